Source: an optimization exercise on an open RTL-to-GDS flow (aim: small area, a short achievable clock period and few clock cycles). Production flows keep margins and buffers that such runs may drop. RTL that was checked went through simulation tests only; none was proved equivalent to the original. Runs are listed by start time; runs that overlapped did not see each other's results, and the first one shown may already differ from the original design. Some runs may be left out. An edit can pass the tests and still lose a function that they never use. The RTL of run 3 was laid out without a check of its function. Power and IR drop assume default switching activity.

==> config.mk <==
export PLATFORM = sky130hd
export DESIGN_NAME = mips_top
export DESIGN_NICKNAME = mips_top
export VERILOG_FILES = /design/flow/design.v
export SDC_FILE = /design/flow/constraint.sdc
export NUM_CORES = 8
export LEC_CHECK = 0
export CAP_MARGIN = 20
export CORE_MARGIN = 2
export CORE_UTILIZATION = 40
export PLACE_DENSITY = 0.6
export SLEW_MARGIN = 20
==> constraint.sdc <==
create_clock -name core_clock -period 14.0 [get_ports {clk}]
set_input_delay 2.8000 -clock core_clock [delete_from_list [all_inputs] [get_ports {clk}]]
set_output_delay 2.8000 -clock core_clock [all_outputs]
set_load 0.01 [all_outputs]
==> design.v <==
 module mips_top (   
                    input clk, 
                    input rst,
                    input port_sel,
                    input port_en,
                    input [31:0] user_input,
                    input  [31:0] mem_rdata,
                    output [7:0]  mem_addr,
                    output [31:0] mem_wdata,
                    output        mem_we,
                    output [31:0] outport,
                    output        halted);
    wire [31:0] opcode;
    wire [5:0]  ALUOp;
    wire        PCWriteCond;
    wire        PCWrite;
    wire        IorD;
    wire        MemRead;
    wire        MemWrite;
    wire        MemToReg;
    wire        IRWrite;
    wire        isSigned;
    wire [1:0]  PCSource;
    wire        ALUSrcA;
    wire [1:0]  ALUSrcB;
    wire        RegWrite;
    wire        RegDst;
    wire        JumpAndLink;
    wire        in_sel;
    wire        in_en;
    wire        port_rst;
    assign in_sel   = port_sel;
    assign in_en    = port_en;
    assign port_rst = 1'b0;
    mips_controller i_mips_controller ( .clk(clk), 
                                        .rst(rst),
                                        .opcode(opcode),
                                        .PCWriteCond(PCWriteCond),
                                        .PCWrite(PCWrite),
                                        .IorD(IorD),
                                        .MemRead(MemRead),
                                        .MemWrite(MemWrite),
                                        .MemToReg(MemToReg),
                                        .IRWrite(IRWrite),
                                        .isSigned(isSigned),
                                        .PCSource(PCSource),
                                        .ALUOp(ALUOp),
                                        .ALUSrcA(ALUSrcA),
                                        .ALUSrcB(ALUSrcB),
                                        .RegWrite(RegWrite),
                                        .RegDst(RegDst),
                                        .JumpAndLink(JumpAndLink),
                                        .halted(halted));
    mips_datapath i_mips_datapath ( .clk(clk), 
                                    .rst(rst),
                                    .port_rst(port_rst),
                                    .PCWriteCond(PCWriteCond),
                                    .PCWrite(PCWrite),
                                    .IorD(IorD),
                                    .MemRead(MemRead),
                                    .MemWrite(MemWrite),
                                    .MemToReg(MemToReg),
                                    .IRWrite(IRWrite),
                                    .JumpAndLink(JumpAndLink),
                                    .isSigned(isSigned),
                                    .PCSrc(PCSource),
                                    .ALUOp(ALUOp),
                                    .ALUSrcA(ALUSrcA),
                                    .ALUSrcB(ALUSrcB),
                                    .RegWrite(RegWrite),
                                    .RegDst(RegDst),
                                    .in_sel(in_sel),
                                    .in_en(in_en),
                                    .in0_1(user_input),
                                    .ram_rdata(mem_rdata),
                                    .ram_addr(mem_addr),
                                    .ram_wdata(mem_wdata),
                                    .ram_we(mem_we),
                                    .outport(outport),
                                    .opcode(opcode));
 endmodule
module mips_controller( input clk,
                        input rst,
                        input [31:0]    opcode,
                        output reg          PCWriteCond,
                        output reg          PCWrite,
                        output reg          IorD,
                        output reg          MemRead,
                        output reg          MemWrite,
                        output reg          MemToReg,
                        output reg          IRWrite,
                        output reg          isSigned,
                        output reg [1:0]    PCSource,
                        output reg [5:0]    ALUOp,
                        output reg          ALUSrcA,
                        output reg [1:0]    ALUSrcB,
                        output reg          RegWrite,
                        output reg          RegDst,
                        output reg          JumpAndLink,
                        output              halted);
    localparam
        INIT                = 5'd0,
        INSTRUCTION_FETCH   = 5'd1,
        INSTRUCTION_DECODE  = 5'd2,
        JUMP_STATE_0        = 5'd3,
        JUMP_STATE_1        = 5'd4,
        JR_STATE            = 5'd5,
        JUMP_LINK_STATE_0   = 5'd6,
        JUMP_LINK_STATE_1   = 5'd7,
        R_TYPE_0            = 5'd8,
        R_TYPE_1            = 5'd9,
        R_TYPE_2            = 5'd10,
        IMMEDIATE_0         = 5'd11,
        IMMEDIATE_1         = 5'd12,
        IMMEDIATE_2         = 5'd13,
        IMMEDIATE_3         = 5'd14,
        LOAD_0              = 5'd15,
        LOAD_1              = 5'd16,
        LOAD_2              = 5'd17,
        LOAD_3              = 5'd18,
        LOAD_4              = 5'd19,
        LOAD_PORT_0         = 5'd20,
        LOAD_PORT_1         = 5'd21,
        STORE_0             = 5'd22,
        STORE_1             = 5'd23,
        STORE_2             = 5'd24,
        WAIT                = 5'd25,
        BRANCH_0            = 5'd26,
        BRANCH_1            = 5'd27,
        BRANCH_2            = 5'd28,
        DUMMY_0             = 5'd29,
        DUMMY_1             = 5'd30,
        DUMMY_2             = 5'd31;
    reg [4:0] state;
    reg [4:0] debug_state;
    assign halted = (state == WAIT);
    always @(posedge clk)
    begin
        if (rst) begin
            state       <= INIT;
            PCWriteCond <= 0;
            JumpAndLink <= 0;
            PCWrite     <= 0;
            IorD        <= 0;
            MemRead     <= 0;
            MemWrite    <= 0;
            MemToReg    <= 0;
            IRWrite     <= 0;
            isSigned    <= 0;
            PCSource    <= 0;
            ALUOp       <= 0;
            ALUSrcA     <= 0;
            ALUSrcB     <= 0;
            RegWrite    <= 0;
            RegDst      <= 0;
        end else begin  
            debug_state <= state;
            PCWriteCond <= 0;
            JumpAndLink <= 0;
            PCWrite     <= 0;
            IorD        <= 0;
            MemRead     <= 0;
            MemWrite    <= 0;
            MemToReg    <= 0;
            IRWrite     <= 0;
            isSigned    <= 0;
            PCSource    <= 0;
            ALUOp       <= 6'b001001;  
            ALUSrcA     <= 0;
            ALUSrcB     <= 0;
            RegWrite    <= 0;
            RegDst      <= 0;
            case (state)
                INIT:
                    begin
                        state   <= INSTRUCTION_FETCH;
                        IRWrite <= 1;
                    end
                INSTRUCTION_FETCH:
                    begin
                        state   <= INSTRUCTION_DECODE;
                        PCWrite <= 1;
                        MemRead <= 1;
                        IRWrite <= 1;
                        ALUOp   <= 6'b001001;
                        ALUSrcB <= 2'b01;
                    end
                INSTRUCTION_DECODE:
                    begin
                        ALUSrcA <= 0;
                        ALUSrcB <= 2'b11;
                        ALUOp   <= 6'b001001;
                        case (opcode[31:26])
                            6'b000000:
                                state   <= R_TYPE_0;
                            6'b000010:
                                state   <= JUMP_STATE_0;
                            6'b000011:
                                state   <= JUMP_LINK_STATE_0;
                            6'b000100:
                                state   <= BRANCH_0;
                            6'b000101:
                                state   <= BRANCH_0;
                            6'b001001:
                                state   <= IMMEDIATE_1;
                            6'b001010:
                                state   <= IMMEDIATE_1;
                            6'b001100:
                                state   <= IMMEDIATE_1;
                            6'b001101:
                                state   <= IMMEDIATE_1;
                            6'b001110:
                                state   <= IMMEDIATE_1;
                            6'b010000:
                                state   <= IMMEDIATE_1;
                            6'b100011:
                                state   <= LOAD_0;
                            6'b101011:
                                state   <= STORE_0;
                            6'b111111:
                                state   <= WAIT;
                            default:
                                state   <= INSTRUCTION_DECODE;
                        endcase
                    end
                JUMP_STATE_0:
                    begin
                        PCWrite     <= 1;
                        PCSource    <= 2'b10;
                        state       <= JUMP_STATE_1;
                    end
                JUMP_STATE_1:
                    begin
                        PCWrite     <= 1;
                        PCSource    <= 2'b10;
                        IRWrite     <= 1;
                        state       <= INIT;  
                    end
                JR_STATE:
                    begin
                        IRWrite     <= 1;
                        state       <= INIT;  
                    end
                JUMP_LINK_STATE_0:
                    begin
                        PCWrite     <= 1;
                        PCSource    <= 2'b10;
                        JumpAndLink <= 1;
                        state       <= JUMP_LINK_STATE_1;
                    end
                JUMP_LINK_STATE_1:
                    begin
                        PCWrite     <= 1;
                        PCSource    <= 2'b10;
                        IRWrite     <= 1;
                        state       <= INIT;  
                    end
                R_TYPE_0:
                    begin
                        ALUSrcA     <= 1;
                        ALUSrcB     <= 0;
                        ALUOp       <= opcode[31:26];
                        MemToReg    <= 0;
                        RegDst      <= 1;  
                        state       <= R_TYPE_1;
                    end
                R_TYPE_1:
                    begin
                        ALUSrcA     <= 1;
                        ALUSrcB     <= 0;
                        ALUOp       <= opcode[31:26];
                        MemToReg    <= 0;
                        RegDst      <= 1;
                        RegWrite    <= 1;  
                        state       <= R_TYPE_2;
                    end
                R_TYPE_2:
                    begin
                        ALUSrcA     <= 1;
                        ALUSrcB     <= 0;
                        ALUOp       <= opcode[31:26];
                        MemToReg    <= 0;
                        RegDst      <= 1;
                        RegWrite    <= 1;
                        IRWrite     <= 1;
                        state       <= INSTRUCTION_FETCH;
                        if (opcode[5:0] == 6'b001000) begin
                            PCWrite <= 1;
                            state   <= JR_STATE;
                        end
                    end
                IMMEDIATE_0:
                    begin
                        ALUSrcA     <= 1;
                        ALUSrcB     <= 2'b10;
                        ALUOp       <= opcode[31:26];
                        state       <= IMMEDIATE_1;
                    end
                IMMEDIATE_1:
                    begin
                        ALUSrcA     <= 1;
                        ALUSrcB     <= 2'b10;
                        ALUOp       <= opcode[31:26];
                        state       <= IMMEDIATE_2;
                    end
                IMMEDIATE_2:
                    begin
                        ALUSrcA     <= 1;
                        ALUSrcB     <= 2'b10;
                        ALUOp       <= opcode[31:26];
                        RegDst      <= 0;
                        RegWrite    <= 0;
                        state       <= IMMEDIATE_3;
                    end
                IMMEDIATE_3:
                    begin
                        RegDst      <= 0;
                        RegWrite    <= 1;
                        IRWrite     <= 1;
                        state       <= INSTRUCTION_FETCH;
                    end
                LOAD_0:
                    begin
                        ALUSrcA     <= 1;
                        ALUSrcB     <= 2'b10;
                        ALUOp       <= 6'b001001;
                        state       <= LOAD_1;
                    end
                LOAD_1:
                    begin
                        ALUSrcA     <= 1;
                        ALUSrcB     <= 2'b10;
                        MemRead     <= 1;
                        IorD        <= 1;
                        ALUOp       <= 6'b001001;  
                        state       <= LOAD_2;
                    end
                LOAD_2:
                    begin
                        RegDst      <= 0;
                        MemToReg    <= 1;
                        RegWrite    <= 0;  
                        IorD        <= 1;  
                        if (opcode[15:0] == 16'hFFF8) begin
                            RegWrite    <= 1;
                            state       <= LOAD_PORT_0;
                        end else if (opcode[15:0] == 16'hFFFC) begin
                            RegWrite    <= 1;
                            state       <= LOAD_PORT_0;
                        end else begin
                            state       <= LOAD_3;
                        end
                    end
                LOAD_3:
                    begin
                        RegDst      <= 0;
                        MemToReg    <= 1;
                        RegWrite    <= 1;
                        state       <= LOAD_4;
                    end
                LOAD_4:
                    begin
                        RegDst      <= 0;
                        MemToReg    <= 1;
                        RegWrite    <= 1;  
                        IRWrite     <= 1;
                        state       <= INSTRUCTION_FETCH;
                    end
                LOAD_PORT_0:
                    begin
                        state       <= LOAD_PORT_1;
                    end
                LOAD_PORT_1:
                    begin
                        IRWrite     <= 1;
                        state       <= INSTRUCTION_FETCH;
                    end
                STORE_0:
                    begin
                        ALUSrcA     <= 1;
                        ALUSrcB     <= 2'b10;
                        ALUOp       <= 6'b001001;
                        state       <= STORE_1;
                    end
                STORE_1:
                    begin
                        MemWrite    <= 1;
                        IorD        <= 1;
                        state       <= STORE_2;
                    end
                STORE_2:
                    begin
                        MemWrite    <= 0;
                        IorD        <= 0;
                        IRWrite     <= 1;
                        state       <= INSTRUCTION_FETCH;
                    end
                WAIT:
                    begin
                        state       <= WAIT;
                    end
                BRANCH_0:
                    begin
                        PCWriteCond <= 0;
                        PCSource    <= 2'b01;
                        ALUOp       <= 6'b001001;
                        ALUSrcA     <= 0;
                        ALUSrcB     <= 2'b11;
                        state       <= BRANCH_1;
                    end
                BRANCH_1:
                    begin
                        PCWriteCond <= 1;
                        PCSource    <= 2'b01;
                        ALUOp       <= opcode[31:26];
                        ALUSrcA     <= 1;
                        ALUSrcB     <= 0;
                        state       <= BRANCH_2;
                    end
                BRANCH_2:
                    begin
                        IRWrite     <= 1;
                        state       <= INIT;  
                    end
                DUMMY_0:
                    begin
                    end
                DUMMY_1:
                    begin
                    end
                DUMMY_2:
                    begin
                    end
            endcase  
        end  
    end  
endmodule
module mips_datapath(   input           clk,
                        input           rst,
                        input           port_rst,
                        input           PCWriteCond,
                        input           PCWrite,
                        input           IorD,
                        input           MemRead,
                        input           MemWrite,
                        input           MemToReg,
                        input           IRWrite,
                        input           JumpAndLink,
                        input           isSigned,
                        input [1:0]     PCSrc,
                        input [5:0]     ALUOp,
                        input           ALUSrcA,
                        input [1:0]     ALUSrcB,
                        input           RegWrite,
                        input           RegDst,
                        input           in_sel,
                        input           in_en,
                        input [31:0]    in0_1,
                        input [31:0]    ram_rdata,
                        output [7:0]    ram_addr,
                        output [31:0]   ram_wdata,
                        output          ram_we,
                        output [31:0]   outport,
                        output [31:0]   opcode);
    wire [31:0] program_counter_reg_in;
    wire [31:0] program_counter_reg_out;
    wire [31:0] program_counter_wire;
    wire [31:0] memory_out_wire;
    wire [31:0] memory_reg_out_wire;
    wire [31:0] memory_reg_mux_wire;
    wire [31:0] instruction_wire;
    wire [4:0]  instruction_mux_wire;
    wire [31:0] alu_mux_wire;
    wire [31:0] RegA_wire;
    wire [31:0] RegB_wire;
    wire [31:0] RegA_mux_wire;
    wire [31:0] RegB_mux_wire;
    wire [4:0]  op_sel;
    wire [31:0] alu_out_lo;
    wire [31:0] alu_out_hi;
    wire [31:0] alu_reg_out;
    wire [31:0] alu_lo_reg_wire;
    wire [31:0] alu_hi_reg_wire;
    wire        bt;
    wire        lo_en;
    wire        hi_en;
    wire [1:0]  alu_mux_sel;
    wire [31:0] shifted_wire;
    wire [31:0] sign_extended_wire;
    register i_program_counter (        .clk(clk),
                                        .rst(rst),
                                        .en(PCWrite || (PCWriteCond && bt)),
                                        .in(program_counter_reg_in),
                                        .out(program_counter_reg_out));
    assign program_counter_wire = (IorD) ? alu_reg_out : program_counter_reg_out;
    memory i_inst_data_memory (         .clk(clk),
                                        .rst(rst),
                                        .port_rst(port_rst),
                                        .addr(program_counter_wire),
                                        .pc_addr(program_counter_reg_out),
                                        .MemRead(MemRead),
                                        .MemWrite(MemWrite),
                                        .inport_sel(in_sel),
                                        .inport_en(in_en),
                                        .WrData(RegB_wire),
                                        .in0_1(in0_1),
                                        .ram_rdata(ram_rdata),
                                        .ram_addr(ram_addr),
                                        .ram_wdata(ram_wdata),
                                        .ram_we(ram_we),
                                        .outport(outport),
                                        .data(memory_out_wire));
    register i_mem_data_reg (           .clk(clk),
                                        .rst(rst),
                                        .en(1'b1),
                                        .in(memory_out_wire),
                                        .out(memory_reg_out_wire));
    assign memory_reg_mux_wire = (MemToReg) ? memory_reg_out_wire : alu_mux_wire;
    register i_instruction_register (   .clk(clk),
                                        .rst(rst),
                                        .en(IRWrite),
                                        .in(memory_out_wire),
                                        .out(instruction_wire));
    assign opcode = instruction_wire;
    assign instruction_mux_wire = (RegDst) ? instruction_wire[15:11] : instruction_wire[20:16];
    register_file i_register_file (     .clk(clk),
                                        .rst(rst),
                                        .wr_en(RegWrite),
                                        .JumpAndLink(JumpAndLink),
                                        .jal_addr(program_counter_reg_out),
                                        .wr_addr(instruction_mux_wire),
                                        .wr_data(memory_reg_mux_wire),
                                        .rd_addr0(instruction_wire[25:21]),
                                        .rd_addr1(instruction_wire[20:16]),
                                        .rd_data0(RegA_wire),
                                        .rd_data1(RegB_wire));
    assign sign_extended_wire = (isSigned) ? {16'hFFFF, instruction_wire[15:0]} : {16'b0, instruction_wire[15:0]};
    assign shifted_wire = {sign_extended_wire[29:0], 2'b0};
    assign RegA_mux_wire = (ALUSrcA) ? RegA_wire : program_counter_reg_out;
    assign RegB_mux_wire = (ALUSrcB[1]) ? (ALUSrcB[0] ? shifted_wire : sign_extended_wire) : (ALUSrcB[0] ? 32'd4 : RegB_wire);
    alu i_alu (                         .in0(RegA_mux_wire),
                                        .in1(RegB_mux_wire),
                                        .shift(instruction_wire[10:6]),
                                        .op(op_sel),
                                        .bt_out(bt),
                                        .result_out(alu_out_lo),
                                        .result_out_high(alu_out_hi));
    alu_controller i_alu_controller (   .ir(instruction_wire[5:0]),
                                        .op(ALUOp),
                                        .op_sel(op_sel),
                                        .hi_en(hi_en),
                                        .lo_en(lo_en),
                                        .alu_lo_hi(alu_mux_sel));
    register i_alu_out_reg (            .clk(clk),
                                        .rst(rst),
                                        .en(1'b1),
                                        .in(alu_out_lo),
                                        .out(alu_reg_out));
    register i_alu_lo_reg (             .clk(clk),
                                        .rst(rst),
                                        .en(lo_en),
                                        .in(alu_out_lo),
                                        .out(alu_lo_reg_wire));
    register i_alu_hi_reg (             .clk(clk),
                                        .rst(rst),
                                        .en(hi_en),
                                        .in(alu_out_hi),
                                        .out(alu_hi_reg_wire));
    assign alu_mux_wire = (alu_mux_sel[1]) ? (alu_mux_sel[0] ? 32'b0 : alu_hi_reg_wire) : (alu_mux_sel[0] ? alu_lo_reg_wire : alu_reg_out);
    assign program_counter_reg_in = (PCSrc[1]) ? (PCSrc[0] ? 32'b0 : ({program_counter_reg_out[31:28], instruction_wire[25:0], 2'b00})) : (PCSrc[0] ? alu_reg_out : alu_out_lo);
endmodule
module memory(  input           clk,
                input           rst,
                input           port_rst,
                input [31:0]    addr,
                input [31:0]    pc_addr,
                input           MemRead,
                input           MemWrite,
                input           inport_sel,
                input           inport_en,
                input [31:0]    WrData,
                input [31:0]    in0_1,
                input [31:0]    ram_rdata,
                output [7:0]    ram_addr,
                output [31:0]   ram_wdata,
                output          ram_we,
                output [31:0]   outport,
                output [31:0]   data);
    wire        wr_en;
    wire        out_en;
    wire        in0_en;
    wire        in1_en;
    wire [1:0]  mux_sel;
    wire [31:0] inport0;
    wire [31:0] inport1;
    wire [31:0] ram_data;
    assign in0_en = (inport_sel == 1'b0 && inport_en == 1'b1) ? 1 : 0;
    assign in1_en = (inport_sel == 1'b1 && inport_en == 1'b1) ? 1 : 0;
    assign ram_addr  = out_en ? pc_addr[9:2] : addr[9:2];
    assign ram_wdata = WrData;
    assign ram_we    = wr_en;
    assign ram_data  = ram_rdata;
    memory_controller i_memory_controller ( .addr(addr),
                                            .MemRead(MemRead),
                                            .MemWrite(MemWrite),
                                            .wr_en(wr_en),
                                            .out_en(out_en),
                                            .mux_sel(mux_sel));
    register i_inport0_register (   .clk(clk),
                                    .rst(port_rst),
                                    .en(in0_en),
                                    .in(in0_1),
                                    .out(inport0));
    register i_inport1_register (   .clk(clk),
                                    .rst(port_rst),
                                    .en(in1_en),
                                    .in(in0_1),
                                    .out(inport1));
    register i_outport_register (   .clk(clk),
                                    .rst(rst),
                                    .en(out_en),
                                    .in(WrData),
                                    .out(outport));
    assign data = (mux_sel[1]) ? (mux_sel[0] ? 32'b0 : inport1) : (mux_sel[0] ? inport0 : ram_data);
endmodule
module memory_controller(   input [31:0]    addr,
                            input           MemRead,
                            input           MemWrite,
                            output reg         wr_en,
                            output reg         out_en,
                            output reg [1:0]    mux_sel);
    localparam
        USER_PORT_0 = 32'h0000FFF8,
        USER_PORT_1 = 32'h0000FFFC,
        USER_PORT_2 = 32'h0000FFFC;
    always @(*)
    begin
        wr_en   = 0;
        out_en  = 0;
        mux_sel = 0;
        if (MemRead) begin
            if (addr == USER_PORT_0)
                mux_sel = 2'b01;
            else if (addr == USER_PORT_1)
                mux_sel = 2'b10;
            else
                mux_sel = 0;
        end else if (MemWrite) begin
            if (addr == USER_PORT_2)
                out_en  = 1;
            else
                wr_en   = 1;
        end
    end
endmodule
module register(    input               clk,
                    input               rst,
                    input               en,
                    input      [31:0]   in,
                    output reg [31:0]   out);
    always @(posedge clk)
    begin
        if (rst)
            out <= 0;
        else begin
            if (en)
                out <= in;
        end
    end
endmodule
module register_file(   input           clk,
                        input           rst,
                        input           wr_en,
                        input           JumpAndLink,
                        input  [31:0]   jal_addr,
                        input  [4:0]    wr_addr,
                        input  [31:0]   wr_data,
                        input  [4:0]    rd_addr0,
                        input  [4:0]    rd_addr1,
                        output reg [31:0]   rd_data0,
                        output reg [31:0]   rd_data1);
    reg [31:0] registers [0:31];
    wire [31:0] rd_next0 = (rd_addr0 == 5'b0) ? 32'b0 :
                           (wr_en && wr_addr == rd_addr0) ? wr_data :
                           (JumpAndLink && rd_addr0 == 5'd31) ? jal_addr :
                           registers[rd_addr0];
    wire [31:0] rd_next1 = (rd_addr1 == 5'b0) ? 32'b0 :
                           (wr_en && wr_addr == rd_addr1) ? wr_data :
                           (JumpAndLink && rd_addr1 == 5'd31) ? jal_addr :
                           registers[rd_addr1];
    integer i;
    always @(posedge clk)
    begin
        if (rst == 1) begin
            for (i = 0; i < 32; i = i + 1)
                registers[i] <= 32'b0;
        end else begin  
            if (JumpAndLink)
                registers[31] <= jal_addr;
            if (wr_en) begin
                if (wr_addr == 5'b0) begin
                    registers[0] <= 32'b0;
                end else begin  
                    registers[wr_addr] <= wr_data;
                end  
            end  
            rd_data0 <= rd_next0;
            rd_data1 <= rd_next1;
        end  
    end  
endmodule
module alu( input [31:0]        in0,
            input [31:0]        in1,
            input [4:0]         shift,
            input [4:0]         op,
            output          bt_out,
            output [31:0]   result_out,
            output [31:0]   result_out_high);
    localparam
        ADD     = 5'd0,
        SUB     = 5'd1,
        MULTS   = 5'd2, 
        MULTU   = 5'd3,
        AND     = 5'd4,
        SRL     = 5'd5,
        SRA     = 5'd6,
        SLT     = 5'd7,
        BGT     = 5'd8,
        BLTE    = 5'd9,
        OR      = 5'd10,
        XOR     = 5'd11,
        BEQ     = 5'd12,
        BNE     = 5'd13,
        BLT     = 5'd14,
        BGTE    = 5'd15,
        SLL     = 5'd16,
        JA      = 5'd17,
        JAL     = 5'd18,
        JR      = 5'd19,
        MFHI    = 5'd20,
        MFLO    = 5'd21,
        SLTU    = 5'd22,
        SW      = 5'd23,
        LW      = 5'd24;
    reg [63:0] tmp_unsigned;
    reg signed [63:0] tmp_signed;
    reg [31:0] result;
    reg [31:0] result_high;
    reg bt;
    assign bt_out = bt;
    assign result_out = result;
    assign result_out_high = result_high;
    always @ (in0 or in1 or shift or op) begin
        tmp_unsigned    = 0;
        tmp_signed      = 0;
        bt              = 0;
        result          = 0;
        result_high     = 0;
        case(op)
            ADD :
                begin
                    result      = in0 + in1;
                end  
            SUB :
                begin
                    result      = in0 - in1;
                end  
            MULTS:
                begin
                    tmp_signed  = $signed(in0) * $signed(in1);
                    result      = tmp_signed[31:0];
                    result_high = tmp_signed[63:32];
                end
            MULTU:
                begin
                    tmp_unsigned    = in0 * in1;
                    result          = tmp_unsigned[31:0];
                    result_high     = tmp_unsigned[63:32];
                end
            AND:
                begin
                    result  = in0 & in1;
                end
            SRL:
                begin
                    result  = in1 >> shift;
                end
            SRA:
                begin
                    result = in1 >>> shift;
                end
            SLT:
                begin
                    if ($signed(in0) < $signed(in1))
                        result = 32'b1;
                end
            BGT:
                begin
                    if ($signed(in0) > $signed(0))
                        bt = 1'b1;
                end
            BLTE:
                begin
                    if ($signed(in0) <= $signed(0))
                        bt = 1'b1;
                end
            OR:
                begin
                    result = in0 | in1;
                end
            XOR:
                begin
                    result = in0 ^ in1;
                end
            BEQ:
                begin
                    if ($signed(in0) == $signed(in1))
                        bt = 1;
                end
            BNE:
                begin
                    if ($signed(in0) != $signed(in1))
                        bt = 1;
                end
            BLT:
                begin
                    if ($signed(in0) < $signed(0))
                        bt = 1;
                end
            BGTE:
                begin
                    if ($signed(in0) >= $signed(0))
                        bt = 1;
                end
            SLL:
                begin
                    result = in1 << shift;
                end
            SW:
                begin
                    result = in0 + in1;
                end
            LW:
                begin
                    result = in0 + in1;
                end
        endcase  
    end  
endmodule
module alu_controller(  input [5:0]         ir,
                        input [5:0]         op,
                        output reg [4:0]    op_sel,
                        output reg          hi_en,
                        output reg          lo_en,
                        output reg [1:0]    alu_lo_hi);
    localparam
        ADD     = 5'd0,
        SUB     = 5'd1,
        MULTS   = 5'd2, 
        MULTU   = 5'd3,
        AND     = 5'd4,
        SRL     = 5'd5,
        SRA     = 5'd6,
        SLT     = 5'd7,
        BGT     = 5'd8,
        BLTE    = 5'd9,
        OR      = 5'd10,
        XOR     = 5'd11,
        BEQ     = 5'd12,
        BNE     = 5'd13,
        BLT     = 5'd14,
        BGTE    = 5'd15,
        SLL     = 5'd16,
        JA      = 5'd17,
        JAL     = 5'd18,
        JR      = 5'd19,
        MFHI    = 5'd20,
        MFLO    = 5'd21,
        SLTU    = 5'd22,
        SW      = 5'd23,
        LW      = 5'd24;
    always @ (*) begin
        op_sel      = 0;
        hi_en       = 0;
        lo_en       = 0;
        alu_lo_hi   = 0;
        case(op)
            6'b000000:
                case(ir)
                6'b100001 :
                    begin
                        op_sel      = ADD;
                        hi_en       = 0;
                        lo_en       = 0;
                        alu_lo_hi   = 0;
                    end  
                6'b100011 :
                    begin
                        op_sel      = SUB;
                        hi_en       = 0;
                        lo_en       = 0;
                        alu_lo_hi   = 0;
                    end  
                6'b011000:
                    begin
                        op_sel      = MULTS;
                        hi_en       = 1;
                        lo_en       = 1;
                        alu_lo_hi   = 0;
                    end
                6'b011001:
                    begin
                        op_sel      = MULTU;
                        hi_en       = 1;
                        lo_en       = 1;
                        alu_lo_hi   = 0;
                    end
                6'b100100:
                    begin
                        op_sel      = AND;
                        hi_en       = 0;
                        lo_en       = 0;
                        alu_lo_hi   = 0;
                    end
                6'b000010:
                    begin
                        op_sel      = SRL;
                        hi_en       = 0;
                        lo_en       = 0;
                        alu_lo_hi   = 0;
                    end
                6'b000011:
                    begin
                        op_sel      = SRA;
                        hi_en       = 0;
                        lo_en       = 0;
                        alu_lo_hi   = 0;
                    end
                6'b101010:
                    begin
                        op_sel      = SLT;
                        hi_en       = 0;
                        lo_en       = 0;
                        alu_lo_hi   = 0;
                    end
                6'b101011:
                    begin
                        op_sel      = SLT;
                        hi_en       = 0;
                        lo_en       = 0;
                        alu_lo_hi   = 0;
                    end
                6'b100101:
                    begin
                        op_sel      = OR;
                        hi_en       = 0;
                        lo_en       = 0;
                        alu_lo_hi   = 0;
                    end
                6'b100110:
                    begin
                        op_sel      = XOR;
                        hi_en       = 0;
                        lo_en       = 0;
                        alu_lo_hi   = 0;
                    end
                6'b000000:
                    begin
                        op_sel      = SLL;
                        hi_en       = 0;
                        lo_en       = 0;
                        alu_lo_hi   = 0;
                    end
                6'b001000:
                    begin
                        op_sel      = ADD;
                        hi_en       = 0;
                        lo_en       = 0;
                        alu_lo_hi   = 0;
                    end
                6'b010000:  
                    begin
                        op_sel      = MFHI;
                        hi_en       = 0;
                        lo_en       = 0;
                        alu_lo_hi   = 2'b10;
                   end
                6'b010010:  
                    begin
                        op_sel      = MFLO;
                        hi_en       = 0;
                        lo_en       = 0;
                        alu_lo_hi   = 2'b01;
                  end
                endcase  
            6'b001001:
                begin
                    op_sel      = ADD;
                    hi_en       = 0;
                    lo_en       = 0;
                    alu_lo_hi   = 0;
                end
            6'b010000:
                begin
                    op_sel      = SUB;
                    hi_en       = 0;
                    lo_en       = 0;
                    alu_lo_hi   = 0;
                end
            6'b001100:
                begin
                    op_sel      = AND;
                    hi_en       = 0;
                    lo_en       = 0;
                    alu_lo_hi   = 0;
                end
            6'b001101:
                begin
                    op_sel      = OR;
                    hi_en       = 0;
                    lo_en       = 0;
                    alu_lo_hi   = 0;
                end
            6'b001110:
                begin
                    op_sel      = XOR;
                    hi_en       = 0;
                    lo_en       = 0;
                    alu_lo_hi   = 0;
                end
            6'b100011:
                begin
                    op_sel      = ADD;
                    hi_en       = 0;
                    lo_en       = 0;
                    alu_lo_hi   = 0;
                end
            6'b101011:
                begin
                    op_sel      = ADD;
                    hi_en       = 0;
                    lo_en       = 0;
                    alu_lo_hi   = 0;
                end
            6'b000100:
                begin
                    op_sel      = BEQ;
                    hi_en       = 0;
                    lo_en       = 0;
                    alu_lo_hi   = 0;
                end
            6'b000101:
                begin
                    op_sel      = BNE;
                    hi_en       = 0;
                    lo_en       = 0;
                    alu_lo_hi   = 0;
                end
            6'b000110:
                begin
                    op_sel      = BLTE;
                    hi_en       = 0;
                    lo_en       = 0;
                    alu_lo_hi   = 0;
                end
            6'b000111:
                begin
                    op_sel      = BGT;
                    hi_en       = 0;
                    lo_en       = 0;
                    alu_lo_hi   = 0;
                end
            6'b000001:
                begin
                    op_sel      = BLT;
                    hi_en       = 0;
                    lo_en       = 0;
                    alu_lo_hi   = 0;
                end
        endcase  
    end  
endmodule
==> run.sh <==
#!/bin/bash
# synth_recipe.tcl (not shown) runs the flow's synth.tcl, then flattens the netlist and writes it again
# the make line also repeats each setting of config.mk as NAME=value (left out here)
make -C /OpenROAD-flow-scripts/flow DESIGN_CONFIG=/design/flow/config.mk WORK_HOME=/design/flow/orfs CLKGATE_MAP_FILE= SYNTH_SCRIPT=/design/flow/synth_recipe.tcl finish
==> run_results.csv, run 1 <==
group,metric,value,unit
run_status,status,"no timing/DRC/antenna violations",
worst_setup_path,ff2ff_path_depth,31,
worst_setup_path,endpoint,"i_mips_datapath.i_alu_hi_reg.out[30]",
routing,dr.pass1.iters,8,
die,dieArea,327500,um2
worst_setup_path,critical_path.max_fanout,37,
routing,final_antenna_net_count,0,
placement,hpwl,354900,um
logic_synthesis,synth_cells,12070,
die,start_util,0.4022,
grt,antenna_found_initial,26,
cts,clk_pin_slew,0.06,ns
placement,gp_congestion,1.044,
cts,cts_resized,0,
logic_synthesis,synth_top_cell_by_area,"edfxtp_1",
worst_setup_path,path_common_cell,"fa_1",
grt,grt_overflow,0,
cells_and_area,syn_to_final_growth,9.197,%
logic_synthesis,synth_warnings,6,
cells_and_area,drive_above_1_share,0.1263,
timing,slew_viol_final,0,
grt,track_usage,0.3070,
timing,fin_crit,11.11,ns
timing,period_share,0.7937,
cts,clockBufferDepth,3,
routing,vias,98500,
timing,setup_tns,0,ns
routing,vias_per_cell,6.042,
cts,h-tree-depth,4,
cts,clock-sinks,1415,
cells_and_area,fill_cells,30260,
placement,io_buffers,141,
grt,grt_pass1_wl,720600,um
logic_synthesis,synth_top_area_share,0.2678,
die,ios,142,
die,die_w,572.3,um
grt,grt_pass1_vias,99190,
cts,cts_buffers,158,
die,dieHeight,572.3,um
die,rows,208,
worst_setup_path,r2r_end,"i_mips_datapath.i_alu_hi_reg.out[30]",
timing,tightestPinTransition,1.287,ns
worst_setup_path,worstSetupStartpointType,"register",
timing,final.setup_skew,0.06131,ns
cts,clk_latency,0.84,ns
cells_and_area,final_nets,13900,
logic_synthesis,syn-cell-area,129200,um2
worst_setup_path,cp_slowest_cell,"buf_4",
timing,maxSlewHeadroom,0.1394,
cells_and_area,largest_register_ffs,1024,
logic_synthesis,synth_edf_count,1152,
cells_and_area,max_flop_register,"i_mips_datapath.i_register_file.registers",
worst_setup_path,r2r-start,"i_mips_controller.ALUSrcB[1]",
worst_setup_path,required,14.73,ns
logic_synthesis,synth_flop_cell,"edfxtp_1",
worst_setup_path,startpoint,"i_mips_controller.ALUSrcB[1]",
logic_synthesis,synth_area_leaders,"edfxtp_1, fa_1, mux4_2, nor2_1, inv_1",
worst_setup_path,cp.arrival,11.84,ns
cts,ctsHoldBuffers,0,
worst_setup_path,critPathMaxStageDelay,0.64,ns
routing,drt_iter0_markers,13180,
timing,hold_viol_final,0,
timing,rsz0062_at_grt,"no",
cts,cts_tree,"built",
logic_synthesis,synth-async-reset-ratio,0,
logic_synthesis,avgSynthCellArea,10.70,um2
routing,drc,0,
timing,setup_violations,0,
hold_path,min_path_type,"reg -> reg",
logic_synthesis,synth.distinct_cells,109,
logic_synthesis,yosysSeqAreaShare,0.3086,
grt,grt_max_degree,143,
job,drv_cap,0,
worst_setup_path,reg2reg_setup_slack,2.89,ns
timing,fmax,89.99,MHz
worst_setup_path,critPathCaptureType,"register",
die,core-area,321100,um2
routing,routed_wl,501500,um
logic_synthesis,synth-seq-cells,1415,
worst_setup_path,crit_type,"reg -> reg",
cts,root_buffer,"clkbuf_16",
cts,cts_setup_buffers,0,
routing,route.detailed.wl_per_inst,30.76,um
## synthesized netlist by cell type (all sizes together), types with 26 or more instances
| cell type | instances |
|---|---|
| a211oi | 127 |
| a21o | 105 |
| a21oi | 402 |
| a221oi | 47 |
| a22o | 38 |
| a22oi | 56 |
| a31oi | 43 |
| a32oi | 26 |
| and2 | 52 |
| and3 | 39 |
| buf | 211 |
| clkbuf | 649 |
| dfxtp | 263 |
| edfxtp | 1152 |
| fa | 1474 |
| ha | 493 |
| inv | 1679 |
| mux2 | 61 |
| mux2i | 197 |
| mux4 | 680 |
| nand2 | 846 |
| nand2b | 31 |
| nand3 | 146 |
| nand4 | 53 |
| nor2 | 2074 |
| nor2b | 42 |
| nor3 | 101 |
| nor4 | 32 |
| o211ai | 46 |
| o21a | 31 |
| o21ai | 331 |
| o21bai | 32 |
| o221ai | 29 |
| o22ai | 48 |
| xnor2 | 85 |
| xor2 | 58 |
## per-stage QoR
stage               instance area, um2  hold WS, ns  setup WS (ns)  instances    util
floorplan                       129300       0.4215          4.794      12100       -
global placement                135900       0.4413          3.316      16000  0.4233
detailed placement              135900       0.4416          3.143      16000  0.4233
CTS                             141000       0.4557          3.071      16290  0.4389
global route                    141000       0.4777          2.422      16300  0.4391
finish                          141000       0.4571          2.888      16300  0.4392
## worst max-delay path: cells and delay by family (launching register included)
family | cells | cell delay, ns
AOI/OAI and AO/OA | 7 | 2.35
xor gates and xnor gates | 1 | 0.19
adders and majority gates | 10 | 5.04
buffers and inverters | 8 | 2.05
DFF | 1 | 0.31
and+or+nand+nor | 5 | 0.99
## layer usage
layer | wire [um] | vias up | track usage | share of wire
met4 | 35640 | 12 | 0.1827 | 0.071
met1 | 185900 | 50450 | 0.3977 | 0.37
met5 | 87 | - | 0 | 0.00017
met3 | 52010 | 1452 | 0.05740 | 0.10
met2 | 227900 | 6205 | 0.4803 | 0.45
li1 | - | 40380 | - | -
## logic make-up after synthesis
group	Yosys count	synth area share
adders and majority gates	1967	0.2762
xor gates and xnor gates	143	0.009697
DFF	1415	0.3086
other	1	0.00002903
buffers and inverters	2560	0.07519
and+or+nand+nor	3502	0.1120
AOI/OAI and AO/OA	1542	0.07916
muxes	938	0.1392
## worst min-delay path by stage
stage	endpoint	from	cells after the start	slack, ns
2_1_floorplan	i_mips_controller.ALUOp[1]	i_mips_datapath.i_instruction_register.out[27]	1	0.42
3_3_place_gp	i_mips_controller.ALUOp[4]	i_mips_datapath.i_instruction_register.out[30]	1	0.44
3_5_place_dp	i_mips_controller.ALUOp[4]	i_mips_datapath.i_instruction_register.out[30]	1	0.44
4_1_cts	i_mips_controller.ALUOp[4]	i_mips_datapath.i_instruction_register.out[30]	1	0.46
5_1_grt	i_mips_controller.ALUOp[4]	i_mips_datapath.i_instruction_register.out[30]	1	0.48
6_report	i_mips_controller.ALUOp[4]	i_mips_datapath.i_instruction_register.out[30]	1	0.46
## area by class of cell
cell class | count | area (um2) | share of cell area
clock buffer | 201 | 4232 | 0.03000
clock inverter | 86 | 788.3 | 0.005589
antenna | 9 | 22.52 | 0.0001597
sequential | 1415 | 39900 | 0.2829
timing repair buffer | 463 | 3918 | 0.02778
multi-input combinational | 8124 | 80400 | 0.5701
inverter | 1700 | 6389 | 0.04530
tap | 4305 | 5386 | 0.03819
## cells in the final DEF (no fill, tap or decap), types with 32 or more instances in the layout
master | Yosys | layout
nor2_1 | 2072 | 2067
inv_1 | 1666 | 1658
fa_1 | 1474 | 1474
edfxtp_1 | 1152 | 1152
nand2_1 | 846 | 787
mux4_2 | 680 | 680
ha_1 | 493 | 493
a21oi_1 | 402 | 369
buf_4 | 6 | 314
o21ai_0 | 312 | 312
dfxtp_1 | 263 | 246
mux2i_1 | 197 | 197
clkbuf_16 | 0 | 160
nand3_1 | 146 | 145
clkdlybuf4s50_1 | 0 | 140
a211oi_1 | 125 | 124
a21o_1 | 105 | 105
nor3_1 | 99 | 93
xnor2_1 | 85 | 85
mux2_2 | 59 | 59
xor2_1 | 58 | 58
nand2_2 | 0 | 58
clkinv_1 | 21 | 56
nand4_1 | 53 | 53
and2_1 | 51 | 51
a221oi_1 | 47 | 47
o22ai_1 | 47 | 46
o211ai_1 | 46 | 46
a22oi_1 | 49 | 44
a31oi_1 | 43 | 43
and3_1 | 39 | 38
a22o_1 | 38 | 38
nor2b_1 | 42 | 38
clkbuf_1 | 649 | 33
o21bai_1 | 32 | 32
conb_1 | 1 | 32
Testbench counts, summed over its fixed seeds: cycles 724,827.
Power of run 1 is left out: the tool's default activity adds up to more than one toggle a clock period on the data nets, which glitch-free logic cannot reach.
==> run 2, diff against run 1 <==
==> design.v (replaced) <==
module mips_top (input         clk,
                 input         rst,
                 input         port_sel,
                 input         port_en,
                 input  [31:0] user_input,
                 input  [31:0] mem_rdata,
                 output [7:0]  mem_addr,
                 output [31:0] mem_wdata,
                 output        mem_we,
                 output [31:0] outport,
                 output        halted);
    reg [31:0] inport0, inport1, outp;
    always @(posedge clk) begin
        if (port_en && !port_sel) inport0 <= user_input;
        if (port_en &&  port_sel) inport1 <= user_input;
    end
    assign outport = outp;
    reg  [7:0]  ma;      
    reg         fv;      
    reg  [7:0]  ra;      
    reg  [7:0]  da;      
    reg         dv;      
    reg         mwe;
    reg  [31:0] mwd;
    assign mem_addr  = ma;
    assign mem_we    = mwe;
    assign mem_wdata = mwd;
    reg         ldm;     
    reg  [4:0]  ldm_rt;
    reg         ldw;     
    reg  [4:0]  ldw_rt;
    reg  [31:0] ir;
    reg         iv;
    reg  [31:0] pc;      
    reg         hlt;
    assign halted = hlt;
    wire [5:0]  op    = ir[31:26];
    wire [5:0]  fn    = ir[5:0];
    wire [4:0]  rs    = ir[25:21];
    wire [4:0]  rt    = ir[20:16];
    wire [4:0]  rd    = ir[15:11];
    wire [4:0]  sh    = ir[10:6];
    wire [15:0] imm   = ir[15:0];
    wire rtype   = (op == 6'h00);
    wire f_addu  = rtype && (fn == 6'h21);
    wire f_subu  = rtype && (fn == 6'h23);
    wire f_and   = rtype && (fn == 6'h24);
    wire f_or    = rtype && (fn == 6'h25);
    wire f_xor   = rtype && (fn == 6'h26);
    wire f_sll   = rtype && (fn == 6'h00);
    wire f_srl   = rtype && (fn == 6'h02 || fn == 6'h03);
    wire f_slt   = rtype && (fn == 6'h2a || fn == 6'h2b);
    wire f_mult  = rtype && (fn == 6'h18 || fn == 6'h19);
    wire f_mfhi  = rtype && (fn == 6'h10);
    wire f_mflo  = rtype && (fn == 6'h12);
    wire f_jr    = rtype && (fn == 6'h08);
    wire i_add   = (op == 6'h09) || (op == 6'h0a);
    wire i_and   = (op == 6'h0c);
    wire i_or    = (op == 6'h0d);
    wire i_xor   = (op == 6'h0e);
    wire i_sub   = (op == 6'h10);
    wire i_lw    = (op == 6'h23);
    wire i_sw    = (op == 6'h2b);
    wire i_beq   = (op == 6'h04);
    wire i_bne   = (op == 6'h05);
    wire i_j     = (op == 6'h02);
    wire i_jal   = (op == 6'h03);
    wire i_halt  = (op == 6'h3f);
    wire lw_p0   = i_lw && (imm == 16'hFFF8);
    wire lw_p1   = i_lw && (imm == 16'hFFFC);
    wire lw_mem  = i_lw && !lw_p0 && !lw_p1;
    wire [31:0] a, b;        
    reg         rf_we;
    reg  [4:0]  rf_wa;
    reg  [31:0] rf_wd;
    register_file i_rf (.clk(clk), .rst(rst), .we(rf_we), .wa(rf_wa), .wd(rf_wd),
                        .ra0(rs), .ra1(rt), .rd0(a), .rd1(b));
    wire        mbusy;
    wire [31:0] hi, lo;
    wire ld_haz = ldm && (ldm_rt != 5'd0) &&
                  (rs == ldm_rt || rt == ldm_rt || (rtype && rd == ldm_rt));
    wire stall  = ldw || ld_haz || ((f_mfhi || f_mflo) && mbusy);
    wire exec   = iv && !hlt && !stall;
    mips_mul i_mul (.clk(clk), .rst(rst), .start(exec && f_mult), .sgn(!fn[0]),
                    .a(a), .b(b), .busy(mbusy), .hi(hi), .lo(lo));
    wire        use_imm = !rtype;
    wire [31:0] zimm    = {16'd0, imm};
    wire [31:0] bop     = use_imm ? zimm : b;
    wire        do_sub  = f_subu || i_sub || f_slt;
    wire [31:0] sum     = a + (do_sub ? ~bop : bop) + {31'd0, do_sub};
    wire        lt      = (a[31] ^ b[31]) ? a[31] : sum[31];
    wire [31:0] pc4     = pc + 32'd4;
    reg [31:0] res;
    always @(*) begin
        res = sum;
        if (f_and || i_and)      res = a & bop;
        else if (f_or || i_or)   res = a | bop;
        else if (f_xor || i_xor) res = a ^ bop;
        else if (f_sll)          res = b << sh;
        else if (f_srl)          res = b >> sh;
        else if (f_slt)          res = {31'd0, lt};
        else if (f_mfhi)         res = hi;
        else if (f_mflo)         res = lo;
        else if (i_jal)          res = pc4;
        else if (lw_p0)          res = inport0;
        else if (lw_p1)          res = inport1;
    end
    wire x_wr = rtype ? !(f_mult || f_jr) :
                (i_add || i_and || i_or || i_xor || i_sub || lw_p0 || lw_p1 || i_jal);
    wire [4:0] x_wa = rtype ? rd : (i_jal ? 5'd31 : rt);
    always @(*) begin
        rf_we = 1'b0;
        rf_wa = x_wa;
        rf_wd = res;
        if (ldw) begin
            rf_we = 1'b1;
            rf_wa = ldw_rt;
            rf_wd = mem_rdata;
        end else if (exec && x_wr) begin
            rf_we = 1'b1;
        end
    end
    wire        eq      = (a == b);
    wire        taken   = (i_beq && eq) || (i_bne && !eq);
    wire [31:0] btarget = {pc[31:2] + {14'd0, imm} + 30'd1, 2'b00};
    wire        x_redir = exec && (taken || f_jr);
    wire [31:0] xtarget = f_jr ? a : btarget;
    reg [31:0] npc;
    always @(*) begin
        npc = pc4;
        if (taken)             npc = btarget;
        else if (f_jr)         npc = a;
        else if (i_j || i_jal) npc = {pc4[31:28], ir[25:0], 2'b00};
    end
    wire [9:0]  dsum    = a[9:0] + imm[9:0];
    wire [31:0] K       = 32'h0000FFFC;
    wire [31:0] cneed   = a ^ zimm ^ K;
    wire [31:0] cgen    = {(a[30:0] & zimm[30:0]) | ((a[30:0] ^ zimm[30:0]) & ~K[30:0]), 1'b0};
    wire        to_port = (cneed == cgen);
    wire        x_mem   = exec && (lw_mem || (i_sw && !to_port));
    wire        ir_free = exec || !iv;
    wire        accept  = dv && !x_redir && ir_free;
    wire        drop    = dv && !x_redir && !ir_free;
    wire        d_jump  = accept && (mem_rdata[31:27] == 5'b00001);    
    always @(posedge clk) begin
        if (rst) begin
            ma     <= 8'd0;
            fv     <= 1'b1;
            dv     <= 1'b0;
            mwe    <= 1'b0;
            ldm    <= 1'b0;
            ldw    <= 1'b0;
            iv     <= 1'b0;
            pc     <= 32'd0;
            hlt    <= 1'b0;
            outp   <= 32'd0;
        end else begin
            da  <= ma;
            if (x_redir) begin
                ma <= xtarget[9:2];
                fv <= 1'b1;
                dv <= 1'b0;
            end else if (x_mem) begin
                ma <= dsum[9:2];
                fv <= 1'b0;
                dv <= fv && !d_jump;
                ra <= d_jump ? mem_rdata[7:0] : (fv ? ma + 8'd1 : ra);
            end else if (drop) begin
                ma <= da;
                fv <= 1'b1;
                dv <= 1'b0;
            end else if (d_jump) begin
                ma <= mem_rdata[7:0];
                fv <= 1'b1;
                dv <= 1'b0;
            end else begin
                ma <= fv ? ma + 8'd1 : ra;
                fv <= 1'b1;
                dv <= fv;
            end
            mwe <= exec && i_sw && !to_port;
            mwd <= b;
            if (exec && i_sw && to_port)
                outp <= b;
            ldm    <= exec && lw_mem;
            ldm_rt <= rt;
            ldw    <= ldm;
            ldw_rt <= ldm_rt;
            if (exec) begin
                pc <= npc;
                if (i_halt)
                    hlt <= 1'b1;
            end
            if (ir_free) begin
                ir <= mem_rdata;
                iv <= accept;
            end else if (x_redir) begin
                iv <= 1'b0;
            end
        end
    end
endmodule
module register_file (input             clk,
                      input             rst,
                      input             we,
                      input      [4:0]  wa,
                      input      [31:0] wd,
                      input      [4:0]  ra0,
                      input      [4:0]  ra1,
                      output     [31:0] rd0,
                      output     [31:0] rd1);
    wire [31:0] wbus = rst ? 32'd0 : wd;
    wire [31:0] rv [0:31];
    assign rv[0] = 32'd0;
    genvar r;
    generate
        for (r = 1; r < 32; r = r + 1) begin : g_reg
            reg [31:0] q;
            always @(posedge clk)
                if (rst || (we && wa == r))
                    q <= wbus;
            assign rv[r] = q;
        end
    endgenerate
    assign rd0 = rv[ra0];
    assign rd1 = rv[ra1];
endmodule
module mips_mul (input             clk,
                 input             rst,
                 input             start,
                 input             sgn,
                 input      [31:0] a,
                 input      [31:0] b,
                 output            busy,
                 output     [31:0] hi,
                 output     [31:0] lo);
    reg [32:0] ma;     
    reg [31:0] mb;     
    reg [33:0] acc;    
    reg [3:0]  cnt;    
    reg        ms;     
    assign busy = (cnt != 4'd0);
    assign hi   = acc[31:0];
    assign lo   = mb;
    wire        neg = ms & (cnt == 4'd1) & mb[3];
    wire [37:0] ax  = {{5{ma[32]}}, ma};
    wire [37:0] r0  = mb[0] ? ax : 38'd0;
    wire [37:0] r1  = mb[1] ? {ax[36:0], 1'b0} : 38'd0;
    wire [37:0] r2  = mb[2] ? {ax[35:0], 2'b0} : 38'd0;
    wire [37:0] r3  = (mb[3] ? {ax[34:0], 3'b0} : 38'd0) ^ {38{neg}};
    wire [37:0] r4  = {{4{acc[33]}}, acc};
    wire [37:0] s1 = r0 ^ r1 ^ r2;
    wire [37:0] c1 = {((r0 & r1) | (r0 & r2) | (r1 & r2)), 1'b0} ;
    wire [37:0] s2 = r3 ^ r4 ^ s1;
    wire [37:0] c2 = {((r3 & r4) | (r3 & s1) | (r4 & s1)), 1'b0};
    wire [37:0] s3 = c1 ^ c2 ^ s2;
    wire [37:0] c3 = {((c1 & c2) | (c1 & s2) | (c2 & s2)), 1'b0};
    wire [37:0] sum = s3 + c3 + {37'd0, neg};
    always @(posedge clk) begin
        if (rst) begin
            acc <= 34'd0;
            mb  <= 32'd0;
            cnt <= 4'd0;
        end else if (start) begin
            ma  <= {sgn & a[31], a};
            mb  <= b;
            acc <= 34'd0;
            ms  <= sgn;
            cnt <= 4'd8;
        end else if (busy) begin
            acc <= sum[37:4];
            mb  <= {sum[3:0], mb[31:4]};
            cnt <= cnt - 4'd1;
        end
    end
endmodule
==> run 2 against run 1 <==
  * Synthesized area fell by 43%
  * Highest routed layer unchanged
  * Sequential share of layout area rose by 18 points
  * Critical path depth fell by 4
  * Setup slack improved by 1.6 ns
  * Design area fell by 41%
  * First-iteration DRC count rose by 3.2%
  * Core utilization rose by 2.1 points
  * Non-clock buffer count fell by 25
  * Wire length fell by 19%
  * Worst hold slack improved by 0.011 ns
  * Synthesized cell count fell by 46%
  * Critical path type unchanged
==> run_results.csv, run 2 <==
group,metric,value,unit
worst_setup_path,worstSetupStartpointType,"register",
timing,setup_tns,0,ns
worst_setup_path,cp.arrival,10.20,ns
worst_setup_path,critical_path.max_fanout,36,
placement,gp_congestion,1.047,
cts,root_buffer,"clkbuf_16",
timing,slew_viol_final,0,
grt,grt_pass1_wl,539600,um
grt,grt_pass1_vias,61970,
cells_and_area,max_flop_register,"i_rf.g.q",
cts,clockBufferDepth,3,
die,core-area,181100,um2
cells_and_area,largest_register_ffs,992,
timing,setup_violations,0,
cells_and_area,syn_to_final_growth,14.16,%
logic_synthesis,synth-async-reset-ratio,0,
cts,cts_buffers,148,
cts,ctsHoldBuffers,0,
cts,clk_pin_slew,0.07,ns
pwr,power_leakage,31.93,nW
logic_synthesis,synth_area_leaders,"edfxtp_1, a22oi_1, dfxtp_1, and3_1, fa_1",
logic_synthesis,synth_commonest_cells,"edfxtp_1, a22oi_1, nand2_1",
timing,maxSlewHeadroom,0.1493,
cells_and_area,drive_above_1_share,0.1104,
die,die_w,431.3,um
die,dieArea,186000,um2
logic_synthesis,synth_edf_count,1180,
logic_synthesis,synth_warnings,3,
grt,grt_overflow,0,
logic_synthesis,syn-cell-area,73020,um2
die,ios,142,
routing,route.detailed.wl_per_inst,44.54,um
timing,final.setup_skew,0.07880,ns
worst_setup_path,r2r-start,"ir[17]",
timing,tightestPinTransition,1.264,ns
placement,place_ws,4.756,ns
logic_synthesis,synth_flop_cell,"edfxtp_1",
worst_setup_path,crit_type,"reg -> reg",
pwr,power_density,154.6,nW/um2
cells_and_area,final_cell_mix,"edfxtp_1, a22oi_1, nand2_1",
cells_and_area,final_nets,6958,
grt,antenna_found_initial,41,
die,rows,156,
pwr,power,12.89,mW
routing,final_antenna_net_count,0,
logic_synthesis,yosysMostFrequentCell,"edfxtp_1",
routing,vias_per_cell,7.324,
timing,period_share,0.6809,
routing,routed_wl,406700,um
run_status,status,"no timing/DRC/antenna violations",
grt,grt_max_degree,72,
cts,clk_latency,0.89,ns
routing,drt_iter0_markers,13600,
pwr,vdd.ir_drop.worst,115.0,uV
cts,cts_setup_buffers,0,
cts,clock-sinks,1329,
routing,dr.pass1.iters,10,
die,dieHeight,431.3,um
cts,cts_tree,"built",
logic_synthesis,synth_top_cell_by_area,"edfxtp_1",
placement,hpwl,254800,um
cells_and_area,fin_util,0.4602,
cells_and_area,fill_cells,16590,
logic_synthesis,synth_cells,6545,
placement,io_buffers,141,
cts,cts_resized,0,
cells_and_area,mostFrequentLayoutCell,"edfxtp_1",
cts,h-tree-depth,4,
timing,fin_crit,9.533,ns
logic_synthesis,synth.distinct_cells,97,
routing,vias,66870,
logic_synthesis,synth-seq-cells,1329,
job,drv_cap,0,
timing,holdWs,0.4681,ns
hold_path,min_path_type,"reg -> reg",
timing,hold_viol_final,0,
die,start_util,0.4031,
logic_synthesis,avgSynthCellArea,11.16,um2
logic_synthesis,yosysSeqAreaShare,0.5261,
cells_and_area,reg_top3,"i_rf.g.q: 992 flops, i_mul.acc: 34 flops, i_mul.ma: 33 flops",
grt,track_usage,0.4253,
worst_setup_path,required,14.67,ns
timing,rsz0062_at_grt,"no",
routing,drc,0,
hold_path,hold_start,"pc[0]",
logic_synthesis,synth_top_area_share,0.4853,
timing,fmax,104.9,MHz
timing,final.setup.worst_slack,4.467,ns
worst_setup_path,critPathCaptureType,"register",
worst_setup_path,startpoint,"ir[17]",
==> run 2: final timing paths <==
path                                to  slack, ns  depth (start not counted)
setup / recovery  i_rf.g_reg[14].q[24]       4.47                         27
hold / removal                   pc[0]       0.47                          2
hold reg to reg                  pc[0]       0.47                          2
setup reg to reg  i_rf.g_reg[14].q[24]       4.47                         27
==> run 2: cells by family after synthesis <==
family / after synthesis / share of synthesized area
AOI/OAI and AO/OA: 1748 / 0.1706
xor gates and xnor gates: 208 / 0.02514
adders and majority gates: 283 / 0.06001
buffers and inverters: 721 / 0.04152
DFF: 1329 / 0.5261
muxes: 228 / 0.03475
and+or+nand+nor: 2028 / 0.1419
==> run 2: critical path, cell delays in order, from the launching register on <==
cell	delay, ns
edfxtp_1	0.33
buf_4	0.43
nor3b_2	0.59
buf_4	0.58
and2_1	0.23
buf_4	0.62
a32oi_1	0.11
nand4_1	0.14
or4_1	0.94
o21a_1	0.37
o21ai_0	0.14
fa_1	0.47
a21o_1	0.23
a21o_1	0.22
a2111oi_0	0.39
dlymetal6s2s_1	0.25
o211ai_1	0.16
nand3_1	0.14
nand2_1	0.06
a2111oi_0	0.88
nor2_1	0.15
xnor2_1	0.17
o211ai_1	0.16
o21ai_0	0.12
a211oi_1	0.31
o311ai_0	0.28
a21oi_2	0.41
buf_4	0.37
==> run 2: area by class of cell <==
type / instances / area, um2 / share of cell area
Inverter: 195 / 737.0 / 0.008840
Clock inverter: 89 / 1110 / 0.01331
Tap cell: 2370 / 2965 / 0.03557
Sequential cell: 1329 / 38420 / 0.4608
Multi-Input combinational cell: 4495 / 32420 / 0.3889
Antenna cell: 33 / 82.58 / 0.0009906
Timing Repair Buffer: 438 / 3647 / 0.04375
Clock buffer: 182 / 3988 / 0.04783
==> run 2: where the power goes <==
part | switching, mW | internal (mW)
registers | 0.530 | 5.22
logic | 2.21 | 0.777
clock network | 1.79 | 2.36
total | 4.53 | 8.35
==> run 2: metal layers <==
metal | up-vias | track usage | routed length [um]
met5 | - | 0 | 136
met4 | 16 | 0.3507 | 42470
met3 | 2035 | 0.1493 | 56140
met2 | 6537 | 0.6044 | 166300
met1 | 32700 | 0.5183 | 141700
li1 | 25590 | - | -
==> run 2: per-stage QoR <==
| stage | cells | area (um2) |
|---|---|---|
| 3_3_place_gp | 8826 | 78170 |
| 2_1_floorplan | 6545 | 73020 |
| 4_1_cts | 9097 | 83270 |
| 5_1_grt | 9101 | 83290 |
| 3_5_place_dp | 8826 | 78170 |
| 6_report | 9131 | 83360 |
Testbench counts for the RTL of run 2, summed over its fixed seeds: cycles 202,231.
==> run 3, diff against run 2 <==
==> design.v (replaced) <==
module mips_top (input         clk,
                 input         rst,
                 input         port_sel,
                 input         port_en,
                 input  [31:0] user_input,
                 input  [31:0] mem_rdata,
                 output [7:0]  mem_addr,
                 output [31:0] mem_wdata,
                 output        mem_we,
                 output [31:0] outport,
                 output        halted);
    reg [31:0] inport0, inport1, outp;
    always @(posedge clk) begin
        if (port_en && !port_sel) inport0 <= user_input;
        if (port_en &&  port_sel) inport1 <= user_input;
    end
    assign outport = outp;
    reg  [7:0]  ma;      
    reg         fv;      
    reg  [7:0]  ra;      
    reg  [7:0]  da;      
    reg         dv;      
    reg         dbp;     
    reg         btb_v;
    reg  [7:0]  btb_a, btb_t;
    reg         mwe;
    reg  [31:0] mwd;
    assign mem_addr  = ma;
    assign mem_we    = mwe;
    assign mem_wdata = mwd;
    reg         ldm;     
    reg  [4:0]  ldm_rt;
    reg         ldw;     
    reg  [4:0]  ldw_rt;
    reg         hlt;
    assign halted = hlt;
    reg  [31:0] ir;
    reg         iv;
    reg         ir_bp;   
    reg  [31:0] rpc;     
    reg         xv;
    reg  [31:0] xa, xb;  
    reg  [31:0] xalt;    
    reg  [15:0] ximm;
    reg  [4:0]  x_wa;    
    reg         x_wr;    
    reg         x_sub, x_rsum, x_rand, x_ror, x_rxor, x_rsll, x_rsrl, x_rslt;
    reg         x_lw, x_sw, x_beq, x_bne, x_pred, x_jr, x_mult, x_sgn, x_halt;
    reg         w_we;
    reg  [4:0]  w_wa;
    reg  [31:0] w_wd;
    wire [5:0]  op    = ir[31:26];
    wire [5:0]  fn    = ir[5:0];
    wire [4:0]  rs    = ir[25:21];
    wire [4:0]  rt    = ir[20:16];
    wire [4:0]  rd    = ir[15:11];
    wire [15:0] imm   = ir[15:0];
    wire rtype   = (op == 6'h00);
    wire f_addu  = rtype && (fn == 6'h21);
    wire f_subu  = rtype && (fn == 6'h23);
    wire f_and   = rtype && (fn == 6'h24);
    wire f_or    = rtype && (fn == 6'h25);
    wire f_xor   = rtype && (fn == 6'h26);
    wire f_sll   = rtype && (fn == 6'h00);
    wire f_srl   = rtype && (fn == 6'h02 || fn == 6'h03);
    wire f_slt   = rtype && (fn == 6'h2a || fn == 6'h2b);
    wire f_mult  = rtype && (fn == 6'h18 || fn == 6'h19);
    wire f_mfhi  = rtype && (fn == 6'h10);
    wire f_mflo  = rtype && (fn == 6'h12);
    wire f_jr    = rtype && (fn == 6'h08);
    wire i_add   = (op == 6'h09) || (op == 6'h0a);
    wire i_and   = (op == 6'h0c);
    wire i_or    = (op == 6'h0d);
    wire i_xor   = (op == 6'h0e);
    wire i_sub   = (op == 6'h10);
    wire i_lw    = (op == 6'h23);
    wire i_sw    = (op == 6'h2b);
    wire i_beq   = (op == 6'h04);
    wire i_bne   = (op == 6'h05);
    wire i_j     = (op == 6'h02);
    wire i_jal   = (op == 6'h03);
    wire i_halt  = (op == 6'h3f);
    wire lw_p0   = i_lw && (imm == 16'hFFF8);
    wire lw_p1   = i_lw && (imm == 16'hFFFC);
    wire lw_mem  = i_lw && !lw_p0 && !lw_p1;
    wire i_alu   = i_add || i_and || i_or || i_xor || i_sub;
    wire branch  = i_beq || i_bne;
    wire pred    = ir_bp || imm[7];   
    wire r_wr = rtype ? !(f_mult || f_jr) :
                (i_alu || lw_p0 || lw_p1 || i_jal);
    wire [4:0] r_wa = rtype ? rd : (i_jal ? 5'd31 : rt);
    wire [31:0] rf_a, rf_b;
    register_file i_rf (.clk(clk), .rst(rst), .we(w_we), .wa(w_wa), .wd(w_wd),
                        .ra0(rs), .ra1(rt), .rd0(rf_a), .rd1(rf_b));
    wire        mbusy;
    wire [31:0] hi, lo;
    wire        x_exec  = xv && !ldw && !hlt;
    wire        x_free  = !xv || x_exec;
    wire        x_free_d = !(xv && ldw);       
    wire [31:0] sum     = xa + (x_sub ? ~xb : xb) + {31'd0, x_sub};
    wire        lt      = (xa[31] ^ xb[31]) ? xa[31] : sum[31];
    wire [31:0] x_res   = ({32{x_rsum}} & sum)
                        | ({32{x_rand}} & (xa & xb))
                        | ({32{x_ror}}  & (xa | xb))
                        | ({32{x_rxor}} & (xa ^ xb))
                        | ({32{x_rsll}} & (xb << ximm[10:6]))
                        | ({32{x_rsrl}} & (xb >> ximm[10:6]))
                        | {31'd0, x_rslt & lt};
    mips_mul i_mul (.clk(clk), .rst(rst), .start(x_exec && x_mult), .sgn(x_sgn),
                    .a(xa), .b(xb), .busy(mbusy), .hi(hi), .lo(lo));
    wire        eq       = (xa == xb);
    wire        taken    = (x_beq && eq) || (x_bne && !eq);
    wire        mispred  = (x_beq || x_bne) && (taken != x_pred);
    wire        x_redir  = x_exec && (mispred || x_jr);
    wire [31:0] xtarget  = x_jr ? xa : xalt;
    wire [9:0]  dsum     = xa[9:0] + ximm[9:0];
    wire [31:0] zimm_x   = {16'd0, ximm};
    wire [31:0] K        = 32'h0000FFFC;
    wire [31:0] cneed    = xa ^ zimm_x ^ K;
    wire [31:0] cgen     = {(xa[30:0] & zimm_x[30:0]) | ((xa[30:0] ^ zimm_x[30:0]) & ~K[30:0]), 1'b0};
    wire        to_port  = (cneed == cgen);
    wire        x_mem    = x_exec && (x_lw || (x_sw && !to_port));
    function automatic ldhit(input [4:0] l);
        ldhit = (l != 5'd0) && (rs == l || rt == l || (rtype && rd == l) || (i_jal && l == 5'd31));
    endfunction
    wire haz = (xv && x_lw && ldhit(x_wa)) || (ldm && ldhit(ldm_rt)) || (ldw && ldhit(ldw_rt)) ||
               ((f_mfhi || f_mflo) && (mbusy || (xv && x_mult)));
    wire r_adv   = iv && x_free_d && !haz;      
    wire r_go    = r_adv && !hlt && !x_redir;
    wire r_jump  = i_j || i_jal || (branch && pred);
    wire r_redir = r_go && r_jump && !ir_bp;
    wire [31:0] rpc4    = rpc + 32'd4;
    wire [31:0] btarget = {rpc[31:2] + {14'd0, imm} + 30'd1, 2'b00};
    wire [31:0] rtarget = (i_j || i_jal) ? {rpc4[31:28], ir[25:0], 2'b00} : btarget;
    wire a_zero = lw_p0 || lw_p1 || i_jal || f_mfhi || f_mflo;
    wire b_rt   = !(i_alu || lw_p0 || lw_p1 || i_jal || f_mfhi || f_mflo);
    wire fxa = xv && x_wr && (x_wa == rs) && !a_zero;
    wire fxb = xv && x_wr && (x_wa == rt) && b_rt;
    wire fwa = w_we && (w_wa == rs);
    wire fwb = w_we && (w_wa == rt);
    wire [31:0] a_base = a_zero ? 32'd0 : (fwa ? w_wd : rf_a);
    reg  [31:0] b_base;
    always @(*) begin
        if (i_alu)       b_base = {16'd0, imm};
        else if (lw_p0)  b_base = inport0;
        else if (lw_p1)  b_base = inport1;
        else if (i_jal)  b_base = rpc4;
        else if (f_mfhi) b_base = hi;
        else if (f_mflo) b_base = lo;
        else             b_base = fwb ? w_wd : rf_b;
    end
    wire [31:0] a_next = fxa ? x_res : a_base;
    wire [31:0] b_next = fxb ? x_res : b_base;
    wire ir_free = r_adv || !iv;
    wire btb_hit = btb_v && fv && (ma == btb_a);
    wire accept  = dv && !x_redir && !r_redir && ir_free;
    wire drop    = dv && !x_redir && !ir_free;
    reg [7:0] seq_next;
    always @(*) begin
        if (x_redir)      seq_next = xtarget[9:2];
        else if (drop)    seq_next = da;
        else if (r_redir) seq_next = rtarget[9:2];
        else if (!fv)     seq_next = ra;
        else if (btb_hit) seq_next = btb_t;
        else              seq_next = ma + 8'd1;
    end
    always @(posedge clk) begin
        if (rst) begin
            ma     <= 8'd0;
            fv     <= 1'b1;
            dv     <= 1'b0;
            mwe    <= 1'b0;
            ldm    <= 1'b0;
            ldw    <= 1'b0;
            iv     <= 1'b0;
            xv     <= 1'b0;
            w_we   <= 1'b0;
            rpc    <= 32'd0;
            hlt    <= 1'b0;
            btb_v  <= 1'b0;
        end else begin
            if (r_redir) begin
                btb_v <= 1'b1;
                btb_a <= rpc[9:2];
                btb_t <= rtarget[9:2];
            end
            dv <= fv && !x_redir && !drop && !r_redir;
            if (x_mem) begin
                ma <= dsum[9:2];
                fv <= 1'b0;
            end else begin
                ma <= seq_next;
                fv <= 1'b1;
            end
            if (x_redir)
                iv <= 1'b0;
            else if (ir_free)
                iv <= accept;
            if (x_redir)
                rpc <= xtarget;
            else if (r_go)
                rpc <= r_jump ? rtarget : rpc4;
            if (r_go)
                xv <= 1'b1;
            else if (x_exec)
                xv <= 1'b0;
            mwe  <= x_exec && x_sw && !to_port;
            ldm  <= x_exec && x_lw;
            ldw  <= ldm;
            w_we <= ldw ? (ldw_rt != 5'd0) : (x_exec && x_wr);
            if (x_exec && x_halt)
                hlt <= 1'b1;
        end
    end
    always @(posedge clk) begin
        if (rst)
            outp <= 32'd0;
        else if (x_exec && x_sw && to_port)
            outp <= xb;
    end
    always @(posedge clk) begin
        da <= ma;
        if (x_mem)
            ra <= seq_next;
        dbp <= btb_hit;
        if (ir_free) begin
            ir    <= mem_rdata;
            ir_bp <= dbp;
        end
        if (x_free_d) begin
            xa     <= a_next;
            xb     <= b_next;
            xalt   <= pred ? rpc4 : btarget;
            ximm   <= imm;
            x_wa   <= r_wa;
            x_wr   <= r_wr && (r_wa != 5'd0);
            x_sub  <= f_subu || i_sub || f_slt;
            x_rsum <= !(f_and || i_and || f_or || i_or || f_xor || i_xor || f_sll || f_srl || f_slt);
            x_rand <= f_and || i_and;
            x_ror  <= f_or  || i_or;
            x_rxor <= f_xor || i_xor;
            x_rsll <= f_sll;
            x_rsrl <= f_srl;
            x_rslt <= f_slt;
            x_lw   <= lw_mem;
            x_sw   <= i_sw;
            x_beq  <= i_beq;
            x_bne  <= i_bne;
            x_pred <= pred;
            x_jr   <= f_jr;
            x_mult <= f_mult;
            x_sgn  <= !fn[0];
            x_halt <= i_halt;
        end
        mwd    <= xb;
        ldm_rt <= x_wa;
        ldw_rt <= ldm_rt;
        if (ldw) begin
            w_wa <= ldw_rt;
            w_wd <= mem_rdata;
        end else begin
            w_wa <= x_wa;
            w_wd <= x_res;
        end
    end
endmodule
module register_file (input             clk,
                      input             rst,
                      input             we,
                      input      [4:0]  wa,
                      input      [31:0] wd,
                      input      [4:0]  ra0,
                      input      [4:0]  ra1,
                      output     [31:0] rd0,
                      output     [31:0] rd1);
    reg  [31:0] vld;
    wire [31:0] wsel = we ? (32'd1 << wa) : 32'd0;
    always @(posedge clk)
        if (rst)
            vld <= 32'd0;
        else
            vld <= (vld | wsel) & 32'hFFFFFFFE;
    wire [31:0] rv [0:31];
    assign rv[0] = 32'd0;
    genvar r;
    generate
        for (r = 1; r < 32; r = r + 1) begin : g_reg
            reg [31:0] q;
            always @(posedge clk)
                if (wsel[r])
                    q <= wd;
            assign rv[r] = q;
        end
    endgenerate
    assign rd0 = rv[ra0] & {32{vld[ra0]}};
    assign rd1 = rv[ra1] & {32{vld[ra1]}};
endmodule
module mips_mul (input             clk,
                 input             rst,
                 input             start,
                 input             sgn,
                 input      [31:0] a,
                 input      [31:0] b,
                 output            busy,
                 output     [31:0] hi,
                 output     [31:0] lo);
    reg [32:0] ma;     
    reg [35:0] mb;     
    reg [33:0] acc;    
    reg [3:0]  cnt;    
    reg        one0, two0, neg0, one1, two1, neg1;    
    assign busy = (cnt != 4'd0);
    assign hi   = {acc[27:0], mb[35:32]};
    assign lo   = mb[31:0];
    function [2:0] booth(input [2:0] t);
        case (t)
            3'b001, 3'b010: booth = 3'b100;    
            3'b011:         booth = 3'b010;    
            3'b100:         booth = 3'b011;    
            3'b101, 3'b110: booth = 3'b101;    
            default:        booth = 3'b000;    
        endcase
    endfunction
    wire [37:0] ax   = {{5{ma[32]}}, ma};
    wire [37:0] sel0 = one0 ? ax : (two0 ? {ax[36:0], 1'b0} : 38'd0);
    wire [37:0] sel1 = one1 ? ax : (two1 ? {ax[36:0], 1'b0} : 38'd0);
    wire [37:0] r0   = sel0 ^ {38{neg0}};                     
    wire [37:0] r1x  = sel1 ^ {38{neg1}};
    wire [37:0] r1   = {r1x[35:0], neg1, neg1};               
    wire [37:0] r2   = {{4{acc[33]}}, acc};
    wire [37:0] s    = r0 ^ r1 ^ r2;
    wire [37:0] c    = {((r0 & r1) | (r0 & r2) | (r1 & r2)), neg0};
    wire [37:0] sum  = s + c + {37'd0, neg1};
    wire [35:0] bx   = {sgn ? {4{b[31]}} : 4'b0, b};
    always @(posedge clk) begin
        if (rst) begin
            acc <= 34'd0;
            mb  <= 36'd0;
            cnt <= 4'd0;
        end else if (start) begin
            mb  <= bx;
            acc <= 34'd0;
            cnt <= 4'd9;
        end else if (busy) begin
            acc <= sum[37:4];
            mb  <= {sum[3:0], mb[35:4]};
            cnt <= cnt - 4'd1;
        end
    end
    always @(posedge clk) begin
        if (start) begin
            ma <= {sgn & a[31], a};
            {one0, two0, neg0} <= booth({bx[1], bx[0], 1'b0});
            {one1, two1, neg1} <= booth({bx[3], bx[2], bx[1]});
        end else begin
            {one0, two0, neg0} <= booth({mb[5], mb[4], mb[3]});
            {one1, two1, neg1} <= booth({mb[7], mb[6], mb[5]});
        end
    end
endmodule
==> flow/run.sh (new file) <==
#!/bin/bash
# Standard ORFS layout (standard.sh: the standard flow's synthesis and flow), with
# repair_timing asked for 10 ns of setup slack at the 14 ns clock, so
# that the critical paths are optimised past the point where the
# constraint alone would stop. The constraints themselves are unchanged.
set -o pipefail
bash standard.sh SETUP_SLACK_MARGIN=10 finish > standard.log 2>&1
==> standard.sh (new file) <==
#!/bin/bash
# synth_recipe.tcl (not shown) runs the flow's synth.tcl, then flattens the netlist and writes it again
# the make line also repeats each setting of config.mk as NAME=value (left out here)
make -C /OpenROAD-flow-scripts/flow DESIGN_CONFIG=/design/flow/config.mk WORK_HOME=/design/flow/orfs CLKGATE_MAP_FILE= SYNTH_SCRIPT=/design/flow/synth_recipe.tcl "${@:-finish}"
removed: run.sh
==> run 3 against run 2 <==
  * Worst hold slack worse by 0.043 ns
  * Total power decreased by 11%
  * Synthesized cell count up 3.2%
  * Critical path depth fell by 17
  * First-iteration DRC count rose by 6.3%
==> run_results.csv, run 3 <==
group,metric,value,unit
logic_synthesis,synth_warnings,3,
cts,clock-sinks,1562,
timing,final.setup_skew,0.08088,ns
pwr,p_switching,3.176,mW
routing,vias_per_cell,7.136,
routing,routed_wl,392200,um
logic_synthesis,synth.distinct_cells,98,
timing,setup_violations,0,
grt,grt_pass1_vias,64590,
cells_and_area,reg_top3,"i_rf.g.q: 992 flops, i_mul.mb: 36 flops, i_mul.acc: 34 flops",
routing,drc,0,
pwr,power_frac_clock,0.413,
pwr,p_seq_frac,0.464,
die,core-area,195000,um2
worst_setup_path,worstSetupStartpointType,"register",
worst_setup_path,cp_slowest_cell,"nor2_4",
cells_and_area,fin_util,0.4778,
logic_synthesis,synth-seq-cells,1562,
routing,route.detailed.wl_per_inst,40.07,um
timing,final.setup.worst_slack,9.794,ns
logic_synthesis,synth-async-reset-ratio,0,
pwr,internal_power,8.241,mW
logic_synthesis,yosysSeqAreaShare,0.5616,
run_status,status,"no timing/DRC/antenna violations",
worst_setup_path,required,14.60,ns
worst_setup_path,path_cells,"buf_4, or3_1, nor2_4, buf_4, a221oi_1, nand4_1, nor3_2, o21ai_0, o21ai_0, nor2_1",
worst_setup_path,critPathMaxStageDelay,0.70,ns
logic_synthesis,synth_commonest_cells,"edfxtp_1, a22oi_1, nor2_1",
logic_synthesis,synth_edf_count,1281,
pwr,vdd.ir_drop.worst,128.5,uV
timing,slew_viol_final,0,
die,dieArea,199800,um2
timing,rsz0062_at_grt,"yes",
timing,setup_tns,0,ns
logic_synthesis,syn-cell-area,78510,um2
logic_synthesis,synth_top_area_share,0.4899,
worst_setup_path,cp.arrival,4.80,ns
timing,maxSlewHeadroom,0.1655,
cts,clk_latency,0.89,ns
cells_and_area,final_area,93160,um2
placement,gp_congestion,1.048,
logic_synthesis,avgSynthCellArea,11.62,um2
timing,hold_viol_final,0,
cts,h-tree-depth,4,
logic_synthesis,synth_top_cell_by_area,"edfxtp_1",
pwr,power,11.42,mW
die,ios,142,
die,start_util,0.4027,
grt,grt_pass1_wl,526700,um
placement,placed_cell_area,83720,um2
cells_and_area,max_flop_register,"i_rf.g.q",
pwr,swShare,0.2782,
die,rows,162,
cts,ctsHoldBuffers,0,
logic_synthesis,yosysMostFrequentCell,"edfxtp_1",
timing,fmax,237.8,MHz
worst_setup_path,critical_path.max_fanout,20,
cells_and_area,final_nets,7294,
worst_setup_path,crit_type,"reg -> reg",
routing,drt_iter0_markers,14450,
cts,clockBufferDepth,3,
routing,dr.pass1.iters,13,
timing,period_share,0.3004,
timing,tightestPinTransition,1.242,ns
routing,final_antenna_net_count,0,
logic_synthesis,synth_cells,6757,
cells_and_area,syn_to_final_growth,18.65,%
die,die_w,447.0,um
grt,grt_max_degree,89,
placement,hpwl,238100,um
cells_and_area,final_cell_mix,"edfxtp_1, a22oi_1, nand2_1",
placement,io_buffers,141,
job,drv_cap,0,
logic_synthesis,synth_area_leaders,"edfxtp_1, dfxtp_1, a22oi_1, ha_1, nor2_1",
hold_path,min_path_type,"reg -> reg",
grt,antenna_found_initial,37,
cts,root_buffer,"clkbuf_16",
placement,place_ws,8.681,ns
cts,cts_tree,"built",
cts,cts_buffers,166,
grt,track_usage,0.3790,
routing,vias,69850,
cells_and_area,mostFrequentLayoutCell,"edfxtp_1",
cells_and_area,largest_register_ffs,992,
pwr,combPwrFrac,0.123,
logic_synthesis,synth_flop_cell,"edfxtp_1",
cts,clk_pin_slew,0.06,ns
timing,fin_crit,4.206,ns
grt,grt_overflow,0,
cells_and_area,drive_above_1_share,0.1793,
die,dieHeight,447.0,um
worst_setup_path,critPathCaptureType,"register",
pwr,power_density,122.5,nW/um2
pwr,power_leakage,32.67,nW
-- run 3: area by class of cell --
class / instances / area (um2)
diodes: 20 / 50.05
clock buffers: 210 / 4392
clock inverters: 97 / 1351
fillers: 17380 / 101800
inverters: 139 / 526.8
multi-input cells: 4542 / 33870
flip-flops and latches: 1562 / 44240
well taps: 2624 / 3283
repair buffers: 594 / 5446
-- run 3: path summary, 6_finish.rpt --
check	startpoint	to	slack, ns	cells after the start
worst max-delay path	ir[23]	xa[3]	9.79	10
worst min-delay path	ma[2]	da[2]	0.43	0
worst max register to register	ir[23]	xa[3]	9.79	10
worst min register to register	ma[2]	da[2]	0.43	0
-- run 3: what timing repair did --
| action | 4_1_cts | 5_1_grt |
|---|---|---|
| cloned | 5 | 3 |
| resized for setup | 602 | 169 |
| endpoints found under the setup margin | 252 | 187 |
| setup buffers | 119 | 91 |
| pin swaps | 38 | 87 |
-- run 3: stage by stage --
step	hold WS (ns)	cells
detailed placement	0.3961	9241
finish	0.4255	9788
global placement	0.3916	9240
CTS	0.4340	9672
floorplan	0.3462	6757
global route	0.4305	9770
-- run 3: layer usage --
| layer | wire length (um) | global-route usage | vias to the layer above | share of wire |
|---|---|---|---|---|
| met5 | 189 | 0.003663 | - | 0.00048 |
| met4 | 42770 | 0.3057 | 26 | 0.11 |
| met3 | 60270 | 0.1491 | 2277 | 0.15 |
| met2 | 160800 | 0.5492 | 7028 | 0.41 |
| met1 | 128100 | 0.4440 | 33460 | 0.33 |
| li1 | - | - | 27060 | - |
-- run 3: logic make-up after synthesis --
| logic type | after synthesis | share of synthesized area |
|---|---|---|
| AOI/OAI and AO/OA | 2074 | 0.1927 |
| and+or+nand+nor | 1687 | 0.1003 |
| DFF | 1562 | 0.5616 |
| buffers and inverters | 655 | 0.03329 |
| xor gates and xnor gates | 284 | 0.03168 |
| muxes | 274 | 0.04088 |
| adders and majority gates | 221 | 0.03962 |
-- run 3: worst max-delay path: cells and delay by family (launching register included) --
family | cells | cell delay, ns
AND/OR/NAND/NOR | 5 | 1.86
AO/OA/AOI/OAI | 3 | 0.86
buffers and inverters | 2 | 0.86
flip-flops | 1 | 0.36
-- run 3: power groups by stage --
stage | Sequential [mW] | Combinational (mW) | Clock [mW]
after CTS | 5.30 | 1.27 | 4.70
after detailed placement | 5.41 | 1.22 | 0
final | 5.30 | 1.40 | 4.72
after global routing | 5.30 | 1.42 | 4.89
after global placement | 5.40 | 1.22 | 0
after floorplan | 5.32 | 0.708 | 0
==> run 4, diff against run 3 <==
--- a/design.v
+++ b/design.v
@@ -19,6 +19,7 @@
     reg         fv;      
     reg  [7:0]  ra;      
     reg  [7:0]  da;      
+    reg  [7:0]  da1;     
     reg         dv;      
     reg         dbp;     
     reg         btb_v;
@@ -41,6 +42,8 @@
     reg         xv;
     reg  [31:0] xa, xb;  
     reg  [31:0] xalt;    
+    reg         mq;      
+    reg  [29:0] aq;      
     reg  [15:0] ximm;
     reg  [4:0]  x_wa;    
     reg         x_wr;    
@@ -85,7 +88,7 @@
     wire lw_mem  = i_lw && !lw_p0 && !lw_p1;
     wire i_alu   = i_add || i_and || i_or || i_xor || i_sub;
     wire branch  = i_beq || i_bne;
-    wire pred    = ir_bp || imm[7];   
+    wire pred    = ir_bp;             
     wire r_wr = rtype ? !(f_mult || f_jr) :
                 (i_alu || lw_p0 || lw_p1 || i_jal);
     wire [4:0] r_wa = rtype ? rd : (i_jal ? 5'd31 : rt);
@@ -99,12 +102,18 @@
     wire        x_free_d = !(xv && ldw);       
     wire [31:0] sum     = xa + (x_sub ? ~xb : xb) + {31'd0, x_sub};
     wire        lt      = (xa[31] ^ xb[31]) ? xa[31] : sum[31];
+    function [31:0] rev32(input [31:0] v);
+        integer i;
+        for (i = 0; i < 32; i = i + 1) rev32[i] = v[31 - i];
+    endfunction
+    wire [31:0] shin    = x_rsll ? rev32(xb) : xb;
+    wire [31:0] shr     = shin >> ximm[10:6];
+    wire [31:0] shout   = x_rsll ? rev32(shr) : shr;
     wire [31:0] x_res   = ({32{x_rsum}} & sum)
                         | ({32{x_rand}} & (xa & xb))
                         | ({32{x_ror}}  & (xa | xb))
                         | ({32{x_rxor}} & (xa ^ xb))
-                        | ({32{x_rsll}} & (xb << ximm[10:6]))
-                        | ({32{x_rsrl}} & (xb >> ximm[10:6]))
+                        | ({32{x_rsll | x_rsrl}} & shout)
                         | {31'd0, x_rslt & lt};
     mips_mul i_mul (.clk(clk), .rst(rst), .start(x_exec && x_mult), .sgn(x_sgn),
                     .a(xa), .b(xb), .busy(mbusy), .hi(hi), .lo(lo));
@@ -128,7 +137,6 @@
     wire r_adv   = iv && x_free_d && !haz;      
     wire r_go    = r_adv && !hlt && !x_redir;
     wire r_jump  = i_j || i_jal || (branch && pred);
-    wire r_redir = r_go && r_jump && !ir_bp;
     wire [31:0] rpc4    = rpc + 32'd4;
     wire [31:0] btarget = {rpc[31:2] + {14'd0, imm} + 30'd1, 2'b00};
     wire [31:0] rtarget = (i_j || i_jal) ? {rpc4[31:28], ir[25:0], 2'b00} : btarget;
@@ -153,17 +161,21 @@
     wire [31:0] b_next = fxb ? x_res : b_base;
     wire ir_free = r_adv || !iv;
     wire btb_hit = btb_v && fv && (ma == btb_a);
-    wire accept  = dv && !x_redir && !r_redir && ir_free;
+    wire accept  = dv && !x_redir && ir_free;
+    wire d_op_j  = (mem_rdata[31:27] == 5'b00001);
+    wire d_op_b  = (mem_rdata[31:27] == 5'b00010) && mem_rdata[7];
+    wire d_jump  = accept && !dbp && (d_op_j || d_op_b);
+    wire [7:0] dtarget = d_op_j ? mem_rdata[7:0] : da1 + mem_rdata[7:0];
     wire drop    = dv && !x_redir && !ir_free;
-    reg [7:0] seq_next;
+    reg [7:0] seq_base;
     always @(*) begin
-        if (x_redir)      seq_next = xtarget[9:2];
-        else if (drop)    seq_next = da;
-        else if (r_redir) seq_next = rtarget[9:2];
-        else if (!fv)     seq_next = ra;
-        else if (btb_hit) seq_next = btb_t;
-        else              seq_next = ma + 8'd1;
+        if (x_redir)      seq_base = xtarget[9:2];
+        else if (drop)    seq_base = da;
+        else if (!fv)     seq_base = ra;
+        else if (btb_hit) seq_base = btb_t;
+        else              seq_base = ma + 8'd1;
     end
+    wire [7:0] seq_next = d_jump ? dtarget : seq_base;
     always @(posedge clk) begin
         if (rst) begin
             ma     <= 8'd0;
@@ -177,14 +189,15 @@
             w_we   <= 1'b0;
             rpc    <= 32'd0;
             hlt    <= 1'b0;
+            mq     <= 1'b0;
             btb_v  <= 1'b0;
         end else begin
-            if (r_redir) begin
+            if (d_jump && d_op_b) begin
                 btb_v <= 1'b1;
-                btb_a <= rpc[9:2];
-                btb_t <= rtarget[9:2];
+                btb_a <= da;
+                btb_t <= dtarget;
             end
-            dv <= fv && !x_redir && !drop && !r_redir;
+            dv <= fv && !x_redir && !drop && !d_jump;
             if (x_mem) begin
                 ma <= dsum[9:2];
                 fv <= 1'b0;
@@ -196,8 +209,11 @@
                 iv <= 1'b0;
             else if (ir_free)
                 iv <= accept;
-            if (x_redir)
-                rpc <= xtarget;
+            mq <= x_exec && mispred;
+            if (x_exec && x_jr)
+                rpc <= xa;
+            else if (mq)
+                rpc <= {aq, 2'b00};
             else if (r_go)
                 rpc <= r_jump ? rtarget : rpc4;
             if (r_go)
@@ -219,13 +235,15 @@
             outp <= xb;
     end
     always @(posedge clk) begin
-        da <= ma;
+        da  <= ma;
+        da1 <= ma + 8'd1;
+        aq  <= xalt[31:2];
         if (x_mem)
             ra <= seq_next;
         dbp <= btb_hit;
         if (ir_free) begin
             ir    <= mem_rdata;
-            ir_bp <= dbp;
+            ir_bp <= dbp || d_jump;
         end
         if (x_free_d) begin
             xa     <= a_next;
==> flow/run.sh (replaced) <==
#!/bin/bash
set -o pipefail
bash standard.sh SETUP_SLACK_MARGIN=10 finish > standard.log 2>&1
--- a/config.mk
+++ b/config.mk
@@ -7,6 +7,8 @@
 export LEC_CHECK = 0
 export CAP_MARGIN = 20
 export CORE_MARGIN = 2
-export CORE_UTILIZATION = 40
-export PLACE_DENSITY = 0.6
+export CORE_UTILIZATION = 55
+export CTS_CLUSTER_DIAMETER = 60
+export CTS_CLUSTER_SIZE = 20
+export PLACE_DENSITY = 0.7
 export SLEW_MARGIN = 20
==> run 4 against run 3 <==
  * Count of clock-buffer cells in the layout is 64 lower
  * Synthesized cell count shrank 0.81%
  * Synthesized area increased by 0.38%
  * Via count rose by 1.5%
  * Non-clock buffer count rose by 40
  * Total power about the same
  * Global-route usage rose by 13 points
  * Wire length is 2.6% lower
  * Setup slack improved by 0.035 ns
  * Clock power shrank 16%
  * Worst hold slack worse by 0.099 ns
  * Largest power group unchanged
==> run_results.csv, run 4 <==
group,metric,value,unit
timing,fin_crit,4.170,ns
worst_setup_path,crit_family,"compound AO/OA/AOI/OAI gates",
timing,final.setup_skew,0.04529,ns
logic_synthesis,avgSynthCellArea,11.76,um2
cells_and_area,max_flop_register,"i_rf.g.q",
logic_synthesis,synth-async-reset-ratio,0,
timing,hold_viol_final,0,
worst_setup_path,required,14.64,ns
cts,cts_buffers,130,
worst_setup_path,worstSetupStartpointType,"register",
routing,dr.pass1.iters,10,
cts,h-tree-depth,4,
pwr,vdd.ir_drop.worst,137.6,uV
cts,clock-sinks,1599,
cells_and_area,largest_register_ffs,992,
die,die_w,382.5,um
logic_synthesis,synth_top_area_share,0.4873,
worst_setup_path,startpoint,"ir[17]",
routing,drt_iter0_markers,14390,
logic_synthesis,synth_flop_cell,"edfxtp_1",
timing,setup_tns,0,ns
placement,io_buffers,141,
logic_synthesis,synth_top_cell_by_area,"edfxtp_1",
cts,cts_tree,"built",
pwr,power_leakage,32.35,nW
logic_synthesis,yosysMostFrequentCell,"edfxtp_1",
cells_and_area,fin_cells,8996,
worst_setup_path,crit_type,"reg -> reg",
logic_synthesis,synth-seq-cells,1599,
cts,root_buffer,"clkbuf_16",
die,start_util,0.5553,
worst_setup_path,cp.arrival,4.81,ns
pwr,power_density,124.4,nW/um2
worst_setup_path,cp_slowest_cell,"and3_2",
placement,placed_cell_area,83380,um2
cells_and_area,final_area,91660,um2
worst_setup_path,critPathMaxStageDelay,0.71,ns
worst_setup_path,ff2ff_path_depth,11,
timing,tightestPinTransition,1.326,ns
cells_and_area,final_cell_mix,"edfxtp_1, a22oi_1, nand2_1",
timing,fmax,239.8,MHz
routing,vias_per_cell,7.878,
timing,maxSlewHeadroom,0.1131,
run_status,status,"no timing/DRC/antenna violations",
grt,antenna_found_initial,28,
worst_setup_path,reg2reg_setup_slack,9.83,ns
logic_synthesis,yosysSeqAreaShare,0.5686,
worst_setup_path,critPathCaptureType,"register",
logic_synthesis,synth_area_leaders,"edfxtp_1, dfxtp_1, a22oi_1, ha_1, a221oi_1",
grt,grt_max_degree,70,
worst_setup_path,crit_buf_inv,2,
logic_synthesis,synth_cells,6702,
routing,routed_wl,382100,um
cells_and_area,reg_top3,"i_rf.g.q: 992 flops, i_mul.mb: 36 flops, i_mul.acc: 34 flops",
job,drv_cap,0,
cells_and_area,drive_above_1_share,0.1853,
logic_synthesis,synth_warnings,3,
timing,final.setup.worst_slack,9.830,ns
die,rows,138,
timing,slew_viol_final,0,
placement,place_inst,8490,
logic_synthesis,synth_edf_count,1279,
cells_and_area,final_nets,7287,
hold_path,min_path_type,"reg -> reg",
cts,clk_pin_slew,0.09,ns
cts,clockBufferDepth,3,
worst_setup_path,r2r_end,"xb[16]",
worst_setup_path,path_cells,"buf_8, nor2_1, and3_2, buf_6, a222oi_1, and3_1, a31oi_1, a211oi_2, a211oi_1, o221ai_1, o21ai_0",
routing,route.detailed.wl_per_inst,42.47,um
routing,vias,70870,
timing,period_share,0.2979,
placement,gp_congestion,1.074,
die,dieHeight,382.5,um
placement,hpwl,231100,um
logic_synthesis,synth_commonest_cells,"edfxtp_1, a22oi_1, nor2_1",
routing,final_antenna_net_count,0,
cells_and_area,mostFrequentLayoutCell,"edfxtp_1",
die,dieArea,146300,um2
cts,clk_latency,0.82,ns
worst_setup_path,critical_path.max_fanout,32,
logic_synthesis,synth.distinct_cells,89,
die,ios,142,
worst_setup_path,cp.depth,11,
routing,drc,0,
pwr,power,11.41,mW
timing,rsz0062_at_grt,"yes",
grt,track_usage,0.5093,
worst_setup_path,endpoint,"xb[16]",
grt,grt_pass1_vias,65200,
worst_setup_path,r2r-start,"ir[17]",
grt,grt_pass1_wl,516800,um
timing,setup_violations,0,
logic_synthesis,syn-cell-area,78810,um2
grt,grt_overflow,0,
cells_and_area,syn_to_final_growth,16.30,%
placement,place_ws,7.800,ns
die,core-area,141900,um2
[run 4: cell count changes after synthesis, sizes merged, moves of 26 or more]
cell,delta
mux2i,-56
dfxtp,+39
mux4,+26
nor2,-39
nand2,+27
buf,-46
[run 4: worst min path at each step]
| stage | from | to | slack (ns) | depth (start not counted) |
|---|---|---|---|---|
| 3_3_place_gp | xalt[27] | aq[25] | 0.32 | 0 |
| 5_1_grt | xalt[17] | aq[15] | 0.34 | 0 |
| 6_report | xalt[31] | aq[29] | 0.33 | 0 |
| 3_5_place_dp | xalt[29] | aq[27] | 0.33 | 0 |
| 2_1_floorplan | xalt[12] | aq[10] | 0.32 | 0 |
| 4_1_cts | xalt[31] | aq[29] | 0.33 | 0 |
[run 4: routing by layer]
metal | share of wire | up-vias | wire, um | track usage
li1 | - | 26900 | - | -
met1 | 0.32 | 33710 | 121200 | 0.6030
met2 | 0.40 | 7752 | 151900 | 0.7056
met3 | 0.17 | 2483 | 65430 | 0.2358
met4 | 0.11 | 30 | 42970 | 0.4096
met5 | 0.0016 | - | 601 | 0.03274
[run 4: cells by family after synthesis]
logic type,after synthesis,share of synthesized area
AO/OA/AOI/OAI,2043,0.1886
XOR/XNOR,299,0.03323
adder cells (fa/ha/maj),229,0.04083
buffers and inverters,641,0.03183
flip-flops,1599,0.5686
multiplexers,229,0.03890
AND/OR/NAND/NOR,1662,0.09805
[run 4: report_power, final]
| part | leakage (nW) | internal [mW] | switching (mW) |
|---|---|---|---|
| logic | 15.4 | 0.537 | 1.19 |
| clock network | 2.19 | 2.00 | 1.95 |
| registers | 14.8 | 5.43 | 0.297 |
| total | 32.3 | 7.96 | 3.44 |
[run 4: final cells by class]
class | instances | area (um2)
Clock inverter | 81 | 993.5
Timing Repair Buffer | 634 | 5588
Antenna cell | 21 | 52.55
Fill cell | 10730 | 50270
Tap cell | 1890 | 2365
Sequential cell | 1599 | 44930
Multi-Input combinational cell | 4464 | 33620
Inverter | 161 | 624.3
Clock buffer | 146 | 3481
[run 4: stage by stage]
step,hold slack [ns],util
global placement,0.3235,0.5875
finish,0.3268,0.6458
CTS,0.3273,0.6361
detailed placement,0.3269,0.5875
global route,0.3398,0.6454
floorplan,0.3233,-
[run 4: what timing repair did]
action                                  CTS  global route
resized for setup                       609           158
hold buffers                              0             0
buffers inserted                        172            77
gates cloned                              5             1
pin swaps                                90            70
endpoints found under the setup margin  289           223
Testbench counts for the RTL of run 4, summed over its fixed seeds: cycles 195,314.
==> run 5, diff against run 4 <==
--- a/config.mk
+++ b/config.mk
@@ -8,7 +8,7 @@
 export CAP_MARGIN = 20
 export CORE_MARGIN = 2
 export CORE_UTILIZATION = 55
-export CTS_CLUSTER_DIAMETER = 60
-export CTS_CLUSTER_SIZE = 20
+export CTS_CLUSTER_DIAMETER = 80
+export CTS_CLUSTER_SIZE = 25
 export PLACE_DENSITY = 0.7
 export SLEW_MARGIN = 20
==> run 5 against run 4 <==
  * Still clean
  * Clock skew increased by 0.040 ns
  * Total power decreased by 9.2%
  * Die area unchanged
  * Core utilization decreased by 1.3 points
  * Non-clock buffer count decreased by 5
  * Sequential share of layout area increased by 0.99 points
  * Critical path depth increased by 1
  * Via count decreased by 0.23%
==> run_results.csv, run 5 <==
group,metric,value,unit
run_status,status,"no timing/DRC/antenna violations",
pwr,p_switching,3.168,mW
hold_path,hold_start,"xalt[31]",
placement,io_buffers,141,
die,die_w,382.5,um
pwr,combPwrFrac,0.168,
placement,gp_congestion,1.074,
logic_synthesis,yosysMostFrequentCell,"edfxtp_1",
routing,routed_wl,381200,um
placement,place_ws,7.800,ns
logic_synthesis,synth_cells,6702,
cts,clk_pin_slew,0.10,ns
worst_setup_path,cp_slowest_cell,"buf_4",
cts,clk_latency,0.77,ns
cells_and_area,reg_top3,"i_rf.g.q: 992 flops, i_mul.mb: 36 flops, i_mul.acc: 34 flops",
worst_setup_path,cp.arrival,4.90,ns
cells_and_area,fill_cells,10940,
logic_synthesis,syn-cell-area,78810,um2
logic_synthesis,synth-seq-cells,1599,
timing,tightestPinTransition,1.260,ns
worst_setup_path,r2r_end,"xb[2]",
die,dieArea,146300,um2
timing,slew_viol_final,0,
worst_setup_path,critical_path.max_fanout,22,
timing,hold_viol_final,0,
logic_synthesis,synth_commonest_cells,"edfxtp_1, a22oi_1, nor2_1",
worst_setup_path,critPathMaxStageDelay,0.68,ns
cts,cts_tree,"built",
cells_and_area,largest_register_ffs,992,
logic_synthesis,synth_edf_count,1279,
grt,grt_pass1_vias,64640,
timing,period_share,0.3061,
grt,track_usage,0.5071,
cts,cts_buffers,84,
logic_synthesis,synth_area_leaders,"edfxtp_1, dfxtp_1, a22oi_1, ha_1, a221oi_1",
logic_synthesis,synth.distinct_cells,89,
worst_setup_path,ff2ff_path_depth,12,
cells_and_area,drive_above_1_share,0.1717,
routing,final_antenna_net_count,0,
worst_setup_path,critPathCaptureType,"register",
pwr,internal_power,7.192,mW
grt,grt_max_degree,70,
die,ios,142,
worst_setup_path,crit_type,"reg -> reg",
job,drv_cap,0,
worst_setup_path,required,14.61,ns
pwr,p_seq_frac,0.551,
die,start_util,0.5553,
hold_path,whs_endpoint,"aq[29]",
cells_and_area,final_cell_mix,"edfxtp_1, a22oi_1, nand2_1",
worst_setup_path,r2r-start,"ir[19]",
logic_synthesis,yosysSeqAreaShare,0.5686,
worst_setup_path,path_cells,"buf_4, nand3b_1, nor2_4, buf_4, a22oi_1, nand2_1, nor4_1, a21oi_1, a211oi_2, nor3_1, nor3_1, nor3_1",
grt,antenna_found_initial,28,
worst_setup_path,path_common_cell,"nor3_1",
worst_setup_path,crit_buf_inv,2,
routing,drc,0,
pwr,power_frac_clock,0.281,
grt,grt_pass1_wl,515100,um
timing,maxSlewHeadroom,0.1539,
pwr,vdd.ir_drop.worst,102.9,uV
worst_setup_path,reg2reg_setup_slack,9.71,ns
logic_synthesis,synth_warnings,3,
routing,dr.pass1.iters,12,
cts,root_buffer,"clkbuf_16",
logic_synthesis,synth_top_area_share,0.4873,
routing,drt_iter0_markers,14370,
timing,rsz0062_at_grt,"yes",
cells_and_area,max_flop_register,"i_rf.g.q",
die,dieHeight,382.5,um
worst_setup_path,crit_family,"simple AND/OR/NAND/NOR gates",
cts,ctsHoldBuffers,0,
worst_setup_path,worstSetupStartpointType,"register",
grt,gr-usage-met3,0.2269,
timing,final.setup_skew,0.08490,ns
timing,fmax,233.4,MHz
die,rows,138,
cells_and_area,final_nets,7236,
routing,vias_per_cell,7.930,
grt,grtUsageMet1,0.6053,
hold_path,whs_path_depth,0,
logic_synthesis,synth-async-reset-ratio,0,
cts,clock-sinks,1599,
logic_synthesis,synth_top_cell_by_area,"edfxtp_1",
grt,grt_overflow,0,
routing,vias,70710,
die,core-area,141900,um2
routing,route.detailed.wl_per_inst,42.76,um
cells_and_area,syn_to_final_growth,13.95,%
cts,clockBufferDepth,3,
placement,hpwl,231100,um
timing,fin_crit,4.285,ns
timing,setup_tns,0,ns
hold_path,min_path_type,"reg -> reg",
timing,setup_violations,0,
timing,final.setup.worst_slack,9.715,ns
cells_and_area,mostFrequentLayoutCell,"edfxtp_1",
grt,grtUsageMet2,0.7048,
pwr,power_density,115.4,nW/um2
pwr,power_leakage,31.40,nW
pwr,swShare,0.3058,
cts,h-tree-depth,3,
logic_synthesis,synth_flop_cell,"edfxtp_1",
logic_synthesis,avgSynthCellArea,11.76,um2
grt,busiest_layer,"met2",
==> run 5: worst max path at each step <==
stage,to,from,slack [ns],depth (start not counted)
after detailed placement,btb_a[2],mem_rdata[30],7.80,9
after global routing,i_mul.acc[25],i_mul.one0,9.79,19
final,xb[2],ir[19],9.71,12
after global placement,btb_a[2],mem_rdata[30],7.79,9
after CTS,mem_addr[5],ma[5],9.91,1
after floorplan,btb_a[0],mem_rdata[29],9.39,8
==> run 5: routing by layer <==
metal / up-vias / wire length (um)
li1: 26710 / -
met1: 33680 / 120200
met2: 7727 / 150700
met3: 2557 / 65640
met4: 36 / 43900
met5: - / 690
==> run 5: final cells by class <==
class / instances / area [um2] / share of cell area
sequential: 1599 / 44920 / 0.5002
multi-input combinational: 4464 / 33650 / 0.3747
timing repair buffer: 629 / 5455 / 0.06075
tap: 1890 / 2365 / 0.02633
clock buffer: 117 / 2288 / 0.02548
inverter: 161 / 620.6 / 0.006911
clock inverter: 35 / 457.9 / 0.005099
antenna: 21 / 52.55 / 0.0005852
==> run 5: metrics by stage <==
step	hold WS (ns)	instance area [um2]	instances	util	total power [mW]
after CTS	0.3364	88470	8826	0.6233	10.15
after global routing	0.3554	89750	8895	0.6324	10.51
after detailed placement	0.3269	83380	8490	0.5875	7.280
after global placement	0.3235	83380	8490	0.5875	7.259
final	0.3457	89800	8916	0.6327	10.36
after floorplan	0.3233	78950	6702	-	6.491
==> run 5: power groups by stage <==
stage                     Clock (mW)  Sequential (mW)  Combinational (mW)
after global placement             0             5.85                1.41
after CTS                       2.88             5.70                1.57
final                           2.91             5.71                1.74
after floorplan                    0             5.70               0.787
after global routing            3.04             5.73                1.75
after detailed placement           0             5.86                1.42
==> run 5: cell families after synthesis <==
logic type,after synthesis,synth area share
buf+inv,641,0.03183
mux,229,0.03890
flops,1599,0.5686
xor+xnor,299,0.03323
fa+ha+maj,229,0.04083
simple gates,1662,0.09805
compound gates,2043,0.1886
==> run 5: what timing repair did <==
| item | 4_1_cts | 5_1_grt |
|---|---|---|
| pin swaps | 80 | 92 |
| hold endpoints to repair | 0 | 0 |
| gates cloned | 7 | 1 |
| resized for setup | 574 | 159 |
| setup endpoints to repair | 291 | 175 |
| buffers inserted | 177 | 64 |
==> run 6, diff against run 5 <==
--- a/design.v
+++ b/design.v
@@ -35,6 +35,9 @@
     reg  [4:0]  ldw_rt;
     reg         hlt;
     assign halted = hlt;
+    reg         rst_q;
+    always @(posedge clk)
+        rst_q <= rst;
     reg  [31:0] ir;
     reg         iv;
     reg         ir_bp;   
@@ -92,9 +95,12 @@
     wire r_wr = rtype ? !(f_mult || f_jr) :
                 (i_alu || lw_p0 || lw_p1 || i_jal);
     wire [4:0] r_wa = rtype ? rd : (i_jal ? 5'd31 : rt);
+    wire a_zero = lw_p0 || lw_p1 || i_jal || f_mfhi || f_mflo;
+    wire b_rt   = !(i_alu || lw_p0 || lw_p1 || i_jal || f_mfhi || f_mflo);
     wire [31:0] rf_a, rf_b;
-    register_file i_rf (.clk(clk), .rst(rst), .we(w_we), .wa(w_wa), .wd(w_wd),
-                        .ra0(rs), .ra1(rt), .rd0(rf_a), .rd1(rf_b));
+    register_file i_rf (.clk(clk), .rst(rst_q), .we(w_we), .wa(w_wa), .wd(w_wd),
+                        .ra0(rs), .ra1(rt), .en0(!a_zero), .en1(b_rt),
+                        .rd0(rf_a), .rd1(rf_b));
     wire        mbusy;
     wire [31:0] hi, lo;
     wire        x_exec  = xv && !ldw && !hlt;
@@ -115,7 +121,7 @@
                         | ({32{x_rxor}} & (xa ^ xb))
                         | ({32{x_rsll | x_rsrl}} & shout)
                         | {31'd0, x_rslt & lt};
-    mips_mul i_mul (.clk(clk), .rst(rst), .start(x_exec && x_mult), .sgn(x_sgn),
+    mips_mul i_mul (.clk(clk), .rst(rst_q), .start(x_exec && x_mult), .sgn(x_sgn),
                     .a(xa), .b(xb), .busy(mbusy), .hi(hi), .lo(lo));
     wire        eq       = (xa == xb);
     wire        taken    = (x_beq && eq) || (x_bne && !eq);
@@ -140,23 +146,16 @@
     wire [31:0] rpc4    = rpc + 32'd4;
     wire [31:0] btarget = {rpc[31:2] + {14'd0, imm} + 30'd1, 2'b00};
     wire [31:0] rtarget = (i_j || i_jal) ? {rpc4[31:28], ir[25:0], 2'b00} : btarget;
-    wire a_zero = lw_p0 || lw_p1 || i_jal || f_mfhi || f_mflo;
-    wire b_rt   = !(i_alu || lw_p0 || lw_p1 || i_jal || f_mfhi || f_mflo);
     wire fxa = xv && x_wr && (x_wa == rs) && !a_zero;
     wire fxb = xv && x_wr && (x_wa == rt) && b_rt;
-    wire fwa = w_we && (w_wa == rs);
-    wire fwb = w_we && (w_wa == rt);
-    wire [31:0] a_base = a_zero ? 32'd0 : (fwa ? w_wd : rf_a);
-    reg  [31:0] b_base;
-    always @(*) begin
-        if (i_alu)       b_base = {16'd0, imm};
-        else if (lw_p0)  b_base = inport0;
-        else if (lw_p1)  b_base = inport1;
-        else if (i_jal)  b_base = rpc4;
-        else if (f_mfhi) b_base = hi;
-        else if (f_mflo) b_base = lo;
-        else             b_base = fwb ? w_wd : rf_b;
-    end
+    wire [31:0] a_base = rf_a;
+    wire [31:0] b_base = rf_b
+                       | ({32{i_alu}}  & {16'd0, imm})
+                       | ({32{lw_p0}}  & inport0)
+                       | ({32{lw_p1}}  & inport1)
+                       | ({32{i_jal}}  & rpc4)
+                       | ({32{f_mfhi}} & hi)
+                       | ({32{f_mflo}} & lo);
     wire [31:0] a_next = fxa ? x_res : a_base;
     wire [31:0] b_next = fxb ? x_res : b_base;
     wire ir_free = r_adv || !iv;
@@ -187,15 +186,14 @@
             iv     <= 1'b0;
             xv     <= 1'b0;
             w_we   <= 1'b0;
-            rpc    <= 32'd0;
             hlt    <= 1'b0;
             mq     <= 1'b0;
             btb_v  <= 1'b0;
         end else begin
-            if (d_jump && d_op_b) begin
+            if (iv && branch && pred) begin
                 btb_v <= 1'b1;
-                btb_a <= da;
-                btb_t <= dtarget;
+                btb_a <= rpc[9:2];
+                btb_t <= btarget[9:2];
             end
             dv <= fv && !x_redir && !drop && !d_jump;
             if (x_mem) begin
@@ -210,12 +208,6 @@
             else if (ir_free)
                 iv <= accept;
             mq <= x_exec && mispred;
-            if (x_exec && x_jr)
-                rpc <= xa;
-            else if (mq)
-                rpc <= {aq, 2'b00};
-            else if (r_go)
-                rpc <= r_jump ? rtarget : rpc4;
             if (r_go)
                 xv <= 1'b1;
             else if (x_exec)
@@ -235,6 +227,16 @@
             outp <= xb;
     end
     always @(posedge clk) begin
+            if (rst_q)
+                rpc <= 32'd0;
+            else if (x_exec && x_jr)
+                rpc <= xa;
+            else if (mq)
+                rpc <= {aq, 2'b00};
+            else if (r_go)
+                rpc <= r_jump ? rtarget : rpc4;
+    end
+    always @(posedge clk) begin
         da  <= ma;
         da1 <= ma + 8'd1;
         aq  <= xalt[31:2];
@@ -289,6 +291,8 @@
                       input      [31:0] wd,
                       input      [4:0]  ra0,
                       input      [4:0]  ra1,
+                      input             en0,     
+                      input             en1,
                       output     [31:0] rd0,
                       output     [31:0] rd1);
     reg  [31:0] vld;
@@ -310,8 +314,22 @@
             assign rv[r] = q;
         end
     endgenerate
-    assign rd0 = rv[ra0] & {32{vld[ra0]}};
-    assign rd1 = rv[ra1] & {32{vld[ra1]}};
+    wire fw0 = en0 && we && (wa == ra0) && (wa != 5'd0);
+    wire fw1 = en1 && we && (wa == ra1) && (wa != 5'd0);
+    wire [31:0] sel0 = (32'd1 << ra0) & vld & {32{en0 && !fw0}};
+    wire [31:0] sel1 = (32'd1 << ra1) & vld & {32{en1 && !fw1}};
+    reg  [31:0] o0, o1;
+    integer k;
+    always @(*) begin
+        o0 = {32{fw0}} & wd;
+        o1 = {32{fw1}} & wd;
+        for (k = 1; k < 32; k = k + 1) begin
+            o0 = o0 | ({32{sel0[k]}} & rv[k]);
+            o1 = o1 | ({32{sel1[k]}} & rv[k]);
+        end
+    end
+    assign rd0 = o0;
+    assign rd1 = o1;
 endmodule
 module mips_mul (input             clk,
                  input             rst,
--- a/config.mk
+++ b/config.mk
@@ -8,7 +8,7 @@
 export CAP_MARGIN = 20
 export CORE_MARGIN = 2
 export CORE_UTILIZATION = 55
-export CTS_CLUSTER_DIAMETER = 80
-export CTS_CLUSTER_SIZE = 25
+export CTS_CLUSTER_DIAMETER = 60
+export CTS_CLUSTER_SIZE = 20
 export PLACE_DENSITY = 0.7
 export SLEW_MARGIN = 20
==> run 6 against run 5 <==
  * The flow now stops in 5_1_grt
  * Synthesized area shrank 0.52%
  * Synthesized cell count fell by 2.3%
==> run_results.csv, run 6 <==
group,metric,value,unit
run_status,status,"stopped before the end",
run_status,stop_stage,"5_1_grt",
run_status,error_line,"[ERROR GRT-0232] Routing congestion too high. Check the congestion heatmap in the GUI.",
logic_synthesis,synth_edf_count,1279,
cts,clock-sinks,1600,
logic_synthesis,synth.distinct_cells,91,
logic_synthesis,synth_area_leaders,"edfxtp_1, dfxtp_1, a22oi_1, a221oi_1, ha_1",
grt,track_usage,0.5618,
placement,gp_congestion,1.068,
logic_synthesis,synth-seq-cells,1600,
placement,hpwl,241300,um
logic_synthesis,synth_warnings,3,
die,die_w,381.6,um
logic_synthesis,yosysMostFrequentCell,"edfxtp_1",
die,rows,138,
die,start_util,0.5538,
cts,cts_buffers,135,
logic_synthesis,synth_cells,6546,
placement,placed_cell_area,83320,um2
cts,h-tree-depth,4,
logic_synthesis,synth_top_area_share,0.4898,
cts,clockBufferDepth,3,
logic_synthesis,synth-async-reset-ratio,0,
logic_synthesis,avgSynthCellArea,11.98,um2
logic_synthesis,syn-cell-area,78410,um2
cts,root_buffer,"clkbuf_16",
logic_synthesis,yosysSeqAreaShare,0.5718,
grt,grt_max_degree,80,
die,ios,142,
grt,grt_overflow,1,
die,dieHeight,381.6,um
logic_synthesis,synth_top_cell_by_area,"edfxtp_1",
cts,ctsHoldBuffers,0,
logic_synthesis,synth_commonest_cells,"edfxtp_1, a22oi_1, nand2_1",
placement,io_buffers,141,
logic_synthesis,synth_flop_cell,"edfxtp_1",
==> run 6: cell count changes after synthesis, moves of 43 or more <==
cell      change
nand4_1      +66
a221oi_1     +46
nor2_1       -93
a21oi_1      -62
a22oi_1     -139
a222oi_1     +43
o21ai_0      -72
mux2i_1      -48
==> run 6: through the flow <==
stage / hold slack, ns / instances / worst slack [ns]
floorplan: 0.3233 / 6546 / 9.474
global placement: 0.3239 / 8382 / 7.512
detailed placement: 0.3289 / 8387 / 7.864
CTS: 0.3424 / 8850 / 9.864
==> run 6: kinds of logic after synthesis <==
family | count (synthesis) | synth area share
buffers and inverters | 605 | 0.03067
multiplexers | 179 | 0.02967
AO/OA/AOI/OAI | 1947 | 0.1885
AND/OR/NAND/NOR | 1695 | 0.1058
flip-flops | 1600 | 0.5718
adder cells (fa/ha/maj) | 229 | 0.04104
XOR/XNOR | 291 | 0.03251
==> run 6: what timing repair did <==
action	4_1_cts
pin swaps	61
setup buffers	206
endpoints found under the setup margin	279
cloned	22
resized for setup	776
endpoints found under the hold margin	0
==> run 6: routing by layer <==
metal,GRT overflow,global-route usage
met5,0,0.07242
met4,0,0.4994
met3,0,0.3216
met2,1,0.7571
met1,0,0.6202
==> run 6: how the worst min path moves through the flow <==
stage | cells past startpoint | from | to | slack (ns)
after floorplan | 0 | xalt[12] | aq[10] | 0.32
after global placement | 0 | xalt[18] | aq[16] | 0.32
after detailed placement | 0 | xalt[25] | aq[23] | 0.33
after CTS | 0 | xalt[10] | aq[8] | 0.34
Testbench counts for the RTL of run 6, summed over its fixed seeds: cycles 195,314.
==> run 7, diff against run 6 <==
--- a/design.v
+++ b/design.v
@@ -22,7 +22,9 @@
     reg  [7:0]  da1;     
     reg         dv;      
     reg         dbp;     
-    reg         btb_v;
+    reg         dtk;     
+    reg         btb_v, btb_1, btb_2, btb_f;
+    reg  [7:0]  ras;
     reg  [7:0]  btb_a, btb_t;
     reg         mwe;
     reg  [31:0] mwd;
@@ -41,6 +43,7 @@
     reg  [31:0] ir;
     reg         iv;
     reg         ir_bp;   
+    reg         ir_btb;  
     reg  [31:0] rpc;     
     reg         xv;
     reg  [31:0] xa, xb;  
@@ -51,10 +54,7 @@
     reg  [4:0]  x_wa;    
     reg         x_wr;    
     reg         x_sub, x_rsum, x_rand, x_ror, x_rxor, x_rsll, x_rsrl, x_rslt;
-    reg         x_lw, x_sw, x_beq, x_bne, x_pred, x_jr, x_mult, x_sgn, x_halt;
-    reg         w_we;
-    reg  [4:0]  w_wa;
-    reg  [31:0] w_wd;
+    reg         x_lw, x_sw, x_beq, x_bne, x_pred, x_jr, x_mult, x_sgn, x_halt, x_btb;
     wire [5:0]  op    = ir[31:26];
     wire [5:0]  fn    = ir[5:0];
     wire [4:0]  rs    = ir[25:21];
@@ -98,6 +98,9 @@
     wire a_zero = lw_p0 || lw_p1 || i_jal || f_mfhi || f_mflo;
     wire b_rt   = !(i_alu || lw_p0 || lw_p1 || i_jal || f_mfhi || f_mflo);
     wire [31:0] rf_a, rf_b;
+    reg         w_we;
+    reg  [4:0]  w_wa;
+    reg  [31:0] w_wd;
     register_file i_rf (.clk(clk), .rst(rst_q), .we(w_we), .wa(w_wa), .wd(w_wd),
                         .ra0(rs), .ra1(rt), .en0(!a_zero), .en1(b_rt),
                         .rd0(rf_a), .rd1(rf_b));
@@ -126,7 +129,8 @@
     wire        eq       = (xa == xb);
     wire        taken    = (x_beq && eq) || (x_bne && !eq);
     wire        mispred  = (x_beq || x_bne) && (taken != x_pred);
-    wire        x_redir  = x_exec && (mispred || x_jr);
+    wire        jr_miss  = x_jr && (xa[9:2] != rpc[9:2]);
+    wire        x_redir  = x_exec && (mispred || jr_miss);
     wire [31:0] xtarget  = x_jr ? xa : xalt;
     wire [9:0]  dsum     = xa[9:0] + ximm[9:0];
     wire [31:0] zimm_x   = {16'd0, ximm};
@@ -139,13 +143,15 @@
         ldhit = (l != 5'd0) && (rs == l || rt == l || (rtype && rd == l) || (i_jal && l == 5'd31));
     endfunction
     wire haz = (xv && x_lw && ldhit(x_wa)) || (ldm && ldhit(ldm_rt)) || (ldw && ldhit(ldw_rt)) ||
-               ((f_mfhi || f_mflo) && (mbusy || (xv && x_mult)));
+               ((f_mfhi || f_mflo) && (mbusy || (xv && x_mult))) ||
+               (xv && x_jr);                  
     wire r_adv   = iv && x_free_d && !haz;      
     wire r_go    = r_adv && !hlt && !x_redir;
-    wire r_jump  = i_j || i_jal || (branch && pred);
+    wire r_jump  = i_j || i_jal || f_jr || (branch && pred);
     wire [31:0] rpc4    = rpc + 32'd4;
     wire [31:0] btarget = {rpc[31:2] + {14'd0, imm} + 30'd1, 2'b00};
-    wire [31:0] rtarget = (i_j || i_jal) ? {rpc4[31:28], ir[25:0], 2'b00} : btarget;
+    wire [31:0] rtarget = (i_j || i_jal) ? {rpc4[31:28], ir[25:0], 2'b00} :
+                          f_jr ? {rpc[31:10], ras, 2'b00} : btarget;
     wire fxa = xv && x_wr && (x_wa == rs) && !a_zero;
     wire fxb = xv && x_wr && (x_wa == rt) && b_rt;
     wire [31:0] a_base = rf_a;
@@ -160,18 +166,21 @@
     wire [31:0] b_next = fxb ? x_res : b_base;
     wire ir_free = r_adv || !iv;
     wire btb_hit = btb_v && fv && (ma == btb_a);
+    wire btb_x   = btb_f ? btb_2 : btb_1;
+    wire btb_tk  = btb_hit && !btb_x;
     wire accept  = dv && !x_redir && ir_free;
     wire d_op_j  = (mem_rdata[31:27] == 5'b00001);
     wire d_op_b  = (mem_rdata[31:27] == 5'b00010) && mem_rdata[7];
-    wire d_jump  = accept && !dbp && (d_op_j || d_op_b);
-    wire [7:0] dtarget = d_op_j ? mem_rdata[7:0] : da1 + mem_rdata[7:0];
+    wire d_op_jr = (mem_rdata[31:26] == 6'd0) && (mem_rdata[5:0] == 6'h08);
+    wire d_jump  = accept && !dbp && (d_op_j || d_op_b || d_op_jr);
+    wire [7:0] dtarget = d_op_j ? mem_rdata[7:0] : d_op_jr ? ras : da1 + mem_rdata[7:0];
     wire drop    = dv && !x_redir && !ir_free;
     reg [7:0] seq_base;
     always @(*) begin
         if (x_redir)      seq_base = xtarget[9:2];
         else if (drop)    seq_base = da;
         else if (!fv)     seq_base = ra;
-        else if (btb_hit) seq_base = btb_t;
+        else if (btb_tk)  seq_base = btb_t;
         else              seq_base = ma + 8'd1;
     end
     wire [7:0] seq_next = d_jump ? dtarget : seq_base;
@@ -185,15 +194,30 @@
             ldw    <= 1'b0;
             iv     <= 1'b0;
             xv     <= 1'b0;
-            w_we   <= 1'b0;
             hlt    <= 1'b0;
+            w_we   <= 1'b0;
             mq     <= 1'b0;
             btb_v  <= 1'b0;
+            ras    <= 8'd0;
         end else begin
-            if (iv && branch && pred) begin
+            if (d_jump && d_op_j && mem_rdata[26])
+                ras <= da1;
+            if (iv && branch && pred && !(btb_v && btb_a == rpc[9:2])) begin
                 btb_v <= 1'b1;
+                btb_1 <= 1'b0;
+                btb_2 <= 1'b0;
+                btb_f <= 1'b0;
                 btb_a <= rpc[9:2];
                 btb_t <= btarget[9:2];
+            end else begin
+                if (x_exec && (x_beq || x_bne) && (x_btb || x_pred)) begin
+                    btb_1 <= taken && (xa == 32'd1) && (xb == 32'd0);
+                    btb_2 <= taken && (xa == 32'd2) && (xb == 32'd0);
+                end
+                if (btb_hit)
+                    btb_f <= 1'b1;
+                else if (x_exec && (x_beq || x_bne) && (x_btb || x_pred))
+                    btb_f <= 1'b0;
             end
             dv <= fv && !x_redir && !drop && !d_jump;
             if (x_mem) begin
@@ -208,6 +232,7 @@
             else if (ir_free)
                 iv <= accept;
             mq <= x_exec && mispred;
+            w_we <= ldw ? (ldw_rt != 5'd0) : (x_exec && x_wr);
             if (r_go)
                 xv <= 1'b1;
             else if (x_exec)
@@ -215,7 +240,6 @@
             mwe  <= x_exec && x_sw && !to_port;
             ldm  <= x_exec && x_lw;
             ldw  <= ldm;
-            w_we <= ldw ? (ldw_rt != 5'd0) : (x_exec && x_wr);
             if (x_exec && x_halt)
                 hlt <= 1'b1;
         end
@@ -243,9 +267,11 @@
         if (x_mem)
             ra <= seq_next;
         dbp <= btb_hit;
+        dtk <= btb_tk;
         if (ir_free) begin
             ir    <= mem_rdata;
-            ir_bp <= dbp || d_jump;
+            ir_bp  <= (dbp && dtk) || d_jump;
+            ir_btb <= dbp;
         end
         if (x_free_d) begin
             xa     <= a_next;
@@ -267,6 +293,7 @@
             x_beq  <= i_beq;
             x_bne  <= i_bne;
             x_pred <= pred;
+            x_btb  <= ir_btb;
             x_jr   <= f_jr;
             x_mult <= f_mult;
             x_sgn  <= !fn[0];
@@ -275,13 +302,8 @@
         mwd    <= xb;
         ldm_rt <= x_wa;
         ldw_rt <= ldm_rt;
-        if (ldw) begin
-            w_wa <= ldw_rt;
-            w_wd <= mem_rdata;
-        end else begin
-            w_wa <= x_wa;
-            w_wd <= x_res;
-        end
+        w_wa   <= ldw ? ldw_rt : x_wa;
+        w_wd   <= ldw ? mem_rdata : x_res;
     end
 endmodule
 module register_file (input             clk,
@@ -295,13 +317,8 @@
                       input             en1,
                       output     [31:0] rd0,
                       output     [31:0] rd1);
-    reg  [31:0] vld;
     wire [31:0] wsel = we ? (32'd1 << wa) : 32'd0;
-    always @(posedge clk)
-        if (rst)
-            vld <= 32'd0;
-        else
-            vld <= (vld | wsel) & 32'hFFFFFFFE;
+    wire [31:0] wbus = rst ? 32'd0 : wd;
     wire [31:0] rv [0:31];
     assign rv[0] = 32'd0;
     genvar r;
@@ -309,15 +326,15 @@
         for (r = 1; r < 32; r = r + 1) begin : g_reg
             reg [31:0] q;
             always @(posedge clk)
-                if (wsel[r])
-                    q <= wd;
+                if (rst || wsel[r])
+                    q <= wbus;
             assign rv[r] = q;
         end
     endgenerate
     wire fw0 = en0 && we && (wa == ra0) && (wa != 5'd0);
     wire fw1 = en1 && we && (wa == ra1) && (wa != 5'd0);
-    wire [31:0] sel0 = (32'd1 << ra0) & vld & {32{en0 && !fw0}};
-    wire [31:0] sel1 = (32'd1 << ra1) & vld & {32{en1 && !fw1}};
+    wire [31:0] sel0 = (32'd1 << ra0) & {32{en0 && !fw0}};
+    wire [31:0] sel1 = (32'd1 << ra1) & {32{en1 && !fw1}};
     reg  [31:0] o0, o1;
     integer k;
     always @(*) begin
==> flow/run.sh (replaced) <==
#!/bin/bash
set -o pipefail
bash standard.sh SETUP_SLACK_MARGIN=10 \
    "BUFFER_PORTS_ARGS=-buffer_cell sky130_fd_sc_hd__buf_4" \
    finish > standard.log 2>&1
--- a/config.mk
+++ b/config.mk
@@ -7,8 +7,8 @@
 export LEC_CHECK = 0
 export CAP_MARGIN = 20
 export CORE_MARGIN = 2
-export CORE_UTILIZATION = 55
+export CORE_UTILIZATION = 50
 export CTS_CLUSTER_DIAMETER = 60
 export CTS_CLUSTER_SIZE = 20
-export PLACE_DENSITY = 0.7
+export PLACE_DENSITY = 0.65
 export SLEW_MARGIN = 20
==> run 7 against run 6 <==
  * The run now finishes clean
  * Synthesized cell count rose by 4.2%
  * Synthesized area rose by 1.6%
==> run_results.csv, run 7 <==
group,metric,value,unit
timing,setup_tns,0,ns
worst_setup_path,cp_slowest_cell,"o211ai_1",
cts,clk_latency,0.85,ns
timing,setup_violations,0,
worst_setup_path,endpoint,"xb[15]",
cells_and_area,max_flop_register,"i_rf.g.q",
cts,root_buffer,"clkbuf_16",
timing,slew_viol_final,0,
logic_synthesis,synth_warnings,3,
pwr,power_leakage,36.88,nW
worst_setup_path,cp.arrival,5.05,ns
pwr,p_switching,5.303,mW
pwr,vdd.ir_drop.worst,191.8,uV
timing,rsz0062_at_grt,"yes",
worst_setup_path,worstSetupStartpointType,"register",
cts,cts_buffers,139,
cts,clk_pin_slew,0.08,ns
cells_and_area,final_nets,7787,
worst_setup_path,path_cells,"buf_4, buf_8, or2_4, nor2_1, buf_4, nand2_1, nor4_4, buf_12, a22oi_2, o211ai_1, nor4_1, a22oi_1",
pwr,swShare,0.3617,
die,dieArea,162500,um2
grt,grt_max_degree,81,
worst_setup_path,ff2ff_path_depth,12,
timing,fin_crit,4.479,ns
cells_and_area,final_cell_mix,"edfxtp_1, buf_4, nand2_1",
logic_synthesis,yosysMostFrequentCell,"edfxtp_1",
worst_setup_path,crit_family,"buffers and inverters",
pwr,power_density,145.5,nW/um2
cts,cts_tree,"built",
pwr,power_frac_clock,0.287,
timing,tightestPinTransition,1.284,ns
worst_setup_path,r2r_end,"xb[15]",
cells_and_area,drive_above_1_share,0.2732,
logic_synthesis,synth.distinct_cells,96,
die,die_w,403.1,um
cts,h-tree-depth,4,
pwr,power,14.66,mW
grt,antenna_found_initial,52,
routing,route.detailed.wl_per_inst,48.25,um
timing,period_share,0.3200,
hold_path,whs_path_depth,0,
cts,clock-sinks,1583,
timing,hold_viol_final,0,
placement,place_inst,8872,
worst_setup_path,cp.depth,12,
cells_and_area,fin_cells,9712,
worst_setup_path,critPathCaptureType,"register",
logic_synthesis,avgSynthCellArea,11.68,um2
die,dieHeight,403.1,um
grt,grt_pass1_wl,594700,um
cells_and_area,syn_to_final_growth,26.50,%
cells_and_area,mostFrequentLayoutCell,"edfxtp_1",
cells_and_area,reg_top3,"i_rf.g.q: 992 flops, i_mul.mb: 36 flops, i_mul.acc: 34 flops",
placement,hpwl,268700,um
grt,grt_overflow,0,
timing,maxSlewHeadroom,0.1401,
die,rows,146,
routing,drc,0,
worst_setup_path,crit_buf_inv,4,
worst_setup_path,path_common_cell,"buf_4",
die,start_util,0.5034,
worst_setup_path,required,14.57,ns
routing,drt_iter0_markers,18370,
routing,dr.pass1.iters,22,
routing,vias,78550,
placement,placed_cell_area,84870,um2
grt,grt_pass1_vias,68640,
die,ios,142,
logic_synthesis,syn-cell-area,79640,um2
worst_setup_path,critical_path.max_fanout,36,
cells_and_area,largest_register_ffs,992,
logic_synthesis,yosysSeqAreaShare,0.5593,
routing,routed_wl,468600,um
die,core-area,158200,um2
pwr,p_seq_frac,0.463,
timing,fmax,223.2,MHz
logic_synthesis,synth_top_area_share,0.4842,
worst_setup_path,startpoint,"ir[16]",
logic_synthesis,synth_flop_cell,"edfxtp_1",
routing,vias_per_cell,8.087,
placement,gp_congestion,1.051,
worst_setup_path,critPathMaxStageDelay,0.60,ns
logic_synthesis,synth_commonest_cells,"edfxtp_1, nand2_1, a22oi_1",
cells_and_area,fill_cells,12060,
logic_synthesis,synth_top_cell_by_area,"edfxtp_1",
logic_synthesis,synth-async-reset-ratio,0,
cells_and_area,fin_util,0.6368,
pwr,combPwrFrac,0.250,
worst_setup_path,crit_type,"reg -> reg",
grt,track_usage,0.5402,
run_status,status,"no timing/DRC/antenna violations",
job,drv_cap,0,
logic_synthesis,synth_cells,6819,
cts,clockBufferDepth,3,
worst_setup_path,reg2reg_setup_slack,9.52,ns
cells_and_area,final_area,100700,um2
logic_synthesis,synth-seq-cells,1583,
timing,final.setup_skew,0.05841,ns
routing,final_antenna_net_count,0,
logic_synthesis,synth_edf_count,1284,
hold_path,min_path_type,"reg -> reg",
logic_synthesis,synth_area_leaders,"edfxtp_1, dfxtp_1, a22oi_1, ha_1, nand2_1",
placement,io_buffers,141,
worst_setup_path,r2r-start,"ir[16]",
pwr,internal_power,9.359,mW
-- run 7: cell count changes after synthesis, moves of 46 or more --
cell      before  now
a221oi_1     262  170
a22o_1       219  132
nand2_1      448  594
clkbuf_1     331  393
a21oi_1      243  334
a222oi_1      94  140
-- run 7: worst min path at each step --
stage | start | to | slack (ns)
finish | xalt[16] | aq[14] | 0.33
global route | xalt[16] | aq[14] | 0.34
CTS | xalt[16] | aq[14] | 0.33
detailed placement | xalt[30] | aq[28] | 0.33
global placement | xalt[31] | aq[29] | 0.32
floorplan | xalt[12] | aq[10] | 0.32
-- run 7: logic make-up (layout without fill, tap and decap cells) --
kind of cell,after synthesis,in the layout,share of synthesized area
xor+xnor,322,322,0.03541
mux,196,196,0.03287
simple gates,1833,1834,0.1120
flops,1583,1583,0.5593
buf+inv,660,1427,0.03279
compound gates,1988,1988,0.1860
fa+ha+maj,237,237,0.04167
other cells,0,53,0
-- run 7: final cells by class --
class | count | area (um2) | share of cell area
clock buffer | 164 | 3819 | 0.03790
timing repair inverter | 2 | 10.01 | 0.00009936
clock inverter | 82 | 997.2 | 0.009899
sequential | 1583 | 44690 | 0.4436
antenna | 53 | 132.6 | 0.001316
tap | 2072 | 2592 | 0.02573
multi-input combinational | 4577 | 36420 | 0.3615
timing repair buffer | 1037 | 11510 | 0.1143
inverter | 142 | 569.3 | 0.005651
-- run 7: repair_timing --
| item | 4_1_cts | 5_1_grt |
|---|---|---|
| endpoints found under the setup margin | 334 | 265 |
| pin swaps | 161 | 311 |
| cloned | 32 | 21 |
| setup buffers | 243 | 243 |
| hold endpoints to repair | 0 | 0 |
| gates resized for setup | 667 | 501 |
| hold buffers | 0 | 0 |
-- run 7: metal layers --
layer | global-route usage | up-vias | routed length, um | part of all wire
li1 | - | 28400 | - | -
met1 | 0.6199 | 37480 | 147000 | 0.31
met2 | 0.7220 | 9191 | 175800 | 0.38
met3 | 0.2889 | 3419 | 84080 | 0.18
met4 | 0.4724 | 59 | 59860 | 0.13
met5 | 0.05114 | - | 1895 | 0.0040
-- run 7: power by group through the flow --
stage                     Clock [mW]  Combinational, mW  Sequential [mW]
after floorplan                    0               1.49             6.51
after global placement             0               2.91             6.82
after detailed placement           0               2.94             6.81
after CTS                       4.17               3.21             6.68
after global routing            4.32               3.64             6.79
final                           4.20               3.67             6.79
-- run 7: worst register-to-register path, cell delays in order, from the launching register on --
cell	delay [ns]
edfxtp_1	0.32
buf_4	0.56
buf_8	0.49
or2_4	0.46
nor2_1	0.11
buf_4	0.22
nand2_1	0.15
nor4_4	0.06
buf_12	0.27
a22oi_2	0.44
o211ai_1	0.61
nor4_1	0.45
a22oi_1	0.12
-- run 7: metrics by stage --
stage	hold WS, ns	setup WS [ns]
global placement	0.3242	8.095
CTS	0.3312	9.694
finish	0.3274	9.521
global route	0.3360	9.573
detailed placement	0.3269	8.088
floorplan	0.3233	8.997
Testbench counts for the RTL of run 7, summed over its fixed seeds: cycles 184,562.
==> run 8, diff against run 7 <==
--- a/design.v
+++ b/design.v
@@ -98,9 +98,9 @@
     wire a_zero = lw_p0 || lw_p1 || i_jal || f_mfhi || f_mflo;
     wire b_rt   = !(i_alu || lw_p0 || lw_p1 || i_jal || f_mfhi || f_mflo);
     wire [31:0] rf_a, rf_b;
-    reg         w_we;
-    reg  [4:0]  w_wa;
-    reg  [31:0] w_wd;
+    wire        w_we = ldw ? (ldw_rt != 5'd0) : (x_exec && x_wr);
+    wire [4:0]  w_wa = ldw ? ldw_rt : x_wa;
+    wire [31:0] w_wd = ldw ? mem_rdata : x_res;
     register_file i_rf (.clk(clk), .rst(rst_q), .we(w_we), .wa(w_wa), .wd(w_wd),
                         .ra0(rs), .ra1(rt), .en0(!a_zero), .en1(b_rt),
                         .rd0(rf_a), .rd1(rf_b));
@@ -195,7 +195,6 @@
             iv     <= 1'b0;
             xv     <= 1'b0;
             hlt    <= 1'b0;
-            w_we   <= 1'b0;
             mq     <= 1'b0;
             btb_v  <= 1'b0;
             ras    <= 8'd0;
@@ -232,7 +231,6 @@
             else if (ir_free)
                 iv <= accept;
             mq <= x_exec && mispred;
-            w_we <= ldw ? (ldw_rt != 5'd0) : (x_exec && x_wr);
             if (r_go)
                 xv <= 1'b1;
             else if (x_exec)
@@ -302,8 +300,6 @@
         mwd    <= xb;
         ldm_rt <= x_wa;
         ldw_rt <= ldm_rt;
-        w_wa   <= ldw ? ldw_rt : x_wa;
-        w_wd   <= ldw ? mem_rdata : x_res;
     end
 endmodule
 module register_file (input             clk,
@@ -331,15 +327,13 @@
             assign rv[r] = q;
         end
     endgenerate
-    wire fw0 = en0 && we && (wa == ra0) && (wa != 5'd0);
-    wire fw1 = en1 && we && (wa == ra1) && (wa != 5'd0);
-    wire [31:0] sel0 = (32'd1 << ra0) & {32{en0 && !fw0}};
-    wire [31:0] sel1 = (32'd1 << ra1) & {32{en1 && !fw1}};
+    wire [31:0] sel0 = (32'd1 << ra0) & {32{en0}};
+    wire [31:0] sel1 = (32'd1 << ra1) & {32{en1}};
     reg  [31:0] o0, o1;
     integer k;
     always @(*) begin
-        o0 = {32{fw0}} & wd;
-        o1 = {32{fw1}} & wd;
+        o0 = 32'd0;
+        o1 = 32'd0;
         for (k = 1; k < 32; k = k + 1) begin
             o0 = o0 | ({32{sel0[k]}} & rv[k]);
             o1 = o1 | ({32{sel1[k]}} & rv[k]);
==> run 8 against run 7 <==
  * Register-to-register slack improved by 0.14 ns
  * Still clean on timing, DRC and antenna
  * Combinational power rose by 31%
  * Maximum frequency rose by 3.1%
  * Total power rose by 12%
  * Final cell count fell by 5.6%
  * Design area fell by 4.8%
  * Clock skew rose by 0.0038 ns
  * Sequential share of layout area rose by 1.5 points
  * Non-clock buffer count fell by 141
==> run_results.csv, run 8 <==
group,metric,value,unit
run_status,status,"no timing/DRC/antenna violations",
pwr,power_leakage,34.80,nW
pwr,power_density,171.0,nW/um2
cells_and_area,multi_input_area,34270,um2
routing,drc,0,
cells_and_area,mostFrequentLayoutCell,"edfxtp_1",
cells_and_area,max_flop_register,"i_rf.g.q",
worst_setup_path,path_common_cell,"nand4_1",
cells_and_area,syn_to_final_growth,24.37,%
worst_setup_path,worstSetupStartpointType,"register",
timing,setup_tns,0,ns
logic_synthesis,syn-cell-area,77090,um2
routing,final_antenna_net_count,0,
worst_setup_path,r2r-start,"ir[5]",
cells_and_area,fin_util,0.6246,
timing,period_share,0.3103,
worst_setup_path,critPathMaxStageDelay,0.64,ns
timing,setup_violations,0,
logic_synthesis,synth_warnings,3,
die,ios,142,
cells_and_area,reg_top3,"i_rf.g.q: 992 flops, i_mul.mb: 36 flops, i_mul.acc: 34 flops",
logic_synthesis,synth_top_family_by_area,"compound AO/OA/AOI/OAI gates",
logic_synthesis,avgSynthCellArea,12.06,um2
die,dieHeight,396.7,um
cells_and_area,final_cell_mix,"edfxtp_1, buf_4, a22oi_1",
timing,final.setup_skew,0.06224,ns
logic_synthesis,synth-seq-cells,1545,
logic_synthesis,synth.distinct_cells,96,
placement,hpwl,242100,um
hold_path,min_path_type,"reg -> reg",
cells_and_area,drive_above_1_share,0.2557,
placement,place_ws,8.101,ns
logic_synthesis,synth_top_cell_by_area,"edfxtp_1",
timing,tightestPinTransition,1.417,ns
cts,cts_tree,"built",
cts,clock-sinks,1545,
cts,cts_buffers,133,
logic_synthesis,synth_area_leaders,"edfxtp_1, dfxtp_1, a22oi_1, a221oi_1, a22o_1",
logic_synthesis,synth_commonest_cells,"edfxtp_1, a22oi_1, nand2_1",
logic_synthesis,synth_cells,6394,
worst_setup_path,critical_path.max_fanout,7,
worst_setup_path,startpoint,"ir[5]",
cts,ctsHoldBuffers,0,
grt,antenna_found_initial,35,
timing,rsz0062_at_grt,"yes",
die,dieArea,157300,um2
logic_synthesis,synthAdderAreaFrac,0.04304,
cts,root_buffer,"clkbuf_16",
placement,io_buffers,141,
worst_setup_path,critPathCaptureType,"register",
logic_synthesis,synth-compound-area-share,0.1973,
placement,gp_congestion,1.057,
routing,vias_per_cell,8.110,
timing,hold_viol_final,0,
grt,grt_pass1_wl,541200,um
worst_setup_path,cp_slowest_cell,"nand4_1",
logic_synthesis,synthSimpleGateAreaFrac,0.09196,
routing,routed_wl,421000,um
routing,vias,74370,
logic_synthesis,synth_edf_count,1284,
die,die_w,396.7,um
cts,clockBufferDepth,3,
logic_synthesis,yosysSeqAreaShare,0.5679,
pwr,vdd.ir_drop.worst,140.5,uV
cts,clk_latency,0.84,ns
routing,route.detailed.wl_per_inst,45.92,um
timing,fmax,230.2,MHz
cells_and_area,regArea,43940,um2
worst_setup_path,cp.arrival,4.91,ns
job,drv_cap,0,
worst_setup_path,required,14.56,ns
logic_synthesis,synth_mux_area_frac,0.03011,
cells_and_area,final_nets,7279,
hold_path,hold_start,"xalt[21]",
timing,slew_viol_final,0,
die,core-area,153500,um2
cells_and_area,largest_register_ffs,992,
logic_synthesis,synth_top_area_share,0.5001,
grt,grt_pass1_vias,65490,
logic_synthesis,synthXorXnorAreaFrac,0.03590,
logic_synthesis,synth_flop_cell,"edfxtp_1",
worst_setup_path,crit_type,"reg -> reg",
logic_synthesis,yosysMostFrequentCell,"edfxtp_1",
die,rows,144,
routing,drt_iter0_markers,17050,
cells_and_area,fill_cells,11670,
grt,grt_max_degree,87,
logic_synthesis,synth-async-reset-ratio,0,
timing,fin_crit,4.344,ns
timing,final.setup.worst_slack,9.656,ns
timing,maxSlewHeadroom,0.05172,
grt,track_usage,0.5019,
worst_setup_path,path_cells,"buf_12, nand4_1, or4_4, a211oi_4, or4_4, or2_4, nand4_1, nor4_2, nand4_1, a2111o_1, o21a_1",
die,start_util,0.5022,
timing,holdWs,0.3425,ns
cts,clk_pin_slew,0.08,ns
routing,dr.pass1.iters,15,
grt,grt_overflow,0,
pwr,power,16.39,mW
cts,h-tree-depth,4,
run 8: changes by cell type after synthesis, sizes merged, moves of 34 or more:
cell | before | now
mux2 | 65 | 31
nor3 | 93 | 150
a222oi | 140 | 72
a22o | 132 | 283
nand3 | 188 | 120
o21ai | 199 | 157
nand2 | 594 | 440
nor4 | 126 | 47
a21oi | 335 | 271
nor2b | 59 | 23
dfxtp | 299 | 261
a221oi | 174 | 306
clkbuf | 393 | 317
run 8: metal layers:
| layer | vias up | wire, um | GRT usage |
|---|---|---|---|
| met5 | - | 2221 | 0.06158 |
| met4 | 63 | 51750 | 0.4138 |
| met3 | 3321 | 78680 | 0.2847 |
| met2 | 8941 | 158300 | 0.6686 |
| met1 | 35260 | 130100 | 0.5753 |
| li1 | 26790 | - | - |
run 8: critical path, delay by kind of cell, from the launching register on:
kind	cells	cell delay [ns]
AND/OR/NAND/NOR	7	2.56
AO/OA/AOI/OAI	3	1.00
flip-flops	1	0.38
buffers and inverters	1	0.14
run 8: worst paths after layout:
| path | endpoint | slack (ns) | cells after the start |
|---|---|---|---|
| hold reg to reg | aq[19] | 0.34 | 0 |
| setup reg to reg | xb[31] | 9.66 | 11 |
| setup / recovery | xb[31] | 9.66 | 11 |
| hold / removal | aq[19] | 0.34 | 0 |
run 8: cell families after synthesis:
family,count (synthesis)
compound gates,2005
fa+ha+maj,237
simple gates,1472
mux,178
xor+xnor,316
flops,1545
buf+inv,641
run 8: stage by stage:
| stage | instances | area [um2] |
|---|---|---|
| 6_report | 9170 | 95880 |
| 5_1_grt | 9128 | 95780 |
| 4_1_cts | 8883 | 90990 |
| 3_5_place_dp | 8387 | 81720 |
| 3_3_place_gp | 8385 | 81690 |
| 2_1_floorplan | 6394 | 77360 |
run 8: cell type report:
class                           count  share of cell area
Tap cell                         2044             0.02667
Clock buffer                      147             0.03646
Multi-Input combinational cell   4232              0.3574
Clock inverter                     92             0.01174
Inverter                          166            0.006773
Antenna cell                       48            0.001253
Timing Repair Buffer              896              0.1014
Sequential cell                  1545              0.4583
run 8: repair_timing:
item                       in CTS  in global routing
setup buffers                 230                209
gates resized for setup       545                485
setup endpoints to repair    1974               1421
pin swaps                      82                194
gates cloned                   27                 27
run 8: report_power, final:
part | switching (mW) | internal, mW | total (mW)
Sequential | 0.893 | 6.67 | 7.56
Clock | 1.95 | 2.09 | 4.04
Combinational | 3.24 | 1.55 | 4.79
Total | 6.09 | 10.3 | 16.4
Testbench counts for the RTL of run 8, summed over its fixed seeds: cycles 184,562.
==> run 9, diff against run 8 <==
--- a/design.v
+++ b/design.v
@@ -98,9 +98,9 @@
     wire a_zero = lw_p0 || lw_p1 || i_jal || f_mfhi || f_mflo;
     wire b_rt   = !(i_alu || lw_p0 || lw_p1 || i_jal || f_mfhi || f_mflo);
     wire [31:0] rf_a, rf_b;
-    wire        w_we = ldw ? (ldw_rt != 5'd0) : (x_exec && x_wr);
-    wire [4:0]  w_wa = ldw ? ldw_rt : x_wa;
-    wire [31:0] w_wd = ldw ? mem_rdata : x_res;
+    reg         w_we;
+    reg  [4:0]  w_wa;
+    reg  [31:0] w_wd;
     register_file i_rf (.clk(clk), .rst(rst_q), .we(w_we), .wa(w_wa), .wd(w_wd),
                         .ra0(rs), .ra1(rt), .en0(!a_zero), .en1(b_rt),
                         .rd0(rf_a), .rd1(rf_b));
@@ -195,12 +195,13 @@
             iv     <= 1'b0;
             xv     <= 1'b0;
             hlt    <= 1'b0;
+            w_we   <= 1'b0;
             mq     <= 1'b0;
             btb_v  <= 1'b0;
             ras    <= 8'd0;
         end else begin
-            if (d_jump && d_op_j && mem_rdata[26])
-                ras <= da1;
+            if (iv && i_jal)
+                ras <= rpc4[9:2];
             if (iv && branch && pred && !(btb_v && btb_a == rpc[9:2])) begin
                 btb_v <= 1'b1;
                 btb_1 <= 1'b0;
@@ -231,6 +232,7 @@
             else if (ir_free)
                 iv <= accept;
             mq <= x_exec && mispred;
+            w_we <= ldw ? (ldw_rt != 5'd0) : (x_exec && x_wr);
             if (r_go)
                 xv <= 1'b1;
             else if (x_exec)
@@ -300,6 +302,8 @@
         mwd    <= xb;
         ldm_rt <= x_wa;
         ldw_rt <= ldm_rt;
+        w_wa   <= ldw ? ldw_rt : x_wa;
+        w_wd   <= ldw ? mem_rdata : x_res;
     end
 endmodule
 module register_file (input             clk,
@@ -327,20 +331,10 @@
             assign rv[r] = q;
         end
     endgenerate
-    wire [31:0] sel0 = (32'd1 << ra0) & {32{en0}};
-    wire [31:0] sel1 = (32'd1 << ra1) & {32{en1}};
-    reg  [31:0] o0, o1;
-    integer k;
-    always @(*) begin
-        o0 = 32'd0;
-        o1 = 32'd0;
-        for (k = 1; k < 32; k = k + 1) begin
-            o0 = o0 | ({32{sel0[k]}} & rv[k]);
-            o1 = o1 | ({32{sel1[k]}} & rv[k]);
-        end
-    end
-    assign rd0 = o0;
-    assign rd1 = o1;
+    wire fw0 = we && (wa == ra0) && (wa != 5'd0);
+    wire fw1 = we && (wa == ra1) && (wa != 5'd0);
+    assign rd0 = {32{en0}} & (fw0 ? wd : rv[ra0]);
+    assign rd1 = {32{en1}} & (fw1 ? wd : rv[ra1]);
 endmodule
 module mips_mul (input             clk,
                  input             rst,
--- a/config.mk
+++ b/config.mk
@@ -7,8 +7,8 @@
 export LEC_CHECK = 0
 export CAP_MARGIN = 20
 export CORE_MARGIN = 2
-export CORE_UTILIZATION = 50
+export CORE_UTILIZATION = 55
 export CTS_CLUSTER_DIAMETER = 60
 export CTS_CLUSTER_SIZE = 20
-export PLACE_DENSITY = 0.65
+export PLACE_DENSITY = 0.7
 export SLEW_MARGIN = 20
==> run 9 against run 8 <==
  * Setup slack gained 0.058 ns
  * Wire length shrank 14%
  * Core utilization grew 0.93 points
  * Die area shrank 6.7%
  * Critical path depth is the same
  * First-iteration DRC count shrank 9.9%
  * Count of clock-buffer cells in the layout shrank 20
  * Non-clock buffer count shrank 288
==> run_results.csv, run 9 <==
group,metric,value,unit
placement,hpwl,206300,um
worst_setup_path,critPathCaptureType,"register",
timing,final.setup_skew,0.04005,ns
worst_setup_path,critical_path.max_fanout,22,
logic_synthesis,synth-compound-area-share,0.1835,
timing,rsz0062_at_grt,"yes",
cells_and_area,reg_top3,"i_rf.g.q: 992 flops, i_mul.mb: 36 flops, i_mul.acc: 34 flops",
pwr,power_density,158.9,nW/um2
cts,clk_latency,0.81,ns
grt,grt_overflow,0,
timing,fmax,233.3,MHz
timing,maxSlewHeadroom,0.1282,
die,dieHeight,383.0,um
logic_synthesis,synth_area_leaders,"edfxtp_1, a22oi_1, dfxtp_1, nand2_1, ha_1",
cts,clk_pin_slew,0.08,ns
logic_synthesis,synthSimpleGateAreaFrac,0.1059,
cells_and_area,mostFrequentLayoutCell,"edfxtp_1",
die,rows,139,
cells_and_area,syn_to_final_growth,14.81,%
cts,cts_buffers,118,
logic_synthesis,synth_edf_count,1284,
cells_and_area,final_nets,7456,
cts,clock-sinks,1583,
logic_synthesis,yosysSeqAreaShare,0.5637,
timing,setup_tns,0,ns
cells_and_area,final_cell_mix,"edfxtp_1, a22oi_1, nand2_1",
worst_setup_path,worstSetupStartpointType,"register",
worst_setup_path,crit_type,"reg -> reg",
cells_and_area,fill_cells,11060,
routing,drc,0,
cts,root_buffer,"clkbuf_16",
placement,gp_congestion,1.075,
hold_path,min_path_type,"reg -> reg",
routing,final_antenna_net_count,0,
logic_synthesis,synth_warnings,3,
timing,slew_viol_final,0,
logic_synthesis,synth_commonest_cells,"edfxtp_1, a22oi_1, nand2_1",
placement,placed_cell_area,83080,um2
cells_and_area,multi_input_area,33820,um2
routing,vias,70800,
logic_synthesis,avgSynthCellArea,11.41,um2
worst_setup_path,cp_slowest_cell,"or3b_2",
grt,grt_max_degree,92,
logic_synthesis,synth-async-reset-ratio,0,
pwr,vdd.ir_drop.worst,155.5,uV
worst_setup_path,cp.arrival,4.93,ns
grt,grt_pass1_wl,490500,um
pwr,power_leakage,33.53,nW
routing,vias_per_cell,7.740,
grt,track_usage,0.4745,
grt,antenna_found_initial,31,
timing,setup_violations,0,
worst_setup_path,required,14.64,ns
die,ios,142,
routing,drt_iter0_markers,15370,
routing,route.detailed.wl_per_inst,39.51,um
logic_synthesis,synth_top_area_share,0.4879,
logic_synthesis,synth_flop_cell,"edfxtp_1",
logic_synthesis,synth.distinct_cells,88,
logic_synthesis,synth-seq-cells,1583,
timing,tightestPinTransition,1.308,ns
logic_synthesis,synth_cells,6927,
cts,cts_tree,"built",
die,start_util,0.5521,
logic_synthesis,synth_top_cell_by_area,"edfxtp_1",
logic_synthesis,synth_top_family_by_area,"compound AO/OA/AOI/OAI gates",
run_status,status,"no timing/DRC/antenna violations",
cells_and_area,final_area,90730,um2
cells_and_area,regArea,44680,um2
timing,fin_crit,4.286,ns
cells_and_area,max_flop_register,"i_rf.g.q",
routing,dr.pass1.iters,13,
worst_setup_path,crit_family,"simple AND/OR/NAND/NOR gates",
die,die_w,383.0,um
die,dieArea,146700,um2
logic_synthesis,yosysMostFrequentCell,"edfxtp_1",
timing,period_share,0.3061,
job,drv_cap,0,
logic_synthesis,syn-cell-area,79020,um2
worst_setup_path,critPathMaxStageDelay,0.64,ns
logic_synthesis,synthAdderAreaFrac,0.04199,
cts,clockBufferDepth,3,
die,core-area,143100,um2
worst_setup_path,crit_buf_inv,1,
logic_synthesis,synth_mux_area_frac,0.03656,
timing,hold_viol_final,0,
logic_synthesis,synthXorXnorAreaFrac,0.03669,
routing,routed_wl,361400,um
placement,io_buffers,141,
cts,h-tree-depth,3,
grt,grt_pass1_vias,64710,
cells_and_area,largest_register_ffs,992,
cells_and_area,drive_above_1_share,0.1723,
worst_setup_path,path_cells,"or3b_2, nor2_4, buf_6, a22oi_1, nand2_1, nor3_1, nand3_1, o21ai_0, a21oi_1, nor3_1, a21oi_1",
timing,holdWs,0.3287,ns
[run 9: changes by cell type after synthesis, sizes merged, moves of 74 or more]
cell,previous run,this run
nor2,369,449
mux2i,107,181
nand2,440,635
clkbuf,317,469
a22oi,461,959
buf,158,38
a22o,283,3
a221oi,306,51
[run 9: timing repair]
action	CTS	global route
endpoints found under the setup margin	265	248
setup buffers	133	99
hold buffers	0	0
resized for setup	247	186
pin swaps	43	100
gates cloned	6	4
[run 9: final timing paths]
| check | from | end | slack [ns] | cells past startpoint |
|---|---|---|---|---|
| max reg2reg | ir[19] | xb[9] | 9.71 | 11 |
| max | ir[19] | xb[9] | 9.71 | 11 |
| min | xalt[28] | aq[26] | 0.33 | 0 |
| min reg2reg | xalt[28] | aq[26] | 0.33 | 0 |
[run 9: area by class of cell]
class,count,share of cell area
antenna,14,0.0003861
multi-input combinational,4682,0.3728
timing repair buffer,608,0.05789
clock buffer,127,0.03362
sequential,1583,0.4925
inverter,158,0.006661
tap,1903,0.02624
clock inverter,73,0.009971
[run 9: where the power goes]
group          switching (mW)  internal, mW  total [mW]
combinational            2.81          1.28        4.09
clock                    1.89          1.71        3.61
sequential              0.582          6.14        6.72
total                    5.28          9.14        14.4
[run 9: per-stage QoR]
stage / cells / utilization / worst slack (ns) / power, mW
after detailed placement: 8692 / 0.5804 / 8.593 / 10.23
final: 9148 / 0.6339 / 9.714 / 14.42
after global routing: 9137 / 0.6337 / 9.825 / 14.64
after CTS: 9031 / 0.6219 / 9.906 / 13.93
after global placement: 8690 / 0.5804 / 8.628 / 10.17
after floorplan: 6927 / - / 9.513 / 8.470
[run 9: per-layer routing]
layer  part of all wire  track usage  vias to the layer above
met5            0.00085     0.009259                        -
met4               0.11       0.3510                       30
met3               0.18       0.2257                     2529
met2               0.40       0.6585                     7579
met1               0.32       0.5708                    33360
li1                   -            -                    27300
[run 9: logic make-up after synthesis]
| logic type | Yosys count |
|---|---|
| xor+xnor | 331 |
| buf+inv | 665 |
| fa+ha+maj | 237 |
| flops | 1583 |
| simple gates | 1811 |
| mux | 242 |
| compound gates | 2058 |
Testbench counts for the RTL of run 9, summed over its fixed seeds: cycles 184,562.
==> run 10, diff against run 9 <==
==> flow/run.sh (replaced) <==
#!/bin/bash
set -o pipefail
bash standard.sh SETUP_SLACK_MARGIN=10 finish > standard.log 2>&1
==> run 10 against run 9 <==
  * Still clean
  * Core utilization is 0.32 points higher
  * Design area is 0.50% higher
  * Synthesized area is the same
  * Die area did not move
  * First-iteration DRC count decreased by 4.6%
  * Critical path depth up 1
  * Non-clock buffer count decreased by 21
  * Clock power increased by 12%
  * Combinational power barely moved
  * Via count down 0.44%
==> run_results.csv, run 10 <==
group,metric,value,unit
routing,vias_per_cell,7.699,
worst_setup_path,crit_type,"reg -> reg",
cells_and_area,fill_cells,11100,
worst_setup_path,required,14.65,ns
grt,grtUsageMet1,0.5871,
timing,slew_viol_final,0,
logic_synthesis,yosysMostFrequentCell,"edfxtp_1",
timing,fmax,235.3,MHz
cells_and_area,multi_input_area,33830,um2
logic_synthesis,synth.distinct_cells,88,
cts,clk_latency,0.82,ns
cells_and_area,syn_to_final_growth,15.39,%
logic_synthesis,synth-seq-cells,1583,
timing,rsz0062_at_grt,"yes",
grt,grt_overflow,0,
grt,antenna_found_initial,27,
die,dieArea,146700,um2
cells_and_area,reg_top3,"i_rf.g.q: 992 flops, i_mul.mb: 36 flops, i_mul.acc: 34 flops",
cts,cts_tree,"built",
cts,root_buffer,"clkbuf_16",
worst_setup_path,critPathCaptureType,"register",
cells_and_area,fin_util,0.6371,
logic_synthesis,synth_commonest_cells,"edfxtp_1, a22oi_1, nand2_1",
logic_synthesis,yosysSeqAreaShare,0.5637,
worst_setup_path,cp.arrival,4.90,ns
die,die_w,383.0,um
cts,h-tree-depth,4,
timing,setup_violations,0,
worst_setup_path,critPathMaxStageDelay,0.65,ns
cells_and_area,max_flop_register,"i_rf.g.q",
grt,grt_pass1_vias,65170,
timing,setup_tns,0,ns
worst_setup_path,path_cells,"buf_4, or3b_2, nor2_4, buf_4, a22oi_1, nand4_1, nor2_1, nand3_1, o21ai_0, a21oi_1, nor2_1, a21oi_1",
cells_and_area,fin_cells,9156,
worst_setup_path,crit_family,"simple AND/OR/NAND/NOR gates",
logic_synthesis,synth_flop_cell,"edfxtp_1",
grt,busiest_layer,"met2",
timing,tightestPinTransition,1.210,ns
routing,drt_iter0_markers,14660,
die,rows,139,
worst_setup_path,worstSetupStartpointType,"register",
worst_setup_path,cp_slowest_cell,"buf_4",
cells_and_area,drive_above_1_share,0.1621,
grt,grt_pass1_wl,497500,um
logic_synthesis,synth_area_leaders,"edfxtp_1, a22oi_1, dfxtp_1, nand2_1, ha_1",
routing,drc,0,
timing,final.setup.worst_slack,9.751,ns
placement,gp_congestion,1.045,
die,dieHeight,383.0,um
die,start_util,0.5521,
logic_synthesis,syn-cell-area,79020,um2
cts,clk_pin_slew,0.08,ns
placement,io_buffers,141,
logic_synthesis,synth_warnings,3,
cells_and_area,regArea,44660,um2
logic_synthesis,synth_edf_count,1284,
timing,fin_crit,4.249,ns
worst_setup_path,critical_path.max_fanout,22,
die,ios,142,
grt,grt_max_degree,89,
routing,final_antenna_net_count,0,
cts,cts_buffers,133,
placement,hpwl,212600,um
cts,ctsHoldBuffers,0,
logic_synthesis,synth_top_cell_by_area,"edfxtp_1",
timing,hold_viol_final,0,
die,core-area,143100,um2
timing,period_share,0.3035,
cells_and_area,final_nets,7451,
pwr,power,14.79,mW
grt,gr-usage-met3,0.2109,
grt,track_usage,0.4836,
routing,routed_wl,367100,um
routing,vias,70490,
logic_synthesis,avgSynthCellArea,11.41,um2
routing,route.detailed.wl_per_inst,40.09,um
cells_and_area,final_cell_mix,"edfxtp_1, a22oi_1, nand2_1",
run_status,status,"no timing/DRC/antenna violations",
cells_and_area,largest_register_ffs,992,
logic_synthesis,synth_cells,6927,
logic_synthesis,synth_top_area_share,0.4879,
cts,clockBufferDepth,3,
cts,clock-sinks,1583,
cells_and_area,mostFrequentLayoutCell,"edfxtp_1",
pwr,power_leakage,33.64,nW
grt,grtUsageMet2,0.6765,
pwr,power_density,162.2,nW/um2
placement,place_inst,8713,
routing,dr.pass1.iters,13,
pwr,vdd.ir_drop.worst,146.6,uV
timing,final.setup_skew,0.05783,ns
hold_path,min_path_type,"reg -> reg",
timing,maxSlewHeadroom,0.1936,
job,drv_cap,0,
logic_synthesis,synth-async-reset-ratio,0,
placement,place_ws,7.987,ns
worst_setup_path,crit_buf_inv,2,
[run 10: cell type report]
cell class              count  area share
well taps                1903     0.02611
repair buffers            587     0.05570
diodes                     11   0.0003019
clock inverters            80     0.01105
inverters                 158    0.006586
multi-input cells        4683      0.3710
clock buffers             151     0.03956
flip-flops and latches   1583      0.4897
[run 10: layer usage]
metal | vias to the layer above | share of wire
met2 | 7442 | 0.40
li1 | 27300 | -
met1 | 33320 | 0.32
met5 | - | 0.0020
met3 | 2399 | 0.17
met4 | 34 | 0.11
[run 10: worst reg2reg max path, stage by stage, from the launching register on]
cell      delay [ns]
edfxtp_1        0.44
buf_4           0.16
or3b_2          0.59
nor2_4          0.53
buf_4           0.65
a22oi_1         0.25
nand4_1         0.13
nor2_1          0.06
nand3_1         0.30
o21ai_0         0.31
a21oi_1         0.41
nor2_1          0.12
a21oi_1         0.14
[run 10: cell families (layout without fill, tap and decap cells)]
logic type	count (synthesis)	in the layout	share of synthesized area
XOR/XNOR	331	331	0.03669
adder cells (fa/ha/maj)	237	237	0.04199
other	0	11	0
AO/OA/AOI/OAI	2058	2059	0.1835
AND/OR/NAND/NOR	1811	1814	0.1059
flip-flops	1583	1583	0.5637
buffers and inverters	665	976	0.03168
multiplexers	242	242	0.03656
[run 10: timing repair]
item / 4_1_cts / 5_1_grt
gates resized for setup: 551 / 165
hold endpoints to repair: 0 / 0
endpoints found under the setup margin: 239 / 223
cloned: 7 / 4
pin swaps: 43 / 110
setup buffers: 113 / 77
[run 10: power breakdown]
part,total [mW],switching (mW),leakage (nW),internal [mW]
logic,4.06,2.83,15.8,1.23
registers,6.69,0.555,15.6,6.13
clock network,4.04,1.97,2.25,2.07
total,14.8,5.36,33.6,9.44
[run 10: metrics by stage]
step / instance area (um2) / hold WS [ns]
finish: 91190 / 0.3355
global route: 91160 / 0.3423
CTS: 89770 / 0.3398
detailed placement: 83610 / 0.3291
global placement: 83600 / 0.3246
floorplan: 79130 / 0.3233
[run 10: final timing paths]
kind | start | end | slack, ns | cells after the start
setup reg to reg | ir[19] | xb[11] | 9.75 | 12
hold reg to reg | xalt[15] | aq[13] | 0.34 | 0
setup / recovery | ir[19] | xb[11] | 9.75 | 12
hold / removal | xalt[15] | aq[13] | 0.34 | 0
==> run 11, diff against run 10 <==
==> flow/run.sh (replaced) <==
#!/bin/bash
set -o pipefail
bash standard.sh SETUP_SLACK_MARGIN=10.3 finish > standard.log 2>&1
==> run 11 against run 10 <==
  * Setup slack better by 0.11 ns
  * Worst hold slack better by 0.0040 ns
  * Non-clock buffer count is 93 higher
  * Clock skew is 0.0048 ns higher
  * Flip-flop and latch count stayed put
  * Synthesized cell count stayed put
  * Global-route usage is 0.40 points lower
  * Count of clock-buffer cells in the layout is 15 lower
  * Clock power is 8.2% lower
  * Sequential share of layout area is 0.78 points lower
  * Critical path type unchanged
  * Critical endpoint is now i_mul.acc[21]
  * Highest routed layer unchanged
==> run_results.csv, run 11 <==
group,metric,value,unit
grt,gr-usage-met3,0.2123,
cells_and_area,final_nets,7534,
cts,clk_latency,0.81,ns
cells_and_area,drive_above_1_share,0.1861,
run_status,status,"no timing/DRC/antenna violations",
hold_path,whs_path_depth,0,
grt,busiest_layer,"met2",
worst_setup_path,required,14.68,ns
grt,track_usage,0.4796,
logic_synthesis,synth_commonest_cells,"edfxtp_1, a22oi_1, nand2_1",
worst_setup_path,r2r_end,"i_mul.acc[21]",
grt,grtUsageMet1,0.5774,
cells_and_area,syn_to_final_growth,17.27,%
cells_and_area,final_area,92670,um2
timing,final.setup_skew,0.06267,ns
cts,clockBufferDepth,3,
grt,antenna_found_initial,25,
die,core-area,143100,um2
cts,root_buffer,"clkbuf_16",
logic_synthesis,syn-cell-area,79020,um2
grt,grt_pass1_vias,65200,
cells_and_area,fill_cells,10860,
grt,grt_overflow,0,
worst_setup_path,crit_type,"reg -> reg",
logic_synthesis,synth_edf_count,1284,
timing,hold_viol_final,0,
logic_synthesis,yosysMostFrequentCell,"edfxtp_1",
die,dieArea,146700,um2
cts,clk_pin_slew,0.09,ns
cts,cts_buffers,121,
timing,setup_violations,0,
worst_setup_path,cp.arrival,4.82,ns
routing,drt_iter0_markers,15320,
logic_synthesis,synth-async-reset-ratio,0,
worst_setup_path,path_cells,"nand2_1, o21ai_0, xnor2_1, fa_1, ha_2, nand2_1, a2111oi_4, a22oi_2, o311ai_4, buf_4, a31oi_4, o211ai_1, a21oi_2, xnor2_1, nand2_1, a21oi_1",
grt,grt_pass1_wl,495900,um
routing,routed_wl,364200,um
worst_setup_path,reg2reg_setup_slack,9.86,ns
cts,cts_tree,"built",
pwr,power_leakage,34.12,nW
placement,io_buffers,141,
cts,h-tree-depth,3,
pwr,power_density,158.1,nW/um2
timing,slew_viol_final,0,
grt,grt_max_degree,80,
worst_setup_path,r2r-start,"i_mul.ma[4]",
cells_and_area,reg_top3,"i_rf.g.q: 992 flops, i_mul.mb: 36 flops, i_mul.acc: 34 flops",
placement,placed_cell_area,83650,um2
logic_synthesis,synth_flop_cell,"edfxtp_1",
logic_synthesis,synth-seq-cells,1583,
routing,drc,0,
worst_setup_path,ff2ff_path_depth,16,
worst_setup_path,path_common_cell,"nand2_1",
cells_and_area,max_flop_register,"i_rf.g.q",
cells_and_area,fin_util,0.6474,
routing,vias_per_cell,7.689,
timing,tightestPinTransition,1.163,ns
cells_and_area,final_cell_mix,"edfxtp_1, a22oi_1, nand2_1",
grt,grtUsageMet2,0.6705,
pwr,vdd.ir_drop.worst,160.4,uV
worst_setup_path,critical_path.max_fanout,6,
pwr,power,14.65,mW
job,drv_cap,0,
timing,maxSlewHeadroom,0.2245,
routing,dr.pass1.iters,11,
logic_synthesis,synth_area_leaders,"edfxtp_1, a22oi_1, dfxtp_1, nand2_1, ha_1",
logic_synthesis,yosysSeqAreaShare,0.5637,
worst_setup_path,crit_family,"compound AO/OA/AOI/OAI gates",
die,dieHeight,383.0,um
logic_synthesis,synth_warnings,3,
cells_and_area,regArea,44660,um2
placement,gp_congestion,1.100,
die,die_w,383.0,um
die,rows,139,
routing,final_antenna_net_count,0,
timing,period_share,0.2957,
timing,setup_tns,0,ns
timing,fmax,241.5,MHz
worst_setup_path,crit_buf_inv,1,
cells_and_area,multi_input_area,34650,um2
logic_synthesis,synth_cells,6927,
timing,fin_crit,4.140,ns
timing,rsz0062_at_grt,"yes",
cells_and_area,largest_register_ffs,992,
hold_path,hold_start,"xalt[10]",
logic_synthesis,avgSynthCellArea,11.41,um2
die,ios,142,
die,start_util,0.5521,
worst_setup_path,cp_slowest_cell,"edfxtp_1",
worst_setup_path,critPathMaxStageDelay,0.61,ns
logic_synthesis,synth_top_cell_by_area,"edfxtp_1",
logic_synthesis,synth_top_area_share,0.4879,
routing,route.detailed.wl_per_inst,39.42,um
cts,ctsHoldBuffers,0,
hold_path,min_path_type,"reg -> reg",
routing,vias,71040,
worst_setup_path,critPathCaptureType,"register",
cts,clock-sinks,1583,
placement,hpwl,210300,um
cells_and_area,mostFrequentLayoutCell,"edfxtp_1",
worst_setup_path,worstSetupStartpointType,"register",
logic_synthesis,synth.distinct_cells,88,
hold_path,whs_endpoint,"aq[8]",
[run 11: cells by family after synthesis]
kind of cell | count (synthesis) | synth area share
xor gates and xnor gates | 331 | 0.03669
DFF | 1583 | 0.5637
muxes | 242 | 0.03656
adders and majority gates | 237 | 0.04199
and+or+nand+nor | 1811 | 0.1059
AOI/OAI and AO/OA | 2058 | 0.1835
buffers and inverters | 665 | 0.03168
[run 11: how the worst max path moves through the flow]
stage	endpoint	cells past startpoint	slack, ns	startpoint
floorplan	ra[7]	10	9.51	mem_rdata[1]
global placement	ra[7]	8	8.01	mem_rdata[28]
detailed placement	ra[7]	8	8.12	mem_rdata[28]
CTS	mem_addr[2]	1	9.91	ma[2]
global route	i_mul.acc[21]	19	9.78	i_mul.one0
finish	i_mul.acc[21]	16	9.86	i_mul.ma[4]
[run 11: power breakdown]
part	internal [mW]	total (mW)	switching [mW]	leakage, nW
Sequential	6.13	6.71	0.577	15.6
Clock	1.80	3.71	1.91	2.01
Combinational	1.36	4.23	2.87	16.5
Total	9.30	14.7	5.36	34.1
[run 11: per-stage QoR]
stage,instances,hold slack [ns],setup slack (ns)
finish,9239,0.3396,9.860
detailed placement,8704,0.3269,8.116
global placement,8704,0.3244,8.013
CTS,9125,0.3376,9.913
floorplan,6927,0.3233,9.513
global route,9225,0.3338,9.782
[run 11: per-layer routing]
| layer | wire (um) | part of all wire | vias to the layer above |
|---|---|---|---|
| li1 | - | - | 27480 |
| met1 | 116000 | 0.32 | 33570 |
| met2 | 145800 | 0.40 | 7579 |
| met3 | 63290 | 0.17 | 2395 |
| met4 | 38620 | 0.11 | 26 |
| met5 | 517 | 0.0014 | - |
[run 11: layout make-up]
cell class,instances,share of cell area
clock inverters,78,0.01032
repair buffers,680,0.06683
inverters,158,0.006575
repair inverters,1,0.00008101
diodes,16,0.0004320
well taps,1903,0.02569
clock buffers,136,0.03419
flip-flops and latches,1583,0.4819
multi-input cells,4684,0.3739
[run 11: worst register-to-register path: cells and delay by family (launching register included)]
family / cells / cell delay (ns)
AOI/OAI and AO/OA: 8 / 1.79
xor gates and xnor gates: 2 / 0.32
adders and majority gates: 2 / 0.87
buffers and inverters: 1 / 0.19
DFF: 1 / 0.61
and+or+nand+nor: 3 / 0.30
[run 11: what timing repair did]
| item | 4_1_cts | 5_1_grt |
|---|---|---|
| setup endpoints to repair | 326 | 295 |
| resized for setup | 760 | 219 |
| setup buffers | 195 | 94 |
| pin swaps | 143 | 126 |
| gates cloned | 12 | 3 |
==> run 12, diff against run 11 <==
--- a/design.v
+++ b/design.v
@@ -102,8 +102,7 @@
     reg  [4:0]  w_wa;
     reg  [31:0] w_wd;
     register_file i_rf (.clk(clk), .rst(rst_q), .we(w_we), .wa(w_wa), .wd(w_wd),
-                        .ra0(rs), .ra1(rt), .en0(!a_zero), .en1(b_rt),
-                        .rd0(rf_a), .rd1(rf_b));
+                        .ra0(rs), .ra1(rt), .rd0(rf_a), .rd1(rf_b));
     wire        mbusy;
     wire [31:0] hi, lo;
     wire        x_exec  = xv && !ldw && !hlt;
@@ -154,16 +153,18 @@
                           f_jr ? {rpc[31:10], ras, 2'b00} : btarget;
     wire fxa = xv && x_wr && (x_wa == rs) && !a_zero;
     wire fxb = xv && x_wr && (x_wa == rt) && b_rt;
-    wire [31:0] a_base = rf_a;
-    wire [31:0] b_base = rf_b
-                       | ({32{i_alu}}  & {16'd0, imm})
+    wire fwa = !a_zero && !fxa && w_we && (w_wa == rs);
+    wire fwb = b_rt && !fxb && w_we && (w_wa == rt);
+    wire fra = !a_zero && !fxa && !fwa;
+    wire frb = b_rt && !fxb && !fwb;
+    wire [31:0] b_alt  = ({32{i_alu}}  & {16'd0, imm})
                        | ({32{lw_p0}}  & inport0)
                        | ({32{lw_p1}}  & inport1)
                        | ({32{i_jal}}  & rpc4)
                        | ({32{f_mfhi}} & hi)
                        | ({32{f_mflo}} & lo);
-    wire [31:0] a_next = fxa ? x_res : a_base;
-    wire [31:0] b_next = fxb ? x_res : b_base;
+    wire [31:0] a_next = ({32{fxa}} & x_res) | ({32{fwa}} & w_wd) | ({32{fra}} & rf_a);
+    wire [31:0] b_next = ({32{fxb}} & x_res) | ({32{fwb}} & w_wd) | ({32{frb}} & rf_b) | b_alt;
     wire ir_free = r_adv || !iv;
     wire btb_hit = btb_v && fv && (ma == btb_a);
     wire btb_x   = btb_f ? btb_2 : btb_1;
@@ -313,8 +314,6 @@
                       input      [31:0] wd,
                       input      [4:0]  ra0,
                       input      [4:0]  ra1,
-                      input             en0,     
-                      input             en1,
                       output     [31:0] rd0,
                       output     [31:0] rd1);
     wire [31:0] wsel = we ? (32'd1 << wa) : 32'd0;
@@ -331,10 +330,8 @@
             assign rv[r] = q;
         end
     endgenerate
-    wire fw0 = we && (wa == ra0) && (wa != 5'd0);
-    wire fw1 = we && (wa == ra1) && (wa != 5'd0);
-    assign rd0 = {32{en0}} & (fw0 ? wd : rv[ra0]);
-    assign rd1 = {32{en1}} & (fw1 ? wd : rv[ra1]);
+    assign rd0 = rv[ra0];
+    assign rd1 = rv[ra1];
 endmodule
 module mips_mul (input             clk,
                  input             rst,
==> flow/run.sh (replaced) <==
#!/bin/bash
set -o pipefail
bash standard.sh SETUP_SLACK_MARGIN=10 finish > standard.log 2>&1
==> run 12 against run 11 <==
  * Wire length down 2.1%
  * Synthesized area decreased by 0.84%
  * Count of clock-buffer cells in the layout shrank 6
  * Final cell count decreased by 6.1%
  * Sequential power shrank 0.7%
  * Die area decreased by 0.83%
  * Setup slack better by 0.032 ns
  * First-iteration DRC count is 5.4% lower
  * Sequential share of layout area increased by 1.5 points
  * Synthesized cell count fell by 5.9%
  * Critical endpoint is now xb[24]
  * Largest cell class unchanged
==> run_results.csv, run 12 <==
group,metric,value,unit
cells_and_area,mostFrequentLayoutCell,"edfxtp_1",
timing,final.setup.worst_slack,9.892,ns
timing,holdWs,0.3244,ns
worst_setup_path,startpoint,"ir[19]",
pwr,vdd.ir_drop.worst,251.7,uV
pwr,power_leakage,32.56,nW
grt,track_usage,0.4749,
logic_synthesis,yosysMostFrequentCell,"edfxtp_1",
cts,clk_latency,0.80,ns
grt,grt_max_degree,79,
cells_and_area,largest_register_ffs,992,
logic_synthesis,synth-async-reset-ratio,0,
grt,grt_overflow,0,
hold_path,min_path_type,"reg -> reg",
placement,placed_cell_area,82900,um2
cells_and_area,final_cell_mix,"edfxtp_1, nand2_1, a221oi_1",
worst_setup_path,path_common_cell,"nand4_1",
die,start_util,0.5541,
cells_and_area,fin_cells,8672,
worst_setup_path,critPathCaptureType,"register",
cts,h-tree-depth,3,
routing,final_antenna_net_count,0,
cts,clock-sinks,1583,
logic_synthesis,synth_warnings,3,
die,core-area,141400,um2
timing,final.setup_skew,0.04424,ns
logic_synthesis,synth_top_cell_by_area,"edfxtp_1",
grt,grt_pass1_vias,63270,
timing,maxSlewHeadroom,0.1181,
cts,ctsHoldBuffers,0,
routing,routed_wl,356500,um
timing,tightestPinTransition,1.320,ns
worst_setup_path,worstSetupStartpointType,"register",
routing,drc,0,
routing,vias_per_cell,7.779,
job,drv_cap,0,
logic_synthesis,yosysSeqAreaShare,0.5685,
logic_synthesis,synth-seq-cells,1583,
logic_synthesis,syn-cell-area,78360,um2
timing,setup_tns,0,ns
die,ios,142,
logic_synthesis,synth_flop_cell,"edfxtp_1",
cells_and_area,fin_util,0.6356,
worst_setup_path,path_cells,"nand3b_1, nor2_4, buf_4, a22o_1, a221oi_1, nand4_1, o21ai_0, nand4_1",
timing,hold_viol_final,0,
die,die_w,381.4,um
logic_synthesis,avgSynthCellArea,12.03,um2
logic_synthesis,synth_edf_count,1284,
die,dieArea,145500,um2
timing,fin_crit,4.108,ns
cells_and_area,final_area,89880,um2
placement,place_inst,8299,
die,dieHeight,381.4,um
die,rows,138,
worst_setup_path,crit_type,"reg -> reg",
cts,root_buffer,"clkbuf_16",
routing,drt_iter0_markers,14500,
placement,io_buffers,141,
logic_synthesis,synth_top_area_share,0.4921,
cts,clockBufferDepth,3,
run_status,status,"no timing/DRC/antenna violations",
routing,dr.pass1.iters,15,
placement,place_ws,8.093,ns
routing,vias,67460,
timing,slew_viol_final,0,
routing,route.detailed.wl_per_inst,41.11,um
logic_synthesis,synth_area_leaders,"edfxtp_1, dfxtp_1, a221oi_1, a22o_1, ha_1",
worst_setup_path,reg2reg_setup_slack,9.89,ns
cts,clk_pin_slew,0.09,ns
timing,period_share,0.2934,
timing,fmax,243.4,MHz
worst_setup_path,cp.arrival,4.73,ns
cells_and_area,reg_top3,"i_rf.g.q: 992 flops, i_mul.mb: 36 flops, i_mul.acc: 34 flops",
pwr,power_density,148.3,nW/um2
worst_setup_path,cp_slowest_cell,"nor2_4",
logic_synthesis,synth_commonest_cells,"edfxtp_1, nand2_1, clkbuf_1",
cts,cts_buffers,117,
cells_and_area,max_flop_register,"i_rf.g.q",
worst_setup_path,required,14.62,ns
hold_path,hold_start,"xalt[10]",
cells_and_area,drive_above_1_share,0.1725,
worst_setup_path,r2r-start,"ir[19]",
timing,rsz0062_at_grt,"yes",
timing,setup_violations,0,
cts,cts_tree,"built",
worst_setup_path,critical_path.max_fanout,22,
pwr,power,13.33,mW
logic_synthesis,synth.distinct_cells,97,
worst_setup_path,critPathMaxStageDelay,0.86,ns
grt,antenna_found_initial,16,
cells_and_area,syn_to_final_growth,14.70,%
logic_synthesis,synth_cells,6515,
cells_and_area,final_nets,7008,
grt,grt_pass1_wl,486900,um
placement,hpwl,210700,um
placement,gp_congestion,1.045,
==> run 12: final timing paths <==
kind,endpoint,depth (start not counted)
setup / recovery,xb[24],8
hold / removal,aq[8],0
setup reg to reg,xb[24],8
hold reg to reg,aq[8],0
==> run 12: logic make-up after synthesis <==
family	share of synthesized area
AO/OA/AOI/OAI	0.1901
flip-flops	0.5685
AND/OR/NAND/NOR	0.09132
buffers and inverters	0.03085
XOR/XNOR	0.03689
multiplexers	0.03891
adder cells (fa/ha/maj)	0.04346
==> run 12: power by group <==
group / leakage, nW / switching [mW] / internal (mW)
logic: 15.0 / 2.11 / 0.949
clock network: 1.92 / 1.85 / 1.76
registers: 15.6 / 0.575 / 6.09
total: 32.6 / 4.53 / 8.80
==> run 12: layer usage <==
metal / GRT usage / vias to the layer above / share of wire
met3: 0.2020 / 2211 / 0.17
met1: 0.5772 / 32100 / 0.32
met2: 0.6724 / 6968 / 0.40
met5: 0.01422 / - / 0.0018
met4: 0.3472 / 27 / 0.10
li1: - / 26160 / -
==> run 12: cell type report <==
type / instances / area, um2
clock buffers: 130 / 3072
clock inverters: 70 / 900.9
flip-flops and latches: 1583 / 44660
multi-input cells: 4302 / 33540
repair buffers: 537 / 4735
well taps: 1890 / 2365
inverters: 155 / 585.6
diodes: 5 / 12.51
fillers: 10820 / 51540
==> run 12: timing repair <==
| item | in CTS | in global routing |
|---|---|---|
| pin swaps | 37 | 70 |
| buffers inserted | 90 | 69 |
| endpoints found under the setup margin | 291 | 200 |
| gates cloned | 6 | 2 |
| resized for setup | 580 | 207 |
==> run 12: worst max-delay path, delay by kind of cell, from the launching register on <==
family | cells | cell delay [ns]
compound gates | 3 | 0.67
simple gates | 4 | 1.72
buf+inv | 1 | 0.73
flops | 1 | 0.78
Testbench counts for the RTL of run 12, summed over its fixed seeds: cycles 184,562.
==> run 13, diff against run 12 <==
==> flow/run.sh (replaced) <==
#!/bin/bash
set -o pipefail
bash standard.sh SETUP_SLACK_MARGIN=10.3 finish > standard.log 2>&1
==> run 13 against run 12 <==
  * Still clean
  * Final cell count up 1.2%
  * Synthesized area unchanged
  * Via count up 2.4%
  * Critical path depth is 7 lower
  * Total power rose by 4.2%
  * Die area unchanged
  * Sequential share of layout area shrank 1.2 points
  * Critical endpoint is now mem_addr[7]
  * Largest cell class unchanged
  * Highest routed layer unchanged
==> run_results.csv, run 13 <==
group,metric,value,unit
run_status,status,"no timing/DRC/antenna violations",
timing,period_share,0.2920,
die,start_util,0.5541,
grt,track_usage,0.4872,
logic_synthesis,yosysSeqAreaShare,0.5685,
cells_and_area,final_nets,7095,
placement,placed_cell_area,82820,um2
cells_and_area,drive_above_1_share,0.2020,
hold_path,min_path_type,"reg -> reg",
grt,grt_pass1_wl,497400,um
routing,drt_iter0_markers,14350,
cells_and_area,largest_register_ffs,992,
logic_synthesis,synth_area_leaders,"edfxtp_1, dfxtp_1, a221oi_1, a22o_1, ha_1",
die,dieHeight,381.4,um
logic_synthesis,synth_top_area_share,0.4921,
timing,final.setup.worst_slack,9.912,ns
cells_and_area,max_flop_register,"i_rf.g.q",
routing,vias_per_cell,7.870,
pwr,p_seq_frac,0.482,
cts,clk_latency,0.83,ns
placement,gp_congestion,1.031,
placement,place_ws,8.069,ns
logic_synthesis,synth_top_cell_by_area,"edfxtp_1",
routing,drc,0,
cts,clk_pin_slew,0.08,ns
worst_setup_path,crit_type,"reg -> out",
routing,final_antenna_net_count,0,
timing,rsz0062_at_grt,"yes",
timing,setup_violations,0,
timing,final.setup_skew,0.04492,ns
logic_synthesis,synth_flop_cell,"edfxtp_1",
placement,hpwl,214300,um
cells_and_area,reg_top3,"i_rf.g.q: 992 flops, i_mul.mb: 36 flops, i_mul.acc: 34 flops",
worst_setup_path,required,11.20,ns
cells_and_area,final_cell_mix,"edfxtp_1, buf_4, nand2_1",
logic_synthesis,synth_commonest_cells,"edfxtp_1, nand2_1, clkbuf_1",
logic_synthesis,synth-seq-cells,1583,
timing,fmax,244.6,MHz
routing,routed_wl,365800,um
logic_synthesis,synth_edf_count,1284,
worst_setup_path,crit_buf_inv,1,
routing,vias,69090,
grt,antenna_found_initial,23,
pwr,swShare,0.3386,
cts,ctsHoldBuffers,0,
logic_synthesis,yosysMostFrequentCell,"edfxtp_1",
worst_setup_path,worstSetupStartpointType,"register",
timing,maxSlewHeadroom,0.09437,
cts,cts_tree,"built",
grt,grt_max_degree,77,
pwr,combPwrFrac,0.231,
die,rows,138,
timing,slew_viol_final,0,
logic_synthesis,avgSynthCellArea,12.03,um2
logic_synthesis,syn-cell-area,78360,um2
logic_synthesis,synth-async-reset-ratio,0,
timing,fin_crit,4.088,ns
cells_and_area,mostFrequentLayoutCell,"edfxtp_1",
logic_synthesis,synth.distinct_cells,97,
cts,clockBufferDepth,3,
job,drv_cap,0,
worst_setup_path,cp_slowest_cell,"dfxtp_4",
die,core-area,141400,um2
cts,cts_buffers,130,
die,dieArea,145500,um2
worst_setup_path,critical_path.max_fanout,2,
die,die_w,381.4,um
pwr,vdd.ir_drop.worst,146.4,uV
routing,route.detailed.wl_per_inst,41.66,um
timing,tightestPinTransition,1.344,ns
logic_synthesis,synth_cells,6515,
grt,grt_pass1_vias,64220,
timing,setup_tns,0,ns
placement,io_buffers,141,
worst_setup_path,critPathMaxStageDelay,0.37,ns
grt,grt_overflow,0,
cells_and_area,final_area,92030,um2
cells_and_area,fill_cells,10530,
cts,h-tree-depth,4,
timing,hold_viol_final,0,
pwr,internal_power,9.184,mW
cts,root_buffer,"clkbuf_16",
pwr,power_leakage,33.43,nW
logic_synthesis,synth_warnings,3,
worst_setup_path,path_cells,"buf_6",
die,ios,142,
worst_setup_path,cp.arrival,1.29,ns
pwr,power_density,150.9,nW/um2
worst_setup_path,crit_family,"flip-flops",
worst_setup_path,critPathCaptureType,"output pin",
cells_and_area,syn_to_final_growth,17.45,%
routing,dr.pass1.iters,13,
pwr,p_switching,4.702,mW
pwr,power_frac_clock,0.286,
cts,clock-sinks,1583,
[run 13: cell families (layout without fill, tap and decap cells)]
| logic type | Yosys count | count (layout) | share of synthesized area |
|---|---|---|---|
| AOI/OAI and AO/OA | 1969 | 1971 | 0.1901 |
| xor gates and xnor gates | 330 | 330 | 0.03689 |
| adders and majority gates | 244 | 244 | 0.04346 |
| buffers and inverters | 633 | 991 | 0.03085 |
| DFF | 1583 | 1583 | 0.5685 |
| muxes | 255 | 255 | 0.03891 |
| other | 0 | 14 | 0 |
| and+or+nand+nor | 1501 | 1501 | 0.09132 |
[run 13: metrics by stage]
stage	hold WS, ns	std cells	utilization	power [mW]
global placement	0.3250	8284	0.5855	9.386
floorplan	0.3233	6515	-	8.016
detailed placement	0.3269	8284	0.5857	9.424
global route	0.3369	8767	0.6506	14.14
finish	0.3321	8779	0.6508	13.89
CTS	0.3302	8696	0.6395	13.49
[run 13: final timing paths]
| kind | startpoint | end | slack (ns) | depth (start not counted) |
|---|---|---|---|---|
| setup / recovery | ma[7] | mem_addr[7] | 9.91 | 1 |
| hold / removal | xalt[23] | aq[21] | 0.33 | 0 |
| setup reg to reg | i_mul.ma[0] | i_mul.acc[32] | 10.07 | 18 |
| hold reg to reg | xalt[23] | aq[21] | 0.33 | 0 |
[run 13: cell type report]
cell class | instances | area [um2] | area share
flip-flops and latches | 1583 | 44670 | 0.4853
diodes | 14 | 35.03 | 0.0003807
clock inverters | 79 | 1050 | 0.01141
inverters | 155 | 589.3 | 0.006404
well taps | 1890 | 2365 | 0.02570
clock buffers | 145 | 3458 | 0.03758
multi-input cells | 4301 | 34320 | 0.3729
repair buffers | 612 | 5549 | 0.06030
[run 13: power by group through the flow]
stage	clock network (mW)	registers (mW)	logic, mW
after global placement	0	6.82	2.56
after detailed placement	0	6.84	2.59
after CTS	3.96	6.64	2.89
after floorplan	0	6.51	1.51
final	3.98	6.70	3.21
after global routing	4.12	6.73	3.28
[run 13: per-layer routing]
layer  vias to the layer above  part of all wire  global-route usage
met5                         -            0.0014            0.003638
met4                        32              0.11              0.3625
met3                      2353              0.17              0.2238
met2                      7412              0.40              0.6764
met1                     32930              0.32              0.5913
li1                      26360                 -                   -
[run 13: timing repair]
item	in CTS	in global routing
buffers inserted	180	66
pin swaps	90	118
endpoints found under the hold margin	0	0
gates resized for setup	783	216
gates cloned	8	2
endpoints found under the setup margin	336	226
==> run 14, diff against run 13 <==
==> flow/run.sh (replaced) <==
#!/bin/bash
set -o pipefail
bash standard.sh SETUP_SLACK_MARGIN=10 \
    "BUFFER_PORTS_ARGS=-buffer_cell sky130_fd_sc_hd__buf_4" \
    finish > standard.log 2>&1
==> run 14 against run 13 <==
  * Flip-flop and latch count did not move
  * Core utilization fell by 1.6 points
  * Clock power fell by 6.3%
  * Largest power group unchanged
  * Count of clock-buffer cells in the layout fell by 13
  * Still clean on timing, DRC and antenna
  * Total power fell by 3.1%
  * Critical path depth rose by 8
  * Combinational power fell by 6%
  * Via count fell by 1.5%
==> run_results.csv, run 14 <==
group,metric,value,unit
timing,fin_crit,4.095,ns
logic_synthesis,yosysMostFrequentCell,"edfxtp_1",
logic_synthesis,avgSynthCellArea,12.03,um2
routing,dr.pass1.iters,14,
cells_and_area,mostFrequentLayoutCell,"edfxtp_1",
cells_and_area,max_flop_register,"i_rf.g.q",
timing,tightestPinTransition,1.201,ns
cts,h-tree-depth,3,
grt,grt_pass1_wl,492400,um
worst_setup_path,path_cells,"nand3_1, nor2_4, buf_4, a22o_1, a221oi_1, nand4_1, nor3_2, nor2_1, a221o_1",
cells_and_area,drive_above_1_share,0.1804,
cells_and_area,final_cell_mix,"edfxtp_1, buf_4, nand2_1",
grt,grt_overflow,0,
die,start_util,0.5541,
grt,antenna_found_initial,19,
timing,hold_viol_final,0,
cts,clock-sinks,1583,
cts,clk_pin_slew,0.09,ns
logic_synthesis,synth_cells,6515,
routing,routed_wl,360600,um
timing,rsz0062_at_grt,"yes",
worst_setup_path,critPathCaptureType,"register",
logic_synthesis,synth_edf_count,1284,
grt,grt_pass1_vias,63560,
cts,ctsHoldBuffers,0,
worst_setup_path,required,14.54,ns
placement,gp_congestion,1.049,
timing,fmax,244.2,MHz
cts,clockBufferDepth,3,
routing,drt_iter0_markers,13580,
hold_path,whs_path_depth,0,
die,ios,142,
worst_setup_path,ff2ff_path_depth,9,
timing,period_share,0.2925,
logic_synthesis,syn-cell-area,78360,um2
worst_setup_path,cp.arrival,4.63,ns
cts,clk_latency,0.83,ns
pwr,power_leakage,32.63,nW
logic_synthesis,yosysSeqAreaShare,0.5685,
logic_synthesis,synth-seq-cells,1583,
logic_synthesis,synth_top_area_share,0.4921,
worst_setup_path,critical_path.max_fanout,25,
run_status,status,"no timing/DRC/antenna violations",
logic_synthesis,synth-async-reset-ratio,0,
pwr,vdd.ir_drop.worst,137.6,uV
worst_setup_path,cp_slowest_cell,"nor3_2",
worst_setup_path,crit_buf_inv,1,
routing,vias,68080,
cts,cts_tree,"built",
timing,slew_viol_final,0,
worst_setup_path,reg2reg_setup_slack,9.90,ns
die,rows,138,
timing,setup_violations,0,
timing,maxSlewHeadroom,0.1973,
hold_path,whs_endpoint,"aq[22]",
worst_setup_path,r2r-start,"ir[24]",
logic_synthesis,synth_commonest_cells,"edfxtp_1, nand2_1, clkbuf_1",
cts,root_buffer,"clkbuf_16",
worst_setup_path,worstSetupStartpointType,"register",
worst_setup_path,r2r_end,"xa[7]",
placement,io_buffers,141,
logic_synthesis,synth_area_leaders,"edfxtp_1, dfxtp_1, a221oi_1, a22o_1, ha_1",
die,core-area,141400,um2
die,dieArea,145500,um2
cells_and_area,reg_top3,"i_rf.g.q: 992 flops, i_mul.mb: 36 flops, i_mul.acc: 34 flops",
cells_and_area,fin_cells,8686,
routing,final_antenna_net_count,0,
hold_path,min_path_type,"reg -> reg",
routing,route.detailed.wl_per_inst,41.52,um
cells_and_area,final_nets,7000,
routing,drc,0,
grt,track_usage,0.4812,
cells_and_area,syn_to_final_growth,14.59,%
worst_setup_path,crit_family,"simple AND/OR/NAND/NOR gates",
timing,final.setup_skew,0.05283,ns
worst_setup_path,critPathMaxStageDelay,0.70,ns
die,die_w,381.4,um
placement,hpwl,213700,um
logic_synthesis,synth_warnings,3,
pwr,power_density,149.8,nW/um2
job,drv_cap,0,
hold_path,hold_start,"xalt[24]",
pwr,power,13.45,mW
worst_setup_path,crit_type,"reg -> reg",
timing,setup_tns,0,ns
placement,place_inst,8287,
logic_synthesis,synth_top_cell_by_area,"edfxtp_1",
cells_and_area,largest_register_ffs,992,
routing,vias_per_cell,7.837,
logic_synthesis,synth.distinct_cells,97,
logic_synthesis,synth_flop_cell,"edfxtp_1",
die,dieHeight,381.4,um
grt,grt_max_degree,75,
cts,cts_buffers,121,
-- run 14: cell counts after synthesis --
No cell type changed its count.
-- run 14: how the worst max path moves through the flow --
stage                        from          end  slack [ns]  cells past startpoint
global route         mem_rdata[1]        ra[7]        9.85                     12
global placement    mem_rdata[29]        ma[2]        8.47                     10
floorplan            mem_rdata[0]        ra[4]        9.38                      9
finish                     ir[24]        xa[7]        9.90                      9
detailed placement  mem_rdata[29]        ma[2]        8.41                     10
CTS                         ma[0]  mem_addr[0]        9.90                      1
-- run 14: cells by family after synthesis --
kind of cell / Yosys count / share of synthesized area
AO/OA/AOI/OAI: 1969 / 0.1901
buffers and inverters: 633 / 0.03085
adder cells (fa/ha/maj): 244 / 0.04346
flip-flops: 1583 / 0.5685
multiplexers: 255 / 0.03891
AND/OR/NAND/NOR: 1501 / 0.09132
XOR/XNOR: 330 / 0.03689
-- run 14: final cells by class --
class | count | area (um2)
Antenna cell | 17 | 42.54
Tap cell | 1890 | 2365
Multi-Input combinational cell | 4302 | 33440
Inverter | 155 | 589.3
Fill cell | 10710 | 51630
Clock buffer | 132 | 3143
Timing Repair Buffer | 525 | 4524
Sequential cell | 1583 | 44680
Clock inverter | 82 | 999.7
-- run 14: power breakdown --
group          switching [mW]  internal [mW]  leakage (nW)
registers               0.611           6.09          15.6
clock network            1.92           1.81          2.03
logic                    2.06          0.956          15.0
total                    4.59           8.86          32.6
-- run 14: timing repair --
item | 4_1_cts | 5_1_grt
pin swaps | 30 | 63
endpoints found under the setup margin | 253 | 208
setup buffers | 66 | 92
cloned | 3 | 4
gates resized for setup | 265 | 162
-- run 14: layer usage --
| layer | part of all wire | track usage | routed length (um) | up-vias |
|---|---|---|---|---|
| li1 | - | - | - | 26170 |
| met1 | 0.32 | 0.5733 | 114800 | 32190 |
| met2 | 0.40 | 0.6706 | 142900 | 7273 |
| met3 | 0.17 | 0.2232 | 62520 | 2420 |
| met4 | 0.11 | 0.3744 | 40180 | 23 |
| met5 | 0.00070 | 0.008598 | 253 | - |
-- run 14: per-stage QoR --
stage | utilization | area, um2 | setup WS (ns) | hold WS (ns)
6_report | 0.6349 | 89780 | 9.905 | 0.3191
5_1_grt | 0.6346 | 89740 | 9.847 | 0.3417
4_1_cts | 0.6233 | 88140 | 9.897 | 0.3243
3_5_place_dp | 0.5831 | 82450 | 8.409 | 0.3269
3_3_place_gp | 0.5830 | 82440 | 8.468 | 0.3237
2_1_floorplan | - | 78430 | 9.375 | 0.3233
==> run 15, diff against run 14 <==
==> flow/run.sh (replaced) <==
#!/bin/bash
set -o pipefail
bash standard.sh SETUP_SLACK_MARGIN=10 finish > standard.log 2>&1
--- a/config.mk
+++ b/config.mk
@@ -7,8 +7,8 @@
 export LEC_CHECK = 0
 export CAP_MARGIN = 20
 export CORE_MARGIN = 2
-export CORE_UTILIZATION = 55
+export CORE_UTILIZATION = 62
 export CTS_CLUSTER_DIAMETER = 60
 export CTS_CLUSTER_SIZE = 20
-export PLACE_DENSITY = 0.7
+export PLACE_DENSITY = 0.75
 export SLEW_MARGIN = 20
==> run 15 against run 14 <==
  * Setup slack got worse by 0.11 ns
  * Clock power fell by 2%
  * Combinational power fell by 2%
  * First-iteration DRC count increased by 19%
  * Via count rose by 1.4%
  * Final cell count down 3.1%
  * Flip-flop and latch count unchanged
  * Global-route usage up 4.5 points
  * Maximum frequency is 2.5% lower
  * Clock skew is 0.0045 ns higher
  * Largest power group unchanged
==> run_results.csv, run 15 <==
group,metric,value,unit
logic_synthesis,synth.distinct_cells,97,
cells_and_area,largest_register_ffs,992,
logic_synthesis,synth_top_cell_by_area,"edfxtp_1",
timing,slew_viol_final,0,
routing,vias,69030,
cells_and_area,mostFrequentLayoutCell,"edfxtp_1",
pwr,p_seq_frac,0.503,
logic_synthesis,avgSynthCellArea,12.03,um2
cells_and_area,reg_top3,"i_rf.g.q: 992 flops, i_mul.mb: 36 flops, i_mul.acc: 34 flops",
grt,grt_pass1_vias,63680,
logic_synthesis,synth_top_area_share,0.4921,
logic_synthesis,synthAdderAreaFrac,0.04347,
hold_path,whs_endpoint,"aq[11]",
cells_and_area,max_flop_register,"i_rf.g.q",
pwr,internal_power,8.778,mW
logic_synthesis,synthSimpleGateAreaFrac,0.09132,
routing,routed_wl,351000,um
die,start_util,0.6240,
grt,grt_pass1_wl,479900,um
cells_and_area,fin_cells,8421,
logic_synthesis,synth-seq-cells,1583,
timing,final.setup.worst_slack,9.799,ns
timing,rsz0062_at_grt,"yes",
cts,clock-sinks,1583,
grt,antenna_found_initial,27,
grt,grt_overflow,0,
placement,hpwl,203600,um
routing,final_antenna_net_count,0,
logic_synthesis,synth_mux_area_frac,0.03891,
timing,fmax,238.1,MHz
routing,drt_iter0_markers,16160,
die,dieHeight,359.5,um
cells_and_area,drive_above_1_share,0.1663,
worst_setup_path,critical_path.max_fanout,32,
timing,tightestPinTransition,1.393,ns
placement,place_inst,8036,
logic_synthesis,synth_area_leaders,"edfxtp_1, dfxtp_1, a221oi_1, a22o_1, ha_1",
run_status,status,"no timing/DRC/antenna violations",
cells_and_area,final_nets,6978,
cts,ctsHoldBuffers,0,
pwr,power_frac_clock,0.274,
logic_synthesis,synth_commonest_cells,"edfxtp_1, nand2_1, clkbuf_1",
routing,drc,0,
pwr,power,13.34,mW
cts,clockBufferDepth,3,
worst_setup_path,crit_type,"reg -> reg",
worst_setup_path,r2r-start,"ir[21]",
cts,clk_latency,0.84,ns
logic_synthesis,synth_flop_cell,"edfxtp_1",
worst_setup_path,required,14.55,ns
timing,maxSlewHeadroom,0.06924,
job,drv_cap,0,
worst_setup_path,critPathCaptureType,"register",
worst_setup_path,r2r_end,"xa[7]",
timing,hold_viol_final,0,
cts,cts_buffers,120,
logic_synthesis,synthXorXnorAreaFrac,0.03689,
routing,dr.pass1.iters,14,
timing,final.setup_skew,0.05736,ns
logic_synthesis,synth-compound-area-share,0.1901,
grt,grt_max_degree,86,
logic_synthesis,yosysSeqAreaShare,0.5685,
cts,root_buffer,"clkbuf_16",
cells_and_area,final_cell_mix,"edfxtp_1, nand2_1, a221oi_1",
die,rows,130,
pwr,swShare,0.3420,
logic_synthesis,yosysMostFrequentCell,"edfxtp_1",
worst_setup_path,worstSetupStartpointType,"register",
timing,period_share,0.3000,
timing,setup_violations,0,
die,ios,142,
routing,vias_per_cell,8.198,
logic_synthesis,syn-cell-area,78360,um2
die,core-area,125600,um2
pwr,combPwrFrac,0.223,
worst_setup_path,reg2reg_setup_slack,9.80,ns
die,die_w,359.5,um
die,dieArea,129200,um2
hold_path,hold_start,"xalt[13]",
logic_synthesis,synth-async-reset-ratio,0,
placement,io_buffers,141,
placement,gp_congestion,1.088,
pwr,power_leakage,32.35,nW
cts,h-tree-depth,3,
worst_setup_path,cp.arrival,4.75,ns
cells_and_area,syn_to_final_growth,13.79,%
placement,place_ws,8.082,ns
logic_synthesis,synth_warnings,3,
routing,route.detailed.wl_per_inst,41.69,um
logic_synthesis,synth_edf_count,1284,
pwr,power_density,149.6,nW/um2
cts,clk_pin_slew,0.08,ns
hold_path,min_path_type,"reg -> reg",
logic_synthesis,synth_cells,6515,
pwr,p_switching,4.563,mW
pwr,vdd.ir_drop.worst,149.7,uV
logic_synthesis,synth_top_family_by_area,"compound AO/OA/AOI/OAI gates",
timing,fin_crit,4.201,ns
timing,setup_tns,0,ns
worst_setup_path,ff2ff_path_depth,9,
cts,cts_tree,"built",
grt,track_usage,0.5259,
hold_path,whs_path_depth,0,
run 15: cell families after synthesis:
logic type	count (synthesis)
flops	1583
compound gates	1969
buf+inv	633
mux	255
fa+ha+maj	244
xor+xnor	330
simple gates	1501
run 15: how the worst max path moves through the flow:
stage	startpoint	to	slack, ns	cells after the start
5_1_grt	i_mul.one0	i_mul.acc[25]	9.85	18
3_3_place_gp	mem_rdata[29]	ma[2]	8.07	10
3_5_place_dp	mem_rdata[29]	ma[2]	8.08	10
2_1_floorplan	mem_rdata[0]	ra[4]	9.38	9
6_report	ir[21]	xa[7]	9.80	9
4_1_cts	mwd[11]	mem_wdata[11]	9.90	1
run 15: metrics by stage:
stage	hold slack (ns)	instance area, um2	util
after global placement	0.3237	82400	0.6562
final	0.3412	89160	0.7100
after floorplan	0.3233	78430	-
after global routing	0.3510	89130	0.7098
after CTS	0.3439	87590	0.6975
after detailed placement	0.3269	82400	0.6562
run 15: metal layers:
metal,vias up,GRT usage,share of wire
met5,-,0.01184,0.0016
met4,38,0.4062,0.11
met3,2551,0.2556,0.18
met2,7765,0.7214,0.39
met1,32580,0.6324,0.31
li1,26100,-,-
run 15: critical path: stages, from the launching register on:
cell and delay (ns):
edfxtp_1 0.76, or2_2 0.49, nor2_4 0.06, buf_4 0.41
a22o_1 0.37, a221oi_1 0.35, nand4_1 0.19, nor3_1 0.69
nor2_1 0.25, a221o_1 0.35
run 15: power by group through the flow:
stage / clock, mW / sequential (mW) / combinational, mW
floorplan: 0 / 6.51 / 1.50
global placement: 0 / 6.79 / 2.52
detailed placement: 0 / 6.81 / 2.55
CTS: 3.62 / 6.66 / 2.68
global route: 3.79 / 6.75 / 3.04
finish: 3.66 / 6.71 / 2.97
run 15: timing repair:
item / CTS / global route
cloned: 3 / 4
setup buffers: 64 / 85
endpoints found under the setup margin: 247 / 199
gates resized for setup: 573 / 185
pin swaps: 19 / 62
run 15: layout make-up:
cell class | count | area (um2)
repair buffers | 505 | 4382
inverters | 155 | 589.3
multi-input cells | 4301 | 33380
clock inverters | 75 | 953.4
clock buffers | 134 | 3087
fillers | 8623 | 36410
diodes | 18 | 45.04
well taps | 1650 | 2064
flip-flops and latches | 1583 | 44660

## port drivers added, routing unchanged
The results above use ideal ports. As a check the final layouts listed here were re-extracted and re-timed, cells and wires unchanged. Step 1 assumes that a clkbuf_16 drives the clock port and a buf_2 every other input. Step 2 times the ports against the registers' clock, not the clock port: input delays grow and output delays shrink by t, the midpoint of the rising clock arrivals with the driver on. Three values: ideal, step 1, step 2; two values: the first two.
run | t, ns | setup WS [ns] | clock arrival spread, ns | worst register clock-pin slew, ns | cell pins on the clock port's net
run 1 | 0.899 | 2.888 / 2.888 / 2.888 | 0.063 / 0.063 | 0.08 / 0.08 | 1
run 2 | 0.941 | 4.467 / 4.467 / 4.467 | 0.078 / 0.079 | 0.08 / 0.08 | 1
run 3 | 0.934 | 9.794 / 9.725 / 9.055 | 0.082 / 0.081 | 0.07 / 0.07 | 1
run 4 | 0.885 | 9.830 / 9.804 / 9.064 | 0.053 / 0.053 | 0.09 / 0.09 | 1
run 5 | 0.824 | 9.715 / 9.715 / 9.099 | 0.104 / 0.104 | 0.11 / 0.11 | 1
run 7 | 0.913 | 9.521 / 9.521 / 8.776 | 0.059 / 0.059 | 0.09 / 0.09 | 1
run 8 | 0.893 | 9.656 / 9.656 / 9.135 | 0.063 / 0.063 | 0.09 / 0.09 | 1
run 9 | 0.870 | 9.714 / 9.714 / 9.183 | 0.048 / 0.048 | 0.09 / 0.09 | 1
run 10 | 0.885 | 9.751 / 9.751 / 9.181 | 0.059 / 0.058 | 0.09 / 0.09 | 1
run 11 | 0.871 | 9.860 / 9.849 / 9.233 | 0.068 / 0.067 | 0.09 / 0.09 | 1
run 12 | 0.862 | 9.892 / 9.845 / 9.097 | 0.051 / 0.052 | 0.09 / 0.09 | 1
run 13 | 0.883 | 9.912 / 9.827 / 9.135 | 0.058 / 0.059 | 0.09 / 0.09 | 1
run 14 | 0.880 | 9.905 / 9.836 / 9.135 | 0.070 / 0.070 | 0.09 / 0.09 | 1
run 15 | 0.887 | 9.799 / 9.799 / 9.103 | 0.063 / 0.063 | 0.09 / 0.09 | 1
After both steps every run listed still meets setup and hold. The setup slack of run 12, which loses most, moves by -0.047 ns with the drivers and by -0.795 ns with both steps.
